From an optimization exercise on the open Yosys and OpenROAD flow, aimed at small area; shortcuts taken in it are not production practice.
Where RTL was checked, it was by simulation tests only, not by an equivalence proof against the original.
Order is by start time. A run may have started before the one above it ended, and the first run may already hold edits.
The series may have gaps, and a smaller design here may also do less where the tests do not look.
No functional check of the RTL was part of run 6.
Power figures rest on the tool's default switching activity, not on a simulated workload.

**flow/constraint.sdc**
```tcl
create_clock -name core_clock -period 5.0 [get_ports {clock}]
set_input_delay 1.0000 -clock core_clock [delete_from_list [all_inputs] [get_ports {clock}]]
set_output_delay 1.0000 -clock core_clock [all_outputs]
set_load 0.01 [all_outputs]
```
**flow/config.mk**
```make
export PLATFORM = sky130hd
export DESIGN_NAME = router
export DESIGN_NICKNAME = router
export VERILOG_FILES = /design/flow/design.v
export SDC_FILE = /design/flow/constraint.sdc
export NUM_CORES = 4
export LEC_CHECK = 0
export CAP_MARGIN = 20
export CORE_MARGIN = 2
export CORE_UTILIZATION = 40
export SLEW_MARGIN = 20
```
**flow/design.v**
```verilog
module fifo_1 (input clock ,resetn,soft_reset,write_enb,read_enb,lfd_state,
        input [7:0]data_in , output reg[7:0]data_out, output full,empty);
integer count,i;
reg [4:0]wr_ptr,rd_ptr;
reg [8:0] mem [15:0];
reg lfd_reg;
always@(posedge clock)
	begin
		lfd_reg<=lfd_state;
	end
always@(posedge clock)  
begin
	if(~resetn)
	begin
	for(i=0;i<16;i=i+1)
		mem[i]<=8'd0;
        end
	else if(soft_reset)  
	       begin
		for(i=0;i<16;i=i+1)
			mem[i]<=8'd0;
	      end
	     else 
                if(write_enb&&~full)
		{mem[wr_ptr[3:0]][8],mem[wr_ptr[3:0]][7:0]}<={lfd_reg,data_in};
	end
always@(posedge clock)
begin  
if(~resetn) data_out<=0;
else if(soft_reset) data_out<=8'd0;
else       
if(read_enb&&~empty)
		data_out<=mem[rd_ptr[3:0]][7:0];
end        
always@(posedge clock)
 begin 
 if(read_enb&&mem[rd_ptr[3:0]][8]&&~empty)
                count<=mem[rd_ptr[3:0]][7:2]+1'b1;  
	    else if(read_enb&&~mem[rd_ptr[3:0]][8] &&~empty)
		count<=count-1'b1;
end	
always@(posedge clock)  
begin
	if(~resetn)
		wr_ptr<=0;
	else if(soft_reset)
		wr_ptr<=0;
	else if(write_enb&&~full)
		wr_ptr<=wr_ptr+1'b1;
end
always @(posedge clock)
begin
	if(~resetn)
		rd_ptr<=0;
	else if(soft_reset)
		rd_ptr<=0;
	else if(read_enb&&~empty)
		rd_ptr<=rd_ptr+1'b1;
end
assign empty=(rd_ptr==wr_ptr)?1'b1:1'b0;
assign full=((rd_ptr[4]!=wr_ptr[4])&&rd_ptr[3:0]==wr_ptr[3:0]);
endmodule
module fsm_1(input clock,resetn,pkt_valid,fifo_full,fifo_empty_0,fifo_empty_1,fifo_empty_2,
	   soft_reset_0,soft_reset_1,soft_reset_2,parity_done,low_packet_valid,input[1:0]data_in, 
	   output write_enb_reg,detect_add,ld_state,laf_state,lfd_state,full_state,rst_int_reg,busy);
parameter decode_address=8'b00000001,
	load_first_data=8'b00000010,
	load_data=8'b00000100,
	wait_till_empty=8'b00001000,
	fifo_full_state=8'b00010000,
	load_after_full=8'b00100000,
	load_parity=8'b01000000,
	check_parity_error=8'b10000000;
reg[7:0]ps,ns;
reg[1:0] temp;
always@(posedge clock)
begin
if(~resetn)
temp<=0;
else
begin
if(detect_add)
temp<=data_in;
end
end
   always@(posedge clock)  
	begin
	if(~resetn)
		ps<=decode_address;
	else if((soft_reset_0&&temp==2'd0)|(soft_reset_1&&temp==2'd1)|(soft_reset_2&&temp==2'd2))
	ps<=decode_address;
	else
	ps<=ns;
end
always@(*)  
begin
if(soft_reset_0|soft_reset_1|soft_reset_2) ns<=decode_address;
else
	case(ps)	
	decode_address:           
	begin
		ns<=decode_address;
	if((pkt_valid&&(data_in==2'b00)&&fifo_empty_0)|(pkt_valid&&(data_in==2'b01)&&fifo_empty_1)|(pkt_valid&&(data_in==2'b10)&&fifo_empty_2))
		ns<=load_first_data;
	if(((pkt_valid)&&(data_in==2'b00)&&(~fifo_empty_0))|((pkt_valid)&&(data_in==2'b01)&&(~fifo_empty_1))|((pkt_valid)&&(data_in==2'b10)&&(~fifo_empty_2)))
		ns<=wait_till_empty;
	end
	load_first_data:ns<=load_data;              
	load_data: 		    
	begin
		ns<=load_data;
	if(fifo_full==1) ns<=fifo_full_state;
	else if(pkt_valid==0) ns<=load_parity;
	end
	wait_till_empty:		            
	begin
		ns<=wait_till_empty;
	if((~fifo_empty_0)|(~fifo_empty_1)|(~fifo_empty_2)) ns<=wait_till_empty;
	if((fifo_empty_0&&temp==2'd0)|(fifo_empty_1&&temp==2'd1)|(fifo_empty_2&&temp==2'd2)) ns<=load_first_data;
        end
	load_parity: ns<=check_parity_error;        
	fifo_full_state:if(fifo_full) ns<=fifo_full_state; 
	else ns<=load_after_full;
	load_after_full:
	begin
		ns<=load_after_full;
	if(parity_done==0&&low_packet_valid==0) ns<=load_data;
	if(parity_done) ns<=decode_address;
	end
	check_parity_error:
		if(fifo_full) ns<=fifo_full_state;
		else ns<=decode_address;
	default:ns<=decode_address;
endcase
end
assign write_enb_reg=(((ps==load_data)|(ps==load_parity)|(ps==load_after_full))&&((ps!=fifo_full_state)&&(ps!=wait_till_empty)))? 1'b1:1'b0;  
assign detect_add=(ps==decode_address)? 1'b1:1'b0; 
assign lfd_state=(ps==load_first_data)? 1'b1:1'b0;
assign busy=((ps==load_first_data)|(ps==fifo_full_state)|(ps==load_after_full)|(ps==wait_till_empty)|(ps==check_parity_error)|(ps==load_parity)) ? 1'b1:1'b0;
assign ld_state=(ps==load_data)? 1'b1:1'b0;  
assign full_state=(ps==fifo_full_state)? 1'b1:1'b0;
assign laf_state=(ps==load_after_full)? 1'b1:1'b0;
assign rst_int_reg=(ps==check_parity_error)? 1'b1:1'b0;
endmodule
module register_1(input clock,resetn,pkt_valid,fifo_full,detect_add,ld_state,laf_state,full_state,lfd_state,rst_int_reg,
		input [7:0]data_in,output reg err,parity_done,low_packet_valid,output reg [7:0]dout);
	reg [7:0]int_header;
	reg[7:0] int_parity;
	reg[7:0] packet_parity;
	reg[7:0] fifo_full_state;
always@(posedge clock)				 
begin
	if(~resetn)
		parity_done<=0;
	else if(detect_add)
		parity_done<=0;
	else 
	begin
		if(~pkt_valid && ld_state && ~fifo_full)
			parity_done<=1;
		else if(parity_done && laf_state && low_packet_valid)
			parity_done<=1;
else 
parity_done<=0;
	end
end
always@(posedge clock) 				 
begin						 
	if(~resetn)
		low_packet_valid<=0;
	else if(rst_int_reg)
		low_packet_valid<=0;
	else 
	begin
		if(~pkt_valid&&ld_state)
			low_packet_valid<=1;
		else
			low_packet_valid<=0;
	end
end
always@(posedge clock) 				 
begin
	if(~resetn)
		int_header<=0;
	else
	begin
		if(detect_add && pkt_valid && data_in!=2'd3)
			int_header<=data_in;
		else
			int_header<=0;
	end
end
always@(posedge clock)				 
begin
	if(~resetn)
	begin
		dout<=0;
		fifo_full_state<=0;
	end
	else
	begin
		if(lfd_state)
			dout<=int_header;
		else if(ld_state && ~fifo_full)
			dout<=data_in;
		else if(ld_state && fifo_full)
			fifo_full_state<=data_in;
		else if(laf_state)
			dout<=fifo_full_state;
	end
end
always@(posedge clock)				 
	begin
	if(~resetn)
		int_parity<=0;
	else
	begin
		if(lfd_state && ~full_state && pkt_valid)
			int_parity<=int_parity^int_header;
		else if(ld_state && ~full_state && pkt_valid)
			int_parity<=int_parity ^ data_in;
		else if(detect_add)
			int_parity<=0;
	end
end
always@(posedge clock) 				 
	begin
	if(~resetn)
		err<=0;
	else if(parity_done)
	begin
		if(int_parity==packet_parity)
			err<=0;
		else
			err<=1;
	end
end
always@(posedge clock)
begin
	if(~resetn)
		packet_parity<=0;
	else if(ld_state && ~pkt_valid)
		packet_parity<=data_in;
end
endmodule
module synchronizer_1 (input clock,resetn,detect_add,write_enb_reg, 
                     input[1:0]data_in,
                     input full_0,full_1,full_2,empty_0,empty_1,empty_2,read_enb_0,read_enb_1,read_enb_2,
                     output  reg[2:0] write_enb,
                     output reg vld_out_0,soft_reset_0, vld_out_1,soft_reset_1, vld_out_2,soft_reset_2, 
                     output reg fifo_full);
reg [1:0]temp;
integer count0,count1,count2;
always@(posedge clock)   
begin
	if(~resetn)
		temp<=2'b11;
	else if(detect_add)
		temp<=data_in;
end
always@(posedge clock)  
begin
	if(~resetn)  
	begin
		soft_reset_0<=0;count0<=5'd0;
	end
	else if(vld_out_0)
	begin 
        	if(read_enb_0)
		begin
		soft_reset_0<=0;count0<=5'd0;
		end
	        else if(count0>=5'd29)
		begin
		soft_reset_0<=1;count0<=5'd0;
		end
	        else	
		begin
		soft_reset_0<=0;count0<=count0+1'b1;
		end
	end
	else
	begin
		soft_reset_0<=0;count0<=5'd0;
	end
	if(~resetn)  
	begin
		soft_reset_1<=0;count1<=5'd0;
	end
	else if(vld_out_1)
	begin 
        	if(read_enb_1)
		begin
		soft_reset_1<=0;count1<=5'd0;
		end
	        else if(count1>=5'd29)
		begin
		soft_reset_1<=1;count1<=5'd0;
		end
	        else	
		begin
		soft_reset_1<=0;count1<=count1+1'b1;
		end
	end
	else
	begin
		soft_reset_1<=0;count1<=5'd0;
	end
	if(~resetn)  
	begin
		soft_reset_2<=0;count2<=5'd0;
	end
	else if(vld_out_2)
	begin 
        	if(read_enb_2)
		begin
		soft_reset_2<=0;count2<=5'd0;
		end
	        else if(count2>=5'd29)
		begin
		soft_reset_2<=1;count2<=5'd0;
		end
	        else	
		begin
		soft_reset_2<=0;count2<=count2+1'b1;
		end
	end
	else
	begin
		soft_reset_2<=0;count2<=5'd0;
	end
end
always@(*)  
begin
 	 if(write_enb_reg)
	case(temp)
		2'b00:write_enb=3'b001;
		2'b01:write_enb=3'b010;
		2'b10:write_enb=3'b100;
		default:write_enb=3'b000;
	endcase
	else
	write_enb=3'b000;
end
always@(*)  
begin
	if(~empty_0)
		vld_out_0=1'b1;
	else 
		vld_out_0=1'b0;
	if(~empty_1)
		vld_out_1=1'b1;
	else
		vld_out_1=1'b0;
        if(~empty_2)
		vld_out_2=1'b1;
	else
		vld_out_2=1'b0;
end
always@(*)  
begin
		case(temp)
			2'b00:fifo_full=full_0;
			2'b01:fifo_full=full_1;
			2'b10:fifo_full=full_2;
			default:fifo_full=0;
		endcase
end
endmodule
module router(input [7:0]data_in,input pkt_valid,clock,resetn,read_enb_0,read_enb_1,read_enb_2, output [7:0]data_out_0,data_out_1,data_out_2,
 	      output vld_out_0,vld_out_1,vld_out_2,err,busy);
wire [2:0]write_enb;
wire[7:0]dout;
fifo_1 FIFO1(clock ,resetn,soft_reset_0,write_enb[0],read_enb_0,lfd_state,dout,data_out_0,full_0,fifo_empty_0);
fifo_1 FIFO2(clock ,resetn,soft_reset_1,write_enb[1],read_enb_1,lfd_state,dout,data_out_1,full_1,fifo_empty_1);
fifo_1 FIFO3(clock ,resetn,soft_reset_2,write_enb[2],read_enb_2,lfd_state,dout,data_out_2,full_2,fifo_empty_2);
synchronizer_1 SYNCHRONISER(clock,resetn,detect_add,write_enb_reg,data_in[1:0],full_0,full_1,full_2,fifo_empty_0,fifo_empty_1,fifo_empty_2,read_enb_0,read_enb_1,read_enb_2,write_enb,vld_out_0,soft_reset_0, vld_out_1,soft_reset_1, vld_out_2,soft_reset_2,fifo_full);
fsm_1 FSM(clock,resetn,pkt_valid,fifo_full,fifo_empty_0,fifo_empty_1,fifo_empty_2,
	   soft_reset_0,soft_reset_1,soft_reset_2,parity_done,low_pkt_valid,data_in[1:0], 
	   write_enb_reg,detect_add,ld_state,laf_state,lfd_state,full_state,rst_int_reg,busy);
register_1 REGISTER(clock,resetn,pkt_valid,fifo_full,detect_add,ld_state,laf_state,full_state,lfd_state,rst_int_reg,
		data_in,err,parity_done,low_pkt_valid,dout);
endmodule
```
**flow/run.sh**
```bash
#!/bin/bash
# synth_recipe.tcl (not shown) runs the flow's synth.tcl, then flattens the netlist and writes it again
# the make line also repeats each setting of config.mk as NAME=value (left out here)
make -C /OpenROAD-flow-scripts/flow DESIGN_CONFIG=/design/flow/config.mk WORK_HOME=/design/flow/orfs CLKGATE_MAP_FILE= SYNTH_SCRIPT=/design/flow/synth_recipe.tcl finish
```
==> run summary, run 1 <==
Yosys reg bits=just under 600; Hold Path Class=reg2reg; post-route ant nets=0; Post-CTS Setup Repair Bufs=0; Worst slew margin=between 20% and 30%; Highest Clock Rate=about 0.24 GHz; met2 WL=roughly 26 mm; Worst R2R Setup Slack=approximately 1.5 ns; length of routed met3 wiring=3.504 mm; cts hold-fix bufs=0; DIE HEIGHT=about 260 µm; Diodes inserted=0; first-pass GRT wire length=around 90 mm; hold depth=2; I/O pin cnt=43; CP arrival=around 3.2 ns; post-synth cell types=63; CTS Buffer Depth=3; FFs w/ async S/R, synth=0%; Initial DRC Count=1063; later-pin clock latency in the skew report=roughly 0.60 ns; total congestion overflow=0; final hold violations=0; skew final=between 0.02 and 0.03 ns; min-delay src=FIFO3.data_out[6]; top sig layer=met4; min cycle time layout=between 4 and 5 ns; clk root buf=clkbuf_16; all-layer global routing usage=between 15 and 20%; multi-input logic area=9368 µm²; unrepaired setup endpoints after global routing=no; Post-Synth XOR/XNOR Area=2.484%; Post-Syn Instances=between 1500 and 2000; hold_ws=approximately 0.45 ns; initial antenna violation count=1; FF/Latch Area=between 15000 and 20000 µm²; status=finished clean; worst vdd ir=0.2631 mV; worst setup path category=reg2out; WL per Instance=between 15 and 20 µm; clock-pin slew on the worst setup and hold paths=~0.06 ns; yosys warns=23; combinational family with the most area after synthesis=simple AND/OR/NAND/NOR gates; fraction of layout cells with a size suffix above 1=13.02%; post-synthesis compound-gate area fraction=approximately 5.4%; Pins Over Slew Limit=0; Initial Util=approximately two fifths; crit-path max FO=11; routed wire length=57.89 mm; met1 wire length=~26 mm; Leak=~11 nW; CTS buffer count=66; Power Density=362.9 nW/µm²; post_cts resized=0; Post-Syn Area=roughly 25000 µm²; total die area=around 65000 µm²; crit path capture type=output pin; Startpoint Class=flip-flop; Primary FF master, synth=edfxtp_1; syn avg cell area=roughly 13 µm²; Synth Area in Adders=1.183%; core box area=roughly 63000 µm²; post-synthesis sequential area ratio=between 60% and 70%; Hold Path End=FIFO3.data_out[6]; FP Rows=92; post-DP HPWL=around 37 mm; TritonRoute pass-1 iters=5; PortBufs=42; via count=around 15000; Placer Congestion=roughly 0.8; post-synthesis mux area share=8.995%; most numerous cell in the Yosys netlist=edfxtp_1; # H-tree levels=3; Setup TNS=0 ns; Max Cap Violations=0; drc violations=0; Yosys top cell area share=45.42%; r2r startpoint=FIFO1.wr_ptr[3]; Fillers=~5500; Data required, critical path=4.00 ns; fin nets=~2100; Critical R2R Capture=FIFO1.mem[1][7]; synth top area cells=edfxtp_1 (45%), dfxtp_1 (16%), mux4_2 (8.5%), and2_1 (6.6%), and3_1 (3.3%); clock sink total=about 590; Setup violations, final=0; Post-synth EDFFs=384; die width=between 200 and 300 µm; worst slew pin tran=1.106 ns; vias per cell=approximately 5.3; final worst-path cycle share=between 80% and 90%; post-synth top area cell=edfxtp_1; Post-synth top cells=edfxtp_1 (384), and2_1 (268), dfxtp_1 (208); R2R cell count=6; Post-Synth Simple-Gate Area=17.59%; vias in the first global route=around 15000; largest net degree at the start of global routing=50; TritonCTS clock tree=yes; area growth from synthesis to layout=14.35%
## cell type report
cell class | count | share of cell area [%]
Clock buffer | 88 | 6.698
Sequential cell | 592 | 54.11
Clock inverter | 31 | 0.7888
Timing Repair Buffer | 70 | 2.172
Multi-Input combinational cell | 1261 | 32.27
Inverter | 24 | 0.3103
Tap cell | 846 | 3.646
## layer usage
layer	up-vias	track usage, %
li1	7141	-
met2	466	27.55
met4	0	7.294
met3	110	2.684
met1	7609	24.82
met5	-	0
## cell families (layout without fill, tap and decap cells)
| logic type | Yosys count | count (layout) |
|---|---|---|
| simple gates | 784 | 784 |
| flops | 592 | 592 |
| compound gates | 195 | 195 |
| buf+inv | 159 | 213 |
| mux | 108 | 108 |
| xor+xnor | 72 | 72 |
| fa+ha+maj | 24 | 24 |
| other cells | 1 | 78 |
## power by group
| group | switching, mW | total, mW | internal [mW] |
|---|---|---|---|
| logic | 0.203 | 0.314 | 0.111 |
| clock network | 1.95 | 4.80 | 2.85 |
| registers | 0.0671 | 5.42 | 5.36 |
| total | 2.22 | 10.5 | 8.32 |
## per-stage QoR
stage | worst slack, ns | instances | total power [mW] | util (%) | instance area, µm²
floorplan | 2.269 | 2012 | 5.717 | - | 25680
global placement | 1.074 | 2793 | 5.832 | 42.63 | 26840
detailed placement | 0.9200 | 2793 | 5.841 | 42.64 | 26850
CTS | 0.7549 | 2912 | 10.63 | 46.09 | 29020
global route | 0.5465 | 2912 | 10.86 | 46.10 | 29030
finish | 0.7773 | 2912 | 10.54 | 46.10 | 29030
## worst max-delay path, stage by stage, from the launching register on
cell	delay, ns
dfxtp_1	0.67
xor2_1	0.15
nor4_2	0.62
nand2_1	0.56
clkdlybuf4s50_1	0.63
## registers in the layout (all words and copies together), names as in the netlist, 8 cells and up
signal / flops
FIFO1.mem: 128
FIFO2.mem: 128
FIFO3.mem: 128
SYNCHRONISER.count0: 32
SYNCHRONISER.count1: 32
SYNCHRONISER.count2: 32
FIFO1.data_out: 8
FIFO2.data_out: 8
FIFO3.data_out: 8
FSM.ps: 8
REGISTER.dout: 8
REGISTER.fifo_full_state: 8
REGISTER.int_header: 8
REGISTER.int_parity: 8
REGISTER.packet_parity: 8
## placed cells by master, fill, tap and decap left out, types with 6 or more instances in the layout
| cell type | n |
|---|---|
| conb_1 | 78 |
| xor2_1 | 49 |
| mux2i_1 | 11 |
| clkbuf_1 | 10 |
| and3_1 | 133 |
| or3_1 | 13 |
| dfxtp_2 | 11 |
| xnor2_1 | 23 |
| nand2b_1 | 19 |
| nor2_1 | 107 |
| a22oi_1 | 48 |
| clkinv_1 | 6 |
| edfxtp_1 | 384 |
| ha_1 | 21 |
| mux4_2 | 96 |
| nand4_1 | 12 |
| clkdlybuf4s50_1 | 42 |
| nor3_1 | 12 |
| nand2_1 | 114 |
| buf_4 | 28 |
| clkinvlp_4 | 6 |
| o22a_1 | 7 |
| a21o_1 | 24 |
| nor4_1 | 22 |
| nand3_1 | 26 |
| clkinv_2 | 12 |
| a21boi_0 | 11 |
| and2_1 | 268 |
| a21oi_1 | 47 |
| nor2b_1 | 16 |
| inv_1 | 24 |
| nor3_2 | 9 |
| a32o_1 | 9 |
| dfxtp_1 | 197 |
| clkbuf_16 | 74 |
| o21ai_1 | 22 |
## how the worst max path moves through the flow
| stage | startpoint | endpoint | slack, ns | cells after the start |
|---|---|---|---|---|
| 6_report | FIFO3.wr_ptr[3] | vld_out_2 | 0.78 | 4 |
| 5_1_grt | FIFO3.wr_ptr[3] | vld_out_2 | 0.55 | 4 |
| 4_1_cts | FIFO3.wr_ptr[3] | vld_out_2 | 0.75 | 4 |
| 3_5_place_dp | resetn | FIFO1.mem[2][0] | 0.92 | 5 |
| 3_3_place_gp | resetn | FIFO1.mem[1][2] | 1.07 | 5 |
| 2_1_floorplan | FSM.ps[5] | FIFO3.mem[3][0] | 2.27 | 6 |
==> run 2, diff against run 1 <==
==> flow/design.v (replaced) <==
module fifo_1 (input clock, resetn, soft_reset, write_enb, read_enb,
               input [7:0] data_in, output reg [7:0] data_out, output full, empty);
reg [4:0] wr_ptr, rd_ptr;
reg [7:0] mem [15:0];
wire wr = write_enb && !full;
wire rd = read_enb && !empty;
always @(posedge clock)
	if (wr) mem[wr_ptr[3:0]] <= data_in;
always @(posedge clock)
	if (!resetn || soft_reset) data_out <= 8'd0;
	else if (rd) data_out <= mem[rd_ptr[3:0]];
always @(posedge clock)
	if (!resetn || soft_reset) wr_ptr <= 5'd0;
	else if (wr) wr_ptr <= wr_ptr + 5'd1;
always @(posedge clock)
	if (!resetn || soft_reset) rd_ptr <= 5'd0;
	else if (rd) rd_ptr <= rd_ptr + 5'd1;
assign empty = (rd_ptr == wr_ptr);
assign full  = (rd_ptr[4] != wr_ptr[4]) && (rd_ptr[3:0] == wr_ptr[3:0]);
endmodule
module fsm_1 (input clock, resetn, pkt_valid, fifo_full, soft_reset,
              input [2:0] fifo_empty, input [1:0] data_in, input [1:0] temp,
              output detect_add, lfd_state, ld_state, wte_state, laf_state,
              output write_enb_reg, busy);
localparam DA = 0, LFD = 1, LD = 2, WTE = 3, FFS = 4, LAF = 5, LP = 6, CPE = 7;
reg [7:0] ps;
reg [7:0] ns;
wire empty_in  = fifo_empty[data_in];
wire empty_tmp = fifo_empty[temp];
always @(*) begin
	ns = 8'd0;
	if (ps[DA]) begin
		if (pkt_valid && data_in != 2'd3) begin
			if (empty_in) ns[LFD] = 1'b1; else ns[WTE] = 1'b1;
		end else ns[DA] = 1'b1;
	end
	if (ps[LFD]) ns[LD] = 1'b1;
	if (ps[LD]) begin
		if (fifo_full) ns[FFS] = 1'b1;
		else if (!pkt_valid) ns[LP] = 1'b1;
		else ns[LD] = 1'b1;
	end
	if (ps[WTE]) begin
		if (empty_tmp) ns[LFD] = 1'b1; else ns[WTE] = 1'b1;
	end
	if (ps[FFS]) begin
		if (fifo_full) ns[FFS] = 1'b1; else ns[LAF] = 1'b1;
	end
	if (ps[LAF]) ns[LD] = 1'b1;
	if (ps[LP]) ns[CPE] = 1'b1;
	if (ps[CPE]) begin
		if (fifo_full) ns[FFS] = 1'b1; else ns[DA] = 1'b1;
	end
end
always @(posedge clock)
	if (!resetn || soft_reset) ps <= 8'd1;
	else ps <= ns;
assign detect_add = ps[DA];
assign lfd_state = ps[LFD];
assign ld_state = ps[LD];
assign wte_state = ps[WTE];
assign laf_state = ps[LAF];
assign write_enb_reg = ps[LD] | ps[LP] | ps[LAF];
assign busy = !(ps[DA] | ps[LD]);
endmodule
module register_1 (input clock, resetn, pkt_valid, fifo_full, detect_add, lfd_state,
                   ld_state, wte_state, laf_state, input [7:0] data_in,
                   output reg err, output reg [7:0] dout);
reg [7:0] int_parity;
reg [7:0] full_byte;
reg parity_done, mismatch;
always @(posedge clock)
	if (!resetn) parity_done <= 1'b0;
	else parity_done <= ld_state && !pkt_valid && !fifo_full;
always @(posedge clock)
	mismatch <= (int_parity != data_in);
always @(posedge clock)
	if (!resetn) err <= 1'b0;
	else if (parity_done) err <= mismatch;
always @(posedge clock)
	if (detect_add || (ld_state && !fifo_full)) dout <= data_in;
	else if (wte_state) dout <= 8'd0;
	else if (laf_state) dout <= full_byte;
always @(posedge clock)
	if (!resetn) full_byte <= 8'd0;
	else if (ld_state && fifo_full) full_byte <= data_in;
always @(posedge clock)
	if (lfd_state) int_parity <= pkt_valid ? dout : 8'd0;
	else if (ld_state && pkt_valid) int_parity <= int_parity ^ data_in;
endmodule
module synchronizer_1 (input clock, resetn, vld_out, read_enb, output reg soft_reset);
reg [4:0] count;
always @(posedge clock)
	if (!resetn || !vld_out || read_enb) begin
		soft_reset <= 1'b0; count <= 5'd0;
	end else if (count == 5'd29) begin
		soft_reset <= 1'b1; count <= 5'd0;
	end else begin
		soft_reset <= 1'b0; count <= count + 5'd1;
	end
endmodule
module router(input [7:0]data_in,input pkt_valid,clock,resetn,read_enb_0,read_enb_1,read_enb_2, output [7:0]data_out_0,data_out_1,data_out_2,
 	      output vld_out_0,vld_out_1,vld_out_2,err,busy);
wire [7:0] dout;
wire [2:0] full, empty;
reg [1:0] temp;
wire detect_add, lfd_state, ld_state, wte_state, laf_state, write_enb_reg;
wire soft_reset_0, soft_reset_1, soft_reset_2;
always @(posedge clock)
	if (detect_add) temp <= data_in[1:0];
wire [2:0] write_enb = write_enb_reg ? {temp == 2'd2, temp == 2'd1, temp == 2'd0} : 3'b000;
wire fifo_full = full[temp];
fifo_1 FIFO1(clock, resetn, soft_reset_0, write_enb[0], read_enb_0, dout, data_out_0, full[0], empty[0]);
fifo_1 FIFO2(clock, resetn, soft_reset_1, write_enb[1], read_enb_1, dout, data_out_1, full[1], empty[1]);
fifo_1 FIFO3(clock, resetn, soft_reset_2, write_enb[2], read_enb_2, dout, data_out_2, full[2], empty[2]);
assign vld_out_0 = !empty[0];
assign vld_out_1 = !empty[1];
assign vld_out_2 = !empty[2];
synchronizer_1 SYNC0(clock, resetn, vld_out_0, read_enb_0, soft_reset_0);
synchronizer_1 SYNC1(clock, resetn, vld_out_1, read_enb_1, soft_reset_1);
synchronizer_1 SYNC2(clock, resetn, vld_out_2, read_enb_2, soft_reset_2);
fsm_1 FSM(clock, resetn, pkt_valid, fifo_full, soft_reset_0 | soft_reset_1 | soft_reset_2,
	  empty, data_in[1:0], temp, detect_add, lfd_state, ld_state, wte_state, laf_state,
	  write_enb_reg, busy);
register_1 REGISTER(clock, resetn, pkt_valid, fifo_full, detect_add, lfd_state, ld_state,
	  wte_state, laf_state, data_in, err, dout);
endmodule
==> run 2 against run 1 <==
Net effect: still clean; maximum frequency up 17%; die area down 22%; sequential power down 15%; final cell count down 34%; power down 17%; clock skew down 0.012 ns; non-clock buffer count down 8; cell area down 22%; global-route usage down 0.95 points; core utilization about the same; count of clock-buffer cells in the layout down 24; synthesized cell count down 40%.
==> run summary, run 2 <==
status=finished clean; Post-CTS Setup Repair Bufs=0 (unchanged); vias in the first global route=10220 (-33%); # H-tree levels=2 (-1); most common cell after layout, fill and taps aside=edfxtp_1; DIE HEIGHT=226.1 µm (-12%); CTS Buffer Depth=3 (unchanged); Post-Syn Instances=1162 (-40%); post-route ant nets=0 (unchanged); Worst R2R Setup Slack=2.05 ns (+0.51 ns); area growth from synthesis to layout=14.11%; Setup violations, final=0 (unchanged); placed cell count=1822 (-35%); Max Cap Violations=0 (unchanged); M1 GR Usage=24.18% (-0.64 points); final hold violations=0 (unchanged); hold_ws=0.4311 ns (-0.02388 ns); TritonRoute pass-1 iters=5 (unchanged); Highest Clock Rate=0.2762 GHz (+17%); Worst slew margin=26.61% (+0.48 points); Setup TNS=0 ns (unchanged); worst slew pin tran=1.092 ns (-0.01353 ns); clock sink total=493 (-17%); worst vdd ir=0.2761 mV (+4.9%); Primary FF master, synth=edfxtp_1; worst setup path category=reg2out; crit-path max FO=10 (-1); worst-path cell chain=xnor2_2, nand4_2, nor2_1, inv_1, clkdlybuf4s50_1; most used routing layer=met2; Initial Util=40.40% (+0.079 points); fin nets=1246 (-39%); core box area=48850 µm² (-22%); first-pass GRT wire length=63.79 mm (-29%); Post-synth EDFFs=402 (+4.7%); fraction of layout cells with a size suffix above 1=16.20% (+3.2 points); Power Density=387.8 nW/µm² (+6.8%); Post-Syn Area=19730 µm² (-22%); WL per Instance=21.79 µm (+9.6%); Post-synth top cells=edfxtp_1 (402), mux4_2 (94), dfxtp_1 (91); total congestion overflow=0 (unchanged); post-synth cell types=57 (-9.5%); Initial DRC Count=907 (-15%); final cell count without fillers=1917 (-34%); met3 Use GR=2.888% (+0.20 points); most frequent cells in the layout=edfxtp_1 (402), mux4_2 (94), dfxtp_1 (88); PortBufs=42 (unchanged); GR Util met2=26.56% (-0.99 points); crit path capture type=output pin; later-pin clock latency in the skew report=0.58 ns (-0.02 ns); Util after Layout=46.10% (about the same); largest delay contributor family on the critical path=simple AND/OR/NAND/NOR gates; post-synth top area cell=edfxtp_1; Startpoint Class=flip-flop; initial antenna violation count=0 (-1); post-DP HPWL=25.78 mm (-31%); final worst-path cycle share=72.41% (-12 points); most numerous cell in the Yosys netlist=edfxtp_1; FFs w/ async S/R, synth=0% (unchanged); CP arrival=2.62 ns (-0.60 ns); min cycle time layout=3.621 ns (-0.6021 ns); all-layer global routing usage=16.74% (-0.95 points); clk root buf=clkbuf_16; synth top area cells=edfxtp_1 (61%), mux4_2 (11%), dfxtp_1 (9.2%), nand2_1 (1.5%), ha_1 (1.3%); Max stage delay on crit path=0.53 ns (-0.14 ns); slowest CP cell=dfxtp_1; Hold Path Class=reg2reg; yosys warns=5 (-78%); total power draw=8.732 mW (-17%); PnR worst setup slack=1.379 ns (+0.6021 ns); TritonCTS clock tree=yes; Diodes inserted=0 (unchanged); Yosys reg bits=493 (-17%); largest net degree at the start of global routing=49 (-2.0%); FP Rows=81 (-12%); drc violations=0 (unchanged); Buf/Inv on CP=2 (+1); Pins Over Slew Limit=0 (unchanged); clock-pin slew on the worst setup and hold paths=0.06 ns (about the same); syn avg cell area=16.98 µm² (+29%); Leak=7.275 nW (-34%); Data required, critical path=4.00 ns (about the same); die width=226.1 µm (-12%); Yosys top cell area share=61.17% (+16 points); vias per cell=5.397 (+2.6%); Placed Area=20850 µm² (-22%); total die area=51130 µm² (-22%); skew final=0.01493 ns (-0.01218 ns); unrepaired setup endpoints after global routing=no; via count=10350 (-32%); post_cts resized=0 (unchanged); I/O pin cnt=43 (unchanged); DP Worst Slack=1.699 ns (+0.7788 ns); CTS buffer count=51 (-23%); post-synthesis sequential area ratio=70.40% (+8.6 points); routed wire length=41.77 mm (-28%); cts hold-fix bufs=0 (unchanged); fin area=22520 µm² (-22%); Placer Congestion=0.7426 (-8.1%)
[run 2: cell count changes after synthesis, moves of 39 or more]
cell      delta
a21oi_1     -39
a22oi_1     -48
and2_1     -255
and3_1      -94
clkbuf_1    -67
dfxtp_1    -117
nor2_1      -47
[run 2: logic make-up after synthesis]
logic type / share of synthesized area (%)
simple gates: 6.772
fa+ha+maj: 1.331
flops: 70.40
buf+inv: 1.877
xor+xnor: 2.555
compound gates: 5.205
mux: 11.86
[run 2: worst min-delay path: stages (launching register included)]
cell	delay, ns
dfxtp_1	0.31
nand2_1	0.05
nor2_1	0.03
[run 2: per-layer routing]
layer	share of wire (%)	vias to the layer above
met5	0	-
met3	5.3	49
met4	1.6	0
met2	47	268
met1	46	5326
li1	-	4704
[run 2: area by class of cell]
cell class                 count  area, µm²
tap                          664      830.8
clock buffer                  64       1388
inverter                      16      60.06
multi-input combinational    587       5499
fill                        4256      26330
timing repair buffer          62      570.5
clock inverter                31      272.8
sequential                   493      13900
[run 2: final timing paths]
| path | from | end | cells after the start |
|---|---|---|---|
| worst min-delay path | FSM.ps[4] | FSM.ps[5] | 2 |
| worst max-delay path | FIFO3.wr_ptr[2] | vld_out_2 | 5 |
| worst min register to register | FSM.ps[4] | FSM.ps[5] | 2 |
| worst max register to register | FIFO2.rd_ptr[1] | FIFO2.mem[13][5] | 5 |
[run 2: power by group]
part	leakage (nW)	switching [mW]	total [mW]	internal [mW]
sequential	4.38	0.0550	4.60	4.55
clock	0.822	1.55	3.77	2.22
combinational	2.07	0.242	0.359	0.117
total	7.27	1.85	8.73	6.88
==> run 3, diff against run 2 <==
--- a/flow/config.mk
+++ b/flow/config.mk
@@ -7,5 +7,8 @@
 export LEC_CHECK = 0
 export CAP_MARGIN = 20
 export CORE_MARGIN = 2
-export CORE_UTILIZATION = 40
+export CORE_UTILIZATION = 60
+export CTS_BUF_LIST = sky130_fd_sc_hd__clkbuf_8
+export CTS_CLUSTER_DIAMETER = 60
+export CTS_CLUSTER_SIZE = 20
 export SLEW_MARGIN = 20
==> run 3 against run 2 <==
Net effect: largest cell class unchanged; non-clock buffer count is the same; sequential share of layout area grew 3.3 points; critical endpoint unchanged; final cell count shrank 13%; still clean on timing, DRC and antenna; via count shrank 2.2%; first-iteration DRC count shrank 2.0%; maximum frequency grew 1.6%; largest power group unchanged.
==> run summary, run 3 <==
status=finished clean; CTS Buffer Depth=3 (unchanged); worst setup path start=FIFO3.wr_ptr[2]; hold_ws=0.4457 ns (+0.01463 ns); R2R cell count=5 (unchanged); Initial DRC Count=889 (-2.0%); Power Density=337.0 nW/µm² (-13%); Comb pwr share=5.1% (+1.0 points); core box area=32450 µm² (-34%); clock sink total=493 (unchanged); Post-synth top cells=edfxtp_1 (402), mux4_2 (94), dfxtp_1 (91); syn avg cell area=16.98 µm² (unchanged); met2 WL=19.26 mm (-2.7%); Worst R2R Setup Slack=2.17 ns (+0.12 ns); CTS buffer count=36 (-29%); area growth from synthesis to layout=8.243%; worst vdd ir=0.2665 mV (-3.5%); r2r startpoint=FIFO3.wr_ptr[2]; met1 wire length=17.55 mm (-8.2%); P_int=5.595 mW (-19%); fraction of layout cells with a size suffix above 1=14.82% (-1.4 points); Max Cap Violations=0 (unchanged); post-route ant nets=0 (unchanged); Critical Path Sink=vld_out_2; TritonRoute pass-1 iters=5 (unchanged); Post-Syn Instances=1162 (unchanged); Fillers=2269 (-47%); Switching Power=1.603 mW (-13%); most common cell after layout, fill and taps aside=edfxtp_1; total congestion overflow=0 (unchanged); Highest Clock Rate=0.2806 GHz (+1.6%); all-layer global routing usage=23.48% (+6.7 points); crit path capture type=output pin; Clock Power Share=31.2% (-12 points); drc violations=0 (unchanged); clock-pin slew on the worst setup and hold paths=0.11 ns (+0.05 ns); FFs w/ async S/R, synth=0% (unchanged); WL per Instance=23.50 µm (+7.8%); PortBufs=42 (unchanged); first-pass GRT wire length=60.11 mm (-5.8%); largest net degree at the start of global routing=49 (unchanged); via count=10120 (-2.2%); Primary FF master, synth=edfxtp_1; skew final=0.02046 ns (+0.005526 ns); FP Rows=66 (-19%); Yosys reg bits=493 (unchanged); top sig layer=met4; post_cts resized=0 (unchanged); Setup violations, final=0 (unchanged); most numerous cell in the Yosys netlist=edfxtp_1; final worst-path cycle share=71.29% (-1.1 points); Worst slew margin=32.60% (+6.0 points); Startpoint Class=flip-flop; I/O pin cnt=43 (unchanged); post-synth cell types=57 (unchanged); min cycle time layout=3.564 ns (-0.05619 ns); Leak=6.844 nW (-5.9%); most frequent cells in the layout=edfxtp_1 (402), mux4_2 (94), dfxtp_1 (88); Diodes inserted=0 (unchanged); TritonCTS clock tree=yes; Pins Over Slew Limit=0 (unchanged); worst slew pin tran=1.003 ns (-0.08917 ns); Post-CTS Setup Repair Bufs=0 (unchanged); total die area=34360 µm² (-33%); final hold violations=0 (unchanged); yosys warns=5 (unchanged); fin nets=1231 (-1.2%); length of routed met3 wiring=1.705 mm (-23%); Post-Syn Area=19730 µm² (unchanged); Placer Congestion=0.8011 (+7.9%); Initial Util=60.81% (+20 points); Data required, critical path=4.00 ns (about the same); Post-synth EDFFs=402 (unchanged); CP arrival=2.56 ns (-0.06 ns); clk root buf=clkbuf_8; vias in the first global route=10110 (-1.0%); vias per cell=6.083 (+13%); unrepaired setup endpoints after global routing=no; cts hold-fix bufs=0 (unchanged); worst setup path category=reg2out; Reg power frac=63.6% (+11 points); DIE HEIGHT=185.4 µm (-18%); initial antenna violation count=0 (unchanged); die width=185.4 µm (-18%); Hold Path Class=reg2reg; Critical R2R Capture=REGISTER.dout[6]; Setup TNS=0 ns (unchanged); crit-path max FO=10 (unchanged); sw frac=22.27% (+1.1 points); Yosys top cell area share=61.17% (unchanged); synth top area cells=edfxtp_1 (61%), mux4_2 (11%), dfxtp_1 (9.2%), nand2_1 (1.5%), ha_1 (1.3%); # H-tree levels=2 (unchanged); post-synth top area cell=edfxtp_1; later-pin clock latency in the skew report=0.56 ns (-0.02 ns); post-synthesis sequential area ratio=70.40% (unchanged); post-DP HPWL=24.71 mm (-4.2%); routed wire length=39.08 mm (-6.4%)
[run 3: cell counts after synthesis]
Identical to the previous run, type by type.
[run 3: area by class of cell]
class                   instances  area, µm²  share of cell area, %
clock inverters                26      267.8                  1.254
flip-flops and latches        493      13900                  65.06
multi-input cells             587       5503                  25.76
well taps                     442      553.0                  2.589
clock buffers                  37      509.2                  2.384
inverters                      16      60.06                 0.2812
repair buffers                 62      570.5                  2.671
[run 3: worst max-delay path, cell delays in order (launching register included)]
cell	delay, ns
dfxtp_1	0.56
xnor2_2	0.16
nand4_2	0.29
nor2_1	0.39
inv_1	0.11
clkdlybuf4s50_1	0.49
[run 3: kinds of logic (layout without fill, tap and decap cells)]
family / Yosys count / in the layout / share of synthesized area (%)
buf+inv: 82 / 141 / 1.877
mux: 113 / 113 / 11.86
flops: 493 / 493 / 70.40
compound gates: 134 / 134 / 5.205
xor+xnor: 55 / 55 / 2.555
simple gates: 264 / 264 / 6.772
fa+ha+maj: 21 / 21 / 1.331
[run 3: how the worst min path moves through the flow]
stage,from,to,slack [ns],depth (start not counted)
after floorplan,FSM.ps[4],FSM.ps[5],0.41,2
after global placement,FSM.ps[4],FSM.ps[5],0.42,2
after detailed placement,FSM.ps[4],FSM.ps[5],0.43,2
after CTS,FSM.ps[4],FSM.ps[5],0.45,2
after global routing,FSM.ps[4],FSM.ps[5],0.48,2
final,FSM.ps[4],FSM.ps[5],0.45,2
[run 3: through the flow]
stage                     util (%)  power (mW)  worst slack (ns)  instance area [µm²]  cells
after global placement       63.40       5.040             1.867                20570   1600
after CTS                    65.82       7.252             1.369                21360   1663
after floorplan                  -       4.881             2.643                19730   1162
final                        65.82       7.198             1.436                21360   1663
after detailed placement     63.42       5.050             1.793                20580   1600
after global routing         65.82       7.420             1.254                21360   1663
[run 3: routing by layer]
layer	track usage, %	up-vias
li1	-	4632
met1	33.92	5223
met2	39.04	221
met3	3.126	40
met4	4.476	0
met5	0	-
[run 3: power by group through the flow]
| stage | Sequential (mW) | Combinational [mW] | Clock, mW |
|---|---|---|---|
| 6_report | 4.58 | 0.370 | 2.25 |
| 5_1_grt | 4.59 | 0.405 | 2.43 |
| 4_1_cts | 4.58 | 0.375 | 2.29 |
| 3_5_place_dp | 4.68 | 0.374 | 0 |
| 3_3_place_gp | 4.68 | 0.365 | 0 |
| 2_1_floorplan | 4.71 | 0.172 | 0 |
==> run 4, diff against run 3 <==
--- a/flow/design.v
+++ b/flow/design.v
@@ -1,67 +1,55 @@
 module fifo_1 (input clock, resetn, soft_reset, write_enb, read_enb,
                input [7:0] data_in, output reg [7:0] data_out, output full, empty);
-reg [4:0] wr_ptr, rd_ptr;
+reg [4:0] last;
 reg [7:0] mem [15:0];
 wire wr = write_enb && !full;
 wire rd = read_enb && !empty;
+integer i;
 always @(posedge clock)
-	if (wr) mem[wr_ptr[3:0]] <= data_in;
+	if (wr) begin
+		mem[0] <= data_in;
+		for (i = 1; i < 16; i = i + 1) mem[i] <= mem[i-1];
+	end
 always @(posedge clock)
 	if (!resetn || soft_reset) data_out <= 8'd0;
-	else if (rd) data_out <= mem[rd_ptr[3:0]];
+	else if (rd) data_out <= mem[last[3:0]];
 always @(posedge clock)
-	if (!resetn || soft_reset) wr_ptr <= 5'd0;
-	else if (wr) wr_ptr <= wr_ptr + 5'd1;
-always @(posedge clock)
-	if (!resetn || soft_reset) rd_ptr <= 5'd0;
-	else if (rd) rd_ptr <= rd_ptr + 5'd1;
-assign empty = (rd_ptr == wr_ptr);
-assign full  = (rd_ptr[4] != wr_ptr[4]) && (rd_ptr[3:0] == wr_ptr[3:0]);
+	if (!resetn || soft_reset) last <= 5'h1f;
+	else if (wr && !rd) last <= last + 5'd1;
+	else if (rd && !wr) last <= last - 5'd1;
+assign empty = last[4];
+assign full  = (last == 5'd15);
 endmodule
 module fsm_1 (input clock, resetn, pkt_valid, fifo_full, soft_reset,
               input [2:0] fifo_empty, input [1:0] data_in, input [1:0] temp,
               output detect_add, lfd_state, ld_state, wte_state, laf_state,
               output write_enb_reg, busy);
-localparam DA = 0, LFD = 1, LD = 2, WTE = 3, FFS = 4, LAF = 5, LP = 6, CPE = 7;
-reg [7:0] ps;
-reg [7:0] ns;
-wire empty_in  = fifo_empty[data_in];
-wire empty_tmp = fifo_empty[temp];
-always @(*) begin
-	ns = 8'd0;
-	if (ps[DA]) begin
-		if (pkt_valid && data_in != 2'd3) begin
-			if (empty_in) ns[LFD] = 1'b1; else ns[WTE] = 1'b1;
-		end else ns[DA] = 1'b1;
-	end
-	if (ps[LFD]) ns[LD] = 1'b1;
-	if (ps[LD]) begin
-		if (fifo_full) ns[FFS] = 1'b1;
-		else if (!pkt_valid) ns[LP] = 1'b1;
-		else ns[LD] = 1'b1;
-	end
-	if (ps[WTE]) begin
-		if (empty_tmp) ns[LFD] = 1'b1; else ns[WTE] = 1'b1;
-	end
-	if (ps[FFS]) begin
-		if (fifo_full) ns[FFS] = 1'b1; else ns[LAF] = 1'b1;
-	end
-	if (ps[LAF]) ns[LD] = 1'b1;
-	if (ps[LP]) ns[CPE] = 1'b1;
-	if (ps[CPE]) begin
-		if (fifo_full) ns[FFS] = 1'b1; else ns[DA] = 1'b1;
-	end
-end
+localparam [2:0] DA = 3'd0, LD = 3'd1, LP = 3'd5, LAF = 3'd7,
+                 LFD = 3'd3, WTE = 3'd2, FFS = 3'd6, CPE = 3'd4;
+reg [2:0] ps, ns;
+wire empty_in  = (data_in == 2'd0) ? fifo_empty[0] : (data_in == 2'd1) ? fifo_empty[1] : fifo_empty[2];
+wire empty_tmp = (temp == 2'd0) ? fifo_empty[0] : (temp == 2'd1) ? fifo_empty[1] : fifo_empty[2];
+always @(*)
+	case (ps)
+	DA:  ns = (pkt_valid && data_in != 2'd3) ? (empty_in ? LFD : WTE) : DA;
+	LFD: ns = LD;
+	LD:  ns = fifo_full ? FFS : !pkt_valid ? LP : LD;
+	WTE: ns = empty_tmp ? LFD : WTE;
+	FFS: ns = fifo_full ? FFS : LAF;
+	LAF: ns = LD;
+	LP:  ns = CPE;
+	default: ns = fifo_full ? FFS : DA;
+	endcase
 always @(posedge clock)
-	if (!resetn || soft_reset) ps <= 8'd1;
+	if (!resetn || soft_reset) ps <= DA;
 	else ps <= ns;
-assign detect_add = ps[DA];
-assign lfd_state = ps[LFD];
-assign ld_state = ps[LD];
-assign wte_state = ps[WTE];
-assign laf_state = ps[LAF];
-assign write_enb_reg = ps[LD] | ps[LP] | ps[LAF];
-assign busy = !(ps[DA] | ps[LD]);
+assign detect_add = (ps == DA);
+assign lfd_state = (ps == LFD);
+assign ld_state = (ps == LD);
+assign wte_state = (ps == WTE);
+assign laf_state = (ps == LAF);
+assign write_enb_reg = (ps == LD) | (ps == LP) | (ps == LAF);
+assign busy = !((ps == DA) | (ps == LD));
 endmodule
 module register_1 (input clock, resetn, pkt_valid, fifo_full, detect_add, lfd_state,
                    ld_state, wte_state, laf_state, input [7:0] data_in,
==> run 4 against run 3 <==
Net effect: global-route usage is 0.74 points higher; core utilization is 0.65 points higher; largest power group unchanged; highest routed layer unchanged; cell area is 2.3% lower; first-iteration DRC count is 31% higher; combinational power is 120% higher; final cell count is 6.1% higher; clock skew is 0.0050 ns higher.
==> run summary, run 4 <==
multi-input logic area=5361 µm² (-2.6%); status=finished clean; all-layer global routing usage=24.23% (+0.74 points); skew final=0.02542 ns (+0.004961 ns); initial antenna violation count=1 (+1); Clock Power Share=29.3% (-1.9 points); Max stage delay on crit path=0.77 ns (+0.21 ns); Comb pwr share=10.2% (+5.1 points); WL per Instance=22.56 µm (-4.0%); post-synth cell types=67 (+18%); FF/Latch Area=13510 µm² (-2.8%); Post-Synth XOR/XNOR Area=1.194% (-1.4 points); via count=11100 (+9.8%); post-route ant nets=0 (unchanged); PnR worst setup slack=1.733 ns (+0.2977 ns); most common cell after layout, fill and taps aside=edfxtp_1; I/O pin cnt=43 (unchanged); Synth Area in Adders=1.626% (+0.29 points); later-pin clock latency in the skew report=0.57 ns (about the same); final hold violations=0 (unchanged); Post-synth EDFFs=402 (unchanged); final cell count without fillers=1765 (+6.1%); most frequent cells in the layout=edfxtp_1 (402), nand2_1 (72), o21ai_0 (69); yosys warns=6 (+1); post-synth top area cell=edfxtp_1; most numerous cell in the Yosys netlist=edfxtp_1; total die area=33240 µm² (-3.3%); crit path capture type=flip-flop; Primary FF master, synth=edfxtp_1; Yosys reg bits=473 (-4.1%); Data required, critical path=5.51 ns (+1.51 ns); Setup violations, final=0 (unchanged); Initial DRC Count=1166 (+31%); FFs w/ async S/R, synth=0% (unchanged); Post-Synth Simple-Gate Area=8.014% (+1.2 points); hold_ws=0.4472 ns (+0.001431 ns); Highest Clock Rate=0.3061 GHz (+9.1%); routed wire length=39.82 mm (+1.9%); Buf/Inv on CP=2 (unchanged); TritonCTS clock tree=yes; CTS Buffer Depth=3 (unchanged); final worst-path cycle share=65.33% (-6.0 points); first-pass GRT wire length=62.33 mm (+3.7%); Placer Congestion=0.8068 (+0.71%); Worst slew margin=25.41% (-7.2 points); Fillers=2265 (-0.18%); Power Density=377.2 nW/µm² (+12%); worst-path cell chain=nand2_1, nor3_4, nor4b_4, buf_4, ha_1, inv_2, ha_4, nor2b_1, o21a_1, or3_1, a21oi_2, mux2i_1; slowest CP cell=dfxtp_1; placed cell count=1702 (+6.4%); sw frac=25.42% (+3.1 points); Initial Util=60.77% (about the same); total power draw=7.869 mW (+9.3%); R2R cell count=12 (+7); hold depth=0 (-2); core box area=31390 µm² (-3.3%); Crit path depth=12 (+7); DIE HEIGHT=182.3 µm (-1.6%); synth top area cells=edfxtp_1 (63%), dfxtp_1 (7.5%), mux2i_1 (3.5%), o21ai_0 (1.9%), nand2_1 (1.4%); Post-Syn Instances=1309 (+13%); fin area=20870 µm² (-2.3%); fraction of layout cells with a size suffix above 1=10.64% (-4.2 points); clk root buf=clkbuf_8; TritonRoute pass-1 iters=5 (unchanged); worst vdd ir=0.2611 mV (-2.0%); post-DP HPWL=24.36 mm (-1.4%); area growth from synthesis to layout=9.365%; # H-tree levels=2 (unchanged); total congestion overflow=0 (unchanged); Post-CTS Setup Repair Bufs=0 (unchanged); Reg power frac=60.5% (-3.1 points); unrepaired setup endpoints after global routing=no; Max Cap Violations=0 (unchanged); post-synthesis sequential area ratio=70.72% (+0.32 points); largest net degree at the start of global routing=95 (+94%); combinational family with the most area after synthesis=compound AO/OA/AOI/OAI gates; Util after Layout=66.46% (+0.65 points); fin nets=1375 (+12%); Startpoint Class=flip-flop; post_cts resized=0 (unchanged); drc violations=0 (unchanged); P_int=5.869 mW (+4.9%); vias in the first global route=10750 (+6.4%); post-synthesis compound-gate area fraction=11.04% (+5.8 points); syn avg cell area=14.57 µm² (-14%); Diodes inserted=0 (unchanged); largest delay contributor family on the critical path=simple AND/OR/NAND/NOR gates; DP Worst Slack=1.216 ns (-0.5770 ns); Yosys top cell area share=63.27% (+2.1 points); FP Rows=65 (-1.5%); CP arrival=3.77 ns (+1.21 ns); clock sink total=473 (-4.1%); crit-path max FO=36 (+26); worst slew pin tran=1.119 ns (+0.1155 ns); vias per cell=6.291 (+3.4%); Pins Over Slew Limit=0 (unchanged); die width=182.3 µm (-1.6%); Leak=7.100 nW (+3.7%); CTS buffer count=36 (unchanged); Switching Power=2.000 mW (+25%); Hold Path Class=reg2reg; Post-Syn Area=19080 µm² (-3.3%); cts hold-fix bufs=0 (unchanged); clock-pin slew on the worst setup and hold paths=0.11 ns (about the same); PortBufs=42 (unchanged); min cycle time layout=3.267 ns (-0.2977 ns); Setup TNS=0 ns (unchanged); Post-synth top cells=edfxtp_1 (402), nand2_1 (73), dfxtp_1 (71), o21ai_0 (71), mux2i_1 (67); post-synthesis mux area share=5.306% (-6.6 points); worst setup path category=reg2reg; Placed Area=20030 µm² (-2.7%)
## run 4: layout make-up
| type | count | share of cell area, % |
|---|---|---|
| Sequential cell | 473 | 64.73 |
| Multi-Input combinational cell | 742 | 25.70 |
| Timing Repair Buffer | 62 | 2.752 |
| Clock buffer | 41 | 2.704 |
| Tap cell | 402 | 2.411 |
| Clock inverter | 22 | 1.277 |
| Inverter | 23 | 0.4258 |
## run 4: path summary, 6_finish.rpt
path | endpoint | from | slack [ns]
min reg2reg | FIFO3.mem[6][5] | FIFO3.mem[5][5] | 0.45
max | FIFO3.last[4] | FIFO3.last[0] | 1.73
min | FIFO3.mem[6][5] | FIFO3.mem[5][5] | 0.45
max reg2reg | FIFO3.last[4] | FIFO3.last[0] | 1.73
## run 4: power groups by stage
stage,registers [mW],clock network (mW),logic [mW]
CTS,4.76,2.36,0.802
finish,4.76,2.31,0.802
global placement,4.84,0,0.787
detailed placement,4.85,0,0.800
floorplan,4.75,0,0.629
global route,4.79,2.50,0.879
## run 4: worst register-to-register path, delay by kind of cell (launching register included)
| kind | cells | cell delay (ns) |
|---|---|---|
| buf+inv | 2 | 0.42 |
| fa+ha+maj | 2 | 0.56 |
| compound gates | 2 | 0.31 |
| simple gates | 5 | 0.99 |
| flops | 1 | 0.77 |
| mux | 1 | 0.18 |
## run 4: cell families after synthesis
| kind of cell | Yosys count |
|---|---|
| multiplexers | 94 |
| AO/OA/AOI/OAI | 308 |
| AND/OR/NAND/NOR | 291 |
| buffers and inverters | 94 |
| adder cells (fa/ha/maj) | 23 |
| flip-flops | 473 |
| XOR/XNOR | 26 |
## run 4: metal layers
metal	vias up	track usage, %	share of wire, %
li1	5131	-	-
met1	5550	37.96	47
met2	352	35.71	45
met3	70	3.073	5.6
met4	0	7.548	3.0
met5	-	0	0
==> run 5, diff against run 4 <==
--- a/flow/design.v
+++ b/flow/design.v
@@ -1,18 +1,21 @@
 module fifo_1 (input clock, resetn, soft_reset, write_enb, read_enb,
                input [7:0] data_in, output reg [7:0] data_out, output full, empty);
 reg [4:0] last;
-reg [7:0] mem [15:0];
+reg [127:0] mem;
 wire wr = write_enb && !full;
 wire rd = read_enb && !empty;
-integer i;
+wire [7:0] m4 [0:3];
+genvar g;
+generate for (g = 0; g < 4; g = g + 1) begin: q
+	assign m4[g] = last[1] ? (last[0] ? mem[(4*g+3)*8 +: 8] : mem[(4*g+2)*8 +: 8])
+	                       : (last[0] ? mem[(4*g+1)*8 +: 8] : mem[(4*g)*8 +: 8]);
+end endgenerate
+wire [7:0] rdata = last[3] ? (last[2] ? m4[3] : m4[2]) : (last[2] ? m4[1] : m4[0]);
 always @(posedge clock)
-	if (wr) begin
-		mem[0] <= data_in;
-		for (i = 1; i < 16; i = i + 1) mem[i] <= mem[i-1];
-	end
+	if (wr) mem <= {mem[119:0], data_in};
 always @(posedge clock)
 	if (!resetn || soft_reset) data_out <= 8'd0;
-	else if (rd) data_out <= mem[last[3:0]];
+	else if (rd) data_out <= rdata;
 always @(posedge clock)
 	if (!resetn || soft_reset) last <= 5'h1f;
 	else if (wr && !rd) last <= last + 5'd1;
==> flow/flow/run.sh (new file) <==
#!/bin/bash
# The standard layout, with two changes: the port buffers are buf_1
# instead of the flow's default choice, and CTS adds no dummy loads.
set -uo pipefail
export BUFFER_PORTS_ARGS="-buffer_cell sky130_fd_sc_hd__buf_1"
export CTS_ARGS="-sink_clustering_enable -repair_clock_nets -sink_clustering_size 20 -sink_clustering_max_diameter 60 -buf_list sky130_fd_sc_hd__clkbuf_8 -dont_use_dummy_load"
bash standard.sh > standard.log 2>&1
==> flow/standard.sh (new file) <==
#!/bin/bash
# synth_recipe.tcl (not shown) runs the flow's synth.tcl, then flattens the netlist and writes it again
# the make line also repeats each setting of config.mk as NAME=value (left out here)
make -C /OpenROAD-flow-scripts/flow DESIGN_CONFIG=/design/flow/config.mk WORK_HOME=/design/flow/orfs CLKGATE_MAP_FILE= SYNTH_SCRIPT=/design/flow/synth_recipe.tcl "${@:-finish}"
removed: flow/run.sh
==> run 5 against run 4 <==
Net effect: largest cell class unchanged; critical path type unchanged; worst hold slack got worse by 0.017 ns; cell area fell by 6.7%; power fell by 4.9%; clock skew rose by 0.031 ns; final cell count fell by 19%; synthesized cell count fell by 25%; combinational power rose by 8.5%.
==> run summary, run 5 <==
status=finished clean; DIE HEIGHT=179.0 µm (-1.8%); PortBufs=42 (unchanged); Leak=6.499 nW (-8.5%); via count=9031 (-19%); Post-Syn Area=18370 µm² (-3.7%); synth top area cells=edfxtp_1 (66%), mux4_2 (12%), dfxtp_1 (7.7%), a22oi_1 (2.0%), a22o_1 (1.5%); Placer Congestion=0.8204 (+1.7%); Diodes inserted=0 (unchanged); Initial DRC Count=671 (-42%); syn avg cell area=18.59 µm² (+28%); total die area=32030 µm² (-3.6%); Max Cap Violations=0 (unchanged); die width=179.0 µm (-1.8%); CTS Buffer Depth=3 (unchanged); TritonCTS clock tree=yes; Power Density=384.0 nW/µm² (+1.8%); P_int=5.660 mW (-3.6%); I/O pin cnt=43 (unchanged); post-synth top area cell=edfxtp_1; met1 wire length=14.41 mm (-23%); Post-CTS Setup Repair Bufs=0 (unchanged); yosys warns=5 (-1); most frequent cells in the layout=edfxtp_1 (402), mux4_2 (96), dfxtp_1 (66); Initial Util=60.53% (-0.24 points); Yosys reg bits=473 (unchanged); FP Rows=64 (-1.5%); Setup violations, final=0 (unchanged); most numerous cell in the Yosys netlist=edfxtp_1; post_cts resized=0 (unchanged); cts hold-fix bufs=0 (unchanged); sw frac=24.34% (-1.1 points); final hold violations=0 (unchanged); worst setup path category=reg2reg; clock-pin slew on the worst setup and hold paths=0.11 ns (about the same); clk root buf=clkbuf_8; largest net degree at the start of global routing=81 (-15%); worst setup path start=FIFO2.last[0]; Post-Syn Instances=988 (-25%); WL per Instance=23.15 µm (+2.6%); area growth from synthesis to layout=6.020%; # H-tree levels=2 (unchanged); post-DP HPWL=20.53 mm (-16%); fraction of layout cells with a size suffix above 1=16.51% (+5.9 points); Comb pwr share=11.6% (+1.4 points); fin nets=1073 (-22%); routed wire length=33.16 mm (-17%); clock sink total=473 (unchanged); Clock Power Share=23.4% (-5.9 points); Yosys top cell area share=65.71% (+2.4 points); worst vdd ir=0.2550 mV (-2.3%); length of routed met3 wiring=1.524 mm (-32%); post-synth cell types=49 (-27%); Primary FF master, synth=edfxtp_1; Startpoint Class=flip-flop; vias per cell=6.307 (+0.25%); FFs w/ async S/R, synth=0% (unchanged); unrepaired setup endpoints after global routing=no; first-pass GRT wire length=52.03 mm (-17%); min-delay src=FIFO2.mem[21]; crit path capture type=flip-flop; total congestion overflow=0 (unchanged); Worst slew margin=29.12% (+3.7 points); all-layer global routing usage=21.40% (-2.8 points); CP arrival=3.17 ns (-0.60 ns); later-pin clock latency in the skew report=0.57 ns (about the same); worst slew pin tran=1.063 ns (-0.05555 ns); r2r startpoint=FIFO2.last[0]; CTS buffer count=35 (-2.8%); Data required, critical path=5.18 ns (-0.33 ns); Pins Over Slew Limit=0 (unchanged); final worst-path cycle share=59.84% (-5.5 points); met2 WL=16.33 mm (-8.2%); TritonRoute pass-1 iters=5 (unchanged); skew final=0.05637 ns (+0.03095 ns); initial antenna violation count=0 (-1); Setup TNS=0 ns (unchanged); total power draw=7.480 mW (-4.9%); vias in the first global route=9332 (-13%); min cycle time layout=2.992 ns (-0.2748 ns); Worst R2R Setup Slack=2.01 ns (+0.27 ns); Reg power frac=65.0% (+4.5 points); Post-synth EDFFs=402 (unchanged); hold depth=0 (unchanged); Hold Path Class=reg2reg; Highest Clock Rate=0.3342 GHz (+9.2%); Switching Power=1.820 mW (-9.0%); core box area=30350 µm² (-3.3%); Post-synth top cells=edfxtp_1 (402), mux4_2 (96), dfxtp_1 (71); post-route ant nets=0 (unchanged); crit-path max FO=66 (+83%); drc violations=0 (unchanged); R2R cell count=6 (-6); most common cell after layout, fill and taps aside=edfxtp_1; post-synthesis sequential area ratio=73.45% (+2.7 points); top sig layer=met4
==> run 5: changes by cell type after synthesis, moves of 17 or more <==
cell | before | now
mux4_2 | 2 | 96
o21ai_0 | 71 | 13
mux2i_1 | 67 | 14
a21oi_1 | 50 | 17
mux2_2 | 24 | 2
nand3_1 | 32 | 11
clkbuf_1 | 38 | 20
a221o_1 | 17 | 0
o211ai_1 | 20 | 3
==> run 5: worst paths after layout <==
check                        to
setup / recovery   FIFO2.mem[1]
hold / removal    FIFO2.mem[29]
setup reg to reg   FIFO2.mem[1]
hold reg to reg   FIFO2.mem[29]
==> run 5: layout make-up <==
type,count,area (µm²)
clock buffers,35,481.7
flip-flops and latches,473,13500
fillers,2081,10870
well taps,396,495.5
inverters,16,60.06
repair buffers,56,262.8
multi-input cells,456,4678
==> run 5: worst max-delay path, stage by stage (launching register included) <==
cell and delay (ns):
dfxtp_2 0.31, buf_4 0.32, nand4_1 0.22, nor2_2 0.06, nor4b_4 0.28, buf_4 0.63
buf_4 0.77
==> run 5: layer usage <==
metal / track usage, % / up-vias
met5: 0 / -
li1: - / 4018
met2: 34.13 / 254
met3: 3.223 / 61
met4: 7.080 / 0
met1: 30.78 / 4698
==> run 5: stage by stage <==
| step | setup WS, ns | std cells | hold WS (ns) | utilization [%] | area (µm²) |
|---|---|---|---|---|---|
| after floorplan | -1.565 | 988 | 0.4207 | - | 18470 |
| after global placement | 2.021 | 1397 | 0.4254 | 62.59 | 19000 |
| after detailed placement | 1.897 | 1397 | 0.4284 | 62.59 | 19000 |
| after CTS | 1.951 | 1432 | 0.4302 | 64.18 | 19480 |
| after global routing | 1.751 | 1432 | 0.4323 | 64.18 | 19480 |
| final | 2.008 | 1432 | 0.4299 | 64.18 | 19480 |
==> run 5: cells by family after synthesis <==
kind of cell    after synthesis  share of synthesized area, %
fa+ha+maj                    21                         1.553
flops                       473                         73.45
simple gates                168                         4.468
buf+inv                      59                         1.464
xor+xnor                     27                         1.287
compound gates              128                         5.128
mux                         112                         12.65
==> run 5: power groups by stage <==
stage	logic, mW	registers [mW]	clock network (mW)
floorplan	0.712	4.87	0
global placement	0.838	4.93	0
detailed placement	0.876	4.95	0
CTS	0.878	4.87	1.80
global route	0.951	4.90	1.93
finish	0.870	4.86	1.75
==> run 6, diff against run 5 <==
--- a/flow/design.v
+++ b/flow/design.v
@@ -1,8 +1,9 @@
-module fifo_1 (input clock, resetn, soft_reset, write_enb, read_enb,
+module fifo_1 (input clock, resetn, soft_reset, write_enb_next, read_enb,
                input [7:0] data_in, output reg [7:0] data_out, output full, empty);
 reg [4:0] last;
+reg [4:0] last_next;
 reg [127:0] mem;
-wire wr = write_enb && !full;
+reg shift, hold;
 wire rd = read_enb && !empty;
 wire [7:0] m4 [0:3];
 genvar g;
@@ -12,21 +13,28 @@
 end endgenerate
 wire [7:0] rdata = last[3] ? (last[2] ? m4[3] : m4[2]) : (last[2] ? m4[1] : m4[0]);
 always @(posedge clock)
-	if (wr) mem <= {mem[119:0], data_in};
+	mem <= ({mem[119:0], data_in} & {128{shift}}) | (mem & {128{hold}});
 always @(posedge clock)
 	if (!resetn || soft_reset) data_out <= 8'd0;
 	else if (rd) data_out <= rdata;
-always @(posedge clock)
-	if (!resetn || soft_reset) last <= 5'h1f;
-	else if (wr && !rd) last <= last + 5'd1;
-	else if (rd && !wr) last <= last - 5'd1;
+always @(*)
+	if (!resetn || soft_reset) last_next = 5'h1f;
+	else if (shift && !rd) last_next = last + 5'd1;
+	else if (rd && !shift) last_next = last - 5'd1;
+	else last_next = last;
+wire shift_next = write_enb_next && (last_next != 5'd15);
+always @(posedge clock) begin
+	last <= last_next;
+	shift <= shift_next;
+	hold <= !shift_next;
+end
 assign empty = last[4];
 assign full  = (last == 5'd15);
 endmodule
 module fsm_1 (input clock, resetn, pkt_valid, fifo_full, soft_reset,
               input [2:0] fifo_empty, input [1:0] data_in, input [1:0] temp,
               output detect_add, lfd_state, ld_state, wte_state, laf_state,
-              output write_enb_reg, busy);
+              output write_enb_reg, write_next, busy);
 localparam [2:0] DA = 3'd0, LD = 3'd1, LP = 3'd5, LAF = 3'd7,
                  LFD = 3'd3, WTE = 3'd2, FFS = 3'd6, CPE = 3'd4;
 reg [2:0] ps, ns;
@@ -52,6 +60,7 @@
 assign wte_state = (ps == WTE);
 assign laf_state = (ps == LAF);
 assign write_enb_reg = (ps == LD) | (ps == LP) | (ps == LAF);
+assign write_next = resetn && !soft_reset && ((ns == LD) | (ns == LP) | (ns == LAF));
 assign busy = !((ps == DA) | (ps == LD));
 endmodule
 module register_1 (input clock, resetn, pkt_valid, fifo_full, detect_add, lfd_state,
@@ -99,11 +108,12 @@
 wire soft_reset_0, soft_reset_1, soft_reset_2;
 always @(posedge clock)
 	if (detect_add) temp <= data_in[1:0];
-wire [2:0] write_enb = write_enb_reg ? {temp == 2'd2, temp == 2'd1, temp == 2'd0} : 3'b000;
-wire fifo_full = full[temp];
-fifo_1 FIFO1(clock, resetn, soft_reset_0, write_enb[0], read_enb_0, dout, data_out_0, full[0], empty[0]);
-fifo_1 FIFO2(clock, resetn, soft_reset_1, write_enb[1], read_enb_1, dout, data_out_1, full[1], empty[1]);
-fifo_1 FIFO3(clock, resetn, soft_reset_2, write_enb[2], read_enb_2, dout, data_out_2, full[2], empty[2]);
+wire write_next;
+wire [2:0] write_enb_next = write_next ? {temp == 2'd2, temp == 2'd1, temp == 2'd0} : 3'b000;
+wire fifo_full = (temp == 2'd0) ? full[0] : (temp == 2'd1) ? full[1] : full[2];
+fifo_1 FIFO1(clock, resetn, soft_reset_0, write_enb_next[0], read_enb_0, dout, data_out_0, full[0], empty[0]);
+fifo_1 FIFO2(clock, resetn, soft_reset_1, write_enb_next[1], read_enb_1, dout, data_out_1, full[1], empty[1]);
+fifo_1 FIFO3(clock, resetn, soft_reset_2, write_enb_next[2], read_enb_2, dout, data_out_2, full[2], empty[2]);
 assign vld_out_0 = !empty[0];
 assign vld_out_1 = !empty[1];
 assign vld_out_2 = !empty[2];
@@ -112,7 +122,7 @@
 synchronizer_1 SYNC2(clock, resetn, vld_out_2, read_enb_2, soft_reset_2);
 fsm_1 FSM(clock, resetn, pkt_valid, fifo_full, soft_reset_0 | soft_reset_1 | soft_reset_2,
 	  empty, data_in[1:0], temp, detect_add, lfd_state, ld_state, wte_state, laf_state,
-	  write_enb_reg, busy);
+	  write_enb_reg, write_next, busy);
 register_1 REGISTER(clock, resetn, pkt_valid, fifo_full, detect_add, lfd_state, ld_state,
 	  wte_state, laf_state, data_in, err, dout);
 endmodule
==> run 6 against run 5 <==
Net effect: clock skew fell by 0.0018 ns; sequential power fell by 3%; clock power rose by 4%; flip-flop and latch count rose by 6; cell area fell by 1.2%; global-route usage rose by 1.2 points; routed wire length rose by 14%; power rose by 4.2%; synthesized cell count rose by 53%; critical path type unchanged; largest cell class unchanged; largest power group unchanged.
==> run summary, run 6 <==
Primary FF master, synth=dfxtp_1; status=finished clean; hold_ws=0.4689 ns (+0.03898 ns); worst vdd ir=0.2335 mV (-8.4%); first-pass GRT wire length=61.05 mm (+17%); fraction of layout cells with a size suffix above 1=11.30% (-5.2 points); worst setup path category=reg2reg; Initial Util=60.84% (+0.31 points); FP Rows=64 (unchanged); Setup violations, final=0 (unchanged); Pins Over Slew Limit=0 (unchanged); all-layer global routing usage=22.56% (+1.2 points); Max Cap Violations=0 (unchanged); Post-Synth Simple-Gate Area=5.204% (+0.74 points); Yosys top cell area share=49.59% (-16 points); via count=12020 (+33%); syn avg cell area=12.34 µm² (-34%); post-route ant nets=0 (unchanged); Post-CTS Setup Repair Bufs=0 (unchanged); Hold Path Class=reg2reg; yosys warns=5 (unchanged); post-synthesis sequential area ratio=52.49% (-21 points); Hold Path End=FIFO2.mem[120]; min-delay src=FIFO2.mem[120]; total congestion overflow=0 (unchanged); Startpoint Class=flip-flop; CTS Buffer Depth=3 (unchanged); die width=180.1 µm (+0.63%); Synth Area in Adders=0.8068% (-0.75 points); Leak=7.398 nW (+14%); fin nets=1488 (+39%); most common cell after layout, fill and taps aside=dfxtp_1; placed cell count=1819 (+30%); vias in the first global route=11290 (+21%); worst slew pin tran=1.039 ns (-0.02476 ns); post_cts resized=0 (unchanged); WL per Instance=20.36 µm (-12%); Post-synth EDFFs=18 (-96%); area growth from synthesis to layout=3.422%; DIE HEIGHT=180.1 µm (+0.63%); Worst R2R Setup Slack=2.28 ns (+0.28 ns); Worst slew margin=30.62% (+1.5 points); # H-tree levels=2 (unchanged); drc violations=0 (unchanged); FFs w/ async S/R, synth=0% (unchanged); total die area=32440 µm² (+1.3%); Data required, critical path=5.42 ns (+0.24 ns); TritonCTS clock tree=yes; Setup TNS=0 ns (unchanged); total power draw=7.796 mW (+4.2%); post-synthesis compound-gate area fraction=23.70% (+19 points); Post-Synth XOR/XNOR Area=1.224% (-0.064 points); Highest Clock Rate=0.3681 GHz (+10%); post-synthesis mux area share=12.70% (+0.046 points); Initial DRC Count=979 (+46%); I/O pin cnt=43 (unchanged); cts hold-fix bufs=0 (unchanged); CP arrival=3.14 ns (-0.03 ns); final cell count without fillers=1856 (+30%); post-DP HPWL=22.65 mm (+10%); CTS buffer count=37 (+5.7%); combinational family with the most area after synthesis=compound AO/OA/AOI/OAI gates; r2r startpoint=FIFO2.last[0]; TritonRoute pass-1 iters=5 (unchanged); R2R cell count=6 (unchanged); initial antenna violation count=0 (unchanged); vias per cell=6.476 (+2.7%); later-pin clock latency in the skew report=0.56 ns (about the same); core box area=30590 µm² (+0.79%); crit path capture type=flip-flop; crit-path max FO=20 (-70%); most frequent cells in the layout=dfxtp_1 (450), a22o_1 (408), mux4_2 (96); Diodes inserted=0 (unchanged); post-synth cell types=58 (+18%); most numerous cell in the Yosys netlist=dfxtp_1; PortBufs=42 (unchanged); Power Density=405.1 nW/µm² (+5.5%); hold depth=1 (+1); clk root buf=clkbuf_8; Post-Syn Instances=1508 (+53%); routed wire length=37.79 mm (+14%); skew final=0.05456 ns (-0.001812 ns); clock sink total=479 (+1.3%); final hold violations=0 (unchanged); Util after Layout=62.92% (-1.3 points); clock-pin slew on the worst setup and hold paths=0.09 ns (-0.02 ns); slowest CP cell=dfxtp_2; Max stage delay on crit path=0.75 ns (-0.02 ns); synth top area cells=dfxtp_1 (50%), a22o_1 (19%), mux4_2 (12%), edfxtp_1 (2.9%), a22oi_1 (1.6%); Post-synth top cells=dfxtp_1 (461), a22o_1 (408), mux4_2 (96); Post-Syn Area=18610 µm² (+1.3%); unrepaired setup endpoints after global routing=no; post-synth top area cell=dfxtp_1; largest net degree at the start of global routing=114 (+41%); Yosys reg bits=479 (+1.3%); worst-path cell chain=buf_4, nand3b_1, o311ai_2, nand4_1, mux2i_1, nor2b_1; Critical R2R Capture=REGISTER.full_byte[2]; min cycle time layout=2.716 ns (-0.2755 ns); Placer Congestion=0.7905 (-3.6%); final worst-path cycle share=54.33% (-5.5 points)
-- run 6: cell types whose count changed in the layout (fill, tap and decap cells not counted), sizes merged, moves of 6 or more --
cell,previous run,this run
nand2,61,70
xor2,21,13
a22oi,48,40
edfxtp,402,18
a22o,32,408
xnor2,6,13
a31oi,1,7
o21ai,13,23
ha,18,12
dfxtp,71,461
-- run 6: power by group --
part           internal (mW)  switching (mW)
clock network          0.668            1.15
logic                  0.596           0.659
registers               4.23           0.496
-- run 6: kinds of logic after synthesis --
logic type               count (synthesis)
AO/OA/AOI/OAI                          524
XOR/XNOR                                26
adder cells (fa/ha/maj)                 12
buffers and inverters                  158
flip-flops                             479
multiplexers                           116
AND/OR/NAND/NOR                        193
-- run 6: critical path: cells and delay by family (launching register included) --
family                 cells  cell delay, ns
buffers and inverters      1            0.47
DFF                        1            0.75
AOI/OAI and AO/OA          1            0.16
and+or+nand+nor            3            0.87
muxes                      1            0.33
-- run 6: area by class of cell --
type                    instances  area, µm²
flip-flops and latches        479       9798
inverters                      21      78.83
clock buffers                  37      509.2
repair buffers                 52      240.2
multi-input cells             871       8125
fillers                      2431      11340
well taps                     396      495.5
-- run 6: metrics by stage --
stage | setup slack, ns | cell area (µm²)
after floorplan | 2.545 | 18610
after global placement | 1.927 | 18730
after detailed placement | 1.886 | 18730
after CTS | 2.072 | 19230
after global routing | 1.995 | 19250
final | 2.284 | 19250
-- run 6: worst max-delay path by stage --
| stage | startpoint | endpoint | cells after the start |
|---|---|---|---|
| 2_1_floorplan | pkt_valid | REGISTER.int_parity[0] | 3 |
| 3_3_place_gp | resetn | FIFO3.hold | 6 |
| 3_5_place_dp | resetn | FIFO3.hold | 6 |
| 4_1_cts | FIFO2.last[0] | REGISTER.dout[2] | 6 |
| 5_1_grt | FIFO2.last[0] | REGISTER.full_byte[5] | 6 |
| 6_report | FIFO2.last[0] | REGISTER.full_byte[2] | 6 |
-- run 6: per-layer routing --
metal  GRT usage (%)  up-vias  wire length (µm)
met4           5.613        0               752
met1           35.40     5998             19220
li1                -     5732                 -
met5               0        -                 0
met3           3.112       47              1557
met2           32.98      242             16260
==> run 7, diff against run 6 <==
--- a/flow/design.v
+++ b/flow/design.v
@@ -90,13 +90,14 @@
 endmodule
 module synchronizer_1 (input clock, resetn, vld_out, read_enb, output reg soft_reset);
 reg [4:0] count;
+wire last = count[4] & ~count[2] & ~count[1] & ~count[0];
 always @(posedge clock)
 	if (!resetn || !vld_out || read_enb) begin
 		soft_reset <= 1'b0; count <= 5'd0;
-	end else if (count == 5'd29) begin
+	end else if (last) begin
 		soft_reset <= 1'b1; count <= 5'd0;
 	end else begin
-		soft_reset <= 1'b0; count <= count + 5'd1;
+		soft_reset <= 1'b0; count <= {count[3:0], ~(count[4] ^ count[2])};
 	end
 endmodule
 module router(input [7:0]data_in,input pkt_valid,clock,resetn,read_enb_0,read_enb_1,read_enb_2, output [7:0]data_out_0,data_out_1,data_out_2,
==> run 7 against run 6 <==
Net effect: flip-flop and latch count did not move; largest power group unchanged; clock power about the same; synthesized area fell by 0.73%; count of clock-buffer cells in the layout down 1.
==> run summary, run 7 <==
WL per Instance=20.51 µm (+0.74%); fraction of layout cells with a size suffix above 1=12.46% (+1.2 points); clock-pin slew on the worst setup and hold paths=0.10 ns (about the same); Critical R2R Capture=REGISTER.full_byte[4]; CTS Buffer Depth=3 (unchanged); syn avg cell area=12.61 µm² (+2.2%); # H-tree levels=2 (unchanged); vias in the first global route=11000 (-2.5%); CTS buffer count=36 (-2.7%); Post-synth EDFFs=18 (unchanged); final hold violations=0 (unchanged); clk root buf=clkbuf_8; post-route ant nets=0 (unchanged); Hold Path Class=reg2reg; vias per cell=6.491 (+0.23%); die width=179.5 µm (-0.36%); Comb pwr share=15.5% (-0.6 points); drc violations=0 (unchanged); Highest Clock Rate=0.3467 GHz (-5.8%); hold depth=1 (unchanged); Post-Syn Area=18470 µm² (-0.73%); Post-Synth Simple-Gate Area=5.059% (-0.14 points); Power Density=422.8 nW/µm² (+4.4%); hold_ws=0.4349 ns (-0.03401 ns); sw frac=28.09% (-1.5 points); first-pass GRT wire length=60.59 mm (-0.76%); min cycle time layout=2.884 ns (+0.1678 ns); unrepaired setup endpoints after global routing=no; Fillers=2419 (-0.49%); Switching Power=2.269 mW (-1.6%); Data required, critical path=5.42 ns (about the same); most frequent cells in the layout=dfxtp_1 (449), a22o_1 (416), mux4_2 (96); worst setup path category=reg2reg; Primary FF master, synth=dfxtp_1; I/O pin cnt=43 (unchanged); cts hold-fix bufs=0 (unchanged); crit path capture type=flip-flop; later-pin clock latency in the skew report=0.56 ns (about the same); Yosys top cell area share=49.96% (+0.37 points); DIE HEIGHT=179.5 µm (-0.36%); core box area=30430 µm² (-0.52%); Worst slew margin=29.54% (-1.1 points); Setup violations, final=0 (unchanged); Max stage delay on crit path=0.64 ns (-0.11 ns); post-synth cell types=64 (+10%); Post-synth top cells=dfxtp_1 (461), a22o_1 (416), clkbuf_1 (99); largest net degree at the start of global routing=110 (-3.5%); PortBufs=42 (unchanged); total die area=32210 µm² (-0.71%); clock sink total=479 (unchanged); PnR worst setup slack=2.116 ns (-0.1678 ns); TritonCTS clock tree=yes; Worst R2R Setup Slack=2.12 ns (-0.17 ns); Pins Over Slew Limit=0 (unchanged); worst slew pin tran=1.057 ns (+0.01836 ns); most common cell after layout, fill and taps aside=dfxtp_1; Initial Util=60.71% (-0.13 points); worst-path cell chain=buf_4, or4b_1, o211ai_2, nand4_1, mux2i_1, nor2b_1; worst setup path start=FIFO1.last[0]; most numerous cell in the Yosys netlist=dfxtp_1; skew final=0.05367 ns (-0.0008918 ns); Leak=7.404 nW (about the same); yosys warns=5 (unchanged); FFs w/ async S/R, synth=0% (unchanged); Post-Synth XOR/XNOR Area=1.002% (-0.22 points); Yosys reg bits=479 (unchanged); fin nets=1437 (-3.4%); r2r startpoint=FIFO1.last[0]; R2R cell count=6 (unchanged); synth top area cells=dfxtp_1 (50%), a22o_1 (20%), mux4_2 (12%), edfxtp_1 (2.9%), a22oi_1 (2.0%); Critical Path Sink=REGISTER.full_byte[4]; initial antenna violation count=1 (+1); via count=11740 (-2.4%); Clock Power Share=22.4% (-0.9 points); Post-Syn Instances=1465 (-2.9%); post-DP HPWL=21.57 mm (-4.8%); status=finished clean; routed wire length=37.08 mm (-1.9%); final worst-path cycle share=57.68% (+3.4 points); TritonRoute pass-1 iters=5 (unchanged); Max Cap Violations=0 (unchanged); Placer Congestion=0.7999 (+1.2%); DP Worst Slack=2.104 ns (+0.2180 ns); post-synthesis mux area share=12.75% (+0.046 points); P_int=5.809 mW (+5.8%); crit-path max FO=23 (+15%); post-synth top area cell=dfxtp_1; area growth from synthesis to layout=3.414% (about the same); Startpoint Class=flip-flop; post-synthesis compound-gate area fraction=23.83% (+0.13 points); CP arrival=3.31 ns (+0.17 ns); FP Rows=64 (unchanged); combinational family with the most area after synthesis=compound AO/OA/AOI/OAI gates; post_cts resized=0 (unchanged); Reg power frac=62.1% (+1.5 points); Initial DRC Count=881 (-10%); Setup TNS=0 ns (unchanged); total congestion overflow=0 (unchanged); Post-CTS Setup Repair Bufs=0 (unchanged); slowest CP cell=dfxtp_2; post-synthesis sequential area ratio=52.88% (+0.39 points); worst vdd ir=0.2361 mV (+1.1%); Synth Area in Adders=0.6095% (-0.20 points); all-layer global routing usage=22.45% (-0.11 points); Diodes inserted=0 (unchanged)
run 7: changes by cell type after synthesis, moves of 10 or more:
cell	before	now
xor2_1	13	1
clkbuf_1	78	99
nor2_1	37	21
nand2_1	70	50
and2_1	4	17
o21ai_0	23	1
buf_4	11	1
a22oi_1	40	50
run 7: worst max-delay path: cells and delay by family (launching register included):
family | cells | cell delay [ns]
AO/OA/AOI/OAI | 1 | 0.12
buffers and inverters | 1 | 0.52
flip-flops | 1 | 0.64
multiplexers | 1 | 0.34
AND/OR/NAND/NOR | 3 | 1.14
run 7: power by group through the flow:
stage | sequential [mW] | combinational, mW | clock, mW
floorplan | 4.77 | 1.23 | 0
finish | 5.01 | 1.26 | 1.81
global route | 5.10 | 1.36 | 2.00
global placement | 5.08 | 1.22 | 0
detailed placement | 5.09 | 1.25 | 0
CTS | 5.01 | 1.25 | 1.87
run 7: final cells by class:
type / instances / area [µm²] / share of cell area (%)
Sequential cell: 479 / 9799 / 51.29
Inverter: 18 / 67.56 / 0.3537
Multi-Input combinational cell: 826 / 7994 / 41.84
Timing Repair Buffer: 53 / 252.7 / 1.323
Clock buffer: 36 / 495.5 / 2.593
Tap cell: 396 / 495.5 / 2.593
run 7: cell families (layout without fill, tap and decap cells):
logic type / after synthesis / after routing
compound gates: 515 / 515
flops: 479 / 479
simple gates: 169 / 169
buf+inv: 160 / 107
mux: 115 / 115
xor+xnor: 18 / 18
fa+ha+maj: 9 / 9
run 7: worst min-delay path by stage:
stage,slack (ns),to,startpoint
after floorplan,0.41,SYNC0.count[4],SYNC0.count[3]
after global placement,0.41,SYNC0.count[4],SYNC0.count[3]
after detailed placement,0.42,SYNC0.count[4],SYNC0.count[3]
after CTS,0.44,SYNC0.count[4],SYNC0.count[3]
after global routing,0.45,SYNC2.count[4],SYNC2.count[3]
final,0.43,SYNC2.count[4],SYNC2.count[3]
run 7: routing by layer:
layer / up-vias / wire length (µm) / track usage [%]
met1: 5901 / 18950 / 35.71
met5: - / 11 / 0
met2: 204 / 16060 / 32.51
met3: 50 / 1355 / 2.958
met4: 2 / 706 / 5.333
li1: 5578 / - / -
run 7: through the flow:
| stage | power, mW | instances | instance area, µm² | util, % |
|---|---|---|---|---|
| detailed placement | 6.340 | 1771 | 18580 | 61.07 |
| finish | 8.078 | 1808 | 19100 | 62.78 |
| floorplan | 6.004 | 1465 | 18470 | - |
| global route | 8.461 | 1808 | 19100 | 62.78 |
| global placement | 6.307 | 1771 | 18580 | 61.07 |
| CTS | 8.130 | 1807 | 19080 | 62.70 |
==> run 8, diff against run 7 <==
==> flow/design.v: back to that of run 5 <==
==> flow/flow/run.sh (replaced) <==
#!/bin/bash
# The standard layout, with two changes: the port buffers are buf_1
# instead of the flow's default choice, and CTS adds no dummy loads.
set -uo pipefail
export BUFFER_PORTS_ARGS="-buffer_cell sky130_fd_sc_hd__buf_1"
export CTS_ARGS="-sink_clustering_enable -repair_clock_nets -sink_clustering_size 10 -sink_clustering_max_diameter 30 -buf_list sky130_fd_sc_hd__clkbuf_4 -dont_use_dummy_load"
bash standard.sh > standard.log 2>&1
==> run 8 against run 7 <==
Net effect: still clean; die area fell by 0.55%; power decreased by 4.0%; worst setup slack worse by 0.11 ns; core utilization grew 1.9 points; worst hold slack got worse by 0.034 ns; register-to-register slack worse by 0.11 ns; final cell count down 18%; via count is 21% lower.
==> run summary, run 8 <==
status=finished clean; Highest Clock Rate=0.3343 GHz (-3.6%); Startpoint Class=flip-flop; DIE HEIGHT=179.0 µm (-0.27%); area growth from synthesis to layout=6.926%; post-DP HPWL=20.53 mm (-4.8%); min cycle time layout=2.991 ns (+0.1071 ns); post-synth top area cell=edfxtp_1; Max stage delay on crit path=0.78 ns (+0.14 ns); CTS buffer count=86 (+140%); clock-pin slew on the worst setup and hold paths=0.10 ns (about the same); TritonRoute pass-1 iters=5 (unchanged); clk root buf=clkbuf_4; Hold Path Class=reg2reg; Initial DRC Count=694 (-21%); final hold violations=0 (unchanged); yosys warns=5 (unchanged); fraction of layout cells with a size suffix above 1=20.42% (+8.0 points); syn avg cell area=18.59 µm² (+47%); Initial Util=60.53% (-0.18 points); skew final=0.07693 ns (+0.02327 ns); final worst-path cycle share=59.82% (+2.1 points); Post-Synth XOR/XNOR Area=1.287% (+0.28 points); post-synthesis compound-gate area fraction=5.128% (-19 points); PortBufs=42 (unchanged); post-route ant nets=0 (unchanged); Synth Area in Adders=1.553% (+0.94 points); worst setup path category=reg2reg; cts hold-fix bufs=0 (unchanged); Post-Synth Simple-Gate Area=4.468% (-0.59 points); via count=9300 (-21%); Placer Congestion=0.8204 (+2.6%); Yosys top cell area share=65.71% (+16 points); Pins Over Slew Limit=0 (unchanged); Post-synth top cells=edfxtp_1 (402), mux4_2 (96), dfxtp_1 (71); Data required, critical path=5.33 ns (-0.09 ns); crit-path max FO=66 (+190%); most common cell after layout, fill and taps aside=edfxtp_1; Primary FF master, synth=edfxtp_1; Util after Layout=64.73% (+1.9 points); Post-synth EDFFs=402 (+384); Max Cap Violations=0 (unchanged); fin nets=1124 (-22%); Buf/Inv on CP=3 (+2); largest net degree at the start of global routing=81 (-26%); total die area=32030 µm² (-0.55%); slowest CP cell=buf_4; all-layer global routing usage=22.13% (-0.32 points); die width=179.0 µm (-0.27%); worst-path cell chain=buf_4, nand4_1, nor2_2, nor4b_4, buf_4, buf_4; routed wire length=34.09 mm (-8.1%); worst slew pin tran=1.094 ns (+0.03727 ns); initial antenna violation count=1 (unchanged); CP arrival=3.32 ns (about the same); TritonCTS clock tree=yes; clock sink total=473 (-1.3%); core box area=30350 µm² (-0.26%); Worst slew margin=27.06% (-2.5 points); final cell count without fillers=1484 (-18%); first-pass GRT wire length=53.61 mm (-12%); most numerous cell in the Yosys netlist=edfxtp_1; later-pin clock latency in the skew report=0.74 ns (+0.18 ns); Leak=6.643 nW (-10%); post-synthesis mux area share=12.65% (-0.092 points); Setup violations, final=0 (unchanged); synth top area cells=edfxtp_1 (66%), mux4_2 (12%), dfxtp_1 (7.7%), a22oi_1 (2.0%), a22o_1 (1.5%); FP Rows=64 (unchanged); most frequent cells in the layout=edfxtp_1 (402), mux4_2 (96), clkbuf_4 (86); largest delay contributor family on the critical path=buffers and inverters; vias per cell=6.267 (-3.4%); Yosys reg bits=473 (-1.3%); post_cts resized=0 (unchanged); Power Density=394.9 nW/µm² (-6.6%); Post-Syn Area=18370 µm² (-0.56%); WL per Instance=22.97 µm (+12%); combinational family with the most area after synthesis=multiplexers; Post-Syn Instances=988 (-33%); drc violations=0 (unchanged); I/O pin cnt=43 (unchanged); Fillers=2109 (-13%); # H-tree levels=3 (+1); placed cell count=1397 (-21%); post-synthesis sequential area ratio=73.45% (+21 points); FFs w/ async S/R, synth=0% (unchanged); worst vdd ir=0.1987 mV (-16%); Post-CTS Setup Repair Bufs=0 (unchanged); crit path capture type=flip-flop; unrepaired setup endpoints after global routing=no; total congestion overflow=0 (unchanged); vias in the first global route=9779 (-11%); post-synth cell types=49 (-23%); most frequent CP cell=buf_4; CTS Buffer Depth=3 (unchanged)
run 8: cell type report:
cell class,count,area (µm²),share of cell area (%)
Tap cell,396,495.5,2.522
Clock buffer,86,645.6,3.287
Antenna cell,1,2.502,0.01274
Inverter,16,60.06,0.3057
Timing Repair Buffer,56,262.8,1.338
Sequential cell,473,13500,68.72
Multi-Input combinational cell,456,4678,23.82
run 8: metrics by stage:
step	setup WS (ns)	hold WS [ns]	TNS, ns	total power, mW	area (µm²)
global route	1.747	0.4006	0	8.107	19640
finish	2.009	0.4004	0	7.758	19640
floorplan	-1.565	0.4207	-61.68	5.577	18470
CTS	1.966	0.3800	0	7.831	19640
detailed placement	1.897	0.4284	0	5.828	19000
global placement	2.021	0.4254	0	5.770	19000
run 8: final timing paths:
kind / startpoint / end / slack [ns] / cells after the start
max reg2reg: FIFO2.last[2] / FIFO2.mem[3] / 2.01 / 6
min reg2reg: FIFO2.mem[119] / FIFO2.mem[127] / 0.40 / 0
min: FIFO2.mem[119] / FIFO2.mem[127] / 0.40 / 0
max: FIFO2.last[2] / FIFO2.mem[3] / 2.01 / 6
run 8: kinds of logic (layout without fill, tap and decap cells):
group / count (synthesis) / after routing
multiplexers: 112 / 112
adder cells (fa/ha/maj): 21 / 21
AND/OR/NAND/NOR: 168 / 168
XOR/XNOR: 27 / 27
flip-flops: 473 / 473
AO/OA/AOI/OAI: 128 / 128
other: 0 / 1
buffers and inverters: 59 / 158
run 8: layer usage:
metal	wire length, µm	GRT usage (%)	up-vias
li1	-	-	4152
met1	14790	31.00	4766
met2	16650	34.46	299
met3	1742	4.580	83
met4	915	9.011	0
met5	0	0	-
run 8: power breakdown:
group / internal [mW] / total [mW] / switching [mW]
Sequential: 4.66 / 4.86 / 0.202
Combinational: 0.368 / 0.872 / 0.503
Clock: 0.786 / 2.02 / 1.24
Total: 5.82 / 7.76 / 1.94
==> run 9, diff against run 8 <==
==> flow/design.v: back to that of run 7 <==
==> flow/flow/run.sh (replaced) <==
#!/bin/bash
# The standard layout, with two changes: the port buffers are buf_1
# instead of the flow's default choice, and CTS adds no dummy loads.
set -uo pipefail
export BUFFER_PORTS_ARGS="-buffer_cell sky130_fd_sc_hd__buf_1"
export CTS_ARGS="-sink_clustering_enable -repair_clock_nets -sink_clustering_size 20 -sink_clustering_max_diameter 60 -buf_list sky130_fd_sc_hd__clkbuf_8 -dont_use_dummy_load"
bash standard.sh > standard.log 2>&1
--- a/flow/config.mk
+++ b/flow/config.mk
@@ -7,8 +7,9 @@
 export LEC_CHECK = 0
 export CAP_MARGIN = 20
 export CORE_MARGIN = 2
-export CORE_UTILIZATION = 60
+export CORE_UTILIZATION = 75
 export CTS_BUF_LIST = sky130_fd_sc_hd__clkbuf_8
 export CTS_CLUSTER_DIAMETER = 60
 export CTS_CLUSTER_SIZE = 20
+export PLACE_DENSITY = 0.8
 export SLEW_MARGIN = 20
==> run 9 against run 8 <==
Net effect: cell area fell by 3.3%; clock skew fell by 0.037 ns; synthesized area rose by 0.56%; clock power fell by 14%; count of clock-buffer cells in the layout fell by 52; flip-flop and latch count rose by 6; register-to-register slack improved by 0.47 ns; power rose by 3.1%; sequential power rose by 3%; final cell count rose by 17%; still clean on timing, DRC and antenna; core utilization rose by 14 points; critical path type is now reg2out.
==> run summary, run 9 <==
status=finished clean; area growth from synthesis to layout=2.791%; worst setup path category=reg2out; CP arrival=1.59 ns (-1.73 ns); initial antenna violation count=0 (-1); r2r startpoint=FIFO3.last[1]; Reg power frac=62.3% (-0.4 points); later-pin clock latency in the skew report=0.55 ns (-0.19 ns); Clock Power Share=21.6% (-4.5 points); FFs w/ async S/R, synth=0% (unchanged); Power Density=421.3 nW/µm² (+6.7%); final worst-path cycle share=51.74% (-8.1 points); sw frac=27.83% (+2.8 points); Util after Layout=78.31% (+14 points); Worst R2R Setup Slack=2.48 ns (+0.47 ns); via count=11810 (+27%); Setup TNS=0 ns (unchanged); Startpoint Class=flip-flop; TritonCTS clock tree=yes; PnR worst setup slack=2.413 ns (+0.4043 ns); Primary FF master, synth=dfxtp_1; synth top area cells=dfxtp_1 (50%), a22o_1 (20%), mux4_2 (12%), edfxtp_1 (2.9%), a22oi_1 (2.0%); min cycle time layout=2.587 ns (-0.4043 ns); Data required, critical path=4.00 ns (-1.33 ns); crit-path max FO=12 (-82%); Max Cap Violations=0 (unchanged); routed wire length=35.77 mm (+4.9%); worst vdd ir=0.2896 mV (+46%); Critical Path Sink=busy; P_int=5.774 mW (-0.72%); R2R cell count=5 (-1); DP Worst Slack=2.059 ns (+0.1624 ns); Post-synth top cells=dfxtp_1 (461), a22o_1 (416), clkbuf_1 (99); Diodes inserted=0 (-1); post_cts resized=0 (unchanged); skew final=0.04008 ns (-0.03685 ns); WL per Instance=20.60 µm (-10%); drc violations=0 (unchanged); final hold violations=0 (unchanged); fin nets=1437 (+28%); I/O pin cnt=43 (unchanged); Critical R2R Capture=REGISTER.full_byte[0]; Placed Area=18510 µm² (-2.5%); cts hold-fix bufs=0 (unchanged); Pins Over Slew Limit=0 (unchanged); crit path capture type=output pin; fin area=18990 µm² (-3.3%); Leak=7.394 nW (+11%); Initial Util=76.19% (+16 points); most numerous cell in the Yosys netlist=dfxtp_1; die width=160.9 µm (-10%); Post-Syn Instances=1465 (+48%); total die area=25900 µm² (-19%); Comb pwr share=16.1% (+4.9 points); post-synth cell types=64 (+31%); Post-synth EDFFs=18 (-96%); unrepaired setup endpoints after global routing=no; total congestion overflow=0 (unchanged); Placer Congestion=0.8194 (-0.12%); worst slew pin tran=1.000 ns (-0.09379 ns); DIE HEIGHT=160.9 µm (-10%); post-synthesis sequential area ratio=52.88% (-21 points); clock sink total=479 (+1.3%); fraction of layout cells with a size suffix above 1=12.25% (-8.2 points); # H-tree levels=2 (-1); CTS Buffer Depth=3 (unchanged); Highest Clock Rate=0.3866 GHz (+16%); syn avg cell area=12.61 µm² (-32%); TritonRoute pass-1 iters=5 (unchanged); vias per cell=6.801 (+8.5%); Yosys reg bits=479 (+1.3%); Post-CTS Setup Repair Bufs=0 (unchanged); Post-Syn Area=18470 µm² (+0.56%); Switching Power=2.227 mW (+15%); post-DP HPWL=21.74 mm (+5.9%); Hold Path Class=reg2reg; vias in the first global route=11440 (+17%); most common cell after layout, fill and taps aside=dfxtp_1; clk root buf=clkbuf_8; all-layer global routing usage=27.77% (+5.6 points); yosys warns=5 (unchanged); Worst slew margin=33.17% (+6.1 points); FP Rows=57 (-11%); first-pass GRT wire length=59.39 mm (+11%); post-synth top area cell=dfxtp_1; CTS buffer count=34 (-60%); worst setup path start=FSM.ps[1]; Setup violations, final=0 (unchanged); PortBufs=42 (unchanged); clock-pin slew on the worst setup and hold paths=0.10 ns (about the same); largest net degree at the start of global routing=125 (+54%); hold_ws=0.4466 ns (+0.04616 ns); Yosys top cell area share=49.96% (-16 points); core box area=24250 µm² (-20%); most frequent cells in the layout=dfxtp_1 (452), a22o_1 (416), mux4_2 (96); post-route ant nets=0 (unchanged); Initial DRC Count=1327 (+91%)
-- run 9: logic make-up (layout without fill, tap and decap cells) --
logic type / after synthesis / count (layout) / share of synthesized area, %
flip-flops: 479 / 479 / 52.88
XOR/XNOR: 18 / 18 / 1.002
AO/OA/AOI/OAI: 515 / 515 / 23.83
AND/OR/NAND/NOR: 169 / 169 / 5.059
buffers and inverters: 160 / 107 / 3.874
multiplexers: 115 / 115 / 12.75
adder cells (fa/ha/maj): 9 / 9 / 0.6096
-- run 9: final cells by class --
class,count,area (µm²)
flip-flops and latches,479,9796
multi-input cells,826,7994
fillers,1544,5259
clock buffers,34,467.9
well taps,324,405.4
repair buffers,55,259.0
inverters,18,67.56
-- run 9: power by group through the flow --
| stage | clock network (mW) | logic [mW] | registers [mW] |
|---|---|---|---|
| final | 1.73 | 1.29 | 4.99 |
| after global routing | 1.91 | 1.39 | 5.07 |
| after CTS | 1.76 | 1.29 | 4.97 |
| after detailed placement | 0 | 1.28 | 5.05 |
| after global placement | 0 | 1.24 | 5.03 |
| after floorplan | 0 | 1.23 | 4.77 |
-- run 9: through the flow --
step                total power, mW  cells
floorplan                     6.004   1465
global placement              6.272   1702
detailed placement            6.335   1702
CTS                           8.021   1736
global route                  8.369   1736
finish                        8.001   1736
-- run 9: worst min path at each step --
stage / from / endpoint / depth (start not counted)
after floorplan: SYNC0.count[3] / SYNC0.count[4] / 1
after global placement: SYNC1.count[3] / SYNC1.count[4] / 1
after detailed placement: SYNC1.count[3] / SYNC1.count[4] / 1
after CTS: SYNC1.count[3] / SYNC1.count[4] / 1
after global routing: SYNC0.count[2] / SYNC0.count[3] / 1
final: SYNC1.count[3] / SYNC1.count[4] / 1
-- run 9: worst max-delay path, stage by stage, from the launching register on --
cell	delay, ns
dfxtp_1	0.57
nor2_1	0.14
inv_1	0.16
buf_1	0.17
-- run 9: per-layer routing --
metal / global-route usage, % / wire [µm] / up-vias / share of wire (%)
met5: 0 / 0 / - / 0
met4: 6.737 / 705 / 0 / 2.0
met3: 3.848 / 1536 / 51 / 4.3
met2: 42.68 / 16490 / 265 / 46
met1: 42.21 / 17030 / 5904 / 48
li1: - / - / 5587 / -
==> run 10, diff against run 9 <==
--- a/flow/config.mk
+++ b/flow/config.mk
@@ -7,9 +7,9 @@
 export LEC_CHECK = 0
 export CAP_MARGIN = 20
 export CORE_MARGIN = 2
-export CORE_UTILIZATION = 75
+export CORE_UTILIZATION = 85
 export CTS_BUF_LIST = sky130_fd_sc_hd__clkbuf_8
 export CTS_CLUSTER_DIAMETER = 60
 export CTS_CLUSTER_SIZE = 20
-export PLACE_DENSITY = 0.8
+export PLACE_DENSITY = 0.9
 export SLEW_MARGIN = 20
==> run 10 against run 9 <==
Net effect: still clean; count of clock-buffer cells in the layout fell by 6; sequential share of layout area rose by 0.35 points; sequential power rose by 0.8%; worst hold slack got worse by 0.0037 ns; cell area fell by 0.65%; synthesized area did not move; register-to-register slack got worse by 0.42 ns; combinational power rose by 3%; first-iteration DRC count fell by 25%; critical path type is now reg2reg; largest power group unchanged.
==> run summary, run 10 <==
status=finished clean; Post-synth top cells=dfxtp_1 (461), a22o_1 (416), clkbuf_1 (99); Primary FF master, synth=dfxtp_1; post-route ant nets=0 (unchanged); Placer Congestion=0.8075 (-1.5%); Startpoint Class=flip-flop; post-synth cell types=64 (unchanged); unrepaired setup endpoints after global routing=no; worst-path cell chain=buf_4, or4b_1, o211ai_2, nand4_1, mux2i_1, nor2b_1; synth top area cells=dfxtp_1 (50%), a22o_1 (20%), mux4_2 (12%), edfxtp_1 (2.9%), a22oi_1 (2.0%); most numerous cell in the Yosys netlist=dfxtp_1; syn avg cell area=12.61 µm² (unchanged); Worst slew margin=25.85% (-7.3 points); Data required, critical path=5.50 ns (+1.50 ns); yosys warns=5 (unchanged); Highest Clock Rate=0.3402 GHz (-12%); fraction of layout cells with a size suffix above 1=11.95% (-0.30 points); R2R cell count=6 (+1); Power Density=422.7 nW/µm² (+0.33%); core box area=21150 µm² (-13%); Post-Syn Area=18470 µm² (unchanged); crit path capture type=flip-flop; Placed Area=18470 µm² (-0.22%); via count=12480 (+5.7%); first-pass GRT wire length=63.16 mm (+6.4%); most frequent cells in the layout=dfxtp_1 (451), a22o_1 (416), mux4_2 (96); post-synth top area cell=dfxtp_1; Reg power frac=63.0% (+0.7 points); area growth from synthesis to layout=2.120%; Hold Path End=SYNC0.count[4]; crit-path max FO=25 (+13); Clock Power Share=20.3% (-1.3 points); FP Rows=53 (-7.0%); WL per Instance=23.69 µm (+15%); total congestion overflow=0 (unchanged); cts hold-fix bufs=0 (unchanged); Hold Path Class=reg2reg; CTS buffer count=28 (-18%); fin area=18870 µm² (-0.65%); P_int=5.668 mW (-1.8%); drc violations=0 (unchanged); later-pin clock latency in the skew report=0.64 ns (+0.09 ns); Max Cap Violations=0 (unchanged); Initial DRC Count=989 (-25%); PortBufs=42 (unchanged); final worst-path cycle share=58.79% (+7.1 points); total die area=22930 µm² (-11%); worst setup path category=reg2reg; total power draw=7.975 mW (-0.32%); I/O pin cnt=43 (unchanged); clock-pin slew on the worst setup and hold paths=0.12 ns (+0.02 ns); routed wire length=39.84 mm (+11%); hold depth=1 (unchanged); min-delay src=SYNC0.count[3]; CP arrival=3.44 ns (+1.85 ns); multi-input logic area=7994 µm² (unchanged); Worst R2R Setup Slack=2.06 ns (-0.42 ns); sw frac=28.92% (+1.1 points); most common cell after layout, fill and taps aside=dfxtp_1; vias in the first global route=12290 (+7.5%); largest net degree at the start of global routing=113 (-9.6%); Yosys reg bits=479 (unchanged); post-synthesis sequential area ratio=52.88% (unchanged); Pins Over Slew Limit=0 (unchanged); Leak=7.359 nW (-0.47%); FF/Latch Area=9797 µm² (about the same); Initial Util=87.33% (+11 points); post_cts resized=0 (unchanged); post-DP HPWL=24.12 mm (+11%); min cycle time layout=2.940 ns (+0.3526 ns); vias per cell=7.421 (+9.1%); fin nets=1431 (-0.42%); slowest CP cell=nand4_1; # H-tree levels=1 (-1); worst slew pin tran=1.112 ns (+0.1119 ns); Max stage delay on crit path=0.61 ns (+0.04 ns); FFs w/ async S/R, synth=0% (unchanged); final hold violations=0 (unchanged); clock sink total=479 (unchanged); Post-CTS Setup Repair Bufs=0 (unchanged); initial antenna violation count=1 (+1); DIE HEIGHT=151.4 µm (-5.9%); CTS Buffer Depth=3 (unchanged); Post-synth EDFFs=18 (unchanged); hold_ws=0.4429 ns (-0.003730 ns); Post-Syn Instances=1465 (unchanged); skew final=0.03498 ns (-0.005100 ns); Yosys top cell area share=49.96% (unchanged); TritonCTS clock tree=yes; r2r startpoint=FIFO1.last[0]; Comb pwr share=16.7% (+0.6 points); Fillers=916 (-41%); Setup TNS=0 ns (unchanged); all-layer global routing usage=34.54% (+6.8 points); die width=151.4 µm (-5.9%); worst vdd ir=0.3124 mV (+7.9%); Critical R2R Capture=REGISTER.full_byte[3]; clk root buf=clkbuf_8; Switching Power=2.307 mW (+3.6%); Setup violations, final=0 (unchanged); TritonRoute pass-1 iters=5 (unchanged)
run 10: cell counts after synthesis:
Identical to the previous run, type by type.
run 10: logic make-up after synthesis:
family	Yosys count	share of synthesized area [%]
compound gates	515	23.83
flops	479	52.88
simple gates	169	5.059
buf+inv	160	3.874
mux	115	12.75
xor+xnor	18	1.002
fa+ha+maj	9	0.6096
run 10: metal layers:
layer / up-vias / GRT usage [%] / part of all wire [%]
li1: 5574 / - / -
met1: 6291 / 47.24 / 41
met2: 505 / 56.56 / 49
met3: 112 / 5.000 / 6.4
met4: 0 / 13.08 / 3.5
met5: - / 0 / 0
run 10: critical path, delay by kind of cell (launching register included):
kind | cells | cell delay [ns]
AND/OR/NAND/NOR | 3 | 1.20
flip-flops | 1 | 0.59
buffers and inverters | 1 | 0.51
multiplexers | 1 | 0.39
AO/OA/AOI/OAI | 1 | 0.13
run 10: metrics by stage:
stage	util (%)	instances	setup slack, ns
3_3_place_gp	87.19	1652	2.167
5_1_grt	89.17	1681	1.879
6_report	89.18	1682	2.060
3_5_place_dp	87.32	1653	2.061
4_1_cts	89.14	1681	2.054
2_1_floorplan	-	1465	2.670
run 10: how the worst max path moves through the flow:
stage	end	from	depth (start not counted)
2_1_floorplan	FIFO1.hold	FIFO1.last[1]	9
3_3_place_gp	FIFO1.hold	resetn	7
3_5_place_dp	FIFO1.hold	resetn	7
4_1_cts	REGISTER.full_byte[2]	FIFO1.last[0]	6
5_1_grt	REGISTER.full_byte[2]	FIFO1.last[0]	6
6_report	REGISTER.full_byte[3]	FIFO1.last[0]	6
run 10: final cells by class:
type                            instances  share of cell area [%]
Multi-Input combinational cell        826                   42.37
Tap cell                              275                   1.824
Timing Repair Buffer                   55                   1.459
Clock buffer                           28                   2.043
Inverter                               18                  0.3581
Antenna cell                            1                 0.01326
Sequential cell                       479                   51.93
run 10: power groups by stage:
| stage | Combinational [mW] | Clock [mW] | Sequential [mW] |
|---|---|---|---|
| 6_report | 1.33 | 1.62 | 5.03 |
| 3_3_place_gp | 1.21 | 0 | 5.05 |
| 5_1_grt | 1.42 | 1.72 | 5.09 |
| 2_1_floorplan | 1.23 | 0 | 4.77 |
| 3_5_place_dp | 1.30 | 0 | 5.08 |
| 4_1_cts | 1.32 | 1.60 | 5.01 |
==> run 11, diff against run 10 <==
--- a/flow/design.v
+++ b/flow/design.v
@@ -88,17 +88,12 @@
 	if (lfd_state) int_parity <= pkt_valid ? dout : 8'd0;
 	else if (ld_state && pkt_valid) int_parity <= int_parity ^ data_in;
 endmodule
-module synchronizer_1 (input clock, resetn, vld_out, read_enb, output reg soft_reset);
+module synchronizer_1 (input clock, resetn, vld_out, read_enb, output soft_reset);
 reg [4:0] count;
-wire last = count[4] & ~count[2] & ~count[1] & ~count[0];
+assign soft_reset = (count == 5'b10000);
 always @(posedge clock)
-	if (!resetn || !vld_out || read_enb) begin
-		soft_reset <= 1'b0; count <= 5'd0;
-	end else if (last) begin
-		soft_reset <= 1'b1; count <= 5'd0;
-	end else begin
-		soft_reset <= 1'b0; count <= {count[3:0], ~(count[4] ^ count[2])};
-	end
+	if (!resetn || !vld_out || read_enb) count <= 5'd0;
+	else count <= {count[3:0], ~(count[4] ^ count[2])};
 endmodule
 module router(input [7:0]data_in,input pkt_valid,clock,resetn,read_enb_0,read_enb_1,read_enb_2, output [7:0]data_out_0,data_out_1,data_out_2,
  	      output vld_out_0,vld_out_1,vld_out_2,err,busy);
==> run 11 against run 10 <==
Net effect: core utilization decreased by 0.43 points; worst setup slack gained 0.15 ns; sequential share of layout area increased by 0.26 points.
==> run summary, run 11 <==
final hold violations=0 (unchanged); Power Density=375.1 nW/µm² (-11%); fin area=18660 µm² (-1.1%); GR Util met2=57.55% (+0.98 points); # H-tree levels=1 (unchanged); Initial DRC Count=1244 (+26%); TritonCTS clock tree=yes; slowest CP cell=nand2b_1; clock sink total=476 (-0.63%); PortBufs=42 (unchanged); initial antenna violation count=1 (unchanged); Synth Area in Adders=0.4120% (-0.20 points); skew final=0.06642 ns (+0.03144 ns); post-synth cell types=61 (-4.7%); post-synth top area cell=dfxtp_1; clk root buf=clkbuf_8; worst setup path category=in2reg; cts hold-fix bufs=0 (unchanged); Fillers=934 (+2.0%); met3 Use GR=4.424% (-0.58 points); Post-synth top cells=dfxtp_1 (458), a22o_1 (392), clkbuf_1 (99); post-route ant nets=0 (unchanged); Yosys reg bits=476 (-0.63%); Placed Area=18240 µm² (-1.3%); vias per cell=7.351 (-0.94%); WL per Instance=23.28 µm (-1.7%); R2R cell count=6 (unchanged); later-pin clock latency in the skew report=0.63 ns (about the same); Initial Util=86.67% (-0.66 points); post_cts resized=0 (unchanged); hold depth=2 (+1); Data required, critical path=5.51 ns (about the same); Hold Path Class=reg2reg; Startpoint Class=primary input; die width=150.4 µm (-0.67%); fin nets=1444 (+0.91%); FP Rows=53 (unchanged); Primary FF master, synth=dfxtp_1; drc violations=0 (unchanged); placed cell count=1667 (+0.85%); most used routing layer=met2; Setup TNS=0 ns (unchanged); total die area=22620 µm² (-1.3%); Post-CTS Setup Repair Bufs=0 (unchanged); I/O pin cnt=43 (unchanged); post-synthesis mux area share=12.14% (-0.61 points); worst vdd ir=0.3127 mV (about the same); fraction of layout cells with a size suffix above 1=11.11% (-0.84 points); most numerous cell in the Yosys netlist=dfxtp_1; Setup violations, final=0 (unchanged); Placer Congestion=0.8588 (+6.4%); Yosys top cell area share=50.32% (+0.37 points); via count=12480 (-0.056%); Hold Path End=REGISTER.full_byte[5]; PnR worst setup slack=2.215 ns (+0.1541 ns); Worst slew margin=33.86% (+8.0 points); Post-Synth XOR/XNOR Area=1.051% (+0.048 points); largest delay contributor family on the critical path=simple AND/OR/NAND/NOR gates; Post-synth EDFFs=18 (unchanged); largest net degree at the start of global routing=121 (+7.1%); yosys warns=5 (unchanged); most frequent cells in the layout=dfxtp_1 (448), a22o_1 (392), mux4_2 (96); core box area=21020 µm² (-0.63%); CTS buffer count=30 (+7.1%); syn avg cell area=12.29 µm² (-2.6%); first-pass GRT wire length=62.97 mm (-0.31%); min cycle time layout=2.785 ns (-0.1541 ns); post-synthesis compound-gate area fraction=24.26% (+0.44 points); Diodes inserted=0 (-1); Max Cap Violations=0 (unchanged); status=finished clean; post-synthesis sequential area ratio=53.29% (+0.41 points); total congestion overflow=0 (unchanged); Buf/Inv on CP=1 (unchanged); worst slew pin tran=0.9921 ns (-0.1202 ns); crit path capture type=flip-flop; TritonRoute pass-1 iters=5 (unchanged); final cell count without fillers=1697 (+0.89%); post-DP HPWL=24.31 mm (+0.77%); min-delay src=REGISTER.full_byte[5]; CTS Buffer Depth=3 (unchanged); total power draw=6.999 mW (-12%); area growth from synthesis to layout=2.396%; most common cell after layout, fill and taps aside=dfxtp_1; M1 GR Usage=47.57% (+0.33 points); Post-Syn Instances=1483 (+1.2%); unrepaired setup endpoints after global routing=no; Post-Syn Area=18220 µm² (-1.4%); worst-path cell chain=buf_1, nand2b_1, and2_1, a41oi_1, xor2_1, a211oi_1, or4_1; Critical R2R Capture=REGISTER.dout[2]; routed wire length=39.50 mm (-0.85%); r2r startpoint=FIFO3.last[1]; synth top area cells=dfxtp_1 (50%), a22o_1 (19%), mux4_2 (12%), edfxtp_1 (3.0%), clkbuf_1 (2.0%); FFs w/ async S/R, synth=0% (unchanged); Worst R2R Setup Slack=2.25 ns (+0.19 ns); Util after Layout=88.75% (-0.43 points); Max stage delay on crit path=0.54 ns (-0.07 ns); DIE HEIGHT=150.4 µm (-0.67%); crit-path max FO=20 (-20%); Pins Over Slew Limit=0 (unchanged); CP arrival=3.30 ns (-0.14 ns); Post-Synth Simple-Gate Area=5.198% (+0.14 points); final worst-path cycle share=55.71% (-3.1 points); Leak=6.951 nW (-5.5%); DP Worst Slack=1.660 ns (-0.4012 ns); Highest Clock Rate=0.3590 GHz (+5.5%); hold_ws=0.4557 ns (+0.01284 ns); clock-pin slew on the worst setup and hold paths=0.12 ns (about the same); vias in the first global route=12280 (-0.049%); all-layer global routing usage=34.82% (+0.29 points); combinational family with the most area after synthesis=compound AO/OA/AOI/OAI gates
## run 11: cell count changes after synthesis, sizes merged, moves of 8 or more
| cell | change |
|---|---|
| a21oi | +46 |
| a22o | -24 |
| mux2i | -12 |
| nand2 | -19 |
| nand3 | +8 |
| nor2 | +19 |
| nor2b | -14 |
| o21ai | +13 |
## run 11: logic make-up after synthesis
kind of cell    count (synthesis)
buf+inv                       160
fa+ha+maj                       6
mux                           101
xor+xnor                       21
simple gates                  172
flops                         476
compound gates                547
## run 11: worst register-to-register path, delay by kind of cell (launching register included)
family          cells  cell delay [ns]
simple gates        3             0.86
compound gates      3             0.61
flops               1             0.88
## run 11: final cells by class
class                           instances  area (µm²)  area share [%]
Tap cell                              275       344.1           1.844
Multi-Input combinational cell        847        7851           42.08
Sequential cell                       476        9737           52.19
Clock buffer                           30       412.9           2.213
Timing Repair Buffer                   55       259.0           1.388
Inverter                               14       52.55          0.2817
## run 11: worst max path at each step
stage / from / endpoint / slack (ns) / depth (start not counted)
final: read_enb_0 / FIFO1.hold / 2.21 / 7
after detailed placement: read_enb_0 / FIFO1.hold / 1.66 / 7
after CTS: FIFO3.last[1] / REGISTER.dout[2] / 2.28 / 6
after global placement: read_enb_0 / FIFO1.hold / 1.78 / 7
after floorplan: resetn / FIFO3.hold / 2.53 / 6
after global routing: FIFO3.last[1] / REGISTER.dout[2] / 2.01 / 6
## run 11: where the power goes
group	switching, mW	internal [mW]
Combinational	0.392	0.444
Clock	1.11	0.538
Sequential	0.371	4.15
## run 11: routing by layer
layer  vias to the layer above  wire length, µm
met5                         -               13
met4                         2             1358
met3                       102             2308
met2                       460            19420
met1                      6275            16400
li1                       5636                -
==> run 12, diff against run 11 <==
==> flow/flow/run.sh (replaced) <==
#!/bin/bash
# The standard layout, with two changes: the port buffers are buf_1
# instead of the flow's default choice, and CTS adds no dummy loads.
set -uo pipefail
export BUFFER_PORTS_ARGS="-buffer_cell sky130_fd_sc_hd__buf_1"
export CTS_ARGS="-sink_clustering_enable -repair_clock_nets -sink_clustering_size 20 -sink_clustering_max_diameter 60 -buf_list {sky130_fd_sc_hd__clkbuf_4 sky130_fd_sc_hd__clkbuf_8 sky130_fd_sc_hd__clkbuf_16} -dont_use_dummy_load"
bash standard.sh > standard.log 2>&1
==> run 12 against run 11 <==
Net effect: routed wire length is 12% higher; synthesized area stayed put; highest routed layer is now met4; cell area is 1.8% higher; largest cell class unchanged.
==> run summary, run 12 <==
Post-synth EDFFs=18 (unchanged); Worst R2R Setup Slack=2.17 ns (-0.08 ns); post-route ant nets=0 (unchanged); all-layer global routing usage=38.80% (+4.0 points); clock-pin slew on the worst setup and hold paths=0.08 ns (-0.04 ns); worst setup path category=in2reg; WL per Instance=26.04 µm (+12%); worst-path cell chain=buf_1, nand2b_1, and2_1, a41oi_1, xor2_1, a211oi_1, or4_1; post-synth top area cell=dfxtp_1; skew final=0.04462 ns (-0.02179 ns); total die area=22620 µm² (unchanged); PortBufs=42 (unchanged); Post-Synth Simple-Gate Area=5.198% (unchanged); post-synth cell types=61 (unchanged); synth top area cells=dfxtp_1 (50%), a22o_1 (19%), mux4_2 (12%), edfxtp_1 (3.0%), clkbuf_1 (2.0%); # H-tree levels=1 (unchanged); DP Worst Slack=1.660 ns (unchanged); CTS buffer count=30 (unchanged); FP Rows=53 (unchanged); Startpoint Class=primary input; DIE HEIGHT=150.4 µm (unchanged); Initial Util=86.67% (unchanged); cts hold-fix bufs=0 (unchanged); fin nets=1444 (unchanged); post-DP HPWL=24.31 mm (unchanged); via count=13060 (+4.7%); Hold Path Class=reg2reg; first-pass GRT wire length=69.03 mm (+9.6%); min cycle time layout=2.875 ns (+0.08981 ns); Post-CTS Setup Repair Bufs=0 (unchanged); TritonCTS clock tree=yes; clock sink total=476 (unchanged); Switching Power=2.016 mW (+7.7%); PnR worst setup slack=2.125 ns (-0.08981 ns); sw frac=26.31% (-0.43 points); fraction of layout cells with a size suffix above 1=11.11% (unchanged); Power Density=403.4 nW/µm² (+7.5%); post-synthesis mux area share=12.14% (unchanged); TritonRoute pass-1 iters=5 (unchanged); Yosys reg bits=476 (unchanged); syn avg cell area=12.29 µm² (unchanged); min-delay src=REGISTER.full_byte[3]; FFs w/ async S/R, synth=0% (unchanged); most common cell after layout, fill and taps aside=dfxtp_1; Max stage delay on crit path=0.57 ns (+0.03 ns); Post-Synth XOR/XNOR Area=1.051% (unchanged); Initial DRC Count=1521 (+22%); crit-path max FO=20 (unchanged); Worst slew margin=31.52% (-2.3 points); total congestion overflow=0 (unchanged); Critical Path Sink=FIFO1.hold; most numerous cell in the Yosys netlist=dfxtp_1; worst setup path start=read_enb_0; area growth from synthesis to layout=4.251%; Post-Syn Instances=1483 (unchanged); Post-Syn Area=18220 µm² (unchanged); Primary FF master, synth=dfxtp_1; yosys warns=5 (unchanged); CTS Buffer Depth=3 (unchanged); worst slew pin tran=1.023 ns (+0.03136 ns); Highest Clock Rate=0.3478 GHz (-3.1%); vias in the first global route=12850 (+4.6%); CP arrival=3.32 ns (+0.02 ns); drc violations=0 (unchanged); slowest CP cell=nand2b_1; combinational family with the most area after synthesis=compound AO/OA/AOI/OAI gates; crit path capture type=flip-flop; Data required, critical path=5.44 ns (-0.07 ns); clk root buf=clkbuf_16; Max Cap Violations=0 (unchanged); Diodes inserted=0 (unchanged); unrepaired setup endpoints after global routing=no; post_cts resized=0 (unchanged); Post-synth top cells=dfxtp_1 (458), a22o_1 (392), clkbuf_1 (99); final hold violations=0 (unchanged); post-synthesis compound-gate area fraction=24.26% (unchanged); Pins Over Slew Limit=0 (unchanged); die width=150.4 µm (unchanged); largest net degree at the start of global routing=121 (unchanged); status=finished clean; routed wire length=44.19 mm (+12%); worst vdd ir=0.3560 mV (+14%); most frequent cells in the layout=dfxtp_1 (448), a22o_1 (392), mux4_2 (96); vias per cell=7.694 (+4.7%); Placer Congestion=0.8588 (unchanged); Synth Area in Adders=0.4120% (unchanged); post-synthesis sequential area ratio=53.29% (unchanged); Setup violations, final=0 (unchanged); Comb pwr share=11.2% (-0.7 points); I/O pin cnt=43 (unchanged); r2r startpoint=FIFO3.last[1]; later-pin clock latency in the skew report=0.57 ns (-0.06 ns); R2R cell count=6 (unchanged); Setup TNS=0 ns (unchanged); initial antenna violation count=0 (-1); Yosys top cell area share=50.32% (unchanged); Clock Power Share=29.7% (+6.2 points); Leak=7.105 nW (+2.2%); Critical R2R Capture=REGISTER.dout[2]; P_int=5.647 mW (+10%); core box area=21020 µm² (unchanged); Reg power frac=59.1% (-5.4 points); final worst-path cycle share=57.50% (+1.8 points)
-- run 12: worst min path at each step --
| stage | to | slack [ns] | cells past startpoint |
|---|---|---|---|
| detailed placement | REGISTER.full_byte[6] | 0.45 | 2 |
| finish | REGISTER.full_byte[3] | 0.46 | 2 |
| global placement | REGISTER.full_byte[6] | 0.44 | 2 |
| global route | REGISTER.full_byte[5] | 0.48 | 2 |
| CTS | REGISTER.full_byte[3] | 0.46 | 2 |
| floorplan | REGISTER.full_byte[5] | 0.43 | 2 |
-- run 12: per-stage QoR --
stage | power [mW] | cells | instance area (µm²) | hold slack (ns) | utilization, %
floorplan | 5.153 | 1483 | 18220 | 0.4281 | -
global placement | 5.334 | 1667 | 18240 | 0.4370 | 86.74
detailed placement | 5.403 | 1667 | 18240 | 0.4527 | 86.74
CTS | 7.608 | 1697 | 18990 | 0.4622 | 90.32
global route | 7.858 | 1697 | 18990 | 0.4758 | 90.36
finish | 7.663 | 1697 | 18990 | 0.4582 | 90.36
-- run 12: cells by family (layout without fill, tap and decap cells) --
kind of cell / count (synthesis) / after routing
AND/OR/NAND/NOR: 172 / 172
XOR/XNOR: 21 / 21
buffers and inverters: 160 / 99
flip-flops: 476 / 476
multiplexers: 101 / 101
adder cells (fa/ha/maj): 6 / 6
AO/OA/AOI/OAI: 547 / 547
-- run 12: layout make-up --
cell class              count  area (µm²)
flip-flops and latches    476        9737
multi-input cells         847        7851
fillers                   812        2027
clock buffers              30       750.7
well taps                 275       344.1
repair buffers             55       259.0
inverters                  14       52.55
-- run 12: worst max-delay path, delay by kind of cell --
family | cells | cell delay [ns]
AND/OR/NAND/NOR | 3 | 1.52
AO/OA/AOI/OAI | 2 | 0.39
XOR/XNOR | 1 | 0.21
buffers and inverters | 1 | 0.20
-- run 12: per-layer routing --
| layer | routed length (µm) | GRT usage, % | vias up |
|---|---|---|---|
| met3 | 3515 | 7.455 | 162 |
| met1 | 16940 | 50.45 | 6478 |
| met5 | 0 | 0 | - |
| met4 | 1970 | 16.46 | 0 |
| li1 | - | - | 5660 |
| met2 | 21760 | 64.18 | 757 |
-- run 12: power groups by stage --
stage | combinational [mW] | clock, mW | sequential, mW
global placement | 0.783 | 0 | 4.55
CTS | 0.844 | 2.25 | 4.51
detailed placement | 0.819 | 0 | 4.58
global route | 0.905 | 2.39 | 4.56
finish | 0.859 | 2.28 | 4.53
floorplan | 0.758 | 0 | 4.40
==> run 13, diff against run 12 <==
==> flow/flow/run.sh (replaced) <==
#!/bin/bash
# The standard layout, with two changes: the port buffers are buf_1
# instead of the flow's default choice, and CTS adds no dummy loads.
set -uo pipefail
export BUFFER_PORTS_ARGS="-buffer_cell sky130_fd_sc_hd__buf_1"
export CTS_ARGS="-sink_clustering_enable -repair_clock_nets -sink_clustering_size 24 -sink_clustering_max_diameter 40 -buf_list sky130_fd_sc_hd__clkbuf_8 -dont_use_dummy_load"
bash standard.sh > standard.log 2>&1
==> run 13 against run 12 <==
Net effect: synthesized area did not move; sequential power barely moved; sequential share of layout area rose by 0.48 points; die area did not move; global-route usage fell by 3.0 points; largest power group unchanged; largest cell class unchanged; core utilization fell by 0.85 points; clock skew rose by 0.017 ns; cell area fell by 0.94%; still clean on timing, DRC and antenna; worst setup slack improved by 0.031 ns; synthesized cell count did not move; worst hold slack improved by 0.00098 ns.
==> run summary, run 13 <==
status=finished clean; Yosys reg bits=476 (unchanged); Post-synth EDFFs=18 (unchanged); most frequent cells in the layout=dfxtp_1 (448), a22o_1 (392), mux4_2 (96); I/O pin cnt=43 (unchanged); total die area=22620 µm² (unchanged); Max Cap Violations=0 (unchanged); FP Rows=53 (unchanged); vias per cell=7.499 (-2.5%); TritonRoute pass-1 iters=6 (+1); Leak=7.037 nW (-0.96%); later-pin clock latency in the skew report=0.59 ns (+0.02 ns); post_cts resized=0 (unchanged); Post-synth top cells=dfxtp_1 (458), a22o_1 (392), clkbuf_1 (99); final hold violations=0 (unchanged); clock-pin slew on the worst setup and hold paths=0.10 ns (+0.02 ns); # H-tree levels=2 (+1); total power draw=7.286 mW (-4.9%); most common cell after layout, fill and taps aside=dfxtp_1; yosys warns=5 (unchanged); DIE HEIGHT=150.4 µm (unchanged); CP arrival=3.29 ns (-0.03 ns); final cell count without fillers=1709 (+0.71%); Yosys top cell area share=50.32% (unchanged); Post-Syn Instances=1483 (unchanged); initial antenna violation count=0 (unchanged); Initial Util=86.67% (unchanged); unrepaired setup endpoints after global routing=no; met3 Use GR=6.333% (-1.1 points); placed cell count=1667 (unchanged); fin nets=1456 (+0.83%); post-DP HPWL=24.31 mm (unchanged); Setup TNS=0 ns (unchanged); first-pass GRT wire length=64.47 mm (-6.6%); Startpoint Class=primary input; CTS buffer count=42 (+40%); FFs w/ async S/R, synth=0% (unchanged); WL per Instance=23.82 µm (-8.5%); syn avg cell area=12.29 µm² (unchanged); fraction of layout cells with a size suffix above 1=11.79% (+0.67 points); most used routing layer=met2; M1 GR Usage=47.79% (-2.7 points); hold depth=2 (unchanged); via count=12820 (-1.9%); Placer Congestion=0.8588 (unchanged); min cycle time layout=2.844 ns (-0.03102 ns); post-synth cell types=61 (unchanged); PortBufs=42 (unchanged); Worst slew margin=31.16% (-0.36 points); GR Util met2=59.82% (-4.4 points); cts hold-fix bufs=0 (unchanged); fin area=18820 µm² (-0.94%); routed wire length=40.71 mm (-7.9%); crit-path max FO=20 (unchanged); core box area=21020 µm² (unchanged); final worst-path cycle share=56.88% (-0.62 points); post-synthesis sequential area ratio=53.29% (unchanged); Data required, critical path=5.45 ns (about the same); Setup violations, final=0 (unchanged); worst slew pin tran=1.025 ns (+0.001315 ns); Highest Clock Rate=0.3516 GHz (+1.1%); most numerous cell in the Yosys netlist=dfxtp_1; R2R cell count=6 (unchanged); skew final=0.06186 ns (+0.01724 ns); die width=150.4 µm (unchanged); synth top area cells=dfxtp_1 (50%), a22o_1 (19%), mux4_2 (12%), edfxtp_1 (3.0%), clkbuf_1 (2.0%); area growth from synthesis to layout=3.276%; all-layer global routing usage=35.80% (-3.0 points); post-route ant nets=0 (unchanged); Primary FF master, synth=dfxtp_1; hold_ws=0.4592 ns (+0.0009820 ns); Pins Over Slew Limit=0 (unchanged); largest net degree at the start of global routing=121 (unchanged); TritonCTS clock tree=yes; Diodes inserted=0 (unchanged); post-synth top area cell=dfxtp_1; vias in the first global route=12480 (-2.9%); total congestion overflow=0 (unchanged); worst setup path category=in2reg; Post-CTS Setup Repair Bufs=0 (unchanged); Power Density=387.2 nW/µm² (-4.0%); crit path capture type=flip-flop; Post-Syn Area=18220 µm² (unchanged); CTS Buffer Depth=3 (unchanged); clk root buf=clkbuf_8; Placed Area=18240 µm² (unchanged); clock sink total=476 (unchanged); Initial DRC Count=1301 (-14%); Hold Path Class=reg2reg; drc violations=0 (unchanged); worst vdd ir=0.3174 mV (-11%)
## run 13: path summary, 6_finish.rpt
kind	startpoint	to	slack, ns
worst max-delay path	read_enb_0	FIFO1.hold	2.16
worst min-delay path	REGISTER.full_byte[6]	REGISTER.full_byte[6]	0.46
worst max register to register	FIFO3.last[1]	REGISTER.dout[3]	2.26
worst min register to register	REGISTER.full_byte[6]	REGISTER.full_byte[6]	0.46
## run 13: critical path: stages
cell and delay (ns):
buf_1 0.21, nand2b_1 0.54, and2_1 0.45, a41oi_1 0.27, xor2_1 0.22, a211oi_1 0.12, or4_1 0.48
## run 13: layout make-up
| type | instances | area (µm²) |
|---|---|---|
| timing repair buffer | 55 | 259.0 |
| fill | 872 | 2205 |
| tap | 275 | 344.1 |
| clock buffer | 42 | 578.1 |
| sequential | 476 | 9737 |
| inverter | 14 | 52.55 |
| multi-input combinational | 847 | 7846 |
## run 13: metrics by stage
step	util [%]	setup WS (ns)
finish	89.51	2.156
global placement	86.74	1.776
global route	89.51	2.034
CTS	89.49	2.235
detailed placement	86.74	1.660
floorplan	-	2.535
## run 13: cells by family (layout without fill, tap and decap cells)
group	after synthesis	after routing	synth area share, %
compound gates	547	547	24.26
flops	476	476	53.29
simple gates	172	172	5.199
buf+inv	160	111	3.646
mux	101	101	12.14
xor+xnor	21	21	1.051
fa+ha+maj	6	6	0.4120
## run 13: where the power goes
group	total [mW]	internal, mW	switching, mW
combinational	0.841	0.444	0.397
clock	1.92	0.753	1.17
sequential	4.52	4.15	0.377
## run 13: routing by layer
layer	part of all wire [%]	wire, µm
met4	2.8	1139
met2	49	20090
met1	40	16440
met5	0	0
met3	7.5	3043
==> run 14, diff against run 13 <==
==> flow/flow/run.sh (replaced) <==
#!/bin/bash
# The standard layout, with two changes: the port buffers are buf_1
# instead of the flow's default choice, and CTS adds no dummy loads.
set -uo pipefail
export BUFFER_PORTS_ARGS="-buffer_cell sky130_fd_sc_hd__buf_1"
export CTS_ARGS="-sink_clustering_enable -repair_clock_nets -sink_clustering_size 20 -sink_clustering_max_diameter 60 -buf_list sky130_fd_sc_hd__clkbuf_8 -dont_use_dummy_load"
bash standard.sh > standard.log 2>&1
--- a/flow/config.mk
+++ b/flow/config.mk
@@ -5,11 +5,11 @@
 export SDC_FILE = /design/flow/constraint.sdc
 export NUM_CORES = 4
 export LEC_CHECK = 0
-export CAP_MARGIN = 20
+export CAP_MARGIN = 0
 export CORE_MARGIN = 2
 export CORE_UTILIZATION = 85
 export CTS_BUF_LIST = sky130_fd_sc_hd__clkbuf_8
 export CTS_CLUSTER_DIAMETER = 60
 export CTS_CLUSTER_SIZE = 20
 export PLACE_DENSITY = 0.9
-export SLEW_MARGIN = 20
+export SLEW_MARGIN = 0
==> run 14 against run 13 <==
Net effect: first-iteration DRC count fell by 5.2%; sequential share of layout area rose by 0.47 points; core utilization fell by 0.80 points; critical path type is now reg2reg; still clean.
==> run summary, run 14 <==
# H-tree levels=1 (-1); final hold violations=0 (unchanged); Post-Syn Area=18220 µm² (unchanged); DIE HEIGHT=150.4 µm (unchanged); R2R cell count=6 (unchanged); first-pass GRT wire length=62.97 mm (-2.3%); CP arrival=3.04 ns (-0.25 ns); Worst slew margin=20.39% (-11 points); Clock Power Share=23.5% (-2.9 points); syn avg cell area=12.29 µm² (unchanged); vias per cell=7.415 (-1.1%); clock-pin slew on the worst setup and hold paths=0.11 ns (about the same); Post-CTS Setup Repair Bufs=0 (unchanged); placed cell count=1667 (unchanged); Critical Path Sink=REGISTER.dout[2]; final cell count without fillers=1697 (-0.70%); crit-path max FO=18 (-10%); WL per Instance=23.30 µm (-2.2%); Placer Congestion=0.8588 (unchanged); clk root buf=clkbuf_8; CTS Buffer Depth=3 (unchanged); Initial Util=86.67% (unchanged); total congestion overflow=0 (unchanged); worst vdd ir=0.3123 mV (-1.6%); Pins Over Slew Limit=0 (unchanged); fraction of layout cells with a size suffix above 1=11.04% (-0.74 points); cts hold-fix bufs=0 (unchanged); routed wire length=39.54 mm (-2.9%); area growth from synthesis to layout=2.349%; Leak=6.950 nW (-1.2%); Diodes inserted=0 (unchanged); Initial DRC Count=1233 (-5.2%); Max Cap Violations=0 (unchanged); CTS buffer count=30 (-29%); Highest Clock Rate=0.3568 GHz (+1.5%); yosys warns=5 (unchanged); TritonCTS clock tree=yes; crit path capture type=flip-flop; DP Worst Slack=1.660 ns (unchanged); hold_ws=0.4557 ns (-0.003524 ns); Worst R2R Setup Slack=2.20 ns (-0.06 ns); Setup TNS=0 ns (unchanged); status=finished clean; skew final=0.06534 ns (+0.003477 ns); PortBufs=42 (unchanged); Power Density=375.1 nW/µm² (-3.1%); Comb pwr share=12.0% (+0.5 points); die width=150.4 µm (unchanged); Yosys top cell area share=50.32% (unchanged); Reg power frac=64.6% (+2.5 points); PnR worst setup slack=2.198 ns (+0.04188 ns); Critical R2R Capture=REGISTER.dout[2]; FFs w/ async S/R, synth=0% (unchanged); sw frac=26.71% (+0.034 points); Hold Path Class=reg2reg; Setup violations, final=0 (unchanged); final worst-path cycle share=56.05% (-0.84 points); Post-synth EDFFs=18 (unchanged); Startpoint Class=flip-flop; total power draw=6.995 mW (-4.0%); post-DP HPWL=24.31 mm (unchanged); worst setup path category=reg2reg; most numerous cell in the Yosys netlist=dfxtp_1; vias in the first global route=12280 (-1.5%); FP Rows=53 (unchanged); Switching Power=1.868 mW (-3.9%); Data required, critical path=5.23 ns (-0.22 ns); fin nets=1444 (-0.82%); TritonRoute pass-1 iters=8 (+2); total die area=22620 µm² (unchanged); most frequent cells in the layout=dfxtp_1 (448), a22o_1 (392), mux4_2 (96); post-synthesis sequential area ratio=53.29% (unchanged); clock sink total=476 (unchanged); Primary FF master, synth=dfxtp_1; post-route ant nets=0 (unchanged); r2r startpoint=FIFO2.last[1]; min cycle time layout=2.802 ns (-0.04188 ns); later-pin clock latency in the skew report=0.63 ns (+0.04 ns); I/O pin cnt=43 (unchanged); largest net degree at the start of global routing=121 (unchanged); all-layer global routing usage=34.82% (-0.98 points); post_cts resized=0 (unchanged); Post-synth top cells=dfxtp_1 (458), a22o_1 (392), clkbuf_1 (99); synth top area cells=dfxtp_1 (50%), a22o_1 (19%), mux4_2 (12%), edfxtp_1 (3.0%), clkbuf_1 (2.0%); drc violations=0 (unchanged); worst setup path start=FIFO2.last[1]; Post-Syn Instances=1483 (unchanged); unrepaired setup endpoints after global routing=no; post-synth cell types=61 (unchanged); core box area=21020 µm² (unchanged); post-synth top area cell=dfxtp_1; P_int=5.126 mW (-4.0%); initial antenna violation count=1 (+1); Yosys reg bits=476 (unchanged); via count=12580 (-1.8%); most common cell after layout, fill and taps aside=dfxtp_1; worst slew pin tran=1.194 ns (+0.1694 ns)
-- run 14: cell count changes in the layout (fill, tap and decap cells not counted) --
cell      delta
buf_4        +1
clkbuf_8    -12
buf_6        -1
-- run 14: how the worst min path moves through the flow --
stage / startpoint / endpoint / slack, ns / cells after the start
global placement: REGISTER.full_byte[6] / REGISTER.full_byte[6] / 0.44 / 2
detailed placement: REGISTER.full_byte[6] / REGISTER.full_byte[6] / 0.45 / 2
floorplan: REGISTER.full_byte[5] / REGISTER.full_byte[5] / 0.43 / 2
finish: REGISTER.full_byte[5] / REGISTER.full_byte[5] / 0.46 / 2
global route: REGISTER.full_byte[5] / REGISTER.full_byte[5] / 0.48 / 2
CTS: REGISTER.full_byte[5] / REGISTER.full_byte[5] / 0.46 / 2
-- run 14: cell type report --
cell class / count / area, µm²
inverter: 14 / 52.55
multi-input combinational: 847 / 7846
timing repair buffer: 55 / 255.2
clock buffer: 30 / 412.9
tap: 275 / 344.1
sequential: 476 / 9737
fill: 938 / 2374
-- run 14: metal layers --
metal,global-route usage (%),part of all wire [%],up-vias
met5,0,0.033,-
met4,13.25,3.7,2
met3,4.424,6.0,121
met2,57.55,49,536
met1,47.57,42,6288
li1,-,-,5637
-- run 14: metrics by stage --
| step | util (%) | instance area, µm² |
|---|---|---|
| 6_report | 88.71 | 18650 |
| 3_3_place_gp | 86.74 | 18240 |
| 5_1_grt | 88.71 | 18650 |
| 4_1_cts | 88.71 | 18650 |
| 3_5_place_dp | 86.74 | 18240 |
| 2_1_floorplan | - | 18220 |
-- run 14: power groups by stage --
stage          clock network [mW]  registers, mW  logic [mW]
3_3_place_gp                    0           4.55       0.783
5_1_grt                      1.76           4.55       0.893
3_5_place_dp                    0           4.58       0.819
6_report                     1.64           4.52       0.836
2_1_floorplan                   0           4.40       0.758
4_1_cts                      1.63           4.50       0.828
-- run 14: logic make-up after synthesis --
kind of cell	Yosys count	share of synthesized area (%)
mux	101	12.14
buf+inv	160	3.646
simple gates	172	5.199
fa+ha+maj	6	0.4120
xor+xnor	21	1.051
compound gates	547	24.26
flops	476	53.29
-- run 14: critical path: stages, from the launching register on --
cell and delay, ns:
dfxtp_1 0.89, nand3_1 0.18, o21a_1 0.24, a21oi_2 0.31
o21ai_0 0.13, nand2b_1 0.32, nand2_1 0.34
==> run 15, diff against run 14 <==
==> flow/flow/run.sh (replaced) <==
#!/bin/bash
# The standard layout, with two changes: the port buffers are buf_1
# instead of the flow's default choice, and CTS adds no dummy loads.
set -uo pipefail
export BUFFER_PORTS_ARGS="-buffer_cell sky130_fd_sc_hd__buf_1"
export CTS_ARGS="-sink_clustering_enable -repair_clock_nets -sink_clustering_size 22 -sink_clustering_max_diameter 45 -buf_list sky130_fd_sc_hd__clkbuf_8 -dont_use_dummy_load"
bash standard.sh > standard.log 2>&1
--- a/flow/config.mk
+++ b/flow/config.mk
@@ -5,11 +5,11 @@
 export SDC_FILE = /design/flow/constraint.sdc
 export NUM_CORES = 4
 export LEC_CHECK = 0
-export CAP_MARGIN = 0
+export CAP_MARGIN = 20
 export CORE_MARGIN = 2
 export CORE_UTILIZATION = 85
 export CTS_BUF_LIST = sky130_fd_sc_hd__clkbuf_8
 export CTS_CLUSTER_DIAMETER = 60
 export CTS_CLUSTER_SIZE = 20
 export PLACE_DENSITY = 0.9
-export SLEW_MARGIN = 0
+export SLEW_MARGIN = 20
==> run 15 against run 14 <==
Net effect: critical path type is now in2reg; core utilization grew 0.49 points; cell area grew 0.55%; register-to-register slack lost 0.03 ns.
==> run summary, run 15 <==
met3 Use GR=6.000% (+1.6 points); Util after Layout=89.20% (+0.49 points); fraction of layout cells with a size suffix above 1=11.48% (+0.44 points); final hold violations=0 (unchanged); Startpoint Class=primary input; yosys warns=5 (unchanged); Power Density=383.6 nW/µm² (+2.3%); most common cell after layout, fill and taps aside=dfxtp_1; Data required, critical path=5.44 ns (+0.21 ns); post-DP HPWL=24.31 mm (unchanged); syn avg cell area=12.29 µm² (unchanged); CP arrival=3.38 ns (+0.34 ns); vias per cell=7.479 (+0.86%); CTS buffer count=37 (+23%); Clock Power Share=25.4% (+1.9 points); worst vdd ir=0.3514 mV (+13%); crit-path max FO=20 (+2); skew final=0.04290 ns (-0.02243 ns); post-synth cell types=61 (unchanged); hold depth=1 (-1); first-pass GRT wire length=65.01 mm (+3.2%); post_cts resized=0 (unchanged); Hold Path Class=reg2reg; Initial Util=86.67% (unchanged); Primary FF master, synth=dfxtp_1; sw frac=26.90% (+0.19 points); post-synth top area cell=dfxtp_1; fin nets=1451 (+0.48%); FP Rows=53 (unchanged); area growth from synthesis to layout=2.912%; post-synthesis sequential area ratio=53.29% (unchanged); initial antenna violation count=0 (-1); total congestion overflow=0 (unchanged); core box area=21020 µm² (unchanged); # H-tree levels=2 (+1); Post-Syn Instances=1483 (unchanged); status=finished clean; Setup TNS=0 ns (unchanged); most numerous cell in the Yosys netlist=dfxtp_1; total power draw=7.193 mW (+2.8%); WL per Instance=23.99 µm (+2.9%); largest net degree at the start of global routing=121 (unchanged); Worst slew margin=28.02% (+7.6 points); Yosys top cell area share=50.32% (unchanged); GR Util met2=59.66% (+2.1 points); synth top area cells=dfxtp_1 (50%), a22o_1 (19%), mux4_2 (12%), edfxtp_1 (3.0%), clkbuf_1 (2.0%); vias in the first global route=12640 (+2.9%); TritonRoute pass-1 iters=6 (-2); Post-Syn Area=18220 µm² (unchanged); die width=150.4 µm (unchanged); later-pin clock latency in the skew report=0.58 ns (-0.05 ns); worst slew pin tran=1.072 ns (-0.1226 ns); crit path capture type=flip-flop; Setup violations, final=0 (unchanged); I/O pin cnt=43 (unchanged); final worst-path cycle share=58.68% (+2.6 points); Post-synth EDFFs=18 (unchanged); all-layer global routing usage=36.10% (+1.3 points); FFs w/ async S/R, synth=0% (unchanged); clock sink total=476 (unchanged); clk root buf=clkbuf_8; min cycle time layout=2.934 ns (+0.1314 ns); Reg power frac=62.9% (-1.7 points); Initial DRC Count=1236 (+0.24%); final cell count without fillers=1705 (+0.47%); most used routing layer=met2; drc violations=0 (unchanged); Placer Congestion=0.8588 (unchanged); Yosys reg bits=476 (unchanged); total die area=22620 µm² (unchanged); Highest Clock Rate=0.3409 GHz (-4.5%); Fillers=875 (-6.7%); TritonCTS clock tree=yes; Leak=7.001 nW (+0.73%); M1 GR Usage=48.05% (+0.48 points); PortBufs=42 (unchanged); via count=12750 (+1.3%); most frequent cells in the layout=dfxtp_1 (448), a22o_1 (392), mux4_2 (96); clock-pin slew on the worst setup and hold paths=0.11 ns (about the same); unrepaired setup endpoints after global routing=no; cts hold-fix bufs=0 (unchanged); fin area=18750 µm² (+0.55%); placed cell count=1667 (unchanged); R2R cell count=6 (unchanged); routed wire length=40.90 mm (+3.4%); Comb pwr share=11.8% (-0.2 points); DIE HEIGHT=150.4 µm (unchanged); Max Cap Violations=0 (unchanged); P_int=5.258 mW (+2.6%); Placed Area=18240 µm² (unchanged); Pins Over Slew Limit=0 (unchanged); Post-CTS Setup Repair Bufs=0 (unchanged); post-route ant nets=0 (unchanged); worst setup path category=in2reg; Switching Power=1.935 mW (+3.6%); CTS Buffer Depth=3 (unchanged); Post-synth top cells=dfxtp_1 (458), a22o_1 (392), clkbuf_1 (99)
-- run 15: layout make-up --
class	count	area, µm²	area share, %
inverter	14	52.55	0.2803
tap	275	344.1	1.835
clock buffer	37	509.2	2.716
multi-input combinational	847	7846	41.85
timing repair buffer	55	259.0	1.381
sequential	476	9737	51.93
antenna	1	2.502	0.01335
-- run 15: power groups by stage --
stage	Clock [mW]	Combinational [mW]	Sequential, mW
finish	1.82	0.846	4.52
global route	1.95	0.900	4.56
global placement	0	0.783	4.55
floorplan	0	0.758	4.40
CTS	1.81	0.834	4.51
detailed placement	0	0.819	4.58
-- run 15: per-layer routing --
layer | wire length (µm) | vias to the layer above
met5 | 0 | -
li1 | - | 5661
met4 | 1434 | 0
met1 | 16280 | 6334
met2 | 20140 | 627
met3 | 3047 | 130
-- run 15: logic make-up (layout without fill, tap and decap cells) --
family	count (synthesis)	count (layout)	synth area share, %
AOI/OAI and AO/OA	547	547	24.26
muxes	101	101	12.14
DFF	476	476	53.29
buffers and inverters	160	106	3.646
other	0	1	0
xor gates and xnor gates	21	21	1.051
adders and majority gates	6	6	0.4120
and+or+nand+nor	172	172	5.199
-- run 15: metrics by stage --
step / hold slack (ns) / worst slack, ns
after floorplan: 0.4281 / 2.535
after global placement: 0.4370 / 1.776
after detailed placement: 0.4527 / 1.660
after CTS: 0.4601 / 2.207
after global routing: 0.4799 / 1.962
final: 0.4584 / 2.066
-- run 15: critical path: stages --
cell and delay, ns:
buf_1 0.20, nand2b_1 0.60, and2_1 0.48, a41oi_1 0.26, xor2_1 0.21, a211oi_1 0.13, or4_1 0.49
-- run 15: final timing paths --
path | to | from | slack [ns]
max | FIFO1.hold | read_enb_0 | 2.07
min | SYNC0.count[3] | SYNC0.count[2] | 0.46
max reg2reg | FIFO1.hold | FIFO1.last[4] | 2.17
min reg2reg | SYNC0.count[3] | SYNC0.count[2] | 0.46
==> run 16, diff against run 15 <==
==> flow/flow/run.sh (replaced) <==
#!/bin/bash
# The standard layout, with two changes: the port buffers are buf_1
# instead of the flow's default choice, and CTS adds no dummy loads.
set -uo pipefail
export BUFFER_PORTS_ARGS="-buffer_cell sky130_fd_sc_hd__buf_1"
export CTS_ARGS="-sink_clustering_enable -repair_clock_nets -sink_clustering_size 30 -sink_clustering_max_diameter 40 -buf_list sky130_fd_sc_hd__clkbuf_16 -dont_use_dummy_load"
bash standard.sh > standard.log 2>&1
==> run 16 against run 15 <==
Net effect: combinational power up 3.7%; critical path type unchanged; flip-flop and latch count unchanged; sequential share of layout area down 1.5 points; maximum frequency down 6.3%; register-to-register slack worse by 0.13 ns; highest routed layer is now met5; worst hold slack better by 0.0050 ns; cell area up 2.9%; sequential power about the same; die area unchanged; critical endpoint unchanged; count of clock-buffer cells in the layout up 5.
==> run summary, run 16 <==
status=finished clean; PortBufs=42 (unchanged); routed wire length=48.21 mm (+18%); skew final=0.04980 ns (+0.006897 ns); sw frac=26.55% (-0.35 points); most common cell after layout, fill and taps aside=dfxtp_1; Primary FF master, synth=dfxtp_1; Pins Over Slew Limit=0 (unchanged); post-synthesis mux area share=12.14% (unchanged); final worst-path cycle share=62.59% (+3.9 points); worst-path cell chain=buf_1, nand2b_1, and2_1, a41oi_1, xor2_1, a211oi_1, or4_1; fin nets=1456 (+0.34%); P_int=6.075 mW (+16%); post-DP HPWL=24.31 mm (unchanged); initial antenna violation count=1 (+1); Clock Power Share=34.4% (+9.0 points); fraction of layout cells with a size suffix above 1=11.85% (+0.38 points); Post-Syn Area=18220 µm² (unchanged); post-synthesis sequential area ratio=53.29% (unchanged); Highest Clock Rate=0.3195 GHz (-6.3%); Startpoint Class=primary input; core box area=21020 µm² (unchanged); Post-Synth XOR/XNOR Area=1.051% (unchanged); Setup violations, final=0 (unchanged); Initial Util=86.67% (unchanged); largest net degree at the start of global routing=121 (unchanged); Worst slew margin=31.06% (+3.0 points); Switching Power=2.196 mW (+14%); via count=13560 (+6.3%); Yosys reg bits=476 (unchanged); die width=150.4 µm (unchanged); Placer Congestion=0.8588 (unchanged); vias in the first global route=13200 (+4.4%); first-pass GRT wire length=74.47 mm (+15%); cts hold-fix bufs=0 (unchanged); Setup TNS=0 ns (unchanged); Reg power frac=55.0% (-7.9 points); Post-synth EDFFs=18 (unchanged); FFs w/ async S/R, synth=0% (unchanged); DP Worst Slack=1.660 ns (unchanged); yosys warns=5 (unchanged); worst vdd ir=0.3946 mV (+12%); all-layer global routing usage=42.24% (+6.1 points); Post-CTS Setup Repair Bufs=0 (unchanged); slowest CP cell=nand2b_1; FP Rows=53 (unchanged); Synth Area in Adders=0.4120% (unchanged); worst setup path category=in2reg; later-pin clock latency in the skew report=0.56 ns (-0.02 ns); I/O pin cnt=43 (unchanged); Yosys top cell area share=50.32% (unchanged); TritonCTS clock tree=yes; final hold violations=0 (unchanged); syn avg cell area=12.29 µm² (unchanged); most frequent cells in the layout=dfxtp_1 (448), a22o_1 (392), mux4_2 (96); area growth from synthesis to layout=5.913%; post-synth top area cell=dfxtp_1; PnR worst setup slack=1.871 ns (-0.1956 ns); Post-synth top cells=dfxtp_1 (458), a22o_1 (392), clkbuf_1 (99); CTS Buffer Depth=3 (unchanged); crit-path max FO=20 (unchanged); DIE HEIGHT=150.4 µm (unchanged); worst slew pin tran=1.034 ns (-0.03736 ns); Power Density=428.6 nW/µm² (+12%); crit path capture type=flip-flop; post-route ant nets=0 (unchanged); min cycle time layout=3.129 ns (+0.1956 ns); CP arrival=3.52 ns (+0.14 ns); Data required, critical path=5.39 ns (-0.05 ns); total die area=22620 µm² (unchanged); Hold Path Class=reg2reg; combinational family with the most area after synthesis=compound AO/OA/AOI/OAI gates; Comb pwr share=10.6% (-1.2 points); most numerous cell in the Yosys netlist=dfxtp_1; synth top area cells=dfxtp_1 (50%), a22o_1 (19%), mux4_2 (12%), edfxtp_1 (3.0%), clkbuf_1 (2.0%); Max stage delay on crit path=0.60 ns (about the same); clk root buf=clkbuf_16; total congestion overflow=0 (unchanged); met3 Use GR=8.758% (+2.8 points); clock-pin slew on the worst setup and hold paths=0.09 ns (-0.02 ns); drc violations=0 (unchanged); Initial DRC Count=1793 (+45%); M1 GR Usage=54.31% (+6.3 points); WL per Instance=28.19 µm (+18%); # H-tree levels=2 (unchanged); GR Util met2=69.20% (+9.5 points); most used routing layer=met2; clock sink total=476 (unchanged); Max Cap Violations=0 (unchanged); Post-Synth Simple-Gate Area=5.198% (unchanged); post-synthesis compound-gate area fraction=24.26% (unchanged); Post-Syn Instances=1483 (unchanged); vias per cell=7.929 (+6.0%); CTS buffer count=42 (+14%); TritonRoute pass-1 iters=6 (unchanged); post-synth cell types=61 (unchanged); post_cts resized=0 (unchanged); Leak=7.253 nW (+3.6%); unrepaired setup endpoints after global routing=no
run 16: final cells by class:
class / instances / area (µm²)
multi-input combinational: 847 / 7851
timing repair buffer: 55 / 259.0
inverter: 14 / 52.55
sequential: 476 / 9737
clock buffer: 42 / 1051
fill: 708 / 1724
tap: 275 / 344.1
antenna: 1 / 2.502
run 16: power groups by stage:
stage	clock (mW)	sequential (mW)	combinational [mW]
final	2.84	4.55	0.877
after global routing	2.93	4.58	0.920
after CTS	2.80	4.53	0.853
after detailed placement	0	4.58	0.819
after global placement	0	4.55	0.783
after floorplan	0	4.40	0.758
run 16: path summary, 6_finish.rpt:
kind	cells after the start	startpoint	slack, ns	end
setup / recovery	7	read_enb_0	1.87	FIFO1.hold
hold / removal	1	FIFO2.mem[63]	0.46	FIFO2.mem[71]
setup reg to reg	6	FIFO1.last[4]	2.04	FIFO1.hold
hold reg to reg	1	FIFO2.mem[63]	0.46	FIFO2.mem[71]
run 16: logic make-up after synthesis:
| group | after synthesis |
|---|---|
| xor gates and xnor gates | 21 |
| and+or+nand+nor | 172 |
| adders and majority gates | 6 |
| AOI/OAI and AO/OA | 547 |
| buffers and inverters | 160 |
| DFF | 476 |
| muxes | 101 |
run 16: routing by layer:
layer / vias to the layer above / wire length (µm)
met5: - / 8
met4: 2 / 2463
met3: 217 / 4497
met2: 1049 / 23630
met1: 6619 / 17620
li1: 5672 / -
run 16: stage by stage:
| step | total power [mW] | area (µm²) | hold WS (ns) | instances | util, % |
|---|---|---|---|---|---|
| 5_1_grt | 8.428 | 19290 | 0.4845 | 1709 | 91.79 |
| 3_3_place_gp | 5.334 | 18240 | 0.4370 | 1667 | 86.74 |
| 6_report | 8.272 | 19300 | 0.4635 | 1710 | 91.80 |
| 4_1_cts | 8.181 | 19290 | 0.4706 | 1709 | 91.74 |
| 3_5_place_dp | 5.403 | 18240 | 0.4527 | 1667 | 86.74 |
| 2_1_floorplan | 5.153 | 18220 | 0.4281 | 1483 | - |
run 16: worst max-delay path, delay by kind of cell:
family / cells / cell delay (ns)
xor+xnor: 1 / 0.24
simple gates: 3 / 1.61
buf+inv: 1 / 0.24
compound gates: 2 / 0.43

afterwards: timing with drivers on the ports:
The flow's constraints put no driver on any port. The routed layouts listed below were extracted and timed again, unchanged, in two steps.
Step 1 sets driving cells, clkbuf_16 on the clock port and buf_2 on the other inputs (assumed; they add their load-dependent delay and slew).
Step 2 moves the port delays by t, midway between the first and last clock arrival at a register: inputs arrive t later, outputs are due t later. That takes back most of the time a late clock gives input paths.
Three values: ideal, step 1, step 2; two values: the first two.
run	t, ns	setup slack, ns	worst setup path after step 2	worst slew at a driven data input, ns
run 1	0.645	0.777 / 0.714 / 0.888	input to register	0.05
run 2	0.625	1.379 / 1.328 / 1.650	input to register	0.04
run 3	0.599	1.436 / 1.388 / 1.815	input to register	0.05
run 4	0.600	1.733 / 1.733 / 1.162	input to register	0.03
run 5	0.590	2.008 / 2.008 / 1.839	input to register	0.04
run 6	0.585	2.284 / 2.284 / 1.862	input to register	0.07
run 7	0.584	2.116 / 2.116 / 2.116	register to register	0.06
run 8	0.738	2.009 / 2.009 / 1.868	input to register	0.04
run 9	0.581	2.413 / 2.367 / 2.006	input to register	0.09
run 10	0.665	2.060 / 2.060 / 2.021	input to register	0.08
run 11	0.641	2.215 / 2.200 / 1.559	input to register	0.06
run 12	0.602	2.125 / 2.113 / 1.511	input to register	0.06
run 13	0.605	2.156 / 2.143 / 1.538	input to register	0.06
run 14	0.643	2.198 / 2.198 / 1.584	input to register	0.06
run 15	0.597	2.066 / 2.049 / 1.452	input to register	0.06
run 16	0.589	1.871 / 1.831 / 1.242	input to register	0.09
After both steps every run listed still meets setup and hold. The setup slack of run 11, which loses most, moves by -0.015 ns with the drivers and by -0.656 ns with both steps.
